Source: an optimization exercise on an open RTL-to-GDS flow (aim: small area). Production flows keep margins and buffers that such runs may drop. RTL that was checked went through simulation tests only; none was proved equivalent to the original. Order is by start time. A run may have started before the one above it ended, and the first run may already hold edits. Some runs may be left out. An edit can pass the tests and still lose a function that they never use. The RTL of runs 4 to 7, 9 to 13, 18 and 24 was laid out without a check of its function. No activity file was given, so power comes from the tool's default toggle rates.

==> flow/design.v <==
`timescale 1ns / 1ps
module compare(
	clk, rst,
	valid_dog,
    data_dog1, data_dog2, data_dog3,
	cpr_end,
	cnt_seed,
	valid_max,
	addr_max
    );
parameter  WIDE = 64,
					  HIGN = 64,
					  DW = 8,
					  CNT_DW = 16;   
  input clk, rst;	
  input valid_dog;
  input signed [DW-1:0] data_dog1, data_dog2, data_dog3;	
  output reg valid_max;
  output reg cpr_end;
  output reg [8:0] cnt_seed;
  output reg [CNT_DW-1:0] addr_max;
  wire valid_row2;
  wire signed [DW-1:0] data_row[0:2][0:5];
  wire valid_cal0;
  wire signed [DW-1:0] data_cal[0:2][0:1];
  reg [CNT_DW-1:0] cnt_w, cnt_h;
 compare_one
 #(WIDE,  HIGN, DW, CNT_DW )
one1 (
	.clk(clk), .rst(rst),
	.valid_dog(valid_dog),
	.data_dog(data_dog1),
	.valid_cal0(valid_cal0),
	.valid_row2(valid_row2),
	.data_row0(data_row[0][0]),. data_row1(data_row[0][1]), .data_row2(data_row[0][2]), .data_row3(data_row[0][3]), .data_row4(data_row[0][4]), .data_row5(data_row[0][5]),
	.data_cal0(data_cal[0][0]), .data_cal1(data_cal[0][1])
	);
	 compare_one
	 #(WIDE,  HIGN, DW, CNT_DW )
	one2 (
		.clk(clk), .rst(rst),
		.valid_dog(valid_dog),
		.data_dog(data_dog2),
		.valid_cal0(),
		.valid_row2(),
		.data_row0(data_row[1][0]),. data_row1(data_row[1][1]), .data_row2(data_row[1][2]), .data_row3(data_row[1][3]), .data_row4(data_row[1][4]), .data_row5(data_row[1][5]),
		.data_cal0(data_cal[1][0]), .data_cal1(data_cal[1][1])
		);		
	 compare_one
	 #(WIDE,  HIGN, DW, CNT_DW )
	one3 (
		.clk(clk), .rst(rst),
		.valid_dog(valid_dog),
		.data_dog(data_dog3),
		.valid_cal0(),
		.valid_row2(),
		.data_row0(data_row[2][0]),. data_row1(data_row[2][1]), .data_row2(data_row[2][2]), .data_row3(data_row[2][3]), .data_row4(data_row[2][4]), .data_row5(data_row[2][5]),
		.data_cal0(data_cal[2][0]), .data_cal1(data_cal[2][1])
		);	
	always @(posedge clk or negedge rst)
		if(!rst)
			begin
			cnt_h<=0;
			cnt_w<=0;
			end
		else if(!valid_row2)
			begin
			cnt_h<=0;
			cnt_w<=0;
			end
		else if(cnt_h==(HIGN-1)&&cnt_w==(WIDE-1))
			begin
			cnt_h<=0;
			cnt_w<=0;
			end
		else if(cnt_w==(WIDE-1))
			begin
			cnt_h<=cnt_h+1;
			cnt_w<=0;
			end
		else 
			begin
			cnt_h<=cnt_h;
			cnt_w<=cnt_w+1;
			end
	always@(posedge clk or negedge rst)
		if(!rst)
			begin
			valid_max<=0;
			addr_max<=0;
			end
		else if((data_row[1][2]>1)&&(cnt_w>17&&cnt_w<WIDE-18)&&(cnt_h>17&&cnt_h<HIGN-18)
					&&(data_row[1][2]>data_dog2&&data_row[1][2]>data_row[1][0]&&data_row[1][2]>data_row[1][1]&&data_row[1][2]>data_cal[1][0]&&data_row[1][2]>data_row[1][3]&&data_row[1][2]>data_cal[1][1]&&data_row[1][2]>data_row[1][4]&&data_row[1][2]>data_row[1][5])	
							&&(data_row[1][2]>data_dog1&&data_row[1][2]>data_row[0][0]&&data_row[1][2]>data_row[0][1]&&data_row[1][2]>data_cal[0][0]&&data_row[1][2]>data_row[0][2]&&data_row[1][2]>data_row[0][3]&&data_row[1][2]>data_cal[0][1]&&data_row[1][2]>data_row[0][4]&&data_row[1][2]>data_row[0][5])	
								&&(data_row[1][2]>data_dog3&&data_row[1][2]>data_row[2][0]&&data_row[1][2]>data_row[2][1]&&data_row[1][2]>data_cal[2][0]&&data_row[1][2]>data_row[2][2]&&data_row[1][2]>data_row[2][3]&&data_row[1][2]>data_cal[2][1]&&data_row[1][2]>data_row[2][4]&&data_row[1][2]>data_row[2][5])	)
											begin
											valid_max<=1;
											addr_max<=cnt_h*WIDE+cnt_w;																		
											end
	 else
		 begin
		 valid_max<=0;
		 addr_max<=0;
		 end
	always @(posedge clk or negedge rst)
		if(!rst)
			cnt_seed<=9'b0;
		else if(valid_max)
			cnt_seed<=cnt_seed+9'd1;
		else
			cnt_seed<=cnt_seed;	
	always @(posedge clk or negedge rst)
		if(!rst)
			cpr_end<=1'b0;
		else if((~valid_cal0)&valid_row2)
			cpr_end<=1'b1;
		else 
			cpr_end<=1'b0;
endmodule
`timescale 1ns / 1ps
module compare_one(
	clk, rst,
	valid_dog,
    data_dog,
	valid_cal0,
	valid_row2,
	data_row0, data_row1, data_row2, data_row3, data_row4, data_row5,
	data_cal0, data_cal1
    );
parameter   WIDE = 256,
					  HIGN = 256,
					  DW = 8,
					  CNT_DW = 16;   
  input clk, rst;	
  input valid_dog;
  input signed [DW-1:0] data_dog;	
  output valid_cal0;
  output valid_row2;
  output signed [DW-1:0] data_row0, data_row1, data_row2, data_row3, data_row4, data_row5;
  output signed [DW-1:0] data_cal0, data_cal1;
  reg valid_row[0:5];
  reg signed [DW-1:0] data_row[0:5];
  wire valid_cal[0:1];
  wire signed [DW-1:0] data_cal[0:1];
  assign data_row0 = data_row[0];
  assign data_row1 = data_row[1];
  assign data_row2 = data_row[2];
  assign data_row3 = data_row[3];
  assign data_row4 = data_row[4];
  assign data_row5 = data_row[5];
  assign data_cal0 = data_cal[0];
  assign data_cal1 = data_cal[1];
  assign valid_cal0 = valid_cal[0];
  assign valid_row2 = valid_row[2];
   Line_buff #(.NUM(WIDE), .DW(DW)) buff1(
	 .clk(clk) ,
	 .rst(rst),
	 .valid_in(valid_dog),
	 .data_in(data_dog),
	 .valid_out(valid_cal[0]),
	 .data_out(data_cal[0])
				 );
  Line_buff #(.NUM(WIDE), .DW(DW)) buff2(
	 .clk(clk) ,
	 .rst(rst),
	 .valid_in(valid_cal[0]),
	 .data_in(data_cal[0]),
	 .valid_out(valid_cal[1]),
	 .data_out(data_cal[1])
				 );
generate
genvar j;
for(j=0;j<6;j=j+1)
	begin
	  always@(posedge clk or negedge rst)
		if(!rst)
			begin
			data_row[j]<=0;
			valid_row[j]<=0;
			end
		else if(j==0)
			begin
			data_row[j]<=data_dog;
			valid_row[j]<=valid_dog;
			end		
		else if(j==2)
			begin
			data_row[j]<=data_cal[0];
			valid_row[j]<=valid_cal[0];
			end	
		else if(j==4)
			begin
			data_row[j]<=data_cal[1];
			valid_row[j]<=valid_cal[1];
			end			
		else 
			begin
			data_row[j]<=data_row[j-1];
			valid_row[j]<=valid_row[j-1];
			end									
	end
endgenerate
endmodule
`timescale 1ns / 1ps
module Line_buff(
	clk ,rst,
	valid_in,
	data_in,
	valid_out,
	data_out
    );
    parameter NUM = 160,
                        DW = 16;
    input clk, rst;
    input valid_in;
    input [DW-1:0] data_in;
    output reg valid_out;
    output reg [DW-1:0] data_out;    
    reg [DW-1:0] data_tem[0:NUM-1];       
    reg valid_tem[0:NUM-1]; 
    generate
    genvar i;
    for(i=0;i<NUM-1;i=i+1)
    	begin
    	always@(posedge clk or negedge rst)
    		if(!rst)
    			begin
    			valid_tem[i]<=1'b0;
    			data_tem[i]<= {DW{1'b0}};
    			end
		   else if(i==0)
    			begin
				valid_tem[i]<=valid_in;
				data_tem[i]<=data_in;
			    end	
		   else 
    			begin
				valid_tem[i]<=valid_tem[i-1];
				data_tem[i]<=data_tem[i-1];
			    end	
		end
   endgenerate
   always@(posedge clk or negedge rst)
		if(!rst)
			begin
			valid_out<=1'b0;
			data_out<={DW{1'b0}};
			end
	   else 
			begin
			valid_out<=valid_tem[NUM-2];
			data_out<=data_tem[NUM-2];
			end	
endmodule
==> flow/run.sh <==
#!/bin/bash
# synth_recipe.tcl (not shown) runs the flow's synth.tcl, then flattens the netlist and writes it again
# the make line also repeats each setting of config.mk as NAME=value (left out here)
make -C /OpenROAD-flow-scripts/flow DESIGN_CONFIG=/design/flow/config.mk WORK_HOME=/design/flow/orfs CLKGATE_MAP_FILE= SYNTH_SCRIPT=/design/flow/synth_recipe.tcl finish
==> flow/config.mk <==
export PLATFORM = sky130hd
export DESIGN_NAME = compare
export DESIGN_NICKNAME = compare
export VERILOG_FILES = /design/flow/design.v
export SDC_FILE = /design/flow/constraint.sdc
export NUM_CORES = 4
export LEC_CHECK = 0
export CAP_MARGIN = 20
export CORE_MARGIN = 2
export CORE_UTILIZATION = 40
export SLEW_MARGIN = 20
==> flow/constraint.sdc <==
create_clock -name core_clock -period 4.0 [get_ports {clk}]
set_input_delay 0.8000 -clock core_clock [delete_from_list [all_inputs] [get_ports {clk}]]
set_output_delay 0.8000 -clock core_clock [all_outputs]
set_load 0.01 [all_outputs]
==> results of run 1 <==
==> sequential cells by signal (all words and copies together) (netlist names), 9 cells and up <==
name / flops
one3.buff1.data_tem: 504
one1.buff1.data_tem: 496
one2.buff1.data_tem: 496
one2.buff2.data_tem: 496
one3.buff2.data_tem: 496
one1.buff2.data_tem: 488
one1.buff1.valid_tem: 63
one1.data_row: 40
one2.data_row: 32
one3.data_row: 24
addr_max: 16
cnt_h: 16
cnt_w: 16
cnt_seed: 9
==> through the flow <==
| stage | hold slack, ns | setup slack (ns) |
|---|---|---|
| global placement | 0.331 | 0.103 |
| floorplan | 0.331 | 0.945 |
| detailed placement | 0.335 | -0.0594 |
| global route | 0.294 | 0.317 |
| CTS | 0.251 | 0.527 |
| finish | 0.284 | 0.505 |
==> power breakdown <==
group	switching [mW]	internal [mW]
clock network	12.1	18.3
registers	0.236	33.4
logic	0.673	0.123
total	13.0	51.9
==> cell usage after synthesis, drive strengths merged (3+ instances only) <==
master,number
a21oi,58
nand2b,13
nand4,46
or4,4
clkbuf,7
and4,4
o21ai,24
a221oi,5
inv,230
a21o,27
o221ai,4
a2111oi,12
nor4,31
o32ai,6
o211ai,12
xor2,22
or3,5
ha,224
nand2,44
and2,5
dfrtp,3244
and3,11
o31ai,3
a21boi,3
nor2,52
xnor2,16
a211oi,5
nor2b,19
o2111ai,3
nor3,10
nor4b,3
nand3,34
o22ai,8
==> metal layers <==
layer / part of all wire (%) / track usage, % / up-vias
met5: 0.039 / 0 / -
met4: 2.7 / 4.26 / 12
met3: 4.5 / 3.06 / 334
met2: 46 / 19.9 / 589
met1: 47 / 20.3 / 18300
li1: - / - / 14400
==> area by class of cell <==
cell class / instances / area share [%]
clock inverter: 107 / 1.45
tap: 2871 / 3.46
antenna: 5 / 0.0121
inverter: 230 / 0.832
sequential: 3244 / 78.2
clock buffer: 446 / 8.94
multi-input combinational: 729 / 5.70
timing repair buffer: 130 / 1.42
==> cells by family (layout without fill, tap and decap cells) <==
logic type	Yosys count	count (layout)	share of synthesized area (%)
AOI/OAI and AO/OA	181	181	1.36
and+or+nand+nor	283	283	1.74
other	0	5	0
DFF	3244	3244	92.3
adders and majority gates	225	225	3.21
muxes	2	2	0.0242
buffers and inverters	240	913	1.04
xor gates and xnor gates	38	38	0.378
==> worst max-delay path, stage by stage, from the launching register on <==
cell       delay (ns)
dfrtp_1          0.67
buf_4            0.40
ha_1             0.30
nand4_1          0.15
nor2_1           0.10
nor4_1           0.27
o2111ai_1        0.22
nor4_1           0.33
buf_4            0.17
nand4_1          0.10
buf_4            0.26
nor4_1           0.35
==> worst paths after layout <==
kind | from | to | slack (ns) | cells after the start
min in group asynchronous | rst | one3.buff2.data_tem[48][2] | 0.44 | 2
max reg2reg | one2.buff2.data_tem[0][4] | addr_max[0] | 0.50 | 11
min | one3.buff1.data_tem[48][2] | one3.buff1.data_tem[49][2] | 0.28 | 0
max in group asynchronous | rst | one2.buff2.data_tem[44][2] | 1.96 | 5
min reg2reg | one3.buff1.data_tem[48][2] | one3.buff1.data_tem[49][2] | 0.28 | 0
max | one2.buff2.data_tem[0][4] | addr_max[0] | 0.50 | 11
==> flow_metrics.env, run 1 <==
export IMPL_status="complete, no violations"
export IMPL_cts_clk_slew_worst_paths_ns=0.07
export IMPL_antenna_found_initial=27
export IMPL_netlist_instances=4213
export IMPL_finalSetupViolations=0
export IMPL_initial_core_util_pct=40.2
export IMPL_ir_worst_vdd_mv=0.405
export IMPL_syn2layout_area_growth_pct=18.0
export IMPL_ctsHoldBuffers=1
export IMPL_relSlewSlack_pct=30.2
export IMPL_cts_resized_gates=0
export IMPL_async_flop_share_pct=100
export IMPL_grt_ovfl_total=0
export IMPL_routedWlPerCell_um=18.5
export IMPL_num_fill_cells=17600
export IMPL_ios=54
export IMPL_fmax_mhz=286
export IMPL_die_w_um=473
export IMPL_holdCritPathClass="reg2reg"
export IMPL_dp_hpwl_um=73100
export IMPL_layout_common_cells="dfrtp_1 (3244), clkbuf_16 (326), inv_1 (230)"
export IMPL_cts_setup_buffers=0
export IMPL_stdcell_count=7762
export IMPL_rsz0062_at_grt="no"
export IMPL_drcViolationCount=0
export IMPL_die_h_um=473
export IMPL_num_vias=33700
export IMPL_grt_pass1_wl_um=234000
export IMPL_nets=4907
export IMPL_finalPower_mw=64.9
export IMPL_avgSynthCellArea_um2=20.9
export IMPL_startpoint_type="flop"
export IMPL_vias_per_cell=4.34
export IMPL_core_um2=219000
export IMPL_cts_buffers_inserted=320
export IMPL_grt_max_degree=161
export IMPL_synth_area_um2=88000
export IMPL_synth_seq_cells=3244
export IMPL_yosysSeqAreaShare_pct=92.3
export IMPL_synth_flop_cell="dfrtp_1"
export IMPL_portBuffers=53
export IMPL_power_density_nw_per_um2=625
export IMPL_cp_end_kind="flop"
export IMPL_antenna_left=0
export IMPL_fin_crit_sh_pct=87.4
export IMPL_place_inst=7203
export IMPL_clkSinkCount=3244
export IMPL_slew_viol_final=0
export IMPL_synth_top_cell_by_area="dfrtp_1"
export IMPL_cp_max_fo=17
export IMPL_clock_latency_ns=0.94
export IMPL_synth_edf_count=0
export IMPL_fin_skew_ns=0.0744
export IMPL_netlist_area_leader_share_pct=92.3
export IMPL_synth_warning_count=9
export IMPL_final_common_cell="dfrtp_1"
export IMPL_synth_area_leaders="dfrtp_1 (92%), ha_1 (3.2%), inv_1 (0.98%)"
export IMPL_setup_worst_path_class="reg2reg"
export IMPL_cts_root_buf="clkbuf_16"
export IMPL_h_tree_depth=5
export IMPL_placed_area_um2=93000
export IMPL_worst_pin_slew_ns=1.04
export IMPL_cp_arrival_ns=4.26
export IMPL_drive_gt1_share_pct=12.1
export IMPL_p_leak_nw=51.9
export IMPL_finalHoldViolations=0
export IMPL_grt_pass1_vias=39000
export IMPL_drtIter0Drc=2436
export IMPL_die_area_um2=224000
export IMPL_yosysUniqueCellTypes=58
export IMPL_clockBufferDepth=4
export IMPL_finalCriticalPeriod_ns=3.50
export IMPL_routabilityCongestion=0.850
export IMPL_first_pass_iters=5
export IMPL_totalWireLength_um=144000
export IMPL_rows=172
export IMPL_fin_tns_setup_ns=0
export IMPL_finish_utilization_pct=47.4
export IMPL_multiInputGateArea_um2=5910
export IMPL_seqCellArea_um2=81200
export IMPL_worstPathRequired_ns=4.76
export IMPL_maxCapViolCount=0
export IMPL_cts_tree="yes"
export IMPL_track_usage_pct=13.6
export IMPL_fin_area_um2=104000
==> inputs of run 2 (changes only) <==
==> flow/design.v (replaced) <==
`timescale 1ns / 1ps
module compare(
	clk, rst,
	valid_dog,
    data_dog1, data_dog2, data_dog3,
	cpr_end,
	cnt_seed,
	valid_max,
	addr_max
    );
  input clk, rst;
  input valid_dog;
  input signed [7:0] data_dog1, data_dog2, data_dog3;
  output reg valid_max;
  output reg cpr_end;
  output reg [8:0] cnt_seed;
  output [15:0] addr_max;
  reg [11:0] pos;
  wire [5:0] col = pos[5:0];    
  wire [5:0] row = pos[11:6];   
  wire win = (col >= 6'd17) && (col <= 6'd44);
  wire row_ok = (row >= 6'd18) && (row <= 6'd45);
  wire [6:0] x1, x2, x3;
  compare_one c1 (.data_dog(data_dog1), .data_clip(x1));
  compare_one c2 (.data_dog(data_dog2), .data_clip(x2));
  compare_one c3 (.data_dog(data_dog3), .data_clip(x3));
  wire [6:0] x13 = (x1 > x3) ? x1 : x3;
  wire [6:0] a_in = (x13 > x2) ? x13 : x2;
  reg [6:0] a1;    
  reg [6:0] m;     
  reg ok1;         
  wire [7:0] head;
  wire hflag = head[7];
  wire [6:0] hx = head[6:0];
  wire [6:0] h_new = (m > a_in) ? m : a_in;
  wire flag_new = ok1 && (a1 > a_in) && (a1 > hx);
  Line_buff #(.NUM(32), .DW(8)) store (
	.clk(clk),
	.load(win),
	.data_in({flag_new, h_new}),
	.data_out(head)
	);
  always @(posedge clk) begin
    a1 <= a_in;
    m <= (a1 > a_in) ? a1 : a_in;
    ok1 <= (x2 > x1) && (x2 > x3) && (x2 > a1);
  end
  wire hit = win && row_ok && hflag && (hx > m) && (hx > a_in);
  always @(posedge clk or negedge rst)
    if (!rst) begin
      pos <= 12'd4030;
      valid_max <= 1'b0;
      cnt_seed <= 9'd0;
    end else begin
      if (valid_dog)
        pos <= pos + 12'd1;
      valid_max <= hit;
      if (valid_max)
        cnt_seed <= cnt_seed + 9'd1;
    end
  assign addr_max = {4'd0, pos & {12{valid_max}}};
  reg prev_valid, run;
  reg [5:0] q;
  wire start = prev_valid && !valid_dog;
  always @(posedge clk)
    q <= start ? 6'd0 : q + 6'd1;
  always @(posedge clk or negedge rst)
    if (!rst) begin
      prev_valid <= 1'b0;
      run <= 1'b0;
      cpr_end <= 1'b0;
    end else begin
      prev_valid <= valid_dog;
      run <= start || (run && q != 6'd63);
      cpr_end <= run && q == 6'd63;
    end
endmodule
`timescale 1ns / 1ps
module compare_one(
	data_dog,
	data_clip
    );
  input signed [7:0] data_dog;
  output [6:0] data_clip;
  assign data_clip = (data_dog[7] || data_dog[6:1] == 6'd0) ? 7'd1 : data_dog[6:0];
endmodule
`timescale 1ns / 1ps
module Line_buff(
	clk,
	load,
	data_in,
	data_out
    );
    parameter NUM = 32,
              DW = 8;
    input clk;
    input load;
    input [DW-1:0] data_in;
    output [DW-1:0] data_out;
    reg [DW-1:0] data_tem[0:NUM-1];
    assign data_out = data_tem[NUM-1];
    generate
    genvar i;
    for(i=0;i<NUM;i=i+1)
    	begin : stage
    	always@(posedge clk)
    		if(i==0)
    			data_tem[i] <= load ? data_in : data_tem[NUM-1];
    		else
    			data_tem[i] <= data_tem[i-1];
    	end
    endgenerate
endmodule
==> run 2 against run 1 <==
Against the previous run: the layout now fails its checks (negative setup slack); clock-buffer cell count decreased by 408; area after synthesis shrank 90%; routed wire length fell by 88%; cell area decreased by 88%; critical path type is now in2reg.
==> flow_metrics.env, run 2 <==
export IMPL_synth_area_um2=9160
export IMPL_cp_max_fo=5
export IMPL_synth_top_cell_by_area="dfxtp_1"
export IMPL_worst_r2r_setup_slack_ns=1.62
export IMPL_p_leak_nw=5.11
export IMPL_core_um2=22600
export IMPL_synth_warning_count=3
export IMPL_drive_gt1_share_pct=26.5
export IMPL_placed_area_um2=10600
export IMPL_clkSinkCount=302
export IMPL_rsz0062_at_grt="yes"
export IMPL_synth_compound_area_share_pct=7.61
export IMPL_cts_buffers_inserted=28
export IMPL_setup_worst_path_class="in2reg"
export IMPL_track_usage_pct=14.6
export IMPL_worstPathRequired_ns=4.42
export IMPL_h_tree_depth=1
export IMPL_first_pass_iters=4
export IMPL_finalHoldViolations=0
export IMPL_grt_pass1_vias=5878
export IMPL_ff2ff_path_depth=8
export IMPL_fin_area_um2=12100
export IMPL_synth_seq_cells=302
export IMPL_grt_max_degree=26
export IMPL_grt_ovfl_total=0
export IMPL_finalCriticalPeriod_ns=4.93
export IMPL_routabilityCongestion=0.847
export IMPL_cts_root_buf="clkbuf_16"
export IMPL_cp_end_kind="flop"
export IMPL_whs_ns=0.249
export IMPL_netlist_instances=712
export IMPL_syn2layout_area_growth_pct=32.4
export IMPL_finalSetupViolations=16
export IMPL_drtIter0Drc=227
export IMPL_muxShareOfSynthArea_pct=1.28
export IMPL_r2r_end="store.data_tem[0][5]"
export IMPL_initial_core_util_pct=40.6
export IMPL_power_density_nw_per_um2=721
export IMPL_synth_xor_area_share_pct=2.39
export IMPL_rr_startpoint="pos[1]"
export IMPL_yosys_area_share_adder_pct=9.93
export IMPL_avgSynthCellArea_um2=12.9
export IMPL_yosysSeqAreaShare_pct=67.5
export IMPL_rows=55
export IMPL_clockBufferDepth=3
export IMPL_grt_pass1_wl_um=28600
export IMPL_routedWlPerCell_um=14.9
export IMPL_synth_area_leaders="dfxtp_1 (61%), ha_1 (9.7%), dfrtp_1 (4.1%)"
export IMPL_layout_common_cells="dfxtp_1 (277), buf_4 (75), ha_1 (57)"
export IMPL_die_area_um2=24100
export IMPL_fin_skew_ns=0.00721
export IMPL_portBuffers=49
export IMPL_antenna_left=0
export IMPL_netlist_area_leader_share_pct=60.5
export IMPL_clock_latency_ns=0.53
export IMPL_setup_ws_ns=-0.933
export IMPL_die_h_um=155
export IMPL_status="finished with violations"
export IMPL_synth_edf_count=0
export IMPL_fmax_mhz=203
export IMPL_synth_flop_cell="dfxtp_1"
export IMPL_drcViolationCount=0
export IMPL_yosysMostFrequentCell="dfxtp_1"
export IMPL_synth_common_cells="dfxtp_1 (277), ha_1 (71), inv_1 (44)"
export IMPL_startpoint_type="input port"
export IMPL_dp_slack_ns=-2.06
export IMPL_fin_crit_sh_pct=123
export IMPL_top_regs="store.data_tem: 256 flops, pos: 12 flops, cnt_seed: 9 flops"
export IMPL_totalWireLength_um=17500
export IMPL_num_vias=5591
export IMPL_final_common_cell="dfxtp_1"
export IMPL_vias_per_cell=4.77
export IMPL_async_flop_share_pct=8.28
export IMPL_holdCritPathClass="in2async"
export IMPL_nets=966
export IMPL_synth_simple_gate_area_share_pct=8.85
export IMPL_synth_top_family_by_area="adder cells"
export IMPL_largest_register_ffs=256
export IMPL_cts_clk_slew_worst_paths_ns=0.06
export IMPL_antenna_found_initial=0
export IMPL_fin_tns_setup_ns=-13.42
export IMPL_n_antenna_cell=0
export IMPL_dp_hpwl_um=12100
export IMPL_top_register="store.data_tem"
export IMPL_cp_arrival_ns=5.35
export IMPL_die_w_um=155
export IMPL_relSlewSlack_pct=58.9
export IMPL_worst_pin_slew_ns=0.610
export IMPL_ios=54
export IMPL_ir_worst_vdd_mv=0.370
export IMPL_violatedChecks="negative setup slack"
export IMPL_yosysUniqueCellTypes=58
export IMPL_cts_tree="yes"
export IMPL_slew_viol_final=0
export IMPL_maxCapViolCount=0
-- run 2: worst max-delay path by stage --
stage | cells past startpoint | startpoint | end | slack, ns
floorplan | 23 | data_dog3[2] | m[1] | -1.12
global placement | 23 | data_dog3[2] | valid_max | -1.81
detailed placement | 23 | data_dog3[2] | valid_max | -2.06
CTS | 23 | data_dog3[1] | store.data_tem[0][1] | -0.87
global route | 23 | data_dog3[4] | store.data_tem[0][3] | -1.07
finish | 24 | data_dog3[4] | store.data_tem[0][5] | -0.93
-- run 2: cells by family after synthesis --
kind of cell / count (synthesis)
flip-flops: 302
XOR/XNOR: 25
other: 1
AO/OA/AOI/OAI: 98
buffers and inverters: 54
adder cells (fa/ha/maj): 73
AND/OR/NAND/NOR: 149
multiplexers: 10
-- run 2: report_power, final --
part | switching [mW] | leakage (nW) | total, mW | internal, mW
Combinational | 0.905 | 2.07 | 1.81 | 0.903
Sequential | 0.330 | 2.57 | 4.23 | 3.90
Clock | 1.07 | 0.471 | 2.71 | 1.64
Total | 2.30 | 5.11 | 8.74 | 6.44
-- run 2: critical path: stages --
cell and delay, ns:
buf_6 0.09, or4_4 0.53, o31ai_4 0.25, ha_2 0.21, nor2b_2 0.04, o22ai_2 0.15, a211oi_4 0.12, o2bb2ai_4 0.27
mux2i_4 0.31, ha_4 0.23, o21ai_2 0.14, o21bai_2 0.09, or2_4 0.26, o31a_1 0.13, a21oi_2 0.19, inv_2 0.08
ha_4 0.26, nand4_1 0.19, buf_4 0.21, nor2_4 0.11, buf_6 0.12, nor3_4 0.04, a22o_1 0.23, a221o_1 0.27
-- run 2: per-stage QoR --
step / util (%) / std cells / total power, mW
2_1_floorplan: - / 715 / 5.02
3_3_place_gp: 46.7 / 1107 / 5.55
3_5_place_dp: 46.7 / 1107 / 5.60
4_1_cts: 52.9 / 1169 / 8.68
5_1_grt: 53.7 / 1173 / 9.21
6_report: 53.7 / 1173 / 8.74
-- run 2: what timing repair did --
action,4_1_cts,5_1_grt
buffers inserted,12,4
pin swaps,47,19
resized for setup,84,44
setup endpoints to repair,20,17
gates cloned,1,0
hold buffers,0,0
-- run 2: layout make-up --
| class | count | area, um^2 |
|---|---|---|
| flip-flops and latches | 302 | 6180 |
| inverters | 44 | 168 |
| multi-input cells | 359 | 3280 |
| repair buffers | 133 | 1160 |
| well taps | 285 | 357 |
| clock inverters | 12 | 184 |
| fillers | 1859 | 10400 |
| clock buffers | 38 | 788 |
-- run 2: per-layer routing --
metal | GRT usage, % | vias up | wire [um]
met2 | 24.7 | 153 | 8160
met1 | 18.5 | 2626 | 7930
met3 | 2.84 | 57 | 784
li1 | - | 2755 | -
met4 | 5.85 | 0 | 643
met5 | 0 | - | 0
==> inputs of run 3 (changes only) <==
--- a/flow/design.v
+++ b/flow/design.v
@@ -15,37 +15,57 @@
   output reg cpr_end;
   output reg [8:0] cnt_seed;
   output [15:0] addr_max;
+  function gt7;
+    input [6:0] a, b;
+    integer i;
+    reg g;
+    begin
+      g = 1'b0;
+      for (i = 0; i < 7; i = i + 1)
+        g = (a[i] & ~b[i]) | (a[i] & g) | (~b[i] & g);
+      gt7 = g;
+    end
+  endfunction
   reg [11:0] pos;
   wire [5:0] col = pos[5:0];    
   wire [5:0] row = pos[11:6];   
-  wire win = (col >= 6'd17) && (col <= 6'd44);
+  wire win_hit = (col >= 6'd17) && (col <= 6'd44);
+  wire win_wr = (col >= 6'd18) && (col <= 6'd45);
   wire row_ok = (row >= 6'd18) && (row <= 6'd45);
   wire [6:0] x1, x2, x3;
   compare_one c1 (.data_dog(data_dog1), .data_clip(x1));
   compare_one c2 (.data_dog(data_dog2), .data_clip(x2));
   compare_one c3 (.data_dog(data_dog3), .data_clip(x3));
-  wire [6:0] x13 = (x1 > x3) ? x1 : x3;
-  wire [6:0] a_in = (x13 > x2) ? x13 : x2;
-  reg [6:0] a1;    
-  reg [6:0] m;     
-  reg ok1;         
-  wire [7:0] head;
-  wire hflag = head[7];
+  wire g21 = gt7(x2, x1);
+  wire g23 = gt7(x2, x3);
+  wire g31 = gt7(x3, x1);
+  wire [6:0] a_in = (g21 & g23) ? x2 : (g31 ? x3 : x1);
+  reg [6:0] a1, a2;    
+  reg [6:0] m;         
+  reg ok1, ok2;        
+  wire ge12 = ~gt7(a2, a1);
+  wire [6:0] mx12 = ge12 ? a1 : a2;
+  wire [6:0] h_new = gt7(m, a1) ? m : a1;
+  wire [7:0] head, head1;
   wire [6:0] hx = head[6:0];
-  wire [6:0] h_new = (m > a_in) ? m : a_in;
-  wire flag_new = ok1 && (a1 > a_in) && (a1 > hx);
+  wire flag_new = ok2 && !ge12 && gt7(a2, hx);
   Line_buff #(.NUM(32), .DW(8)) store (
 	.clk(clk),
-	.load(win),
+	.load(win_wr),
 	.data_in({flag_new, h_new}),
-	.data_out(head)
+	.data_out(head),
+	.data_next(head1)
 	);
   always @(posedge clk) begin
     a1 <= a_in;
-    m <= (a1 > a_in) ? a1 : a_in;
-    ok1 <= (x2 > x1) && (x2 > x3) && (x2 > a1);
+    a2 <= a1;
+    m <= mx12;
+    ok1 <= g21 && g23 && gt7(x2, a1) && (x2[6:1] != 6'd0);
+    ok2 <= ok1;
   end
-  wire hit = win && row_ok && hflag && (hx > m) && (hx > a_in);
+  wire [6:0] hx1 = head1[6:0];
+  wire hit = win_hit && row_ok && head1[7] && gt7(hx1, mx12)
+             && gt7(hx1, x1) && gt7(hx1, x2) && gt7(hx1, x3);
   always @(posedge clk or negedge rst)
     if (!rst) begin
       pos <= 12'd4030;
@@ -82,14 +102,15 @@
     );
   input signed [7:0] data_dog;
   output [6:0] data_clip;
-  assign data_clip = (data_dog[7] || data_dog[6:1] == 6'd0) ? 7'd1 : data_dog[6:0];
+  assign data_clip = data_dog[6:0] & {7{~data_dog[7]}};
 endmodule
 `timescale 1ns / 1ps
 module Line_buff(
 	clk,
 	load,
 	data_in,
-	data_out
+	data_out,
+	data_next
     );
     parameter NUM = 32,
               DW = 8;
@@ -97,8 +118,10 @@
     input load;
     input [DW-1:0] data_in;
     output [DW-1:0] data_out;
+    output [DW-1:0] data_next;    
     reg [DW-1:0] data_tem[0:NUM-1];
     assign data_out = data_tem[NUM-1];
+    assign data_next = data_tem[NUM-2];
     generate
     genvar i;
     for(i=0;i<NUM;i=i+1)
==> run 3 against run 2 <==
Against the previous run: the run now finishes clean; combinational power decreased by 64%; hold slack improved by 0.075 ns; clock power increased by 8.5%; critical path depth decreased by 15; critical endpoint is now valid_max; largest power group unchanged; clock-buffer cell count decreased by 1; clock skew increased by 0.0070 ns; register-to-register slack got worse by 0.37 ns; maximum frequency increased by 70%.
==> flow_metrics.env, run 3 <==
export IMPL_yosysSeqAreaShare_pct=71.9
export IMPL_finalSetupViolations=0
export IMPL_cpPeakStageDelay_ns=0.64
export IMPL_place_inst=1016
export IMPL_drcViolationCount=0
export IMPL_cts_tree="yes"
export IMPL_netlist_area_leader_share_pct=64.7
export IMPL_relSlewSlack_pct=39.6
export IMPL_p_leak_nw=4.35
export IMPL_n_antenna_cell=0
export IMPL_top_regs="store.data_tem: 256 flops, pos: 12 flops, cnt_seed: 9 flops"
export IMPL_crit_top_cell="a22oi_1"
export IMPL_yosysUniqueCellTypes=63
export IMPL_cts_clk_slew_worst_paths_ns=0.07
export IMPL_syn2layout_area_growth_pct=21.2
export IMPL_nets=798
export IMPL_yosys_area_share_adder_pct=3.42
export IMPL_startpoint_type="input port"
export IMPL_grt_ovfl_total=0
export IMPL_die_area_um2=23200
export IMPL_synth_xor_area_share_pct=2.28
export IMPL_grt_max_degree=22
export IMPL_top_register="store.data_tem"
export IMPL_rsz0062_at_grt="no"
export IMPL_clockBufferDepth=3
export IMPL_grt_pass1_vias=4879
export IMPL_avgSynthCellArea_um2=12.7
export IMPL_finalCriticalPeriod_ns=2.89
export IMPL_finish_utilization_pct=49.1
export IMPL_num_fill_cells=1886
export IMPL_multiInputGateArea_um2=2270
export IMPL_slew_viol_final=0
export IMPL_ios=54
export IMPL_seqCellArea_um2=6340
export IMPL_cts_root_buf="clkbuf_16"
export IMPL_clkSinkCount=310
export IMPL_num_vias=4993
export IMPL_ctsHoldBuffers=0
export IMPL_synth_top_cell_by_area="dfxtp_1"
export IMPL_synth_top_family_by_area="simple AND/OR/NAND/NOR gates"
export IMPL_stdcell_count=1068
export IMPL_drtIter0Drc=303
export IMPL_initial_core_util_pct=40.5
export IMPL_worstPathRequired_ns=4.39
export IMPL_portBuffers=49
export IMPL_cp_max_fo=9
export IMPL_routabilityCongestion=0.927
export IMPL_core_um2=21800
export IMPL_fin_skew_ns=0.0142
export IMPL_fmax_mhz=346
export IMPL_synth_warning_count=3
export IMPL_synth_edf_count=0
export IMPL_cts_resized_gates=0
export IMPL_layout_common_cells="dfxtp_1 (285), clkdlybuf4s50_1 (49), nand2_1 (41)"
export IMPL_worst_pin_slew_ns=0.904
export IMPL_totalWireLength_um=15400
export IMPL_synth_common_cells="dfxtp_1 (285), nand2_1 (41), inv_1 (34)"
export IMPL_holdCritPathClass="reg2reg"
export IMPL_cts_setup_buffers=0
export IMPL_maxCapViolCount=0
export IMPL_setup_worst_path_class="in2reg"
export IMPL_synth_area_um2=8820
export IMPL_clock_latency_ns=0.53
export IMPL_die_h_um=152
export IMPL_routedWlPerCell_um=14.4
export IMPL_synth_flop_cell="dfxtp_1"
export IMPL_vias_per_cell=4.68
export IMPL_drive_gt1_share_pct=10.4
export IMPL_cts_buffers_inserted=28
export IMPL_cp_arrival_ns=3.28
export IMPL_yosysMostFrequentCell="dfxtp_1"
export IMPL_async_flop_share_pct=8.06
export IMPL_antenna_found_initial=0
export IMPL_h_tree_depth=1
export IMPL_slowest_stage="clkdlybuf4s50_1"
export IMPL_finalHoldViolations=0
export IMPL_synth_area_leaders="dfxtp_1 (65%), dfrtp_1 (4.3%), dfstp_2 (3.0%)"
export IMPL_netlist_instances=694
export IMPL_grt_pass1_wl_um=25300
export IMPL_dp_hpwl_um=10300
export IMPL_antenna_left=0
export IMPL_final_common_cell="dfxtp_1"
export IMPL_fin_crit_sh_pct=72.3
export IMPL_power_density_nw_per_um2=743
export IMPL_synth_compound_area_share_pct=8.50
export IMPL_die_w_um=152
export IMPL_status="complete, no violations"
export IMPL_track_usage_pct=13.2
export IMPL_path_cells="clkdlybuf4s50_1 > inv_2 > a22oi_1 > a221oi_1 > a22oi_1 > maj3_1 > a21oi_1 > or4_1 > a311oi_1"
export IMPL_muxShareOfSynthArea_pct=2.28
export IMPL_synth_simple_gate_area_share_pct=9.12
export IMPL_largest_register_ffs=256
export IMPL_first_pass_iters=5
export IMPL_fin_tns_setup_ns=0
export IMPL_cp_end_kind="flop"
export IMPL_synth_seq_cells=310
export IMPL_ir_worst_vdd_mv=0.587
export IMPL_rows=54
## run 3: cell type report
cell class | count | share of cell area [%]
clock buffer | 37 | 7.74
tap | 280 | 3.28
clock inverter | 15 | 2.21
multi-input combinational | 337 | 21.3
sequential | 310 | 59.4
timing repair buffer | 52 | 4.80
inverter | 37 | 1.30
## run 3: final timing paths
check	cells after the start	slack [ns]	to	from
min	0	0.32	store.data_tem[8][0]	store.data_tem[7][0]
max in group asynchronous	2	2.51	pos[5]	rst
max	9	1.11	valid_max	data_dog2[7]
min in group asynchronous	1	0.79	cnt_seed[1]	rst
min reg2reg	0	0.32	store.data_tem[8][0]	store.data_tem[7][0]
max reg2reg	8	1.25	valid_max	store.data_tem[30][2]
## run 3: report_power, final
part | internal, mW | total, mW | switching (mW) | leakage, nW
Clock | 1.84 | 2.94 | 1.09 | 0.517
Sequential | 4.02 | 4.35 | 0.334 | 2.64
Combinational | 0.292 | 0.655 | 0.363 | 1.19
## run 3: critical path: cells and delay by family
kind / cells / cell delay (ns)
AO/OA/AOI/OAI: 5 / 0.92
adder cells (fa/ha/maj): 1 / 0.23
buffers and inverters: 2 / 0.81
AND/OR/NAND/NOR: 1 / 0.51
## run 3: stage by stage
stage	hold WS, ns	power [mW]	area, um^2	setup slack (ns)
6_report	0.324	7.94	10700	1.11
5_1_grt	0.329	8.32	10700	0.872
4_1_cts	0.323	8.04	10700	1.08
3_5_place_dp	0.312	5.06	9620	0.546
3_3_place_gp	0.311	5.05	9620	0.459
2_1_floorplan	0.310	4.77	8830	1.43
## run 3: cells by family after synthesis
| group | count (synthesis) |
|---|---|
| flip-flops | 310 |
| AND/OR/NAND/NOR | 158 |
| AO/OA/AOI/OAI | 104 |
| buffers and inverters | 50 |
| adder cells (fa/ha/maj) | 28 |
| XOR/XNOR | 23 |
| multiplexers | 20 |
| other | 1 |
## run 3: layer usage
| layer | vias up | routed length, um | track usage [%] | part of all wire [%] |
|---|---|---|---|---|
| met2 | 118 | 6420 | 19.2 | 42 |
| met3 | 30 | 856 | 3.10 | 5.6 |
| li1 | 2477 | - | - | - |
| met4 | 0 | 342 | 3.31 | 2.2 |
| met5 | - | 0 | 0 | 0 |
| met1 | 2368 | 7740 | 19.8 | 50 |
==> inputs of run 4 (changes only) <==
--- a/flow/design.v
+++ b/flow/design.v
@@ -11,7 +11,7 @@
   input clk, rst;
   input valid_dog;
   input signed [7:0] data_dog1, data_dog2, data_dog3;
-  output reg valid_max;
+  output reg valid_max;    
   output reg cpr_end;
   output reg [8:0] cnt_seed;
   output [15:0] addr_max;
@@ -30,54 +30,48 @@
   wire [5:0] col = pos[5:0];    
   wire [5:0] row = pos[11:6];   
   wire win_hit = (col >= 6'd17) && (col <= 6'd44);
-  wire win_wr = (col >= 6'd18) && (col <= 6'd45);
+  wire win_wr = (col >= 6'd17) && (col <= 6'd46);
   wire row_ok = (row >= 6'd18) && (row <= 6'd45);
   wire [6:0] x1, x2, x3;
   compare_one c1 (.data_dog(data_dog1), .data_clip(x1));
   compare_one c2 (.data_dog(data_dog2), .data_clip(x2));
   compare_one c3 (.data_dog(data_dog3), .data_clip(x3));
-  wire g21 = gt7(x2, x1);
-  wire g23 = gt7(x2, x3);
   wire g31 = gt7(x3, x1);
-  wire [6:0] a_in = (g21 & g23) ? x2 : (g31 ? x3 : x1);
+  wire [6:0] x13 = g31 ? x3 : x1;
+  wire g2 = gt7(x2, x13);
+  wire [6:0] a_in = g2 ? x2 : x13;
   reg [6:0] a1, a2;    
-  reg [6:0] m;         
-  reg ok1, ok2;        
-  wire ge12 = ~gt7(a2, a1);
-  wire [6:0] mx12 = ge12 ? a1 : a2;
-  wire [6:0] h_new = gt7(m, a1) ? m : a1;
-  wire [7:0] head, head1;
-  wire [6:0] hx = head[6:0];
-  wire flag_new = ok2 && !ge12 && gt7(a2, hx);
+  reg ok1;             
+  reg ok2;             
+  wire [7:0] r0, r1, r2;    
   Line_buff #(.NUM(32), .DW(8)) store (
 	.clk(clk),
 	.load(win_wr),
-	.data_in({flag_new, h_new}),
-	.data_out(head),
-	.data_next(head1)
+	.data_in({ok2 && gt7(a2, a1), a2}),
+	.data_out(r0),
+	.tap1(r1),
+	.tap2(r2)
 	);
   always @(posedge clk) begin
     a1 <= a_in;
     a2 <= a1;
-    m <= mx12;
-    ok1 <= g21 && g23 && gt7(x2, a1) && (x2[6:1] != 6'd0);
-    ok2 <= ok1;
+    ok1 <= g2 && gt7(x2, a1) && (x2[6:1] != 6'd0);
+    ok2 <= ok1 && gt7(a1, r0[6:0]) && gt7(a1, r1[6:0]) && gt7(a1, r2[6:0]);
   end
-  wire [6:0] hx1 = head1[6:0];
-  wire hit = win_hit && row_ok && head1[7] && gt7(hx1, mx12)
-             && gt7(hx1, x1) && gt7(hx1, x2) && gt7(hx1, x3);
+  reg hp;
   always @(posedge clk or negedge rst)
     if (!rst) begin
       pos <= 12'd4030;
-      valid_max <= 1'b0;
+      hp <= 1'b0;
       cnt_seed <= 9'd0;
     end else begin
       if (valid_dog)
         pos <= pos + 12'd1;
-      valid_max <= hit;
+      hp <= win_hit && row_ok && r1[7] && gt7(r1[6:0], a1) && gt7(r1[6:0], a2);
       if (valid_max)
         cnt_seed <= cnt_seed + 9'd1;
     end
+  always @(*) valid_max = hp && gt7(r0[6:0], a1);
   assign addr_max = {4'd0, pos & {12{valid_max}}};
   reg prev_valid, run;
   reg [5:0] q;
@@ -110,7 +104,8 @@
 	load,
 	data_in,
 	data_out,
-	data_next
+	tap1,
+	tap2
     );
     parameter NUM = 32,
               DW = 8;
@@ -118,10 +113,12 @@
     input load;
     input [DW-1:0] data_in;
     output [DW-1:0] data_out;
-    output [DW-1:0] data_next;    
+    output [DW-1:0] tap1;
+    output [DW-1:0] tap2;
     reg [DW-1:0] data_tem[0:NUM-1];
     assign data_out = data_tem[NUM-1];
-    assign data_next = data_tem[NUM-2];
+    assign tap1 = data_tem[NUM-2];
+    assign tap2 = data_tem[NUM-3];
     generate
     genvar i;
     for(i=0;i<NUM;i=i+1)
==> run 4 against run 3 <==
Against the previous run: area after synthesis shrank 5.7%; clock power fell by 12%; synthesized cell count shrank 8.2%; routed wire length shrank 13%; maximum frequency fell by 22%; cell area down 6.0%; utilization rose by 0.35 points; final cell count shrank 6.6%; critical path type is now reg2out.
==> flow_metrics.env, run 4 <==
export IMPL_status="complete, no violations"
export IMPL_top_register="store.data_tem"
export IMPL_synth_area_um2=8320
export IMPL_cts_buffers_inserted=28
export IMPL_yosysSeqAreaShare_pct=74.6
export IMPL_ctsHoldBuffers=0
export IMPL_ff2ff_path_depth=7
export IMPL_synth_warning_count=3
export IMPL_synth_common_cells="dfxtp_1 (278), inv_1 (38), nand2_1 (24)"
export IMPL_clock_latency_ns=0.54
export IMPL_synth_flop_cell="dfxtp_1"
export IMPL_worstPathRequired_ns=3.20
export IMPL_cp_end_kind="output port"
export IMPL_grt_pass1_vias=4675
export IMPL_synth_top_cell_by_area="dfxtp_1"
export IMPL_synth_seq_cells=303
export IMPL_netlist_instances=637
export IMPL_cts_clk_slew_worst_paths_ns=0.07
export IMPL_setup_worst_path_class="reg2out"
export IMPL_relSlewSlack_pct=60.3
export IMPL_layout_common_cells="dfxtp_1 (278), clkdlybuf4s50_1 (48), inv_1 (38)"
export IMPL_path_delay_family="simple AND/OR/NAND/NOR gates"
export IMPL_fin_skew_ns=0.0253
export IMPL_cts_root_buf="clkbuf_16"
export IMPL_cpPeakStageDelay_ns=0.53
export IMPL_worst_r2r_setup_slack_ns=1.41
export IMPL_ios=54
export IMPL_syn2layout_area_growth_pct=20.7
export IMPL_num_fill_cells=1758
export IMPL_cp_arrival_ns=2.93
export IMPL_holdCritPathClass="in2async"
export IMPL_h_tree_depth=1
export IMPL_fmax_mhz=268
export IMPL_stdcell_count=998
export IMPL_clockBufferDepth=3
export IMPL_seqCellArea_um2=6200
export IMPL_finish_utilization_pct=49.5
export IMPL_totalWireLength_um=13400
export IMPL_grt_max_degree=26
export IMPL_power_density_nw_per_um2=732
export IMPL_die_area_um2=22000
export IMPL_n_antenna_cell=0
export IMPL_avgSynthCellArea_um2=13.1
export IMPL_p_sw_share_pct=23.1
export IMPL_drtIter0Drc=147
export IMPL_maxCapViolCount=0
export IMPL_core_um2=20300
export IMPL_yosysUniqueCellTypes=57
export IMPL_startpoint_type="flop"
export IMPL_pwr_share_comb_pct=7.2
export IMPL_routabilityCongestion=0.816
export IMPL_synth_xor_area_share_pct=2.32
export IMPL_grt_ovfl_total=0
export IMPL_track_usage_pct=12.6
export IMPL_fin_crit_sh_pct=93.2
export IMPL_largest_register_ffs=256
export IMPL_rsz0062_at_grt="no"
export IMPL_synth_edf_count=0
export IMPL_top_regs="store.data_tem: 256 flops, pos: 12 flops, cnt_seed: 9 flops"
export IMPL_cts_tree="yes"
export IMPL_async_flop_share_pct=8.25
export IMPL_cp_max_fo=12
export IMPL_cts_setup_buffers=0
export IMPL_worst_pin_slew_ns=0.596
export IMPL_slowest_stage="clkdlybuf4s50_1"
export IMPL_vias_per_cell=4.57
export IMPL_first_pass_iters=6
export IMPL_antenna_left=0
export IMPL_critPathBufInv=1
export IMPL_portBuffers=49
export IMPL_synth_simple_gate_area_share_pct=8.41
export IMPL_clockPowerShare_pct=35.2
export IMPL_nets=738
export IMPL_drive_gt1_share_pct=10.7
export IMPL_dp_hpwl_um=8660
export IMPL_initial_core_util_pct=41.0
export IMPL_p_leak_nw=4.07
export IMPL_final_common_cell="dfxtp_1"
export IMPL_ir_worst_vdd_mv=0.434
export IMPL_seqPwrFrac_pct=57.6
export IMPL_grt_pass1_wl_um=22900
export IMPL_netlist_area_leader_share_pct=66.9
export IMPL_p_sw_mw=1.69
export IMPL_finalHoldViolations=0
export IMPL_synth_area_leaders="dfxtp_1 (67%), dfrtp_1 (4.5%), dfstp_2 (3.2%)"
export IMPL_drcViolationCount=0
export IMPL_yosysMostFrequentCell="dfxtp_1"
export IMPL_muxShareOfSynthArea_pct=0.812
export IMPL_whs_ns=0.235
export IMPL_finalCriticalPeriod_ns=3.73
export IMPL_cts_resized_gates=0
export IMPL_synth_compound_area_share_pct=7.46
export IMPL_finalSetupViolations=0
export IMPL_die_w_um=148
export IMPL_antenna_found_initial=0
export IMPL_routedWlPerCell_um=13.4
export IMPL_path_cells="nand2b_1 > maj3_1 > a221oi_1 > o22ai_1 > nand2_2 > and2_1 > clkdlybuf4s50_1"
export IMPL_yosys_area_share_adder_pct=3.72
export IMPL_rows=52
export IMPL_fin_tns_setup_ns=0
export IMPL_p_int_mw=5.66
export IMPL_clkSinkCount=303
export IMPL_multiInputGateArea_um2=1910
export IMPL_place_inst=946
export IMPL_num_vias=4559
export IMPL_cp_num_cells=7
export IMPL_die_h_um=148
export IMPL_slew_viol_final=0
export IMPL_synth_top_family_by_area="simple AND/OR/NAND/NOR gates"
-- run 4: changes by cell type in the layout (fill, tap and decap cells not counted), moves of 5 or more --
| cell | change |
|---|---|
| mux2i_1 | -19 |
| and3_1 | +5 |
| o22ai_1 | +7 |
| bufinv_16 | -5 |
| dfxtp_1 | -7 |
| xor2_1 | -5 |
| nand2_1 | -18 |
| mux2_2 | +5 |
| nor2_1 | -15 |
| nand2b_1 | -6 |
| nor2b_1 | -8 |
| o21ai_1 | -11 |
-- run 4: path summary, 6_finish.rpt --
kind | to | startpoint
worst max register to register | ok2 | a1[0]
worst min register to register | store.data_tem[24][0] | store.data_tem[23][0]
max in group asynchronous | pos[2] | rst
worst min-delay path | pos[0] | rst
worst max-delay path | addr_max[9] | a1[0]
min in group core_clock | store.data_tem[24][0] | store.data_tem[23][0]
-- run 4: metrics by stage --
| stage | total power, mW | setup WS (ns) | instance area, um^2 |
|---|---|---|---|
| floorplan | 4.57 | 1.37 | 8330 |
| global placement | 4.81 | 0.718 | 9100 |
| detailed placement | 4.81 | 0.663 | 9100 |
| CTS | 7.45 | 0.0804 | 10000 |
| global route | 7.72 | 0.0139 | 10000 |
| finish | 7.35 | 0.271 | 10000 |
-- run 4: cell families after synthesis --
group	Yosys count
adders and majority gates	29
AOI/OAI and AO/OA	91
xor gates and xnor gates	22
DFF	303
muxes	6
and+or+nand+nor	130
buffers and inverters	55
other	1
-- run 4: area by class of cell --
| type | count | area share, % |
|---|---|---|
| timing repair buffer | 51 | 4.99 |
| clock inverter | 16 | 1.58 |
| multi-input combinational | 282 | 19.0 |
| tap | 270 | 3.37 |
| sequential | 303 | 61.8 |
| inverter | 40 | 1.50 |
| clock buffer | 36 | 7.78 |
-- run 4: power groups by stage --
| stage | Clock, mW | Combinational, mW | Sequential (mW) |
|---|---|---|---|
| final | 2.59 | 0.526 | 4.23 |
| after global routing | 2.80 | 0.590 | 4.33 |
| after CTS | 2.66 | 0.531 | 4.26 |
| after detailed placement | 0 | 0.528 | 4.29 |
| after global placement | 0 | 0.523 | 4.28 |
| after floorplan | 0 | 0.398 | 4.17 |
-- run 4: per-layer routing --
metal  GRT usage (%)  up-vias  share of wire [%]
met5               0        -                  0
met4            4.10        0                2.5
met3            3.22       32                4.7
met2            19.3       87                 44
met1            17.4     2140                 49
li1                -     2300                  -
==> inputs of run 5 (changes only) <==
--- a/flow/config.mk
+++ b/flow/config.mk
@@ -7,5 +7,8 @@
 export LEC_CHECK = 0
 export CAP_MARGIN = 20
 export CORE_MARGIN = 2
-export CORE_UTILIZATION = 40
+export CORE_UTILIZATION = 60
+export CTS_BUF_LIST = sky130_fd_sc_hd__clkbuf_8
+export CTS_CLUSTER_DIAMETER = 60
+export CTS_CLUSTER_SIZE = 20
 export SLEW_MARGIN = 20
==> run 5 against run 4 <==
Against the previous run: still clean on timing, DRC and antenna; register-to-register slack better by 0.06 ns; clock power down 49%; sequential power about the same; hold slack better by 0.011 ns; area after synthesis unchanged; cell area down 7.5%; clock-buffer cell count down 16; combinational power down 2%; critical path type unchanged; critical endpoint is now addr_max[2].
==> flow_metrics.env, run 5 <==
export IMPL_core_um2=13700
export IMPL_synth_top_cell_by_area="dfxtp_1"
export IMPL_rows=43
export IMPL_totalWireLength_um=12500
export IMPL_avgSynthCellArea_um2=13.1
export IMPL_num_fill_cells=1013
export IMPL_finalCriticalPeriod_ns=3.74
export IMPL_clock_latency_ns=0.52
export IMPL_cts_tree="yes"
export IMPL_cp_max_fo=20
export IMPL_path_delay_family="simple AND/OR/NAND/NOR gates"
export IMPL_netlist_area_leader_share_pct=66.9
export IMPL_fin_crit_sh_pct=93.5
export IMPL_ios=54
export IMPL_synth_warning_count=3
export IMPL_nets=727
export IMPL_grt_max_degree=26
export IMPL_relSlewSlack_pct=55.8
export IMPL_die_area_um2=14800
export IMPL_synth_edf_count=0
export IMPL_layout_common_cells="dfxtp_1 (278), clkdlybuf4s50_1 (48), inv_1 (40)"
export IMPL_first_pass_iters=4
export IMPL_fin_area_um2=9280
export IMPL_fin_skew_ns=0.0161
export IMPL_final_common_cell="dfxtp_1"
export IMPL_place_inst=854
export IMPL_num_vias=4419
export IMPL_maxCapViolCount=0
export IMPL_p_leak_nw=3.76
export IMPL_netlist_instances=637
export IMPL_p_int_mw=4.64
export IMPL_holdCritPathClass="in2async"
export IMPL_power_density_nw_per_um2=653
export IMPL_routabilityCongestion=0.848
export IMPL_worst_pin_slew_ns=0.657
export IMPL_cp_arrival_ns=2.94
export IMPL_stdcell_count=879
export IMPL_async_flop_share_pct=8.25
export IMPL_fin_tns_setup_ns=0
export IMPL_p_sw_share_pct=23.4
export IMPL_path_cells="nand2b_1 > maj3_1 > a221oi_1 > o22ai_1 > nand2_2 > and2_1 > clkdlybuf4s50_1"
export IMPL_drcViolationCount=0
export IMPL_yosysUniqueCellTypes=57
export IMPL_dp_hpwl_um=8300
export IMPL_yosysSeqAreaShare_pct=74.6
export IMPL_clockBufferDepth=3
export IMPL_grt_pass1_wl_um=20900
export IMPL_antenna_found_initial=0
export IMPL_rsz0062_at_grt="no"
export IMPL_clkSinkCount=303
export IMPL_cpPeakStageDelay_ns=0.54
export IMPL_status="complete, no violations"
export IMPL_placed_area_um2=8970
export IMPL_n_antenna_cell=0
export IMPL_worstPathRequired_ns=3.20
export IMPL_ir_worst_vdd_mv=0.504
export IMPL_pwr_share_comb_pct=8.5
export IMPL_syn2layout_area_growth_pct=11.6
export IMPL_die_h_um=122
export IMPL_drive_gt1_share_pct=7.15
export IMPL_critPathBufInv=1
export IMPL_top_register="store.data_tem"
export IMPL_synth_common_cells="dfxtp_1 (278), inv_1 (38), nand2_1 (24)"
export IMPL_die_w_um=122
export IMPL_top_regs="store.data_tem: 256 flops, pos: 12 flops, cnt_seed: 9 flops"
export IMPL_slowest_stage="clkdlybuf4s50_1"
export IMPL_cts_clk_slew_worst_paths_ns=0.12
export IMPL_fmax_mhz=267
export IMPL_finalPower_mw=6.06
export IMPL_drtIter0Drc=193
export IMPL_cts_buffers_inserted=19
export IMPL_largest_register_ffs=256
export IMPL_slew_viol_final=0
export IMPL_yosysMostFrequentCell="dfxtp_1"
export IMPL_clockPowerShare_pct=21.7
export IMPL_seqPwrFrac_pct=69.8
export IMPL_cp_end_kind="output port"
export IMPL_grt_pass1_vias=4331
export IMPL_h_tree_depth=1
export IMPL_vias_per_cell=5.03
export IMPL_finalHoldViolations=0
export IMPL_synth_flop_cell="dfxtp_1"
export IMPL_portBuffers=49
export IMPL_startpoint_type="flop"
export IMPL_cts_root_buf="clkbuf_8"
export IMPL_track_usage_pct=17.5
export IMPL_whs_ns=0.245
export IMPL_routedWlPerCell_um=14.2
export IMPL_grt_ovfl_total=0
export IMPL_synth_area_leaders="dfxtp_1 (67%), dfrtp_1 (4.5%), dfstp_2 (3.2%)"
export IMPL_setup_worst_path_class="reg2out"
export IMPL_finalSetupViolations=0
export IMPL_p_sw_mw=1.42
export IMPL_synth_area_um2=8320
export IMPL_initial_core_util_pct=60.6
export IMPL_antenna_left=0
export IMPL_synth_seq_cells=303
run 5: path summary, 6_finish.rpt:
check	slack, ns	start	depth (start not counted)	end
max in group asynchronous	3.39	rst	1	pos[10]
setup / recovery	0.26	a1[0]	7	addr_max[2]
hold reg to reg	0.32	store.data_tem[1][7]	0	store.data_tem[2][7]
hold / removal	0.25	rst	1	cpr_end
min in group core_clock	0.32	store.data_tem[1][7]	0	store.data_tem[2][7]
setup reg to reg	1.47	a1[0]	7	ok2
run 5: cell type report:
class	instances	area [um^2]	share of cell area (%)
flip-flops and latches	303	6200	66.8
multi-input cells	282	1910	20.5
repair buffers	49	485	5.23
clock buffers	20	275	2.97
well taps	180	225	2.43
inverters	40	150	1.62
clock inverters	5	36.3	0.391
run 5: per-stage QoR:
| stage | utilization [%] | setup slack, ns |
|---|---|---|
| after CTS | 67.7 | 0.0162 |
| after global placement | 65.4 | 0.687 |
| after global routing | 67.7 | 0.0704 |
| final | 67.7 | 0.261 |
| after floorplan | - | 1.37 |
| after detailed placement | 65.4 | 0.536 |
run 5: cell families after synthesis:
logic type                 Yosys count  synth area share [%]
and+or+nand+nor                    130                  8.41
adders and majority gates           29                  3.72
DFF                                303                  74.6
other                                1                0.0451
muxes                                6                 0.812
buffers and inverters               55                  2.66
xor gates and xnor gates            22                  2.32
AOI/OAI and AO/OA                   91                  7.46
run 5: routing by layer:
metal,vias up,part of all wire (%),GRT usage [%],wire length (um)
met2,63,44,28.0,5570
met3,19,3.4,3.09,425
met4,0,1.6,4.67,202
met5,-,0,0,0
li1,2251,-,-,-
met1,2086,51,24.8,6320
run 5: power groups by stage:
stage,clock (mW),sequential (mW),combinational [mW]
2_1_floorplan,0,4.17,0.398
3_3_place_gp,0,4.28,0.505
3_5_place_dp,0,4.29,0.517
4_1_cts,1.36,4.26,0.521
5_1_grt,1.46,4.33,0.582
6_report,1.31,4.24,0.515
run 5: worst register-to-register path, cell delays in order (launching register included):
cell       delay [ns]
dfxtp_1          0.45
nand2b_1         0.11
maj3_2           0.31
maj3_2           0.31
maj3_2           0.31
maj3_2           0.31
maj3_2           0.32
a2111oi_2        0.33
run 5: repair_timing:
item                       CTS  global route
setup buffers                0             0
hold buffers                 0             0
gates resized for setup      0             1
setup endpoints to repair    0            11
==> inputs of run 6 (changes only) <==
--- a/flow/config.mk
+++ b/flow/config.mk
@@ -8,7 +8,7 @@
 export CAP_MARGIN = 20
 export CORE_MARGIN = 2
 export CORE_UTILIZATION = 60
-export CTS_BUF_LIST = sky130_fd_sc_hd__clkbuf_8
-export CTS_CLUSTER_DIAMETER = 60
-export CTS_CLUSTER_SIZE = 20
+export CTS_BUF_LIST = sky130_fd_sc_hd__clkbuf_4
+export CTS_CLUSTER_DIAMETER = 40
+export CTS_CLUSTER_SIZE = 12
 export SLEW_MARGIN = 20
==> run 6 against run 5 <==
Against the previous run: register-to-register slack got worse by 0.05 ns; area after synthesis unchanged; combinational power about the same; utilization increased by 0.25 points; critical path type unchanged; largest cell class unchanged; still clean; sequential power about the same; highest routed layer unchanged; sequential share of layout area decreased by 0.24 points; critical path depth unchanged.
==> flow_metrics.env, run 6 <==
export IMPL_grt_pass1_vias=4464
export IMPL_h_tree_depth=1
export IMPL_ir_worst_vdd_mv=0.419
export IMPL_pwr_share_comb_pct=8.5
export IMPL_grt_ovfl_total=0
export IMPL_cp_end_kind="output port"
export IMPL_top_regs="store.data_tem: 256 flops, pos: 12 flops, cnt_seed: 9 flops"
export IMPL_stdcell_count=896
export IMPL_finalCriticalPeriod_ns=3.81
export IMPL_finish_utilization_pct=67.9
export IMPL_portBuffers=49
export IMPL_avgSynthCellArea_um2=13.1
export IMPL_die_w_um=122
export IMPL_maxCapViolCount=0
export IMPL_rsz0062_at_grt="no"
export IMPL_vias_per_cell=5.08
export IMPL_clock_latency_ns=0.66
export IMPL_clockPowerShare_pct=21.8
export IMPL_nets=740
export IMPL_die_area_um2=14800
export IMPL_num_fill_cells=1027
export IMPL_routabilityCongestion=0.848
export IMPL_drtIter0Drc=179
export IMPL_rows=43
export IMPL_holdCritPathClass="in2async"
export IMPL_synth_edf_count=0
export IMPL_yosysUniqueCellTypes=57
export IMPL_power_density_nw_per_um2=653
export IMPL_rr_startpoint="a1[0]"
export IMPL_synth_top_cell_by_area="dfxtp_1"
export IMPL_finalPower_mw=6.08
export IMPL_initial_core_util_pct=60.6
export IMPL_final_common_cell="dfxtp_1"
export IMPL_synth_flop_cell="dfxtp_1"
export IMPL_p_leak_nw=3.79
export IMPL_relSlewSlack_pct=55.9
export IMPL_p_int_mw=4.64
export IMPL_largest_register_ffs=256
export IMPL_synth_area_um2=8320
export IMPL_synth_common_cells="dfxtp_1 (278), inv_1 (38), nand2_1 (24)"
export IMPL_num_vias=4549
export IMPL_worstPathRequired_ns=3.20
export IMPL_p_sw_mw=1.44
export IMPL_grt_pass1_wl_um=21200
export IMPL_drive_gt1_share_pct=9.51
export IMPL_drcViolationCount=0
export IMPL_core_um2=13700
export IMPL_layout_common_cells="dfxtp_1 (278), clkdlybuf4s50_1 (48), inv_1 (38)"
export IMPL_die_h_um=122
export IMPL_synth_area_leaders="dfxtp_1 (67%), dfrtp_1 (4.5%), dfstp_2 (3.2%)"
export IMPL_wl_met1_um=6230
export IMPL_netlist_area_leader_share_pct=66.9
export IMPL_async_flop_share_pct=8.25
export IMPL_synth_seq_cells=303
export IMPL_route_met3_wl_um=462
export IMPL_routedWlPerCell_um=14.0
export IMPL_slew_viol_final=0
export IMPL_ios=54
export IMPL_netlist_instances=637
export IMPL_synth_warning_count=3
export IMPL_cts_clk_slew_worst_paths_ns=0.12
export IMPL_top_register="store.data_tem"
export IMPL_yosysSeqAreaShare_pct=74.6
export IMPL_yosysMostFrequentCell="dfxtp_1"
export IMPL_worst_pin_slew_ns=0.655
export IMPL_clockBufferDepth=3
export IMPL_totalWireLength_um=12600
export IMPL_critPathLaunch="a1[0]"
export IMPL_grt_max_degree=26
export IMPL_status="complete, no violations"
export IMPL_clkSinkCount=303
export IMPL_startpoint_type="flop"
export IMPL_antenna_left=0
export IMPL_setup_worst_path_class="reg2out"
export IMPL_cts_root_buf="clkbuf_4"
export IMPL_finalHoldViolations=0
export IMPL_fin_skew_ns=0.0377
export IMPL_cp_max_fo=10
export IMPL_fin_crit_sh_pct=95.4
export IMPL_p_sw_share_pct=23.7
export IMPL_fmax_mhz=262
export IMPL_fin_tns_setup_ns=0
export IMPL_track_usage_pct=17.6
export IMPL_syn2layout_area_growth_pct=12.0
export IMPL_dr_wl_met2_um=5680
export IMPL_dp_hpwl_um=8300
export IMPL_cp_arrival_ns=3.01
export IMPL_cts_tree="yes"
export IMPL_finalSetupViolations=0
export IMPL_place_inst=854
export IMPL_first_pass_iters=4
export IMPL_worst_r2r_setup_slack_ns=1.42
export IMPL_antenna_found_initial=1
export IMPL_top_layer="met4"
export IMPL_cts_buffers_inserted=31
export IMPL_ctsHoldBuffers=0
export IMPL_seqPwrFrac_pct=69.6
-- run 6: cell count changes in the layout (fill, tap and decap cells not counted), moves of 2 or more --
cell	previous run	this run
inv_1	40	38
clkbuf_4	0	33
clkinv_4	0	2
clkbuf_8	20	0
-- run 6: metrics by stage --
step | worst slack [ns] | hold slack (ns) | area (um^2)
6_report | 0.186 | 0.114 | 9320
5_1_grt | 0.0367 | 0.108 | 9320
4_1_cts | 0.00149 | 0.297 | 9300
3_5_place_dp | 0.536 | 0.312 | 8970
3_3_place_gp | 0.687 | 0.312 | 8970
2_1_floorplan | 1.37 | 0.310 | 8330
-- run 6: logic make-up (layout without fill, tap and decap cells) --
family	count (synthesis)	count (layout)	synth area share [%]
compound gates	91	91	7.46
xor+xnor	22	22	2.32
fa+ha+maj	29	29	3.72
buf+inv	55	129	2.66
flops	303	303	74.6
mux	6	6	0.812
other cells	1	5	0.0451
simple gates	130	131	8.41
-- run 6: area by class of cell --
type | count | area, um^2 | share of cell area (%)
inverter | 40 | 150 | 1.61
multi-input combinational | 283 | 1920 | 20.7
antenna | 1 | 2.50 | 0.0269
tap | 180 | 225 | 2.42
clock buffer | 33 | 248 | 2.66
clock inverter | 7 | 77.6 | 0.833
timing repair buffer | 49 | 485 | 5.21
sequential | 303 | 6200 | 66.6
-- run 6: path summary, 6_finish.rpt --
path                       cells after the start                    end
hold reg to reg                                0  store.data_tem[18][5]
min in group core_clock                        0  store.data_tem[18][5]
max in group asynchronous                      1                pos[10]
setup / recovery                               7            addr_max[2]
setup reg to reg                               7                    ok2
hold / removal                                 1            cnt_seed[8]
-- run 6: critical path: stages (launching register included) --
cell,delay (ns)
dfxtp_1,0.39
nand2b_1,0.17
maj3_1,0.35
a221oi_1,0.37
o22ai_2,0.23
nand2_4,0.16
and2_1,0.15
clkdlybuf4s50_1,0.54
-- run 6: repair_timing --
action / CTS / global route
setup endpoints to repair: 11 / 10
resized for setup: 1 / 2
pin swaps: 0 / 1
gates cloned: 0 / 1
endpoints found under the hold margin: 0 / 0
buffers inserted: 0 / 0
-- run 6: routing by layer --
metal	vias up	track usage [%]
li1	2287	-
met2	81	28.4
met5	-	0
met4	0	4.67
met1	2161	24.4
met3	20	3.70
-- run 6: power by group through the flow --
| stage | logic, mW | registers [mW] | clock network, mW |
|---|---|---|---|
| floorplan | 0.398 | 4.17 | 0 |
| global placement | 0.505 | 4.28 | 0 |
| detailed placement | 0.517 | 4.29 | 0 |
| CTS | 0.521 | 4.25 | 1.38 |
| global route | 0.584 | 4.33 | 1.50 |
| finish | 0.518 | 4.23 | 1.33 |
==> inputs of run 7 (changes only) <==
==> flow/flow/run.sh (new file) <==
#!/bin/bash
# The standard layout (standard.sh: ORFS synthesis to finish), with
# every input and output port buffered by the smallest buffer cell.
set -euo pipefail
export BUFFER_PORTS_ARGS="-buffer_cell sky130_fd_sc_hd__buf_1"
bash standard.sh > standard.log 2>&1
==> flow/standard.sh (new file) <==
#!/bin/bash
# synth_recipe.tcl (not shown) runs the flow's synth.tcl, then flattens the netlist and writes it again
# the make line also repeats each setting of config.mk as NAME=value (left out here)
make -C /OpenROAD-flow-scripts/flow DESIGN_CONFIG=/design/flow/config.mk WORK_HOME=/design/flow/orfs CLKGATE_MAP_FILE= SYNTH_SCRIPT=/design/flow/synth_recipe.tcl "${@:-finish}"
--- a/flow/config.mk
+++ b/flow/config.mk
@@ -8,7 +8,7 @@
 export CAP_MARGIN = 20
 export CORE_MARGIN = 2
 export CORE_UTILIZATION = 60
-export CTS_BUF_LIST = sky130_fd_sc_hd__clkbuf_4
-export CTS_CLUSTER_DIAMETER = 40
-export CTS_CLUSTER_SIZE = 12
+export CTS_BUF_LIST = sky130_fd_sc_hd__clkbuf_8
+export CTS_CLUSTER_DIAMETER = 60
+export CTS_CLUSTER_SIZE = 20
 export SLEW_MARGIN = 20
removed: flow/run.sh
==> run 7 against run 6 <==
Against the previous run: combinational power shrank 3%; final cell count shrank 1.8%; total power is essentially flat; synthesized cell count is the same; routed wire length shrank 4.2%; global-route usage shrank 0.61 points; sequential power is essentially flat; sequential share of layout area grew 2.3 points; still clean on timing, DRC and antenna; utilization shrank 2.3 points.
==> flow_metrics.env, run 7 <==
export IMPL_synth_common_cells="dfxtp_1 (278), inv_1 (38), nand2_1 (24)"
export IMPL_power_density_nw_per_um2=675
export IMPL_routedWlPerCell_um=13.7
export IMPL_fin_crit_sh_pct=88.3
export IMPL_clock_latency_ns=0.52
export IMPL_syn2layout_area_growth_pct=8.21
export IMPL_dp_slack_ns=0.963
export IMPL_maxCapViolCount=0
export IMPL_nets=728
export IMPL_place_inst=855
export IMPL_yosysMostFrequentCell="dfxtp_1"
export IMPL_rows=43
export IMPL_cp_max_fo=20
export IMPL_layout_common_cells="dfxtp_1 (278), buf_1 (49), inv_1 (41)"
export IMPL_final_common_cell="dfxtp_1"
export IMPL_finalCriticalPeriod_ns=3.53
export IMPL_netlist_area_leader_share_pct=66.9
export IMPL_yosysUniqueCellTypes=57
export IMPL_finalHoldViolations=0
export IMPL_core_um2=13700
export IMPL_synth_top_cell_by_area="dfxtp_1"
export IMPL_num_vias=4413
export IMPL_grt_max_degree=26
export IMPL_fin_tns_setup_ns=0
export IMPL_first_pass_iters=4
export IMPL_status="complete, no violations"
export IMPL_worst_r2r_setup_slack_ns=1.46
export IMPL_cts_setup_buffers=0
export IMPL_grt_ovfl_total=0
export IMPL_num_fill_cells=1030
export IMPL_antenna_found_initial=0
export IMPL_portBuffers=49
export IMPL_r2r_end="ok2"
export IMPL_synth_flop_cell="dfxtp_1"
export IMPL_cts_buffers_inserted=19
export IMPL_grt_pass1_wl_um=20300
export IMPL_track_usage_pct=17.0
export IMPL_worstSetupEndpoint="addr_max[11]"
export IMPL_relSlewSlack_pct=56.7
export IMPL_p_leak_nw=3.66
export IMPL_ff2ff_path_depth=7
export IMPL_netlist_instances=637
export IMPL_setup_ws_ns=0.468
export IMPL_rr_startpoint="a1[1]"
export IMPL_ctsHoldBuffers=0
export IMPL_worstPathRequired_ns=3.20
export IMPL_initial_core_util_pct=60.6
export IMPL_cts_root_buf="clkbuf_8"
export IMPL_fin_skew_ns=0.0243
export IMPL_cts_clk_slew_worst_paths_ns=0.12
export IMPL_top_regs="store.data_tem: 256 flops, pos: 12 flops, cnt_seed: 9 flops"
export IMPL_finalSetupViolations=0
export IMPL_synth_warning_count=3
export IMPL_clkSinkCount=303
export IMPL_grt_pass1_vias=4219
export IMPL_dp_hpwl_um=8070
export IMPL_critPathLaunch="a1[0]"
export IMPL_drive_gt1_share_pct=6.86
export IMPL_n_antenna_cell=0
export IMPL_stdcell_count=880
export IMPL_routabilityCongestion=0.831
export IMPL_holdCritPathClass="in2async"
export IMPL_avgSynthCellArea_um2=13.1
export IMPL_vias_per_cell=5.01
export IMPL_clockBufferDepth=3
export IMPL_totalWireLength_um=12100
export IMPL_largest_register_ffs=256
export IMPL_finalPower_mw=6.08
export IMPL_antenna_left=0
export IMPL_fin_area_um2=9000
export IMPL_die_area_um2=14800
export IMPL_synth_edf_count=0
export IMPL_h_tree_depth=1
export IMPL_yosysSeqAreaShare_pct=74.6
export IMPL_synth_area_um2=8320
export IMPL_top_register="store.data_tem"
export IMPL_synth_seq_cells=303
export IMPL_setup_worst_path_class="reg2out"
export IMPL_cp_end_kind="output port"
export IMPL_startpoint_type="flop"
export IMPL_cp_arrival_ns=2.73
export IMPL_synth_area_leaders="dfxtp_1 (67%), dfrtp_1 (4.5%), dfstp_2 (3.2%)"
export IMPL_drcViolationCount=0
export IMPL_ios=54
export IMPL_cts_tree="yes"
export IMPL_async_flop_share_pct=8.25
export IMPL_drtIter0Drc=208
export IMPL_rsz0062_at_grt="no"
export IMPL_cts_resized_gates=0
export IMPL_slew_viol_final=0
export IMPL_placed_area_um2=8670
export IMPL_die_w_um=122
export IMPL_fmax_mhz=283
export IMPL_worst_pin_slew_ns=0.644
export IMPL_die_h_um=122
export IMPL_ir_worst_vdd_mv=0.464
## run 7: final cells by class
cell class                 count  area, um^2  area share, %
clock buffer                  19         262           2.91
clock inverter                 6        65.1          0.723
inverter                      40         150           1.67
multi-input combinational    282        1900           21.2
sequential                   303        6200           68.9
tap                          180         225           2.50
timing repair buffer          50         191           2.13
## run 7: metal layers
metal | GRT usage (%) | wire length, um | part of all wire [%] | up-vias
met5 | 0 | 0 | 0 | -
met4 | 4.53 | 248 | 2.1 | 0
met3 | 3.18 | 552 | 4.6 | 22
met2 | 25.8 | 5190 | 43 | 86
met1 | 25.2 | 6060 | 50 | 2040
li1 | - | - | - | 2265
## run 7: kinds of logic (layout without fill, tap and decap cells)
kind of cell / Yosys count / count (layout) / synth area share (%)
xor gates and xnor gates: 22 / 22 / 2.32
AOI/OAI and AO/OA: 91 / 91 / 7.46
and+or+nand+nor: 130 / 130 / 8.41
other: 1 / 4 / 0.0451
DFF: 303 / 303 / 74.6
buffers and inverters: 55 / 115 / 2.66
adders and majority gates: 29 / 29 / 3.72
muxes: 6 / 6 / 0.812
## run 7: report_power, final
| group | total [mW] | internal, mW | leakage (nW) | switching, mW |
|---|---|---|---|---|
| clock network | 1.35 | 0.513 | 0.174 | 0.833 |
| registers | 4.23 | 3.93 | 2.60 | 0.301 |
| logic | 0.503 | 0.231 | 0.887 | 0.272 |
| total | 6.08 | 4.67 | 3.66 | 1.41 |
## run 7: metrics by stage
step / hold WS, ns / util, %
after floorplan: 0.310 / -
after global placement: 0.313 / 63.2
after detailed placement: 0.312 / 63.2
after CTS: 0.216 / 65.6
after global routing: 0.229 / 65.6
final: 0.227 / 65.6
## run 7: worst min path at each step
| stage | startpoint | to | slack (ns) |
|---|---|---|---|
| after floorplan | store.data_tem[9][0] | store.data_tem[10][0] | 0.31 |
| after global placement | store.data_tem[14][6] | store.data_tem[15][6] | 0.31 |
| after detailed placement | store.data_tem[15][1] | store.data_tem[16][1] | 0.31 |
| after CTS | rst | cnt_seed[5] | 0.22 |
| after global routing | rst | cnt_seed[6] | 0.23 |
| final | rst | cnt_seed[6] | 0.23 |
## run 7: worst max-delay path, cell delays in order (launching register included)
cell,delay [ns]
dfxtp_1,0.37
nand2b_1,0.17
maj3_1,0.35
a221oi_1,0.32
o22ai_1,0.19
nand2_1,0.45
and2_1,0.21
buf_1,0.16
==> inputs of run 8 (changes only) <==
--- a/flow/design.v
+++ b/flow/design.v
@@ -26,7 +26,8 @@
       gt7 = g;
     end
   endfunction
-  reg [11:0] pos;
+  reg [11:0] pos_n;             
+  wire [11:0] pos = ~pos_n;
   wire [5:0] col = pos[5:0];    
   wire [5:0] row = pos[11:6];   
   wire win_hit = (col >= 6'd17) && (col <= 6'd44);
@@ -61,18 +62,18 @@
   reg hp;
   always @(posedge clk or negedge rst)
     if (!rst) begin
-      pos <= 12'd4030;
+      pos_n <= 12'd65;
       hp <= 1'b0;
       cnt_seed <= 9'd0;
     end else begin
       if (valid_dog)
-        pos <= pos + 12'd1;
+        pos_n <= pos_n - 12'd1;
       hp <= win_hit && row_ok && r1[7] && gt7(r1[6:0], a1) && gt7(r1[6:0], a2);
       if (valid_max)
         cnt_seed <= cnt_seed + 9'd1;
     end
   always @(*) valid_max = hp && gt7(r0[6:0], a1);
-  assign addr_max = {4'd0, pos & {12{valid_max}}};
+  assign addr_max = {4'd0, ~(pos_n | {12{~valid_max}})};
   reg prev_valid, run;
   reg [5:0] q;
   wire start = prev_valid && !valid_dog;
--- a/flow/config.mk
+++ b/flow/config.mk
@@ -10,5 +10,5 @@
 export CORE_UTILIZATION = 60
 export CTS_BUF_LIST = sky130_fd_sc_hd__clkbuf_8
 export CTS_CLUSTER_DIAMETER = 60
-export CTS_CLUSTER_SIZE = 20
+export CTS_CLUSTER_SIZE = 16
 export SLEW_MARGIN = 20
==> run 8 against run 7 <==
Against the previous run: clock skew decreased by 0.010 ns; non-clock buffer count is 1 higher; final cell count is 0.91% higher; sequential share of layout area is essentially flat; total power grew 6.2%; routed wire length increased by 1.6%; maximum frequency grew 9.1%; global-route usage up 0.31 points; sequential power grew 5.9%; critical endpoint is now addr_max[0].
==> flow_metrics.env, run 8 <==
export IMPL_layout_common_cells="dfxtp_1 (278), buf_1 (49), nor2_1 (45)"
export IMPL_cp_arrival_ns=2.44
export IMPL_ios=54
export IMPL_relSlewSlack_pct=53.4
export IMPL_grt_max_degree=26
export IMPL_top_register="store.data_tem"
export IMPL_grt_pass1_wl_um=20800
export IMPL_antenna_left=0
export IMPL_synth_area_um2=8300
export IMPL_vias_per_cell=5.10
export IMPL_routedWlPerCell_um=13.8
export IMPL_maxCapViolCount=0
export IMPL_setup_worst_path_class="reg2out"
export IMPL_rsz0062_at_grt="no"
export IMPL_n_antenna_cell=0
export IMPL_synth_seq_cells=303
export IMPL_synth_common_cells="dfxtp_1 (278), nor2_1 (45), inv_1 (33)"
export IMPL_worstPathRequired_ns=3.20
export IMPL_place_inst=861
export IMPL_antenna_found_initial=0
export IMPL_portBuffers=49
export IMPL_cts_setup_buffers=0
export IMPL_fmax_mhz=309
export IMPL_grt_pass1_vias=4338
export IMPL_synth_area_leaders="dfxtp_1 (67%), dfrtp_1 (6.9%), nor2_1 (2.0%)"
export IMPL_rr_startpoint="store.data_tem[30][0]"
export IMPL_die_w_um=122
export IMPL_cts_clk_slew_worst_paths_ns=0.10
export IMPL_path_delay_family="compound AO/OA/AOI/OAI gates"
export IMPL_route_met3_wl_um=633
export IMPL_cp_max_fo=20
export IMPL_cts_tree="yes"
export IMPL_power_density_nw_per_um2=719
export IMPL_finalSetupViolations=0
export IMPL_yosysMostFrequentCell="dfxtp_1"
export IMPL_synth_flop_cell="dfxtp_1"
export IMPL_startpoint_type="flop"
export IMPL_final_common_cell="dfxtp_1"
export IMPL_drive_gt1_share_pct=5.48
export IMPL_avgSynthCellArea_um2=12.8
export IMPL_drcViolationCount=0
export IMPL_num_vias=4533
export IMPL_syn2layout_area_growth_pct=8.23
export IMPL_ctsHoldBuffers=0
export IMPL_initial_core_util_pct=61.9
export IMPL_cts_root_buf="clkbuf_8"
export IMPL_synth_top_cell_by_area="dfxtp_1"
export IMPL_crit_top_cell="nor2_1"
export IMPL_cts_buffers_inserted=22
export IMPL_grt_ovfl_total=0
export IMPL_nets=742
export IMPL_totalWireLength_um=12200
export IMPL_first_pass_iters=7
export IMPL_track_usage_pct=17.3
export IMPL_clock_latency_ns=0.53
export IMPL_wl_met1_um=6100
export IMPL_h_tree_depth=1
export IMPL_yosysUniqueCellTypes=56
export IMPL_ir_worst_vdd_mv=0.496
export IMPL_critPathBufInv=3
export IMPL_drtIter0Drc=285
export IMPL_synth_edf_count=0
export IMPL_routabilityCongestion=0.888
export IMPL_die_area_um2=14800
export IMPL_netlist_instances=647
export IMPL_finish_utilization_pct=67.0
export IMPL_async_flop_share_pct=8.25
export IMPL_cts_resized_gates=0
export IMPL_top_regs="store.data_tem: 256 flops, pos_n: 12 flops, cnt_seed: 9 flops"
export IMPL_die_h_um=122
export IMPL_top_layer="met4"
export IMPL_synth_warning_count=3
export IMPL_dr_wl_met2_um=5180
export IMPL_slew_viol_final=0
export IMPL_rows=42
export IMPL_worst_pin_slew_ns=0.689
export IMPL_dp_hpwl_um=7940
export IMPL_stdcell_count=888
export IMPL_largest_register_ffs=256
export IMPL_clockBufferDepth=3
export IMPL_holdCritPathClass="in2async"
export IMPL_critPathLaunch="a1[2]"
export IMPL_path_cells="inv_1 > nor2_1 > o32ai_1 > o311a_1 > o2111a_1 > nor2_1 > buf_4 > nor2_1 > buf_1"
export IMPL_p_leak_nw=3.72
export IMPL_clkSinkCount=303
export IMPL_finalCriticalPeriod_ns=3.24
export IMPL_fin_tns_setup_ns=0
export IMPL_slowest_stage="dfxtp_1"
export IMPL_finalHoldViolations=0
export IMPL_fin_skew_ns=0.0143
export IMPL_core_um2=13400
export IMPL_cpPeakStageDelay_ns=0.37
export IMPL_status="complete, no violations"
export IMPL_cp_end_kind="output port"
export IMPL_netlist_area_leader_share_pct=67.1
export IMPL_yosysSeqAreaShare_pct=74.6
export IMPL_fin_crit_sh_pct=80.9
[run 8: per-layer routing]
| metal | vias up | global-route usage (%) |
|---|---|---|
| met5 | - | 0 |
| met4 | 0 | 5.68 |
| met3 | 31 | 3.32 |
| met2 | 149 | 26.0 |
| met1 | 2095 | 25.5 |
| li1 | 2258 | - |
[run 8: path summary, 6_finish.rpt]
path	endpoint	slack (ns)	depth (start not counted)
worst max-delay path	addr_max[0]	0.76	9
worst min-delay path	run	0.24	2
worst max register to register	hp	1.65	8
worst min register to register	store.data_tem[14][6]	0.32	0
max in group asynchronous	pos_n[6]	3.48	2
min in group core_clock	store.data_tem[14][6]	0.32	0
[run 8: area by class of cell]
cell class              instances  area (um^2)
clock buffers                  23          317
well taps                     176          220
inverters                      34          128
fillers                      1016         4420
multi-input cells             297         1910
clock inverters                 4         15.0
flip-flops and latches        303         6190
repair buffers                 51          199
[run 8: report_power, final]
group / switching (mW) / internal [mW]
logic: 0.339 / 0.291
clock network: 0.826 / 0.521
registers: 0.413 / 4.07
[run 8: through the flow]
stage	area, um^2	hold slack, ns	worst slack, ns	total power [mW]
2_1_floorplan	8310	0.310	1.47	4.89
3_3_place_gp	8650	0.312	0.772	5.14
3_5_place_dp	8650	0.312	0.539	5.17
4_1_cts	8980	0.217	0.723	6.55
5_1_grt	8980	0.241	0.588	6.84
6_report	8980	0.236	0.763	6.46
[run 8: cells by family (layout without fill, tap and decap cells)]
group,count (synthesis),count (layout),share of synthesized area [%]
flip-flops,303,303,74.6
multiplexers,12,12,1.48
AO/OA/AOI/OAI,94,94,7.55
adder cells (fa/ha/maj),24,24,3.18
AND/OR/NAND/NOR,140,140,8.20
other,1,4,0.0452
XOR/XNOR,23,23,2.43
buffers and inverters,50,112,2.49
==> inputs of run 9 (changes only) <==
--- a/flow/design.v
+++ b/flow/design.v
@@ -26,8 +26,7 @@
       gt7 = g;
     end
   endfunction
-  reg [11:0] pos_n;             
-  wire [11:0] pos = ~pos_n;
+  reg [11:0] pos;
   wire [5:0] col = pos[5:0];    
   wire [5:0] row = pos[11:6];   
   wire win_hit = (col >= 6'd17) && (col <= 6'd44);
@@ -62,18 +61,18 @@
   reg hp;
   always @(posedge clk or negedge rst)
     if (!rst) begin
-      pos_n <= 12'd65;
+      pos <= 12'd4030;
       hp <= 1'b0;
       cnt_seed <= 9'd0;
     end else begin
       if (valid_dog)
-        pos_n <= pos_n - 12'd1;
+        pos <= pos + 12'd1;
       hp <= win_hit && row_ok && r1[7] && gt7(r1[6:0], a1) && gt7(r1[6:0], a2);
       if (valid_max)
         cnt_seed <= cnt_seed + 9'd1;
     end
   always @(*) valid_max = hp && gt7(r0[6:0], a1);
-  assign addr_max = {4'd0, ~(pos_n | {12{~valid_max}})};
+  assign addr_max = {4'd0, pos & {12{valid_max}}};
   reg prev_valid, run;
   reg [5:0] q;
   wire start = prev_valid && !valid_dog;
--- a/flow/config.mk
+++ b/flow/config.mk
@@ -7,7 +7,7 @@
 export LEC_CHECK = 0
 export CAP_MARGIN = 20
 export CORE_MARGIN = 2
-export CORE_UTILIZATION = 60
+export CORE_UTILIZATION = 75
 export CTS_BUF_LIST = sky130_fd_sc_hd__clkbuf_8
 export CTS_CLUSTER_DIAMETER = 60
 export CTS_CLUSTER_SIZE = 16
==> run 9 against run 8 <==
Against the previous run: still clean; clock power about the same; combinational power down 16%; first-iteration DRC count up 26%; setup slack worse by 0.29 ns; routed wire length up 18%; register-to-register slack worse by 0.30 ns; maximum frequency down 8.3%; sequential power down 4%; die area down 19%; final cell count down 5.0%; critical path type unchanged; critical endpoint is now addr_max[9]; largest cell class unchanged; largest power group unchanged.
==> flow_metrics.env, run 9 <==
export IMPL_cts_setup_buffers=0
export IMPL_die_w_um=109
export IMPL_clockBufferDepth=3
export IMPL_cts_root_buf="clkbuf_8"
export IMPL_die_area_um2=11900
export IMPL_netlist_instances=637
export IMPL_fin_area_um2=8960
export IMPL_p_sw_share_pct=24.1
export IMPL_first_pass_iters=5
export IMPL_totalWireLength_um=14500
export IMPL_dp_hpwl_um=9890
export IMPL_clkSinkCount=303
export IMPL_layout_common_cells="dfxtp_1 (278), buf_1 (49), inv_1 (44)"
export IMPL_antenna_found_initial=0
export IMPL_ir_worst_vdd_mv=0.660
export IMPL_finalSetupViolations=0
export IMPL_synth_warning_count=3
export IMPL_finalCriticalPeriod_ns=3.53
export IMPL_ctsHoldBuffers=0
export IMPL_rows=38
export IMPL_final_common_cell="dfxtp_1"
export IMPL_routedWlPerCell_um=17.1
export IMPL_grt_pass1_vias=4770
export IMPL_status="complete, no violations"
export IMPL_yosysSeqAreaShare_pct=74.6
export IMPL_initial_core_util_pct=76.7
export IMPL_finalHoldViolations=0
export IMPL_setup_ws_ns=0.470
export IMPL_dp_slack_ns=0.969
export IMPL_setup_worst_path_class="reg2out"
export IMPL_ff2ff_path_depth=7
export IMPL_seqPwrFrac_pct=69.3
export IMPL_largest_register_ffs=256
export IMPL_rsz0062_at_grt="no"
export IMPL_placed_area_um2=8620
export IMPL_slew_viol_final=0
export IMPL_synth_common_cells="dfxtp_1 (278), inv_1 (38), nand2_1 (24)"
export IMPL_cts_buffers_inserted=22
export IMPL_drive_gt1_share_pct=6.96
export IMPL_cts_resized_gates=0
export IMPL_syn2layout_area_growth_pct=7.76
export IMPL_routabilityCongestion=0.912
export IMPL_cp_end_kind="output port"
export IMPL_vias_per_cell=5.68
export IMPL_fmax_mhz=283
export IMPL_pwr_share_comb_pct=8.6
export IMPL_cp_arrival_ns=2.73
export IMPL_yosysMostFrequentCell="dfxtp_1"
export IMPL_grt_pass1_wl_um=23100
export IMPL_die_h_um=109
export IMPL_synth_edf_count=0
export IMPL_track_usage_pct=25.1
export IMPL_ios=54
export IMPL_grt_ovfl_total=0
export IMPL_synth_flop_cell="dfxtp_1"
export IMPL_synth_area_um2=8320
export IMPL_drcViolationCount=0
export IMPL_fin_tns_setup_ns=0
export IMPL_p_leak_nw=3.68
export IMPL_synth_area_leaders="dfxtp_1 (67%), dfrtp_1 (4.5%), dfstp_2 (3.2%)"
export IMPL_synth_top_cell_by_area="dfxtp_1"
export IMPL_clockPowerShare_pct=22.1
export IMPL_top_register="store.data_tem"
export IMPL_fin_crit_sh_pct=88.2
export IMPL_p_int_mw=4.69
export IMPL_netlist_area_leader_share_pct=66.9
export IMPL_fin_skew_ns=0.0159
export IMPL_top_regs="store.data_tem: 256 flops, pos: 12 flops, cnt_seed: 9 flops"
export IMPL_startpoint_type="flop"
export IMPL_cts_clk_slew_worst_paths_ns=0.10
export IMPL_antenna_left=0
export IMPL_async_flop_share_pct=8.25
export IMPL_p_sw_mw=1.49
export IMPL_maxCapViolCount=0
export IMPL_grt_max_degree=25
export IMPL_clock_latency_ns=0.52
export IMPL_cp_max_fo=20
export IMPL_worstPathRequired_ns=3.20
export IMPL_relSlewSlack_pct=59.3
export IMPL_worst_pin_slew_ns=0.606
export IMPL_core_um2=10800
export IMPL_yosysUniqueCellTypes=57
export IMPL_drtIter0Drc=360
export IMPL_h_tree_depth=1
export IMPL_portBuffers=49
export IMPL_avgSynthCellArea_um2=13.1
export IMPL_nets=731
export IMPL_n_antenna_cell=0
export IMPL_holdCritPathClass="in2async"
export IMPL_cts_tree="yes"
export IMPL_num_vias=4792
export IMPL_power_density_nw_per_um2=689
export IMPL_synth_seq_cells=303
==> run 9: cell types whose count changed in the layout (fill, tap and decap cells not counted), moves of 8 or more <==
cell | before | now
a21oi_1 | 21 | 12
and2_1 | 0 | 12
maj3_1 | 11 | 19
dfrtp_1 | 23 | 15
mux2i_1 | 10 | 0
nor2_1 | 45 | 15
o22ai_1 | 0 | 15
dfstp_2 | 2 | 10
xor2_1 | 12 | 4
nand3_1 | 8 | 19
==> run 9: layout make-up <==
class                   instances  area, um^2
fillers                       585        1880
flip-flops and latches        303        6200
clock inverters                 6        22.5
well taps                     140         175
clock buffers                  23         317
repair buffers                 50         191
multi-input cells             282        1900
inverters                      40         150
==> run 9: metal layers <==
layer,up-vias,wire [um],GRT usage [%]
met1,2243,5920,31.0
met5,-,0,0
met4,0,608,11.7
met2,217,7020,43.3
li1,2263,-,-
met3,69,904,4.39
==> run 9: path summary, 6_finish.rpt <==
check	startpoint	to	slack, ns
max in group asynchronous	rst	pos[2]	3.42
worst min register to register	store.data_tem[15][0]	store.data_tem[16][0]	0.33
worst min-delay path	rst	cnt_seed[8]	0.04
min in group core_clock	store.data_tem[15][0]	store.data_tem[16][0]	0.33
worst max-delay path	a1[0]	addr_max[9]	0.47
worst max register to register	a1[0]	ok2	1.35
==> run 9: per-stage QoR <==
| stage | cells | power [mW] | hold WS [ns] | util (%) |
|---|---|---|---|---|
| after detailed placement | 815 | 4.85 | 0.312 | 79.6 |
| final | 844 | 6.18 | 0.0406 | 82.7 |
| after global placement | 815 | 4.76 | 0.312 | 79.6 |
| after CTS | 844 | 6.21 | 0.0242 | 82.7 |
| after global routing | 844 | 6.44 | 0.0284 | 82.7 |
| after floorplan | 640 | 4.57 | 0.310 | - |
==> run 9: power by group through the flow <==
stage	combinational, mW	clock (mW)	sequential (mW)
global placement	0.488	0	4.28
detailed placement	0.516	0	4.34
finish	0.529	1.37	4.28
global route	0.582	1.49	4.37
floorplan	0.398	0	4.17
CTS	0.524	1.39	4.30
==> run 9: kinds of logic (layout without fill, tap and decap cells) <==
kind of cell,count (synthesis),count (layout),share of synthesized area [%]
AOI/OAI and AO/OA,91,91,7.46
xor gates and xnor gates,22,22,2.32
adders and majority gates,29,29,3.72
buffers and inverters,55,119,2.66
DFF,303,303,74.6
muxes,6,6,0.812
other,1,4,0.0451
and+or+nand+nor,130,130,8.41
==> run 9: worst max-delay path, cell delays in order, from the launching register on <==
cell      delay, ns
dfxtp_1        0.38
nand2b_1       0.17
maj3_1         0.36
a221oi_1       0.29
o22ai_1        0.18
nand2_1        0.46
and2_1         0.20
buf_1          0.15
==> inputs of run 10 (changes only) <==
--- a/flow/design.v
+++ b/flow/design.v
@@ -26,20 +26,33 @@
       gt7 = g;
     end
   endfunction
-  reg [11:0] pos;
+  function gt8;
+    input [7:0] a, b;
+    integer i;
+    reg g;
+    begin
+      g = 1'b0;
+      for (i = 0; i < 8; i = i + 1)
+        g = (a[i] & ~b[i]) | (a[i] & g) | (~b[i] & g);
+      gt8 = g;
+    end
+  endfunction
+  reg [11:0] pos_n;             
+  wire [11:0] pos = ~pos_n;
   wire [5:0] col = pos[5:0];    
   wire [5:0] row = pos[11:6];   
   wire win_hit = (col >= 6'd17) && (col <= 6'd44);
   wire win_wr = (col >= 6'd17) && (col <= 6'd46);
   wire row_ok = (row >= 6'd18) && (row <= 6'd45);
-  wire [6:0] x1, x2, x3;
-  compare_one c1 (.data_dog(data_dog1), .data_clip(x1));
-  compare_one c2 (.data_dog(data_dog2), .data_clip(x2));
-  compare_one c3 (.data_dog(data_dog3), .data_clip(x3));
-  wire g31 = gt7(x3, x1);
-  wire [6:0] x13 = g31 ? x3 : x1;
-  wire g2 = gt7(x2, x13);
-  wire [6:0] a_in = g2 ? x2 : x13;
+  function sgt8;
+    input [7:0] a, b;
+    sgt8 = gt8({~a[7], a[6:0]}, {~b[7], b[6:0]});
+  endfunction
+  wire [7:0] d13 = sgt8(data_dog3, data_dog1) ? data_dog3 : data_dog1;
+  wire g2 = sgt8(data_dog2, d13);
+  wire [7:0] dmax = g2 ? data_dog2 : d13;
+  wire [6:0] a_in = dmax[6:0] & {7{~dmax[7]}};
+  wire [6:0] x2 = data_dog2[6:0] & {7{~data_dog2[7]}};
   reg [6:0] a1, a2;    
   reg ok1;             
   reg ok2;             
@@ -61,23 +74,24 @@
   reg hp;
   always @(posedge clk or negedge rst)
     if (!rst) begin
-      pos <= 12'd4030;
+      pos_n <= 12'd65;
       hp <= 1'b0;
       cnt_seed <= 9'd0;
     end else begin
       if (valid_dog)
-        pos <= pos + 12'd1;
+        pos_n <= pos_n - 12'd1;
       hp <= win_hit && row_ok && r1[7] && gt7(r1[6:0], a1) && gt7(r1[6:0], a2);
       if (valid_max)
         cnt_seed <= cnt_seed + 9'd1;
     end
   always @(*) valid_max = hp && gt7(r0[6:0], a1);
-  assign addr_max = {4'd0, pos & {12{valid_max}}};
+  assign addr_max = {4'd0, ~(pos_n | {12{~valid_max}})};
   reg prev_valid, run;
-  reg [5:0] q;
+  reg [6:0] q;
   wire start = prev_valid && !valid_dog;
+  wire q_end = (q == 7'd120);
   always @(posedge clk)
-    q <= start ? 6'd0 : q + 6'd1;
+    q <= start ? 7'd0 : {q[5:0], ~(q[6] ^ q[5])};
   always @(posedge clk or negedge rst)
     if (!rst) begin
       prev_valid <= 1'b0;
@@ -85,8 +99,8 @@
       cpr_end <= 1'b0;
     end else begin
       prev_valid <= valid_dog;
-      run <= start || (run && q != 6'd63);
-      cpr_end <= run && q == 6'd63;
+      run <= start || (run && !q_end);
+      cpr_end <= run && q_end;
     end
 endmodule
 `timescale 1ns / 1ps
==> run 10 against run 9 <==
Against the previous run: largest cell class unchanged; combinational power is 56% higher; synthesized cell count is 3.0% lower; still clean; global-route usage is 1.7 points higher; cell area is 0.21% lower; utilization is 0.19 points higher; register-to-register slack worse by 0.19 ns; clock power about the same.
==> flow_metrics.env, run 10 <==
export IMPL_die_area_um2=11900
export IMPL_p_leak_nw=3.73
export IMPL_yosysSeqAreaShare_pct=75.0
export IMPL_syn2layout_area_growth_pct=7.94
export IMPL_portBuffers=49
export IMPL_vias_per_cell=5.57
export IMPL_top_register="store.data_tem"
export IMPL_slowest_stage="or4_1"
export IMPL_synth_edf_count=0
export IMPL_cts_setup_buffers=0
export IMPL_routedWlPerCell_um=18.4
export IMPL_startpoint_type="flop"
export IMPL_cts_buffers_inserted=22
export IMPL_die_w_um=109
export IMPL_ios=54
export IMPL_netlist_area_leader_share_pct=67.4
export IMPL_synth_seq_cells=304
export IMPL_holdCritPathClass="in2async"
export IMPL_nets=715
export IMPL_grt_pass1_wl_um=24400
export IMPL_ir_worst_vdd_mv=0.590
export IMPL_grt_ovfl_total=0
export IMPL_initial_core_util_pct=76.8
export IMPL_status="complete, no violations"
export IMPL_num_fill_cells=528
export IMPL_fin_skew_ns=0.0506
export IMPL_synth_warning_count=3
export IMPL_die_h_um=109
export IMPL_routabilityCongestion=0.814
export IMPL_maxCapViolCount=0
export IMPL_num_vias=4606
export IMPL_totalWireLength_um=15200
export IMPL_synth_flop_cell="dfxtp_1"
export IMPL_drive_gt1_share_pct=10.3
export IMPL_clock_latency_ns=0.57
export IMPL_n_antenna_cell=0
export IMPL_finalCriticalPeriod_ns=3.83
export IMPL_slew_viol_final=0
export IMPL_dp_hpwl_um=9820
export IMPL_synth_area_um2=8290
export IMPL_grt_max_degree=26
export IMPL_finalPower_mw=6.97
export IMPL_rows=38
export IMPL_first_pass_iters=4
export IMPL_yosysUniqueCellTypes=63
export IMPL_grt_pass1_vias=4742
export IMPL_finalHoldViolations=0
export IMPL_fin_crit_sh_pct=95.8
export IMPL_cts_clk_slew_worst_paths_ns=0.12
export IMPL_avgSynthCellArea_um2=13.4
export IMPL_antenna_left=0
export IMPL_yosysMostFrequentCell="dfxtp_1"
export IMPL_worst_pin_slew_ns=0.996
export IMPL_synth_common_cells="dfxtp_1 (279), nor2_1 (40), inv_1 (27)"
export IMPL_final_common_cell="dfxtp_1"
export IMPL_layout_common_cells="dfxtp_1 (277), buf_1 (49), nor2_1 (38)"
export IMPL_cts_root_buf="clkbuf_8"
export IMPL_power_density_nw_per_um2=779
export IMPL_worstPathRequired_ns=3.20
export IMPL_setup_worst_path_class="reg2out"
export IMPL_core_um2=10800
export IMPL_synth_area_leaders="dfxtp_1 (67%), dfrtp_1 (6.9%), maj3_2 (2.4%)"
export IMPL_finalSetupViolations=0
export IMPL_clockBufferDepth=3
export IMPL_track_usage_pct=26.8
export IMPL_largest_register_ffs=256
export IMPL_top_regs="store.data_tem: 256 flops, pos_n: 12 flops, cnt_seed: 9 flops"
export IMPL_finish_utilization_pct=82.9
export IMPL_path_cells="nor2_2 > a21o_1 > a31oi_1 > or4_1 > maj3_1 > a21oi_2 > o21ai_4 > nor2_1 > buf_1"
export IMPL_cp_end_kind="output port"
export IMPL_cts_tree="yes"
export IMPL_synth_top_cell_by_area="dfxtp_1"
export IMPL_clkSinkCount=304
export IMPL_netlist_instances=618
export IMPL_async_flop_share_pct=8.22
export IMPL_cp_arrival_ns=3.03
export IMPL_h_tree_depth=1
export IMPL_cp_max_fo=17
export IMPL_drtIter0Drc=434
export IMPL_whs_ns=0.203
export IMPL_relSlewSlack_pct=33.5
export IMPL_drcViolationCount=0
export IMPL_antenna_found_initial=1
export IMPL_fmax_mhz=261
export IMPL_cpPeakStageDelay_ns=0.52
==> run 10: changes by cell type in the layout (fill, tap and decap cells not counted), sizes merged, moves of 4 or more <==
cell    previous run  this run
and2              13         8
nor2              15        41
xor2               4         8
a211oi             5         1
xnor2             18        11
dfstp             10         2
o22ai             15         3
maj3              24        32
inv               45        37
nor2b              9         4
nand4              8         2
dfrtp             15        23
nand3             19         7
mux2i              0         5
==> run 10: critical path, delay by kind of cell (launching register included) <==
family	cells	cell delay, ns
adder cells (fa/ha/maj)	1	0.39
AO/OA/AOI/OAI	4	0.66
flip-flops	1	0.40
buffers and inverters	1	0.16
AND/OR/NAND/NOR	3	0.84
==> run 10: power by group <==
| group | switching (mW) | internal (mW) | leakage (nW) | total [mW] |
|---|---|---|---|---|
| registers | 0.565 | 4.20 | 2.64 | 4.76 |
| clock network | 0.874 | 0.508 | 0.186 | 1.38 |
| logic | 0.453 | 0.370 | 0.905 | 0.823 |
| total | 1.89 | 5.07 | 3.73 | 6.97 |
==> run 10: cells by family after synthesis <==
group | share of synthesized area, %
flops | 75.0
simple gates | 7.40
compound gates | 6.58
buf+inv | 2.42
fa+ha+maj | 4.74
xor+xnor | 2.01
mux | 1.83
other cells | 0.0453
==> run 10: worst paths after layout <==
check | end | slack [ns] | start | cells after the start
worst max-delay path | addr_max[1] | 0.17 | a1[1] | 9
worst min register to register | store.data_tem[20][5] | 0.31 | store.data_tem[19][5] | 0
max in group asynchronous | pos_n[0] | 3.46 | rst | 2
worst min-delay path | pos_n[10] | 0.20 | rst | 2
min in group core_clock | store.data_tem[20][5] | 0.31 | store.data_tem[19][5] | 0
worst max register to register | cnt_seed[7] | 1.16 | a1[1] | 10
==> run 10: what timing repair did <==
action	in CTS	in global routing
endpoints found under the setup margin	1	13
hold buffers	0	0
endpoints found under the hold margin	0	0
gates resized for setup	1	5
==> run 10: through the flow <==
stage / area [um^2] / TNS, ns / instances / setup slack (ns)
4_1_cts: 8930 / 0 / 827 / 0.00534
5_1_grt: 8940 / -0.00580 / 827 / -0.00580
3_5_place_dp: 8590 / 0 / 800 / 0.580
2_1_floorplan: 8300 / 0 / 621 / 1.00
3_3_place_gp: 8590 / 0 / 800 / 0.675
6_report: 8940 / 0 / 827 / 0.167
==> run 10: cell type report <==
type                       count  area (um^2)  area share [%]
clock buffer                  22          303            3.39
clock inverter                 5         31.3           0.350
inverter                      34          128            1.43
multi-input combinational    272         1900            21.2
sequential                   304         6220            69.5
tap                          140          175            1.96
timing repair buffer          50          191            2.14
==> run 10: routing by layer <==
layer	share of wire [%]	track usage [%]	vias up	routed length, um
met5	0	0	-	0
met4	3.8	12.2	0	576
met3	4.4	4.72	56	665
met2	51	47.9	152	7830
met1	40	31.5	2225	6150
li1	-	-	2173	-
==> inputs of run 11 (changes only) <==
--- a/flow/config.mk
+++ b/flow/config.mk
@@ -5,6 +5,7 @@
 export SDC_FILE = /design/flow/constraint.sdc
 export NUM_CORES = 4
 export LEC_CHECK = 0
+export ABC_AREA = 1
 export CAP_MARGIN = 20
 export CORE_MARGIN = 2
 export CORE_UTILIZATION = 75
==> run 11 against run 10 <==
Against the previous run: still clean on timing, DRC and antenna; clock-buffer cell count stayed put; maximum frequency increased by 16%; sequential share of layout area is 1.1 points higher; first-iteration DRC count is 17% lower.
==> flow_metrics.env, run 11 <==
export IMPL_final_common_cell="dfxtp_1"
export IMPL_fmax_mhz=302
export IMPL_finalSetupViolations=0
export IMPL_power_density_nw_per_um2=781
export IMPL_cts_resized_gates=0
export IMPL_status="complete, no violations"
export IMPL_synth_flop_cell="dfxtp_1"
export IMPL_p_leak_nw=4.02
export IMPL_h_tree_depth=1
export IMPL_cts_setup_buffers=0
export IMPL_drive_gt1_share_pct=5.81
export IMPL_avgSynthCellArea_um2=11.6
export IMPL_grt_ovfl_total=0
export IMPL_worst_pin_slew_ns=0.742
export IMPL_yosysUniqueCellTypes=39
export IMPL_cts_root_buf="clkbuf_8"
export IMPL_yosysSeqAreaShare_pct=76.1
export IMPL_nets=802
export IMPL_portBuffers=49
export IMPL_whs_ns=0.244
export IMPL_die_w_um=108
export IMPL_ios=54
export IMPL_clkSinkCount=304
export IMPL_die_area_um2=11700
export IMPL_drcViolationCount=0
export IMPL_slew_viol_final=0
export IMPL_rsz0062_at_grt="no"
export IMPL_synth_common_cells="dfxtp_1 (279), nand2_1 (108), inv_1 (75)"
export IMPL_track_usage_pct=24.8
export IMPL_top_regs="store.data_tem: 256 flops, pos_n: 12 flops, cnt_seed: 9 flops"
export IMPL_startpoint_type="flop"
export IMPL_fin_crit_sh_pct=82.8
export IMPL_vias_per_cell=5.19
export IMPL_relSlewSlack_pct=50.3
export IMPL_layout_common_cells="dfxtp_1 (279), nand2_1 (108), inv_1 (79)"
export IMPL_routabilityCongestion=0.912
export IMPL_ff2ff_path_depth=14
export IMPL_grt_pass1_vias=4928
export IMPL_num_vias=4748
export IMPL_maxCapViolCount=0
export IMPL_finalCriticalPeriod_ns=3.31
export IMPL_antenna_left=0
export IMPL_cts_clk_slew_worst_paths_ns=0.10
export IMPL_cp_max_fo=18
export IMPL_cts_tree="yes"
export IMPL_syn2layout_area_growth_pct=7.80
export IMPL_synth_top_cell_by_area="dfxtp_1"
export IMPL_cp_arrival_ns=2.51
export IMPL_rr_startpoint="a1[1]"
export IMPL_ir_worst_vdd_mv=0.565
export IMPL_worstPathRequired_ns=3.20
export IMPL_async_flop_share_pct=8.22
export IMPL_antenna_found_initial=0
export IMPL_ctsHoldBuffers=0
export IMPL_top_register="store.data_tem"
export IMPL_clockBufferDepth=3
export IMPL_dp_hpwl_um=9670
export IMPL_netlist_instances=704
export IMPL_largest_register_ffs=256
export IMPL_clock_latency_ns=0.52
export IMPL_synth_area_leaders="dfxtp_1 (68%), dfrtp_1 (7.0%), nand2_1 (5.0%)"
export IMPL_cts_buffers_inserted=22
export IMPL_setup_worst_path_class="reg2out"
export IMPL_totalWireLength_um=13900
export IMPL_fin_skew_ns=0.0302
export IMPL_finalPower_mw=6.87
export IMPL_first_pass_iters=5
export IMPL_synth_warning_count=3
export IMPL_grt_max_degree=26
export IMPL_finalHoldViolations=0
export IMPL_grt_pass1_wl_um=22900
export IMPL_yosysMostFrequentCell="dfxtp_1"
export IMPL_r2r_end="cnt_seed[8]"
export IMPL_synth_area_um2=8160
export IMPL_routedWlPerCell_um=15.2
export IMPL_initial_core_util_pct=76.0
export IMPL_synth_seq_cells=304
export IMPL_core_um2=10700
export IMPL_drtIter0Drc=362
export IMPL_cp_end_kind="output port"
export IMPL_die_h_um=108
export IMPL_synth_edf_count=0
export IMPL_fin_tns_setup_ns=0
export IMPL_holdCritPathClass="in2async"
export IMPL_n_antenna_cell=0
export IMPL_netlist_area_leader_share_pct=68.4
export IMPL_rows=38
export IMPL_worst_r2r_setup_slack_ns=1.40
## run 11: cell types whose count changed in the layout (fill, tap and decap cells not counted), sizes merged, moves of 8 or more
cell    previous run  this run
o22ai              3        11
inv               37        87
nand2             26       113
mux2               9         0
o21ai             25        35
nand2b             9         0
maj3              32         0
and2               8         0
nand3              7        19
nor2              41        61
o221ai             2        13
## run 11: report_power, final
| part | internal (mW) | switching (mW) | leakage (nW) | total (mW) |
|---|---|---|---|---|
| combinational | 0.258 | 0.463 | 1.19 | 0.720 |
| clock | 0.505 | 0.838 | 0.184 | 1.34 |
| sequential | 4.30 | 0.504 | 2.65 | 4.81 |
## run 11: routing by layer
layer,global-route usage (%),routed length [um],up-vias
met4,6.23,219,0
met1,30.5,5840,2241
met2,45.4,7050,156
met3,4.58,770,20
met5,0,0,-
li1,-,-,2331
## run 11: how the worst max path moves through the flow
stage                        to  depth (start not counted)    startpoint  slack (ns)
floorplan                 a1[4]                         22  data_dog3[2]        1.52
global placement          a1[4]                         26  data_dog1[1]        1.35
detailed placement        a1[0]                         24  data_dog1[1]        1.13
CTS                 addr_max[3]                         11         a1[1]        0.67
global route        addr_max[3]                         11         a1[1]        0.43
finish              addr_max[3]                         11         a1[1]        0.69
## run 11: layout make-up
class                           instances  area, um^2
Fill cell                             598        1940
Clock inverter                          5        23.8
Sequential cell                       304        6210
Timing Repair Buffer                   50         191
Tap cell                              140         175
Inverter                               83         312
Clock buffer                           22         303
Multi-Input combinational cell        310        1580
## run 11: critical path, stage by stage, from the launching register on
cell	delay, ns
dfxtp_1	0.34
inv_2	0.15
nand2_1	0.09
o21ai_1	0.08
nor3b_1	0.21
o21ai_1	0.09
nand2_1	0.06
o221ai_1	0.10
o211ai_1	0.15
nand3_2	0.34
nor2_1	0.21
buf_1	0.17
## run 11: logic make-up (layout without fill, tap and decap cells)
| kind of cell | count (synthesis) | after routing | synth area share [%] |
|---|---|---|---|
| buffers and inverters | 93 | 160 | 4.64 |
| AOI/OAI and AO/OA | 78 | 78 | 6.12 |
| and+or+nand+nor | 206 | 206 | 10.5 |
| adders and majority gates | 4 | 4 | 0.613 |
| other | 1 | 4 | 0.0459 |
| xor gates and xnor gates | 18 | 18 | 1.93 |
| DFF | 304 | 304 | 76.1 |
## run 11: metrics by stage
step | worst slack (ns) | utilization (%) | cell area [um^2] | instances
3_5_place_dp | 1.13 | 78.9 | 8470 | 887
3_3_place_gp | 1.35 | 78.9 | 8470 | 887
6_report | 0.688 | 81.9 | 8800 | 914
5_1_grt | 0.431 | 81.9 | 8800 | 914
4_1_cts | 0.669 | 81.9 | 8800 | 914
2_1_floorplan | 1.52 | - | 8180 | 707
==> inputs of run 12 (changes only) <==
==> flow/flow/run.sh (replaced) <==
#!/bin/bash
# The standard layout (standard.sh: ORFS synthesis to finish), with
# every input and output port buffered by the smallest buffer cell, and a
# clock tree of clkbuf_8 cells without dummy loads.
set -euo pipefail
export BUFFER_PORTS_ARGS="-buffer_cell sky130_fd_sc_hd__buf_1"
export CTS_ARGS="-sink_clustering_enable -repair_clock_nets -sink_clustering_size 16 -sink_clustering_max_diameter 60 -buf_list sky130_fd_sc_hd__clkbuf_8 -dont_use_dummy_load"
bash standard.sh > standard.log 2>&1
==> run 12 against run 11 <==
Against the previous run: utilization is 0.22 points lower; sequential share of layout area is 0.19 points higher; final cell count is 0.55% lower; clock power hardly changed; still clean; critical path depth stayed put; area after synthesis stayed put; clock skew is 0.017 ns higher; maximum frequency is 1.5% lower; die area stayed put.
==> flow_metrics.env, run 12 <==
export IMPL_status="complete, no violations"
export IMPL_drtIter0Drc=419
export IMPL_maxCapViolCount=0
export IMPL_relSlewSlack_pct=50.8
export IMPL_die_w_um=108
export IMPL_n_antenna_cell=0
export IMPL_holdCritPathClass="in2async"
export IMPL_ctsHoldBuffers=0
export IMPL_totalWireLength_um=14000
export IMPL_async_flop_share_pct=8.22
export IMPL_nets=802
export IMPL_dp_hpwl_um=9670
export IMPL_h_tree_depth=1
export IMPL_rows=38
export IMPL_met1_usage_pct=30.6
export IMPL_netlist_instances=704
export IMPL_cts_tree="yes"
export IMPL_p_leak_nw=4.00
export IMPL_drive_gt1_share_pct=5.72
export IMPL_synth_seq_cells=304
export IMPL_finalCriticalPeriod_ns=3.36
export IMPL_finalSetupViolations=0
export IMPL_path_delay_family="simple AND/OR/NAND/NOR gates"
export IMPL_core_um2=10700
export IMPL_power_density_nw_per_um2=780
export IMPL_first_pass_iters=4
export IMPL_cts_resized_gates=0
export IMPL_grt_max_degree=26
export IMPL_cts_root_buf="clkbuf_8"
export IMPL_final_common_cell="dfxtp_1"
export IMPL_met2_usage_pct=45.3
export IMPL_cts_buffers_inserted=22
export IMPL_cpPeakStageDelay_ns=0.36
export IMPL_finalPower_mw=6.85
export IMPL_initial_core_util_pct=76.0
export IMPL_syn2layout_area_growth_pct=7.51
export IMPL_cts_clk_slew_worst_paths_ns=0.09
export IMPL_setup_worst_path_class="reg2out"
export IMPL_drcViolationCount=0
export IMPL_routabilityCongestion=0.912
export IMPL_antenna_found_initial=0
export IMPL_synth_warning_count=3
export IMPL_grt_pass1_wl_um=23000
export IMPL_slew_viol_final=0
export IMPL_cts_setup_buffers=0
export IMPL_num_vias=4754
export IMPL_portBuffers=49
export IMPL_synth_common_cells="dfxtp_1 (279), nand2_1 (108), inv_1 (75)"
export IMPL_startpoint_type="flop"
export IMPL_synth_area_um2=8160
export IMPL_fmax_mhz=297
export IMPL_top_register="store.data_tem"
export IMPL_avgSynthCellArea_um2=11.6
export IMPL_routedWlPerCell_um=15.4
export IMPL_grt_pass1_vias=4958
export IMPL_clockBufferDepth=3
export IMPL_critPathBufInv=2
export IMPL_yosysMostFrequentCell="dfxtp_1"
export IMPL_fin_tns_setup_ns=0
export IMPL_finalHoldViolations=0
export IMPL_p_sw_share_pct=26.2
export IMPL_fin_area_um2=8780
export IMPL_die_area_um2=11700
export IMPL_netlist_area_leader_share_pct=68.4
export IMPL_p_sw_mw=1.79
export IMPL_ir_worst_vdd_mv=0.566
export IMPL_cp_max_fo=18
export IMPL_largest_register_ffs=256
export IMPL_worstPathRequired_ns=3.20
export IMPL_clkSinkCount=304
export IMPL_placed_area_um2=8470
export IMPL_layout_common_cells="dfxtp_1 (279), nand2_1 (108), inv_1 (75)"
export IMPL_pwr_share_comb_pct=10.6
export IMPL_top_regs="store.data_tem: 256 flops, pos_n: 12 flops, cnt_seed: 9 flops"
export IMPL_cp_arrival_ns=2.56
export IMPL_fin_crit_sh_pct=84.1
export IMPL_seqPwrFrac_pct=70.2
export IMPL_synth_edf_count=0
export IMPL_synth_area_leaders="dfxtp_1 (68%), dfrtp_1 (7.0%), nand2_1 (5.0%)"
export IMPL_clockPowerShare_pct=19.2
export IMPL_whs_ns=0.246
export IMPL_antenna_left=0
export IMPL_cp_end_kind="output port"
export IMPL_slowest_stage="nand3_2"
export IMPL_die_h_um=108
export IMPL_yosysUniqueCellTypes=39
export IMPL_rsz0062_at_grt="no"
export IMPL_use_met3_pct=4.46
export IMPL_vias_per_cell=5.23
export IMPL_yosysSeqAreaShare_pct=76.1
export IMPL_synth_top_cell_by_area="dfxtp_1"
export IMPL_grt_ovfl_total=0
export IMPL_synth_flop_cell="dfxtp_1"
export IMPL_p_int_mw=5.06
export IMPL_clock_latency_ns=0.52
export IMPL_worst_pin_slew_ns=0.735
export IMPL_path_cells="inv_2 > nand2_1 > o21ai_1 > nor3b_1 > o21ai_1 > nand2_1 > o221ai_1 > o211ai_1 > nand3_2 > nor2_1 > buf_1"
export IMPL_track_usage_pct=25.0
export IMPL_grt_busiest_layer="met2"
export IMPL_ios=54
export IMPL_fin_skew_ns=0.0471
run 12: kinds of logic after synthesis:
logic type / count (synthesis) / synth area share, %
flops: 304 / 76.1
fa+ha+maj: 4 / 0.613
other cells: 1 / 0.0459
compound gates: 78 / 6.12
buf+inv: 93 / 4.64
xor+xnor: 18 / 1.93
simple gates: 206 / 10.5
run 12: metal layers:
metal	up-vias	wire length, um
met5	-	0
met3	29	820
met4	0	318
met2	156	7040
met1	2240	5780
li1	2329	-
run 12: final cells by class:
cell class	count	area, um^2
clock buffers	22	303
fillers	605	1970
inverters	83	312
multi-input cells	310	1580
flip-flops and latches	304	6210
well taps	140	175
repair buffers	50	191
run 12: per-stage QoR:
stage / util [%] / setup slack (ns) / cells
after floorplan: - / 1.52 / 707
after global placement: 78.9 / 1.35 / 887
after detailed placement: 78.9 / 1.13 / 887
after CTS: 81.7 / 0.644 / 909
after global routing: 81.7 / 0.428 / 909
final: 81.7 / 0.636 / 909
run 12: path summary, 6_finish.rpt:
kind                                              end                   from  cells after the start  slack, ns
worst min-delay path                              run                    rst                      2       0.25
max in group asynchronous                    pos_n[6]                    rst                      2       3.47
worst min register to register  store.data_tem[11][4]  store.data_tem[10][4]                      0       0.31
worst max register to register            cnt_seed[8]                  a1[1]                     14       1.33
worst max-delay path                      addr_max[3]                  a1[1]                     11       0.64
min in group core_clock         store.data_tem[11][4]  store.data_tem[10][4]                      0       0.31
run 12: power by group through the flow:
stage | combinational (mW) | sequential (mW) | clock (mW)
after global placement | 0.674 | 4.78 | 0
after detailed placement | 0.705 | 4.87 | 0
after floorplan | 0.538 | 4.63 | 0
after CTS | 0.716 | 4.83 | 1.35
after global routing | 0.820 | 4.93 | 1.46
final | 0.723 | 4.81 | 1.32
==> inputs of run 13 (changes only) <==
==> flow/flow/run.sh (replaced) <==
#!/bin/bash
# The standard layout (standard.sh: ORFS synthesis to finish), with
# every input and output port buffered by the smallest buffer cell.
set -euo pipefail
export BUFFER_PORTS_ARGS="-buffer_cell sky130_fd_sc_hd__buf_1"
bash standard.sh > standard.log 2>&1
--- a/flow/config.mk
+++ b/flow/config.mk
@@ -9,7 +9,7 @@
 export CAP_MARGIN = 20
 export CORE_MARGIN = 2
 export CORE_UTILIZATION = 75
-export CTS_BUF_LIST = sky130_fd_sc_hd__clkbuf_8
-export CTS_CLUSTER_DIAMETER = 60
-export CTS_CLUSTER_SIZE = 16
+export CTS_BUF_LIST = sky130_fd_sc_hd__clkbuf_16
+export CTS_CLUSTER_DIAMETER = 80
+export CTS_CLUSTER_SIZE = 30
 export SLEW_MARGIN = 20
==> run 13 against run 12 <==
Against the previous run: clock power up about 20%; critical path type unchanged; clock skew decreased by 0.019 ns; sequential power about the same; global-route usage is 3.1 points higher; critical path depth unchanged; area after synthesis unchanged; non-clock buffer count is the same; hold slack improved by 0.056 ns.
==> flow_metrics.env, run 13 <==
export IMPL_finalSetupViolations=0
export IMPL_top_register="store.data_tem"
export IMPL_slew_viol_final=0
export IMPL_cp_end_kind="output port"
export IMPL_ir_worst_vdd_mv=0.680
export IMPL_syn2layout_area_growth_pct=8.90
export IMPL_cp_max_fo=18
export IMPL_finalHoldViolations=0
export IMPL_synth_compound_area_share_pct=6.11
export IMPL_synth_simple_gate_area_share_pct=10.5
export IMPL_yosysMostFrequentCell="dfxtp_1"
export IMPL_synth_flop_cell="dfxtp_1"
export IMPL_ios=54
export IMPL_num_fill_cells=556
export IMPL_synth_top_family_by_area="simple AND/OR/NAND/NOR gates"
export IMPL_holdCritPathClass="in2async"
export IMPL_largest_register_ffs=256
export IMPL_setup_worst_path_class="reg2out"
export IMPL_grt_pass1_vias=5056
export IMPL_muxShareOfSynthArea_pct=0
export IMPL_r2r_end="cnt_seed[8]"
export IMPL_worst_r2r_setup_slack_ns=1.43
export IMPL_die_h_um=108
export IMPL_grt_ovfl_total=0
export IMPL_cpPeakStageDelay_ns=0.34
export IMPL_initial_core_util_pct=76.0
export IMPL_grt_pass1_wl_um=25000
export IMPL_routabilityCongestion=0.912
export IMPL_rsz0062_at_grt="no"
export IMPL_layout_common_cells="dfxtp_1 (279), nand2_1 (108), inv_1 (78)"
export IMPL_cts_resized_gates=0
export IMPL_clkSinkCount=304
export IMPL_top_regs="store.data_tem: 256 flops, pos_n: 12 flops, cnt_seed: 9 flops"
export IMPL_cts_root_buf="clkbuf_16"
export IMPL_dp_hpwl_um=9670
export IMPL_slowest_stage="dfxtp_1"
export IMPL_worstPathRequired_ns=3.20
export IMPL_cts_setup_buffers=0
export IMPL_relSlewSlack_pct=50.6
export IMPL_cts_clk_slew_worst_paths_ns=0.11
export IMPL_async_flop_share_pct=8.22
export IMPL_yosysUniqueCellTypes=39
export IMPL_fin_skew_ns=0.0278
export IMPL_final_common_cell="dfxtp_1"
export IMPL_synth_warning_count=3
export IMPL_fin_area_um2=8890
export IMPL_die_area_um2=11700
export IMPL_drcViolationCount=0
export IMPL_status="complete, no violations"
export IMPL_rr_startpoint="a1[1]"
export IMPL_synth_seq_cells=304
export IMPL_maxCapViolCount=0
export IMPL_track_usage_pct=28.1
export IMPL_rows=38
export IMPL_routedWlPerCell_um=17.4
export IMPL_cts_buffers_inserted=14
export IMPL_n_antenna_cell=0
export IMPL_worst_pin_slew_ns=0.738
export IMPL_avgSynthCellArea_um2=11.6
export IMPL_p_leak_nw=4.05
export IMPL_num_vias=4854
export IMPL_yosys_area_share_adder_pct=0.613
export IMPL_finalCriticalPeriod_ns=3.31
export IMPL_synth_top_cell_by_area="dfxtp_1"
export IMPL_synth_xor_area_share_pct=1.93
export IMPL_die_w_um=108
export IMPL_portBuffers=49
export IMPL_drtIter0Drc=435
export IMPL_netlist_area_leader_share_pct=68.4
export IMPL_clock_latency_ns=0.49
export IMPL_antenna_found_initial=0
export IMPL_synth_area_um2=8160
export IMPL_path_cells="inv_2 > nand2_1 > o21ai_1 > nor3b_1 > o21ai_1 > nand2_1 > o221ai_1 > o211ai_1 > nand3_2 > nor2_1 > buf_1"
export IMPL_ff2ff_path_depth=14
export IMPL_startpoint_type="flop"
export IMPL_clockBufferDepth=3
export IMPL_fin_crit_sh_pct=82.7
export IMPL_synth_area_leaders="dfxtp_1 (68%), dfrtp_1 (7.0%), nand2_1 (5.0%)"
export IMPL_drive_gt1_share_pct=4.96
export IMPL_h_tree_depth=1
export IMPL_cp_arrival_ns=2.51
export IMPL_fin_tns_setup_ns=0
export IMPL_yosysSeqAreaShare_pct=76.1
export IMPL_first_pass_iters=5
export IMPL_totalWireLength_um=15800
export IMPL_fmax_mhz=302
export IMPL_core_um2=10700
export IMPL_vias_per_cell=5.36
export IMPL_netlist_instances=704
export IMPL_finalPower_mw=7.17
export IMPL_antenna_left=0
export IMPL_synth_edf_count=0
export IMPL_cts_tree="yes"
export IMPL_synth_common_cells="dfxtp_1 (279), nand2_1 (108), inv_1 (75)"
export IMPL_power_density_nw_per_um2=806
export IMPL_nets=794
export IMPL_ctsHoldBuffers=0
export IMPL_grt_max_degree=32
export IMPL_placed_area_um2=8470
==> run 13: cell families after synthesis <==
family | after synthesis
adders and majority gates | 4
and+or+nand+nor | 206
xor gates and xnor gates | 18
buffers and inverters | 93
DFF | 304
other | 1
AOI/OAI and AO/OA | 78
==> run 13: worst max-delay path by stage <==
| stage | start | endpoint | slack, ns | cells past startpoint |
|---|---|---|---|---|
| 2_1_floorplan | data_dog3[2] | a1[4] | 1.52 | 22 |
| 3_3_place_gp | data_dog1[1] | a1[4] | 1.35 | 26 |
| 3_5_place_dp | data_dog1[1] | a1[0] | 1.13 | 24 |
| 4_1_cts | a1[1] | addr_max[4] | 0.70 | 11 |
| 5_1_grt | a1[1] | addr_max[6] | 0.45 | 11 |
| 6_report | a1[1] | addr_max[4] | 0.69 | 11 |
==> run 13: critical path, delay by kind of cell (launching register included) <==
kind            cells  cell delay [ns]
flops               1             0.34
simple gates        5             0.92
compound gates      4             0.42
buf+inv             2             0.34
==> run 13: per-layer routing <==
layer | GRT usage [%] | up-vias | wire [um]
li1 | - | 2324 | -
met3 | 4.76 | 53 | 971
met5 | 0 | - | 0
met1 | 32.5 | 2260 | 6110
met4 | 11.5 | 0 | 601
met2 | 51.5 | 217 | 8080
==> run 13: cell type report <==
cell class	instances	area [um^2]	share of cell area [%]
clock buffer	15	375	4.22
clock inverter	4	41.3	0.464
inverter	83	312	3.50
multi-input combinational	310	1580	17.8
sequential	304	6210	69.9
tap	140	175	1.97
timing repair buffer	50	191	2.15
==> run 13: power breakdown <==
group          internal (mW)  switching [mW]
logic                  0.259           0.493
clock network          0.695           0.888
registers               4.30           0.533
total                   5.26            1.91
==> run 13: per-stage QoR <==
| step | hold WS (ns) | instances | util [%] | worst slack (ns) |
|---|---|---|---|---|
| floorplan | 0.310 | 707 | - | 1.52 |
| global route | 0.315 | 906 | 82.7 | 0.451 |
| global placement | 0.310 | 887 | 78.9 | 1.35 |
| finish | 0.303 | 906 | 82.7 | 0.692 |
| CTS | 0.313 | 906 | 82.7 | 0.697 |
| detailed placement | 0.312 | 887 | 78.9 | 1.13 |
==> inputs of run 14 (changes only) <==
--- a/flow/design.v
+++ b/flow/design.v
@@ -37,8 +37,7 @@
       gt8 = g;
     end
   endfunction
-  reg [11:0] pos_n;             
-  wire [11:0] pos = ~pos_n;
+  reg [11:0] pos;
   wire [5:0] col = pos[5:0];    
   wire [5:0] row = pos[11:6];   
   wire win_hit = (col >= 6'd17) && (col <= 6'd44);
@@ -74,18 +73,27 @@
   reg hp;
   always @(posedge clk or negedge rst)
     if (!rst) begin
-      pos_n <= 12'd65;
+      pos <= 12'd4030;
       hp <= 1'b0;
       cnt_seed <= 9'd0;
     end else begin
-      if (valid_dog)
-        pos_n <= pos_n - 12'd1;
+      pos <= pos ^ pos_t;
       hp <= win_hit && row_ok && r1[7] && gt7(r1[6:0], a1) && gt7(r1[6:0], a2);
-      if (valid_max)
-        cnt_seed <= cnt_seed + 9'd1;
+      cnt_seed <= cnt_seed ^ cnt_t;
     end
   always @(*) valid_max = hp && gt7(r0[6:0], a1);
-  assign addr_max = {4'd0, ~(pos_n | {12{~valid_max}})};
+  assign addr_max = {4'd0, pos & {12{valid_max}}};
+  reg [11:0] pos_t;
+  reg [8:0] cnt_t;
+  integer i;
+  always @(*) begin
+    pos_t[0] = valid_dog;
+    for (i = 1; i < 12; i = i + 1)
+      pos_t[i] = pos_t[i-1] & pos[i-1];
+    cnt_t[0] = valid_max;
+    for (i = 1; i < 9; i = i + 1)
+      cnt_t[i] = cnt_t[i-1] & cnt_seed[i-1];
+  end
   reg prev_valid, run;
   reg [6:0] q;
   wire start = prev_valid && !valid_dog;
==> flow/flow/run.sh (replaced) <==
#!/bin/bash
# The standard layout (standard.sh: ORFS synthesis to finish), with
# every input and output port buffered by the smallest buffer cell, and a
# clock tree of clkbuf_4 and clkbuf_8 cells without dummy loads.
set -euo pipefail
export BUFFER_PORTS_ARGS="-buffer_cell sky130_fd_sc_hd__buf_1"
export CTS_ARGS="-sink_clustering_enable -repair_clock_nets -sink_clustering_size 16 -sink_clustering_max_diameter 60 -buf_list {sky130_fd_sc_hd__clkbuf_4 sky130_fd_sc_hd__clkbuf_8} -dont_use_dummy_load"
bash standard.sh > standard.log 2>&1
--- a/flow/config.mk
+++ b/flow/config.mk
@@ -9,7 +9,7 @@
 export CAP_MARGIN = 20
 export CORE_MARGIN = 2
 export CORE_UTILIZATION = 75
-export CTS_BUF_LIST = sky130_fd_sc_hd__clkbuf_16
-export CTS_CLUSTER_DIAMETER = 80
-export CTS_CLUSTER_SIZE = 30
+export CTS_BUF_LIST = sky130_fd_sc_hd__clkbuf_8
+export CTS_CLUSTER_DIAMETER = 60
+export CTS_CLUSTER_SIZE = 16
 export SLEW_MARGIN = 20
==> run 14 against run 13 <==
Against the previous run: final cell count decreased by 4.3%; synthesized cell count decreased by 5.5%; maximum frequency decreased by 9.9%; still clean; largest power group unchanged; area after synthesis decreased by 1.4%.
==> flow_metrics.env, run 14 <==
export IMPL_status="complete, no violations"
export IMPL_pwr_share_comb_pct=8.2
export IMPL_worst_pin_slew_ns=0.651
export IMPL_portBuffers=49
export IMPL_drcViolationCount=0
export IMPL_p_sw_mw=1.57
export IMPL_critPathLaunch="a1[1]"
export IMPL_clockBufferDepth=3
export IMPL_rsz0062_at_grt="no"
export IMPL_p_int_mw=4.72
export IMPL_num_fill_cells=500
export IMPL_die_h_um=108
export IMPL_worstPathRequired_ns=4.39
export IMPL_synth_common_cells="dfxtp_1 (279), nand2_1 (104), inv_1 (72)"
export IMPL_cts_setup_buffers=0
export IMPL_yosysMostFrequentCell="dfxtp_1"
export IMPL_core_um2=10400
export IMPL_rows=37
export IMPL_ir_worst_vdd_mv=0.513
export IMPL_grt_pass1_vias=4773
export IMPL_finalPower_mw=6.29
export IMPL_synth_area_leaders="dfxtp_1 (69%), nand2_1 (4.9%), dfrtp_1 (4.7%)"
export IMPL_netlist_instances=665
export IMPL_cts_tree="yes"
export IMPL_totalWireLength_um=14600
export IMPL_grt_ovfl_total=0
export IMPL_initial_core_util_pct=77.6
export IMPL_dp_hpwl_um=9780
export IMPL_multiInputGateArea_um2=1490
export IMPL_async_flop_share_pct=8.22
export IMPL_cp_end_kind="flop"
export IMPL_fin_tns_setup_ns=0
export IMPL_holdCritPathClass="in2async"
export IMPL_routedWlPerCell_um=16.8
export IMPL_antenna_left=0
export IMPL_drtIter0Drc=348
export IMPL_clock_latency_ns=0.51
export IMPL_maxCapViolCount=0
export IMPL_cts_buffers_inserted=22
export IMPL_cp_max_fo=13
export IMPL_top_register="store.data_tem"
export IMPL_routabilityCongestion=0.819
export IMPL_yosysSeqAreaShare_pct=77.3
export IMPL_n_antenna_cell=0
export IMPL_die_w_um=108
export IMPL_synth_edf_count=0
export IMPL_cpPeakStageDelay_ns=0.37
export IMPL_slew_viol_final=0
export IMPL_synth_top_family_by_area="simple AND/OR/NAND/NOR gates"
export IMPL_cp_arrival_ns=4.06
export IMPL_p_leak_nw=3.89
export IMPL_synth_seq_cells=304
export IMPL_finalSetupViolations=0
export IMPL_netlist_area_leader_share_pct=69.4
export IMPL_antenna_found_initial=0
export IMPL_path_delay_family="adder cells"
export IMPL_synth_area_um2=8050
export IMPL_slowest_stage="dfxtp_1"
export IMPL_cts_resized_gates=0
export IMPL_syn2layout_area_growth_pct=7.60
export IMPL_synth_compound_area_share_pct=5.54
export IMPL_yosys_area_share_adder_pct=2.95
export IMPL_fin_skew_ns=0.0138
export IMPL_top_regs="store.data_tem: 256 flops, pos: 12 flops, cnt_seed: 9 flops"
export IMPL_ios=54
export IMPL_clockPowerShare_pct=20.9
export IMPL_cts_root_buf="clkbuf_8"
export IMPL_fin_crit_sh_pct=91.8
export IMPL_seqPwrFrac_pct=70.8
export IMPL_final_common_cell="dfxtp_1"
export IMPL_critPathBufInv=3
export IMPL_grt_pass1_wl_um=23200
export IMPL_finalCriticalPeriod_ns=3.67
export IMPL_first_pass_iters=5
export IMPL_cts_clk_slew_worst_paths_ns=0.09
export IMPL_synth_warning_count=3
export IMPL_grt_max_degree=25
export IMPL_finalHoldViolations=0
export IMPL_p_sw_share_pct=24.9
export IMPL_rr_startpoint="a1[1]"
export IMPL_die_area_um2=11600
export IMPL_synth_simple_gate_area_share_pct=9.56
export IMPL_setup_worst_path_class="reg2reg"
export IMPL_synth_flop_cell="dfxtp_1"
export IMPL_drive_gt1_share_pct=6.16
export IMPL_vias_per_cell=5.34
export IMPL_layout_common_cells="dfxtp_1 (279), nand2_1 (104), inv_1 (72)"
export IMPL_relSlewSlack_pct=56.5
export IMPL_clkSinkCount=304
export IMPL_largest_register_ffs=256
export IMPL_startpoint_type="flop"
export IMPL_power_density_nw_per_um2=727
export IMPL_seqCellArea_um2=6220
export IMPL_nets=779
export IMPL_synth_xor_area_share_pct=0.218
export IMPL_fmax_mhz=272
export IMPL_track_usage_pct=26.2
export IMPL_muxShareOfSynthArea_pct=0
export IMPL_synth_top_cell_by_area="dfxtp_1"
export IMPL_path_cells="clkinv_1 > nand2_1 > o21ai_0 > inv_1 > o211ai_1 > o221a_2 > o21ai_0 > nand2_1 > nand2_1 > inv_1 > ha_1 > ha_1 > ha_1 > ha_1 > ha_1 > ha_1 > ha_1 > ha_1 > xor2_1"
export IMPL_num_vias=4629
export IMPL_yosysUniqueCellTypes=36
export IMPL_avgSynthCellArea_um2=12.1
export IMPL_crit_top_cell="ha_1"
export IMPL_ctsHoldBuffers=0
export IMPL_h_tree_depth=1
-- run 14: changes by cell type after synthesis, sizes merged, moves of 2 or more --
cell | previous run | this run
dfrtp | 23 | 15
nand2 | 113 | 108
a21oi | 8 | 6
dfstp | 2 | 10
xnor2 | 5 | 0
xor2 | 13 | 2
o21ai | 35 | 31
or2 | 1 | 3
clkinv | 1 | 4
nor2 | 61 | 46
o221a | 0 | 2
inv | 82 | 72
ha | 4 | 19
-- run 14: kinds of logic (layout without fill, tap and decap cells) --
| family | Yosys count | count (layout) |
|---|---|---|
| xor+xnor | 2 | 2 |
| other cells | 1 | 4 |
| compound gates | 69 | 69 |
| fa+ha+maj | 19 | 19 |
| flops | 304 | 304 |
| simple gates | 185 | 185 |
| buf+inv | 85 | 148 |
-- run 14: path summary, 6_finish.rpt --
path | endpoint | slack, ns | cells after the start
setup / recovery | cnt_seed[8] | 0.33 | 19
hold / removal | cnt_seed[8] | 0.06 | 1
setup reg to reg | cnt_seed[8] | 0.33 | 19
hold reg to reg | store.data_tem[15][1] | 0.32 | 0
max in group asynchronous | pos[7] | 3.41 | 2
min in group core_clock | store.data_tem[15][1] | 0.32 | 0
-- run 14: stage by stage --
step	util [%]	std cells	worst slack (ns)	hold slack [ns]	area (um^2)
final	83.5	867	0.329	0.0577	8660
after floorplan	-	668	0.664	0.310	8060
after global routing	83.5	867	0.137	0.0497	8660
after detailed placement	80.6	845	0.420	0.312	8360
after CTS	83.5	867	0.346	0.0449	8660
after global placement	80.6	845	0.602	0.313	8360
-- run 14: routing by layer --
layer / vias to the layer above / share of wire, % / track usage [%]
met2: 172 / 53 / 48.9
met4: 0 / 3.9 / 11.0
met1: 2179 / 39 / 29.8
met5: - / 0 / 0
met3: 56 / 4.6 / 3.75
li1: 2222 / - / -
-- run 14: power groups by stage --
stage / logic [mW] / registers [mW] / clock network [mW]
after detailed placement: 0.498 / 4.50 / 0
final: 0.519 / 4.46 / 1.32
after global placement: 0.444 / 4.43 / 0
after global routing: 0.577 / 4.54 / 1.43
after floorplan: 0.361 / 4.30 / 0
after CTS: 0.512 / 4.47 / 1.35
-- run 14: final cells by class --
type | count | area share [%]
inverter | 76 | 3.29
sequential | 304 | 71.9
clock buffer | 22 | 3.50
multi-input combinational | 279 | 17.2
tap | 136 | 1.97
timing repair buffer | 50 | 2.21
==> inputs of run 15 (changes only) <==
==> flow/flow/run.sh (replaced) <==
#!/bin/bash
# The standard layout (standard.sh: ORFS synthesis to finish), with
# every input and output port buffered by the smallest buffer cell, and a
# clock tree of clkbuf_8 cells without dummy loads.
set -euo pipefail
export BUFFER_PORTS_ARGS="-buffer_cell sky130_fd_sc_hd__buf_1"
export CTS_ARGS="-sink_clustering_enable -repair_clock_nets -sink_clustering_size 16 -sink_clustering_max_diameter 60 -buf_list sky130_fd_sc_hd__clkbuf_8 -dont_use_dummy_load"
bash standard.sh > standard.log 2>&1
==> run 15 against run 14 <==
Against the previous run: area after synthesis is the same; global-route usage did not move; utilization did not move; first-iteration DRC count stayed put; largest cell class unchanged; setup slack unchanged; clock power barely moved; largest power group unchanged; synthesized cell count unchanged; clock-buffer cell count unchanged; routed wire length is the same.
==> flow_metrics.env, run 15 <==
export IMPL_fin_tns_setup_ns=0
export IMPL_routabilityCongestion=0.819
export IMPL_ir_worst_vdd_mv=0.513
export IMPL_finalCriticalPeriod_ns=3.67
export IMPL_worst_pin_slew_ns=0.651
export IMPL_path_delay_family="adder cells"
export IMPL_startpoint_type="flop"
export IMPL_status="complete, no violations"
export IMPL_core_um2=10400
export IMPL_critPathBufInv=3
export IMPL_ff2ff_path_depth=19
export IMPL_synth_warning_count=3
export IMPL_cts_root_buf="clkbuf_8"
export IMPL_yosysMostFrequentCell="dfxtp_1"
export IMPL_maxCapViolCount=0
export IMPL_slew_viol_final=0
export IMPL_synth_flop_cell="dfxtp_1"
export IMPL_placed_area_um2=8360
export IMPL_vias_per_cell=5.34
export IMPL_cts_setup_buffers=0
export IMPL_drive_gt1_share_pct=6.16
export IMPL_path_cells="clkinv_1 > nand2_1 > o21ai_0 > inv_1 > o211ai_1 > o221a_2 > o21ai_0 > nand2_1 > nand2_1 > inv_1 > ha_1 > ha_1 > ha_1 > ha_1 > ha_1 > ha_1 > ha_1 > ha_1 > xor2_1"
export IMPL_synth_edf_count=0
export IMPL_synth_top_cell_by_area="dfxtp_1"
export IMPL_cp_arrival_ns=4.06
export IMPL_worst_r2r_setup_slack_ns=0.33
export IMPL_num_vias=4629
export IMPL_drtIter0Drc=348
export IMPL_finalHoldViolations=0
export IMPL_yosysUniqueCellTypes=36
export IMPL_cts_buffers_inserted=22
export IMPL_synth_area_leaders="dfxtp_1 (69%), nand2_1 (4.9%), dfrtp_1 (4.7%)"
export IMPL_totalWireLength_um=14600
export IMPL_setup_worst_path_class="reg2reg"
export IMPL_track_usage_pct=26.2
export IMPL_top_register="store.data_tem"
export IMPL_multiInputGateArea_um2=1490
export IMPL_worstSetupEndpoint="cnt_seed[8]"
export IMPL_rr_startpoint="a1[1]"
export IMPL_synth_seq_cells=304
export IMPL_clock_latency_ns=0.51
export IMPL_portBuffers=49
export IMPL_async_flop_share_pct=8.22
export IMPL_nets=779
export IMPL_slowest_stage="dfxtp_1"
export IMPL_yosysSeqAreaShare_pct=77.3
export IMPL_rows=37
export IMPL_num_fill_cells=500
export IMPL_cp_end_kind="flop"
export IMPL_seqCellArea_um2=6220
export IMPL_cts_clk_slew_worst_paths_ns=0.09
export IMPL_layout_common_cells="dfxtp_1 (279), nand2_1 (104), inv_1 (72)"
export IMPL_cp_max_fo=13
export IMPL_first_pass_iters=5
export IMPL_finalSetupViolations=0
export IMPL_critPathLaunch="a1[1]"
export IMPL_drcViolationCount=0
export IMPL_ctsHoldBuffers=0
export IMPL_grt_pass1_vias=4773
export IMPL_cpPeakStageDelay_ns=0.37
export IMPL_setup_ws_ns=0.329
export IMPL_fin_crit_sh_pct=91.8
export IMPL_final_common_cell="dfxtp_1"
export IMPL_grt_pass1_wl_um=23200
export IMPL_ios=54
export IMPL_cp_num_cells=19
export IMPL_cts_resized_gates=0
export IMPL_die_h_um=108
export IMPL_n_antenna_cell=0
export IMPL_antenna_left=0
export IMPL_synth_area_um2=8050
export IMPL_h_tree_depth=1
export IMPL_relSlewSlack_pct=56.5
export IMPL_synth_common_cells="dfxtp_1 (279), nand2_1 (104), inv_1 (72)"
export IMPL_antenna_found_initial=0
export IMPL_worstPathRequired_ns=4.39
export IMPL_die_area_um2=11600
export IMPL_fin_skew_ns=0.0138
export IMPL_top_regs="store.data_tem: 256 flops, pos: 12 flops, cnt_seed: 9 flops"
export IMPL_rsz0062_at_grt="no"
export IMPL_clockBufferDepth=3
export IMPL_grt_max_degree=25
export IMPL_clkSinkCount=304
export IMPL_crit_top_cell="ha_1"
export IMPL_dp_hpwl_um=9780
export IMPL_syn2layout_area_growth_pct=7.60
export IMPL_routedWlPerCell_um=16.8
export IMPL_p_leak_nw=3.89
export IMPL_power_density_nw_per_um2=727
export IMPL_r2r_end="cnt_seed[8]"
export IMPL_stdcell_count=867
export IMPL_holdCritPathClass="in2async"
export IMPL_netlist_instances=665
export IMPL_avgSynthCellArea_um2=12.1
export IMPL_fmax_mhz=272
export IMPL_netlist_area_leader_share_pct=69.4
export IMPL_grt_ovfl_total=0
export IMPL_place_inst=845
export IMPL_initial_core_util_pct=77.6
export IMPL_largest_register_ffs=256
export IMPL_cts_tree="yes"
export IMPL_fin_area_um2=8660
export IMPL_dp_slack_ns=0.420
export IMPL_die_w_um=108
run 15: worst min-delay path by stage:
stage | from | endpoint
after floorplan | store.data_tem[9][0] | store.data_tem[10][0]
after global placement | store.data_tem[15][4] | store.data_tem[16][4]
after detailed placement | store.data_tem[20][7] | store.data_tem[21][7]
after CTS | rst | cnt_seed[8]
after global routing | rst | cnt_seed[8]
final | rst | cnt_seed[8]
run 15: metal layers:
metal | vias up | track usage, % | share of wire [%]
met5 | - | 0 | 0
met4 | 0 | 11.0 | 3.9
met3 | 56 | 3.75 | 4.6
met2 | 172 | 48.9 | 53
met1 | 2179 | 29.8 | 39
li1 | 2222 | - | -
run 15: logic make-up (layout without fill, tap and decap cells):
kind of cell / count (synthesis) / after routing / share of synthesized area, %
compound gates: 69 / 69 / 5.54
flops: 304 / 304 / 77.3
xor+xnor: 2 / 2 / 0.218
other cells: 1 / 4 / 0.0466
simple gates: 185 / 185 / 9.56
fa+ha+maj: 19 / 19 / 2.95
buf+inv: 85 / 148 / 4.34
run 15: layout make-up:
| type | instances | share of cell area (%) |
|---|---|---|
| inverters | 76 | 3.29 |
| flip-flops and latches | 304 | 71.9 |
| well taps | 136 | 1.97 |
| repair buffers | 50 | 2.21 |
| multi-input cells | 279 | 17.2 |
| clock buffers | 22 | 3.50 |
run 15: power breakdown:
group / internal, mW / switching (mW) / leakage (nW)
logic: 0.167 / 0.352 / 1.13
registers: 4.06 / 0.394 / 2.61
clock network: 0.496 / 0.822 / 0.158
run 15: stage by stage:
step           util (%)  hold WS [ns]  power, mW
2_1_floorplan         -         0.310       4.66
3_3_place_gp       80.6         0.313       4.87
3_5_place_dp       80.6         0.312       5.00
4_1_cts            83.5        0.0449       6.33
5_1_grt            83.5        0.0497       6.54
6_report           83.5        0.0577       6.29
==> inputs of run 16 (changes only) <==
==> flow/flow/run.sh (replaced) <==
#!/bin/bash
# The standard layout (standard.sh: ORFS synthesis to finish), with
# every input and output port buffered by the smallest buffer cell, and a
# clock tree of clkbuf_8 cells without dummy loads.
set -euo pipefail
export BUFFER_PORTS_ARGS="-buffer_cell sky130_fd_sc_hd__buf_1"
export CTS_ARGS="-sink_clustering_enable -repair_clock_nets -sink_clustering_size 18 -sink_clustering_max_diameter 60 -buf_list sky130_fd_sc_hd__clkbuf_8 -dont_use_dummy_load"
bash standard.sh > standard.log 2>&1
==> run 16 against run 15 <==
Against the previous run: still clean; routed wire length up 0.95%; combinational power about the same; area after synthesis unchanged; synthesized cell count unchanged; die area unchanged; highest routed layer unchanged.
==> flow_metrics.env, run 16 <==
export IMPL_fin_crit_sh_pct=92.8
export IMPL_synth_seq_cells=304
export IMPL_grt_pass1_vias=4783
export IMPL_syn2layout_area_growth_pct=7.43
export IMPL_clockBufferDepth=3
export IMPL_n_antenna_cell=0
export IMPL_power_density_nw_per_um2=727
export IMPL_die_area_um2=11600
export IMPL_first_pass_iters=7
export IMPL_h_tree_depth=1
export IMPL_p_sw_mw=1.58
export IMPL_grt_pass1_wl_um=24000
export IMPL_clockPowerShare_pct=20.7
export IMPL_drcViolationCount=0
export IMPL_fin_tns_setup_ns=0
export IMPL_slew_viol_final=0
export IMPL_cts_root_buf="clkbuf_8"
export IMPL_cts_tree="yes"
export IMPL_p_sw_share_pct=25.2
export IMPL_antenna_left=0
export IMPL_synth_common_cells="dfxtp_1 (279), nand2_1 (104), inv_1 (72)"
export IMPL_seqPwrFrac_pct=71.0
export IMPL_maxCapViolCount=0
export IMPL_fmax_mhz=269
export IMPL_path_delay_family="adder cells"
export IMPL_nets=778
export IMPL_top_register="store.data_tem"
export IMPL_avgSynthCellArea_um2=12.1
export IMPL_grt_ovfl_total=0
export IMPL_grt_max_degree=25
export IMPL_num_vias=4570
export IMPL_synth_edf_count=0
export IMPL_rr_startpoint="a1[1]"
export IMPL_clock_latency_ns=0.51
export IMPL_vias_per_cell=5.28
export IMPL_finish_utilization_pct=83.4
export IMPL_finalSetupViolations=0
export IMPL_setup_ws_ns=0.286
export IMPL_ctsHoldBuffers=0
export IMPL_slowest_stage="dfxtp_1"
export IMPL_track_usage_pct=27.1
export IMPL_cp_end_kind="flop"
export IMPL_num_fill_cells=503
export IMPL_worst_pin_slew_ns=0.609
export IMPL_yosysUniqueCellTypes=36
export IMPL_synth_area_um2=8050
export IMPL_initial_core_util_pct=77.6
export IMPL_holdCritPathClass="in2async"
export IMPL_relSlewSlack_pct=59.3
export IMPL_dp_hpwl_um=9780
export IMPL_crit_top_cell="ha_1"
export IMPL_status="complete, no violations"
export IMPL_fin_skew_ns=0.0414
export IMPL_cts_clk_slew_worst_paths_ns=0.10
export IMPL_yosysSeqAreaShare_pct=77.3
export IMPL_pwr_share_comb_pct=8.2
export IMPL_cp_max_fo=13
export IMPL_die_w_um=108
export IMPL_path_cells="clkinv_1 > nand2_1 > o21ai_0 > inv_1 > o211ai_1 > o221a_2 > o21ai_0 > nand2_1 > nand2_1 > inv_1 > ha_1 > ha_1 > ha_1 > ha_1 > ha_1 > ha_1 > ha_1 > ha_1 > xor2_1"
export IMPL_cts_buffers_inserted=21
export IMPL_drtIter0Drc=325
export IMPL_synth_flop_cell="dfxtp_1"
export IMPL_synth_top_cell_by_area="dfxtp_1"
export IMPL_die_h_um=108
export IMPL_finalHoldViolations=0
export IMPL_cp_arrival_ns=4.10
export IMPL_yosysMostFrequentCell="dfxtp_1"
export IMPL_dp_slack_ns=0.420
export IMPL_drive_gt1_share_pct=6.03
export IMPL_critPathBufInv=3
export IMPL_netlist_instances=665
export IMPL_final_common_cell="dfxtp_1"
export IMPL_synth_warning_count=3
export IMPL_p_int_mw=4.70
export IMPL_setup_worst_path_class="reg2reg"
export IMPL_finalCriticalPeriod_ns=3.71
export IMPL_totalWireLength_um=14700
export IMPL_portBuffers=49
export IMPL_cpPeakStageDelay_ns=0.37
export IMPL_routedWlPerCell_um=17.0
export IMPL_synth_area_leaders="dfxtp_1 (69%), nand2_1 (4.9%), dfrtp_1 (4.7%)"
export IMPL_seqCellArea_um2=6220
export IMPL_ir_worst_vdd_mv=0.536
export IMPL_rows=37
export IMPL_cts_setup_buffers=0
export IMPL_top_regs="store.data_tem: 256 flops, pos: 12 flops, cnt_seed: 9 flops"
export IMPL_critPathLaunch="a1[1]"
export IMPL_multiInputGateArea_um2=1490
export IMPL_ios=54
export IMPL_core_um2=10400
export IMPL_largest_register_ffs=256
export IMPL_layout_common_cells="dfxtp_1 (279), nand2_1 (104), inv_1 (72)"
export IMPL_p_leak_nw=3.89
export IMPL_cts_resized_gates=0
export IMPL_startpoint_type="flop"
export IMPL_antenna_found_initial=0
export IMPL_netlist_area_leader_share_pct=69.4
export IMPL_worstPathRequired_ns=4.39
export IMPL_clkSinkCount=304
export IMPL_async_flop_share_pct=8.22
export IMPL_whs_ns=0.0619
export IMPL_rsz0062_at_grt="no"
export IMPL_routabilityCongestion=0.819
==> run 16: cells by family (layout without fill, tap and decap cells) <==
family	Yosys count	after routing	synth area share, %
flip-flops	304	304	77.3
XOR/XNOR	2	2	0.218
other	1	4	0.0466
buffers and inverters	85	147	4.34
AND/OR/NAND/NOR	185	185	9.56
adder cells (fa/ha/maj)	19	19	2.95
AO/OA/AOI/OAI	69	69	5.54
==> run 16: routing by layer <==
| metal | vias up | wire length [um] | global-route usage [%] |
|---|---|---|---|
| li1 | 2219 | - | - |
| met1 | 2147 | 5730 | 30.6 |
| met2 | 156 | 7820 | 49.9 |
| met3 | 48 | 634 | 4.30 |
| met4 | 0 | 538 | 12.3 |
| met5 | - | 0 | 0 |
==> run 16: worst paths after layout <==
kind,endpoint,slack (ns),cells past startpoint
max,cnt_seed[8],0.29,19
min,cnt_seed[8],0.06,1
max reg2reg,cnt_seed[8],0.29,19
min reg2reg,store.data_tem[22][0],0.28,0
max in group asynchronous,pos[5],3.41,2
min in group core_clock,store.data_tem[22][0],0.28,0
==> run 16: final cells by class <==
class / count / share of cell area [%]
multi-input combinational: 279 / 17.2
tap: 136 / 1.97
sequential: 304 / 72.0
inverter: 76 / 3.30
clock buffer: 21 / 3.34
timing repair buffer: 50 / 2.21
==> run 16: stage by stage <==
stage               std cells  power [mW]  cell area [um^2]
floorplan                 668        4.66              8060
global placement          845        4.87              8360
detailed placement        845        5.00              8360
CTS                       866        6.32              8640
global route              866        6.54              8640
finish                    866        6.29              8640
==> run 16: power groups by stage <==
| stage | sequential [mW] | combinational [mW] | clock (mW) |
|---|---|---|---|
| 2_1_floorplan | 4.30 | 0.361 | 0 |
| 3_3_place_gp | 4.43 | 0.444 | 0 |
| 3_5_place_dp | 4.50 | 0.498 | 0 |
| 4_1_cts | 4.48 | 0.512 | 1.33 |
| 5_1_grt | 4.54 | 0.582 | 1.42 |
| 6_report | 4.47 | 0.518 | 1.30 |
==> inputs of run 17 (changes only) <==
==> flow/flow/run.sh (replaced) <==
#!/bin/bash
# The standard layout (standard.sh: ORFS synthesis to finish), with
# every input and output port buffered by the smallest buffer cell, and a
# clock tree of clkbuf_8 cells without dummy loads.
set -euo pipefail
export BUFFER_PORTS_ARGS="-buffer_cell sky130_fd_sc_hd__buf_1"
export CTS_ARGS="-sink_clustering_enable -repair_clock_nets -sink_clustering_size 20 -sink_clustering_max_diameter 100 -buf_list sky130_fd_sc_hd__clkbuf_8 -dont_use_dummy_load"
bash standard.sh > standard.log 2>&1
==> run 17 against run 16 <==
Against the previous run: still clean on timing, DRC and antenna; first-iteration DRC count grew 9.2%; via count shrank 0.66%; die area is the same; sequential share of layout area grew 0.23 points; setup slack gained 0.048 ns; critical path depth is the same; global-route usage shrank 1.6 points; cell area shrank 0.32%; combinational power shrank 1%; register-to-register slack gained 0.05 ns; final cell count shrank 0.23%; routed wire length shrank 4.2%; largest cell class unchanged.
==> flow_metrics.env, run 17 <==
export IMPL_track_usage_pct=25.5
export IMPL_synth_seq_cells=304
export IMPL_seqCellArea_um2=6220
export IMPL_routabilityCongestion=0.819
export IMPL_num_fill_cells=518
export IMPL_finish_utilization_pct=83.1
export IMPL_cts_setup_buffers=0
export IMPL_finalPower_mw=6.20
export IMPL_stdcell_count=864
export IMPL_setup_worst_path_class="reg2reg"
export IMPL_place_inst=845
export IMPL_finalHoldViolations=0
export IMPL_relSlewSlack_pct=60.2
export IMPL_antenna_left=0
export IMPL_cts_clk_slew_worst_paths_ns=0.11
export IMPL_maxCapViolCount=0
export IMPL_cp_arrival_ns=4.05
export IMPL_synth_edf_count=0
export IMPL_drcViolationCount=0
export IMPL_clkSinkCount=304
export IMPL_grt_pass1_vias=4683
export IMPL_status="complete, no violations"
export IMPL_dp_hpwl_um=9780
export IMPL_rows=37
export IMPL_grt_max_degree=25
export IMPL_ir_worst_vdd_mv=0.624
export IMPL_p_leak_nw=3.87
export IMPL_path_cells="clkinv_1 > nand2_1 > o21ai_0 > inv_1 > o211ai_1 > o221a_2 > o21ai_0 > nand2_1 > nand2_1 > inv_1 > ha_1 > ha_1 > ha_1 > ha_1 > ha_1 > ha_1 > ha_1 > ha_1 > xor2_1"
export IMPL_die_h_um=108
export IMPL_cts_root_buf="clkbuf_8"
export IMPL_syn2layout_area_growth_pct=7.09
export IMPL_grt_ovfl_total=0
export IMPL_synth_common_cells="dfxtp_1 (279), nand2_1 (104), inv_1 (72)"
export IMPL_fin_skew_ns=0.0599
export IMPL_cp_max_fo=13
export IMPL_dp_slack_ns=0.420
export IMPL_worst_pin_slew_ns=0.595
export IMPL_cts_tree="yes"
export IMPL_antenna_found_initial=0
export IMPL_fmax_mhz=273
export IMPL_fin_tns_setup_ns=0
export IMPL_top_register="store.data_tem"
export IMPL_fin_crit_sh_pct=91.6
export IMPL_synth_area_um2=8050
export IMPL_yosysSeqAreaShare_pct=77.3
export IMPL_multiInputGateArea_um2=1490
export IMPL_finalSetupViolations=0
export IMPL_clockBufferDepth=3
export IMPL_slew_viol_final=0
export IMPL_ios=54
export IMPL_netlist_area_leader_share_pct=69.4
export IMPL_nets=776
export IMPL_cp_end_kind="flop"
export IMPL_power_density_nw_per_um2=719
export IMPL_num_vias=4540
export IMPL_startpoint_type="flop"
export IMPL_final_common_cell="dfxtp_1"
export IMPL_h_tree_depth=1
export IMPL_grt_pass1_wl_um=22800
export IMPL_cpPeakStageDelay_ns=0.37
export IMPL_crit_top_cell="ha_1"
export IMPL_yosysMostFrequentCell="dfxtp_1"
export IMPL_die_w_um=108
export IMPL_critPathLaunch="a1[1]"
export IMPL_synth_top_cell_by_area="dfxtp_1"
export IMPL_routedWlPerCell_um=16.3
export IMPL_core_um2=10400
export IMPL_totalWireLength_um=14100
export IMPL_layout_common_cells="dfxtp_1 (279), nand2_1 (104), inv_1 (72)"
export IMPL_cts_buffers_inserted=19
export IMPL_rr_startpoint="a1[1]"
export IMPL_cts_resized_gates=0
export IMPL_holdCritPathClass="in2async"
export IMPL_drtIter0Drc=355
export IMPL_n_antenna_cell=0
export IMPL_setup_ws_ns=0.334
export IMPL_synth_area_leaders="dfxtp_1 (69%), nand2_1 (4.9%), dfrtp_1 (4.7%)"
export IMPL_worstPathRequired_ns=4.38
export IMPL_die_area_um2=11600
export IMPL_netlist_instances=665
export IMPL_portBuffers=49
export IMPL_initial_core_util_pct=77.6
export IMPL_first_pass_iters=5
export IMPL_rsz0062_at_grt="no"
export IMPL_async_flop_share_pct=8.22
export IMPL_clock_latency_ns=0.49
export IMPL_slowest_stage="dfxtp_1"
export IMPL_ctsHoldBuffers=0
export IMPL_finalCriticalPeriod_ns=3.67
export IMPL_synth_flop_cell="dfxtp_1"
export IMPL_largest_register_ffs=256
export IMPL_top_regs="store.data_tem: 256 flops, pos: 12 flops, cnt_seed: 9 flops"
export IMPL_drive_gt1_share_pct=5.77
export IMPL_vias_per_cell=5.25
export IMPL_avgSynthCellArea_um2=12.1
export IMPL_yosysUniqueCellTypes=36
export IMPL_synth_warning_count=3
run 17: cell count changes in the layout (fill, tap and decap cells not counted), sizes merged:
cell	before	now
clkbuf	21	19
run 17: critical path: cells and delay by family (launching register included):
kind                     cells  cell delay [ns]
AO/OA/AOI/OAI                4             0.52
XOR/XNOR                     1             0.15
adder cells (fa/ha/maj)      8             1.50
buffers and inverters        3             0.42
flip-flops                   1             0.37
AND/OR/NAND/NOR              3             0.58
run 17: area by class of cell:
type / count / area share [%]
timing repair buffer: 50 / 2.22
inverter: 76 / 3.31
multi-input combinational: 279 / 17.2
tap: 136 / 1.97
clock buffer: 19 / 3.03
sequential: 304 / 72.2
run 17: final timing paths:
check | end | slack, ns | cells past startpoint
setup / recovery | cnt_seed[8] | 0.33 | 19
hold / removal | cnt_seed[8] | 0.07 | 1
setup reg to reg | cnt_seed[8] | 0.33 | 19
hold reg to reg | store.data_tem[9][0] | 0.25 | 0
max in group asynchronous | pos[11] | 3.40 | 2
min in group core_clock | store.data_tem[9][0] | 0.25 | 0
run 17: report_power, final:
group | internal [mW] | leakage (nW) | total [mW] | switching, mW
Combinational | 0.168 | 1.13 | 0.511 | 0.343
Clock | 0.431 | 0.137 | 1.24 | 0.805
Sequential | 4.06 | 2.61 | 4.45 | 0.391
run 17: through the flow:
| step | hold slack [ns] | cell area (um^2) |
|---|---|---|
| 2_1_floorplan | 0.310 | 8060 |
| 3_3_place_gp | 0.313 | 8360 |
| 3_5_place_dp | 0.312 | 8360 |
| 4_1_cts | 0.0520 | 8620 |
| 5_1_grt | 0.0444 | 8620 |
| 6_report | 0.0691 | 8620 |
run 17: cells by family (layout without fill, tap and decap cells):
| logic type | Yosys count | after routing | share of synthesized area (%) |
|---|---|---|---|
| other | 1 | 4 | 0.0466 |
| buffers and inverters | 85 | 145 | 4.34 |
| adder cells (fa/ha/maj) | 19 | 19 | 2.95 |
| XOR/XNOR | 2 | 2 | 0.218 |
| AND/OR/NAND/NOR | 185 | 185 | 9.56 |
| flip-flops | 304 | 304 | 77.3 |
| AO/OA/AOI/OAI | 69 | 69 | 5.54 |
run 17: layer usage:
metal  track usage (%)  wire length, um
met5                 0                0
met2              47.1             7310
met4              9.34              561
met1              29.9             5640
met3              3.93              597
==> inputs of run 18 (changes only) <==
--- a/flow/design.v
+++ b/flow/design.v
@@ -11,7 +11,7 @@
   input clk, rst;
   input valid_dog;
   input signed [7:0] data_dog1, data_dog2, data_dog3;
-  output reg valid_max;    
+  output reg valid_max;
   output reg cpr_end;
   output reg [8:0] cnt_seed;
   output [15:0] addr_max;
@@ -41,7 +41,7 @@
   wire [5:0] col = pos[5:0];    
   wire [5:0] row = pos[11:6];   
   wire win_hit = (col >= 6'd17) && (col <= 6'd44);
-  wire win_wr = (col >= 6'd17) && (col <= 6'd46);
+  wire win_wr = (col >= 6'd16) && (col <= 6'd45);
   wire row_ok = (row >= 6'd18) && (row <= 6'd45);
   function sgt8;
     input [7:0] a, b;
@@ -52,36 +52,39 @@
   wire [7:0] dmax = g2 ? data_dog2 : d13;
   wire [6:0] a_in = dmax[6:0] & {7{~dmax[7]}};
   wire [6:0] x2 = data_dog2[6:0] & {7{~data_dog2[7]}};
-  reg [6:0] a1, a2;    
+  reg [6:0] a1;        
   reg ok1;             
   reg ok2;             
-  wire [7:0] r0, r1, r2;    
-  Line_buff #(.NUM(32), .DW(8)) store (
+  wire [6:0] u1;       
+  wire f1;             
+  wire [6:0] u2;       
+  wire [6:0] w0;       
+  Line_buff #(.NUM(32), .DW(7)) store (
 	.clk(clk),
 	.load(win_wr),
-	.data_in({ok2 && gt7(a2, a1), a2}),
-	.data_out(r0),
-	.tap1(r1),
-	.tap2(r2)
+	.data_in(a1),
+	.flag_in(ok2 && gt7(w0, a1)),
+	.data_last(u1),
+	.flag_last(f1),
+	.data_prev(u2),
+	.data_first(w0)
 	);
   always @(posedge clk) begin
     a1 <= a_in;
-    a2 <= a1;
-    ok1 <= g2 && gt7(x2, a1) && (x2[6:1] != 6'd0);
-    ok2 <= ok1 && gt7(a1, r0[6:0]) && gt7(a1, r1[6:0]) && gt7(a1, r2[6:0]);
+    ok1 <= g2 && gt7(x2, a1) && gt7(x2, u1) && (x2[6:1] != 6'd0);
+    ok2 <= ok1 && gt7(a1, u1) && gt7(a1, u2);
   end
-  reg hp;
   always @(posedge clk or negedge rst)
     if (!rst) begin
       pos <= 12'd4030;
-      hp <= 1'b0;
+      valid_max <= 1'b0;
       cnt_seed <= 9'd0;
     end else begin
       pos <= pos ^ pos_t;
-      hp <= win_hit && row_ok && r1[7] && gt7(r1[6:0], a1) && gt7(r1[6:0], a2);
+      valid_max <= win_hit && row_ok && f1 && gt7(u1, w0) && gt7(u1, a1)
+                   && gt7(u1, a_in);
       cnt_seed <= cnt_seed ^ cnt_t;
     end
-  always @(*) valid_max = hp && gt7(r0[6:0], a1);
   assign addr_max = {4'd0, pos & {12{valid_max}}};
   reg [11:0] pos_t;
   reg [8:0] cnt_t;
@@ -125,31 +128,43 @@
 	clk,
 	load,
 	data_in,
-	data_out,
-	tap1,
-	tap2
+	flag_in,
+	data_last,
+	flag_last,
+	data_prev,
+	data_first
     );
     parameter NUM = 32,
-              DW = 8;
+              DW = 7;
     input clk;
     input load;
     input [DW-1:0] data_in;
-    output [DW-1:0] data_out;
-    output [DW-1:0] tap1;
-    output [DW-1:0] tap2;
+    input flag_in;
+    output [DW-1:0] data_last;     
+    output flag_last;
+    output [DW-1:0] data_prev;     
+    output [DW-1:0] data_first;    
     reg [DW-1:0] data_tem[0:NUM-1];
-    assign data_out = data_tem[NUM-1];
-    assign tap1 = data_tem[NUM-2];
-    assign tap2 = data_tem[NUM-3];
+    reg flag_tem[0:NUM-1];
+    assign data_last = data_tem[NUM-1];
+    assign flag_last = flag_tem[NUM-1];
+    assign data_prev = data_tem[NUM-2];
+    assign data_first = data_tem[0];
     generate
     genvar i;
     for(i=0;i<NUM;i=i+1)
     	begin : stage
     	always@(posedge clk)
-    		if(i==0)
+    		if(i==0) begin
     			data_tem[i] <= load ? data_in : data_tem[NUM-1];
-    		else
+    			flag_tem[i] <= flag_tem[NUM-1];
+    		end else if(i==1) begin
     			data_tem[i] <= data_tem[i-1];
+    			flag_tem[i] <= load ? flag_in : flag_tem[i-1];
+    		end else begin
+    			data_tem[i] <= data_tem[i-1];
+    			flag_tem[i] <= flag_tem[i-1];
+    		end
     	end
     endgenerate
 endmodule
==> flow/flow/run.sh (replaced) <==
#!/bin/bash
# The standard layout (standard.sh: ORFS synthesis to finish), with
# every input and output port buffered by the smallest buffer cell, and a
# clock tree of clkbuf_8 cells without dummy loads.
set -euo pipefail
export BUFFER_PORTS_ARGS="-buffer_cell sky130_fd_sc_hd__buf_1"
export CTS_ARGS="-sink_clustering_enable -repair_clock_nets -sink_clustering_size 18 -sink_clustering_max_diameter 60 -buf_list sky130_fd_sc_hd__clkbuf_8 -dont_use_dummy_load"
bash standard.sh > standard.log 2>&1
==> run 18 against run 17 <==
Against the previous run: clock power hardly changed; clock skew is 0.018 ns lower; die area is 0.33% lower; sequential power is 2% lower; synthesized cell count is 0.90% lower; non-clock buffer count stayed put; total power is 0.30% lower; combinational power is about 10% higher; cell area is 0.12% lower; maximum frequency is 22% higher; final cell count is 0.46% lower.
==> flow_metrics.env, run 18 <==
export IMPL_holdCritPathClass="in2async"
export IMPL_netlist_area_leader_share_pct=67.9
export IMPL_first_pass_iters=5
export IMPL_final_common_cell="dfxtp_1"
export IMPL_worstPathRequired_ns=4.39
export IMPL_cts_root_buf="clkbuf_8"
export IMPL_fin_tns_setup_ns=0
export IMPL_vias_per_cell=5.35
export IMPL_cts_setup_buffers=0
export IMPL_track_usage_pct=25.4
export IMPL_maxCapViolCount=0
export IMPL_synth_common_cells="dfxtp_1 (272), nand2_1 (100), inv_1 (77)"
export IMPL_ir_worst_vdd_mv=0.607
export IMPL_crit_top_cell="nand2_1"
export IMPL_fin_crit_sh_pct=74.9
export IMPL_ctsHoldBuffers=0
export IMPL_clockBufferDepth=3
export IMPL_num_vias=4604
export IMPL_nets=772
export IMPL_routabilityCongestion=0.860
export IMPL_drtIter0Drc=382
export IMPL_syn2layout_area_growth_pct=7.33
export IMPL_finalPower_mw=6.18
export IMPL_finalHoldViolations=0
export IMPL_antenna_left=0
export IMPL_initial_core_util_pct=77.3
export IMPL_portBuffers=49
export IMPL_synth_top_cell_by_area="dfxtp_1"
export IMPL_yosysMostFrequentCell="dfxtp_1"
export IMPL_antenna_found_initial=0
export IMPL_cts_resized_gates=0
export IMPL_largest_register_ffs=224
export IMPL_rsz0062_at_grt="no"
export IMPL_slew_viol_final=0
export IMPL_yosysSeqAreaShare_pct=75.9
export IMPL_h_tree_depth=1
export IMPL_slowest_stage="nand4_1"
export IMPL_cp_max_fo=13
export IMPL_top_register="store.data_tem"
export IMPL_synth_flop_cell="dfxtp_1"
export IMPL_startpoint_type="input port"
export IMPL_drcViolationCount=0
export IMPL_yosysUniqueCellTypes=41
export IMPL_synth_seq_cells=297
export IMPL_die_h_um=107
export IMPL_power_density_nw_per_um2=718
export IMPL_worst_pin_slew_ns=0.540
export IMPL_cp_end_kind="flop"
export IMPL_finalCriticalPeriod_ns=2.99
export IMPL_async_flop_share_pct=8.42
export IMPL_multiInputGateArea_um2=1570
export IMPL_cts_tree="yes"
export IMPL_synth_warning_count=4
export IMPL_cts_clk_slew_worst_paths_ns=0.10
export IMPL_drive_gt1_share_pct=8.70
export IMPL_grt_pass1_vias=4601
export IMPL_netlist_instances=659
export IMPL_wl_met1_um=5650
export IMPL_dp_hpwl_um=9610
export IMPL_setup_worst_path_class="in2reg"
export IMPL_status="complete, no violations"
export IMPL_seqCellArea_um2=6080
export IMPL_fin_skew_ns=0.0416
export IMPL_dr_wl_met2_um=6940
export IMPL_num_fill_cells=503
export IMPL_grt_ovfl_total=0
export IMPL_synth_area_um2=8020
export IMPL_synth_area_leaders="dfxtp_1 (68%), dfrtp_1 (4.7%), nand2_1 (4.7%)"
export IMPL_n_antenna_cell=0
export IMPL_synth_edf_count=0
export IMPL_die_w_um=107
export IMPL_totalWireLength_um=14000
export IMPL_p_leak_nw=3.94
export IMPL_layout_common_cells="dfxtp_1 (272), nand2_1 (100), inv_1 (77)"
export IMPL_fmax_mhz=334
export IMPL_rows=37
export IMPL_clkSinkCount=297
export IMPL_top_regs="store.data_tem: 224 flops, store.flag_tem: 32 flops, pos: 12 flops"
export IMPL_grt_pass1_wl_um=22500
export IMPL_grt_max_degree=26
export IMPL_route_met3_wl_um=692
export IMPL_die_area_um2=11500
export IMPL_ios=54
export IMPL_cp_arrival_ns=3.38
export IMPL_avgSynthCellArea_um2=12.2
export IMPL_relSlewSlack_pct=63.9
export IMPL_finalSetupViolations=0
export IMPL_top_layer="met4"
export IMPL_cpPeakStageDelay_ns=0.13
export IMPL_clock_latency_ns=0.53
export IMPL_routedWlPerCell_um=16.3
export IMPL_core_um2=10400
export IMPL_cts_buffers_inserted=20
==> run 18: cell families (layout without fill, tap and decap cells) <==
kind of cell / after synthesis / after routing / share of synthesized area, %
AO/OA/AOI/OAI: 66 / 66 / 5.20
XOR/XNOR: 2 / 2 / 0.218
adder cells (fa/ha/maj): 31 / 31 / 4.65
buffers and inverters: 93 / 155 / 4.73
flip-flops: 297 / 297 / 75.9
other: 1 / 4 / 0.0468
AND/OR/NAND/NOR: 169 / 169 / 9.30
==> run 18: layer usage <==
metal / track usage (%) / vias up
met4: 13.0 / 0
li1: - / 2203
met1: 30.3 / 2125
met2: 44.2 / 201
met3: 4.48 / 75
met5: 0 / -
==> run 18: through the flow <==
| stage | utilization [%] | instances | hold WS [ns] | setup WS, ns | instance area, um^2 |
|---|---|---|---|---|---|
| final | 83.0 | 860 | 0.258 | 1.01 | 8610 |
| after global routing | 83.0 | 860 | 0.262 | 0.727 | 8610 |
| after CTS | 83.0 | 860 | 0.253 | 1.14 | 8610 |
| after detailed placement | 80.3 | 840 | 0.312 | 0.643 | 8330 |
| after global placement | 80.3 | 840 | 0.311 | 0.820 | 8330 |
| after floorplan | - | 662 | 0.310 | 1.09 | 8030 |
==> run 18: final cells by class <==
type / count / share of cell area (%)
inverters: 85 / 3.71
clock buffers: 20 / 3.20
flip-flops and latches: 297 / 70.7
well taps: 136 / 1.98
multi-input cells: 272 / 18.2
repair buffers: 50 / 2.22
==> run 18: final timing paths <==
kind / startpoint / to / slack [ns] / depth (start not counted)
min in group core_clock: store.data_tem[7][5] / store.data_tem[8][5] / 0.32 / 0
worst max-delay path: data_dog3[2] / valid_max / 1.01 / 34
max in group asynchronous: rst / pos[3] / 3.44 / 2
worst min-delay path: rst / pos[0] / 0.26 / 2
worst max register to register: pos[0] / pos[11] / 1.23 / 12
worst min register to register: store.data_tem[7][5] / store.data_tem[8][5] / 0.32 / 0
==> run 18: where the power goes <==
group | internal [mW] | switching, mW
Clock | 0.452 | 0.801
Combinational | 0.202 | 0.361
Sequential | 3.96 | 0.405
Total | 4.61 | 1.57
==> run 18: worst max-delay path: cells and delay by family <==
| family | cells | cell delay (ns) |
|---|---|---|
| simple gates | 28 | 2.17 |
| compound gates | 1 | 0.05 |
| buf+inv | 5 | 0.38 |
==> inputs of run 19 (changes only) <==
--- a/flow/design.v
+++ b/flow/design.v
@@ -100,19 +100,18 @@
   reg prev_valid, run;
   reg [6:0] q;
   wire start = prev_valid && !valid_dog;
-  wire q_end = (q == 7'd120);
+  wire q_end = (q == 7'd113);
   always @(posedge clk)
     q <= start ? 7'd0 : {q[5:0], ~(q[6] ^ q[5])};
   always @(posedge clk or negedge rst)
     if (!rst) begin
       prev_valid <= 1'b0;
       run <= 1'b0;
-      cpr_end <= 1'b0;
     end else begin
       prev_valid <= valid_dog;
       run <= start || (run && !q_end);
-      cpr_end <= run && q_end;
     end
+  always @(*) cpr_end = run && q_end;    
 endmodule
 `timescale 1ns / 1ps
 module compare_one(
==> run 19 against run 18 <==
Against the previous run: clock power hardly changed; final cell count is the same; sequential cell count is 1 lower; still clean; area after synthesis is 0.27% lower; utilization up 0.17 points; via count grew 1.2%; combinational power up 3%; clock-buffer cell count is the same; critical endpoint unchanged.
==> flow_metrics.env, run 19 <==
export IMPL_worstPathRequired_ns=4.43
export IMPL_synth_area_leaders="dfxtp_1 (68%), nand2_1 (4.7%), dfrtp_1 (4.4%)"
export IMPL_nets=772
export IMPL_num_vias=4659
export IMPL_die_w_um=107
export IMPL_synth_top_cell_by_area="dfxtp_1"
export IMPL_synth_compound_area_share_pct=5.23
export IMPL_cp_max_fo=13
export IMPL_multiInputGateArea_um2=1570
export IMPL_grt_pass1_wl_um=24200
export IMPL_totalWireLength_um=15100
export IMPL_routabilityCongestion=0.865
export IMPL_netlist_instances=659
export IMPL_clkSinkCount=296
export IMPL_synth_flop_cell="dfxtp_1"
export IMPL_cts_resized_gates=0
export IMPL_p_sw_mw=1.63
export IMPL_grt_ovfl_total=0
export IMPL_yosysUniqueCellTypes=41
export IMPL_routedWlPerCell_um=17.5
export IMPL_status="complete, no violations"
export IMPL_die_area_um2=11500
export IMPL_slew_viol_final=0
export IMPL_track_usage_pct=27.5
export IMPL_synth_warning_count=4
export IMPL_vias_per_cell=5.42
export IMPL_startpoint_type="input port"
export IMPL_power_density_nw_per_um2=726
export IMPL_drtIter0Drc=456
export IMPL_cts_setup_buffers=0
export IMPL_maxCapViolCount=0
export IMPL_cpPeakStageDelay_ns=0.16
export IMPL_top_register="store.data_tem"
export IMPL_worst_pin_slew_ns=0.562
export IMPL_cts_root_buf="clkbuf_8"
export IMPL_layout_common_cells="dfxtp_1 (272), nand2_1 (101), inv_1 (78)"
export IMPL_cp_arrival_ns=3.46
export IMPL_die_h_um=107
export IMPL_num_fill_cells=479
export IMPL_syn2layout_area_growth_pct=7.35
export IMPL_fin_skew_ns=0.0404
export IMPL_clock_latency_ns=0.53
export IMPL_ir_worst_vdd_mv=0.522
export IMPL_netlist_area_leader_share_pct=68.1
export IMPL_clockBufferDepth=3
export IMPL_grt_max_degree=25
export IMPL_antenna_found_initial=0
export IMPL_finalHoldViolations=0
export IMPL_place_inst=840
export IMPL_rr_startpoint="pos[0]"
export IMPL_n_antenna_cell=0
export IMPL_finalSetupViolations=0
export IMPL_synth_area_um2=8000
export IMPL_synth_xor_area_share_pct=0.219
export IMPL_synth_common_cells="dfxtp_1 (272), nand2_1 (101), inv_1 (78)"
export IMPL_ctsHoldBuffers=0
export IMPL_p_int_mw=4.60
export IMPL_avgSynthCellArea_um2=12.1
export IMPL_fin_tns_setup_ns=0
export IMPL_fin_crit_sh_pct=75.6
export IMPL_ios=54
export IMPL_portBuffers=49
export IMPL_p_leak_nw=3.92
export IMPL_holdCritPathClass="in2async"
export IMPL_yosysMostFrequentCell="dfxtp_1"
export IMPL_drive_gt1_share_pct=8.70
export IMPL_antenna_left=0
export IMPL_p_sw_share_pct=26.1
export IMPL_clockPowerShare_pct=20.4
export IMPL_synth_top_family_by_area="simple AND/OR/NAND/NOR gates"
export IMPL_muxShareOfSynthArea_pct=0
export IMPL_finalCriticalPeriod_ns=3.03
export IMPL_final_common_cell="dfxtp_1"
export IMPL_h_tree_depth=1
export IMPL_relSlewSlack_pct=62.4
export IMPL_rsz0062_at_grt="no"
export IMPL_critPathLaunch="data_dog3[1]"
export IMPL_grt_pass1_vias=4758
export IMPL_seqPwrFrac_pct=70.3
export IMPL_synth_simple_gate_area_share_pct=9.31
export IMPL_pwr_share_comb_pct=9.3
export IMPL_finalPower_mw=6.23
export IMPL_cts_buffers_inserted=20
export IMPL_stdcell_count=860
export IMPL_cts_tree="yes"
export IMPL_initial_core_util_pct=77.5
export IMPL_async_flop_share_pct=8.11
export IMPL_yosysSeqAreaShare_pct=75.8
export IMPL_synth_edf_count=0
export IMPL_synth_seq_cells=296
export IMPL_drcViolationCount=0
export IMPL_first_pass_iters=6
export IMPL_slowest_stage="buf_1"
export IMPL_fmax_mhz=331
export IMPL_setup_worst_path_class="in2reg"
export IMPL_cts_clk_slew_worst_paths_ns=0.11
export IMPL_dp_hpwl_um=9550
export IMPL_top_regs="store.data_tem: 224 flops, store.flag_tem: 32 flops, pos: 12 flops"
export IMPL_seqCellArea_um2=6060
export IMPL_cp_end_kind="flop"
export IMPL_core_um2=10300
export IMPL_rows=37
export IMPL_yosys_area_share_adder_pct=4.66
export IMPL_crit_top_cell="nand2_1"
export IMPL_largest_register_ffs=224
## run 19: cell count changes in the layout (fill, tap and decap cells not counted), sizes merged
| cell | before | now |
|---|---|---|
| o22ai | 14 | 15 |
| inv | 83 | 84 |
| nand2 | 107 | 108 |
| nand4 | 3 | 2 |
| o21ai | 28 | 27 |
| nor3 | 5 | 4 |
| dfrtp | 15 | 14 |
| nor4 | 1 | 2 |
## run 19: critical path, delay by kind of cell
kind / cells / cell delay, ns
AO/OA/AOI/OAI: 1 / 0.12
AND/OR/NAND/NOR: 29 / 2.21
buffers and inverters: 3 / 0.29
## run 19: path summary, 6_finish.rpt
kind | end | cells after the start | slack, ns
setup reg to reg | pos[11] | 12 | 1.23
hold reg to reg | store.data_tem[12][5] | 0 | 0.31
hold / removal | valid_max | 2 | 0.27
max in group asynchronous | pos[2] | 2 | 3.44
min in group core_clock | store.data_tem[12][5] | 0 | 0.31
setup / recovery | valid_max | 33 | 0.97
## run 19: logic make-up (layout without fill, tap and decap cells)
kind of cell             count (synthesis)  count (layout)
buffers and inverters                   94             156
AND/OR/NAND/NOR                        169             169
flip-flops                             296             296
AO/OA/AOI/OAI                           66              66
XOR/XNOR                                 2               2
adder cells (fa/ha/maj)                 31              31
other                                    1               4
## run 19: area by class of cell
class                      instances  area share (%)
clock buffer                      20            3.21
inverter                          86            3.76
multi-input combinational        272            18.3
sequential                       296            70.6
tap                              136            1.98
timing repair buffer              50            2.23
## run 19: stage by stage
stage / utilization, % / area, um^2 / setup slack, ns / hold slack (ns)
6_report: 83.2 / 8590 / 0.975 / 0.272
3_3_place_gp: 80.5 / 8310 / 0.820 / 0.311
5_1_grt: 83.2 / 8590 / 0.632 / 0.296
3_5_place_dp: 80.5 / 8310 / 0.673 / 0.312
4_1_cts: 83.2 / 8590 / 1.09 / 0.277
2_1_floorplan: - / 8010 / 1.09 / 0.310
## run 19: layer usage
layer  share of wire [%]  routed length, um  GRT usage (%)
met5                   0                  0              0
met4                 4.9                734           12.4
met3                 5.4                820           4.12
met2                  50               7570           48.8
met1                  39               5940           33.0
## run 19: power groups by stage
stage | registers, mW | clock network (mW) | logic, mW
floorplan | 4.20 | 0 | 0.406
global placement | 4.32 | 0 | 0.482
detailed placement | 4.39 | 0 | 0.546
CTS | 4.38 | 1.29 | 0.563
global route | 4.44 | 1.38 | 0.635
finish | 4.38 | 1.27 | 0.578
==> inputs of run 20 (changes only) <==
--- a/flow/flow/run.sh
+++ b/flow/flow/run.sh
@@ -5,4 +5,5 @@
 set -euo pipefail
 export BUFFER_PORTS_ARGS="-buffer_cell sky130_fd_sc_hd__buf_1"
 export CTS_ARGS="-sink_clustering_enable -repair_clock_nets -sink_clustering_size 18 -sink_clustering_max_diameter 60 -buf_list sky130_fd_sc_hd__clkbuf_8 -dont_use_dummy_load"
+export RECOVER_POWER=100
 bash standard.sh > standard.log 2>&1
==> run 20 against run 19 <==
Against the previous run: still clean; sequential cell count did not move; critical path depth stayed put; total power about the same; sequential power about the same.
==> flow_metrics.env, run 20 <==
export IMPL_status="complete, no violations"
export IMPL_worstPathRequired_ns=4.43
export IMPL_relSlewSlack_pct=16.9
export IMPL_finalCriticalPeriod_ns=3.26
export IMPL_drive_gt1_share_pct=8.01
export IMPL_ios=54
export IMPL_n_antenna_cell=0
export IMPL_fmax_mhz=307
export IMPL_synth_top_cell_by_area="dfxtp_1"
export IMPL_clkSinkCount=296
export IMPL_rr_startpoint="pos[0]"
export IMPL_synth_flop_cell="dfxtp_1"
export IMPL_top_regs="store.data_tem: 224 flops, store.flag_tem: 32 flops, pos: 12 flops"
export IMPL_startpoint_type="input port"
export IMPL_route_met3_wl_um=830
export IMPL_ctsHoldBuffers=0
export IMPL_slew_viol_final=0
export IMPL_hold_depth=0
export IMPL_grt_pass1_wl_um=24200
export IMPL_placed_area_um2=8310
export IMPL_avgSynthCellArea_um2=12.1
export IMPL_cts_clk_slew_worst_paths_ns=0.11
export IMPL_fin_tns_setup_ns=0
export IMPL_grt_max_degree=25
export IMPL_dp_hpwl_um=9550
export IMPL_track_usage_pct=27.5
export IMPL_initial_core_util_pct=77.5
export IMPL_setup_ws_ns=0.738
export IMPL_portBuffers=49
export IMPL_dp_slack_ns=0.673
export IMPL_h_tree_depth=1
export IMPL_largest_register_ffs=224
export IMPL_synth_area_um2=8000
export IMPL_vias_per_cell=5.42
export IMPL_totalWireLength_um=15000
export IMPL_clockBufferDepth=3
export IMPL_netlist_instances=659
export IMPL_antenna_left=0
export IMPL_crit_top_cell="nand2_1"
export IMPL_cts_root_buf="clkbuf_8"
export IMPL_cp_end_kind="flop"
export IMPL_cts_resized_gates=0
export IMPL_drcViolationCount=0
export IMPL_finalHoldViolations=0
export IMPL_finalSetupViolations=0
export IMPL_synth_common_cells="dfxtp_1 (272), nand2_1 (101), inv_1 (78)"
export IMPL_rsz0062_at_grt="no"
export IMPL_holdCritPathClass="reg2reg"
export IMPL_cpPeakStageDelay_ns=0.29
export IMPL_p_leak_nw=3.92
export IMPL_maxCapViolCount=0
export IMPL_top_layer="met4"
export IMPL_yosysUniqueCellTypes=41
export IMPL_slowest_stage="o21ai_0"
export IMPL_antenna_found_initial=0
export IMPL_wl_met1_um=5890
export IMPL_cts_buffers_inserted=20
export IMPL_clock_latency_ns=0.53
export IMPL_cts_setup_buffers=0
export IMPL_die_w_um=107
export IMPL_yosysSeqAreaShare_pct=75.8
export IMPL_r2r_end="pos[11]"
export IMPL_core_um2=10300
export IMPL_num_vias=4664
export IMPL_worst_pin_slew_ns=1.25
export IMPL_whs_ns=0.315
export IMPL_die_area_um2=11500
export IMPL_cp_max_fo=13
export IMPL_grt_ovfl_total=0
export IMPL_fin_area_um2=8570
export IMPL_die_h_um=107
export IMPL_routabilityCongestion=0.865
export IMPL_fin_crit_sh_pct=81.5
export IMPL_seqCellArea_um2=6060
export IMPL_power_density_nw_per_um2=726
export IMPL_num_fill_cells=483
export IMPL_routedWlPerCell_um=17.5
export IMPL_grt_pass1_vias=4758
export IMPL_async_flop_share_pct=8.11
export IMPL_final_common_cell="dfxtp_1"
export IMPL_first_pass_iters=11
export IMPL_synth_area_leaders="dfxtp_1 (68%), nand2_1 (4.7%), dfrtp_1 (4.4%)"
export IMPL_rows=37
export IMPL_setup_worst_path_class="in2reg"
export IMPL_cp_arrival_ns=3.69
export IMPL_fin_skew_ns=0.0398
export IMPL_ff2ff_path_depth=12
export IMPL_synth_edf_count=0
export IMPL_top_register="store.data_tem"
export IMPL_holdPathEnd="store.data_tem[12][5]"
export IMPL_yosysMostFrequentCell="dfxtp_1"
export IMPL_synth_seq_cells=296
export IMPL_drtIter0Drc=496
export IMPL_layout_common_cells="dfxtp_1 (272), nand2_1 (102), inv_1 (80)"
export IMPL_holdCritStartpoint="store.data_tem[11][5]"
export IMPL_dr_wl_met2_um=7430
export IMPL_finish_utilization_pct=83.1
export IMPL_netlist_area_leader_share_pct=68.1
export IMPL_critPathLaunch="data_dog3[1]"
export IMPL_multiInputGateArea_um2=1560
export IMPL_syn2layout_area_growth_pct=7.21
export IMPL_cts_tree="yes"
export IMPL_nets=772
export IMPL_synth_warning_count=4
export IMPL_ir_worst_vdd_mv=0.522
export IMPL_worst_r2r_setup_slack_ns=1.23
## run 20: how the worst max path moves through the flow
stage	to	slack (ns)	cells after the start
CTS	valid_max	1.09	33
detailed placement	valid_max	0.67	33
finish	valid_max	0.74	33
global placement	ok1	0.82	10
global route	valid_max	0.32	33
floorplan	pos[11]	1.09	12
## run 20: logic make-up after synthesis
logic type,after synthesis,share of synthesized area (%)
compound gates,66,5.23
xor+xnor,2,0.219
fa+ha+maj,31,4.66
buf+inv,94,4.79
flops,296,75.8
other cells,1,0.0469
simple gates,169,9.31
## run 20: final cells by class
type | instances | share of cell area [%]
clock buffer | 20 | 3.21
inverter | 86 | 3.76
multi-input combinational | 272 | 18.2
sequential | 296 | 70.7
tap | 136 | 1.98
timing repair buffer | 50 | 2.19
## run 20: through the flow
step	cells	power [mW]
6_report	860	6.22
3_5_place_dp	840	4.94
3_3_place_gp	840	4.80
2_1_floorplan	662	4.60
4_1_cts	860	6.23
5_1_grt	860	6.45
## run 20: worst max-delay path: cells and delay by family
family / cells / cell delay (ns)
AOI/OAI and AO/OA: 2 / 0.41
buffers and inverters: 4 / 0.33
and+or+nand+nor: 27 / 2.16
## run 20: power breakdown
group | internal (mW) | leakage (nW) | switching (mW)
sequential | 3.95 | 2.53 | 0.430
combinational | 0.201 | 1.24 | 0.374
clock | 0.452 | 0.144 | 0.819
## run 20: layer usage
layer | track usage (%) | vias to the layer above
li1 | - | 2201
met1 | 33.0 | 2127
met2 | 48.8 | 243
met3 | 4.12 | 93
met4 | 12.4 | 0
met5 | 0 | -
==> inputs of run 21 (changes only) <==
--- a/flow/flow/run.sh
+++ b/flow/flow/run.sh
@@ -5,5 +5,4 @@
 set -euo pipefail
 export BUFFER_PORTS_ARGS="-buffer_cell sky130_fd_sc_hd__buf_1"
 export CTS_ARGS="-sink_clustering_enable -repair_clock_nets -sink_clustering_size 18 -sink_clustering_max_diameter 60 -buf_list sky130_fd_sc_hd__clkbuf_8 -dont_use_dummy_load"
-export RECOVER_POWER=100
 bash standard.sh > standard.log 2>&1
--- a/flow/config.mk
+++ b/flow/config.mk
@@ -8,7 +8,7 @@
 export ABC_AREA = 1
 export CAP_MARGIN = 20
 export CORE_MARGIN = 2
-export CORE_UTILIZATION = 75
+export CORE_UTILIZATION = 85
 export CTS_BUF_LIST = sky130_fd_sc_hd__clkbuf_8
 export CTS_CLUSTER_DIAMETER = 60
 export CTS_CLUSTER_SIZE = 16
==> run 21 against run 20 <==
Against the previous run: the run now fails in global routing (5_1_grt); area after synthesis is the same; synthesized cell count is the same.
==> flow_metrics.env, run 21 <==
export IMPL_synth_seq_cells=296
export IMPL_synth_area_leaders="dfxtp_1 (68%), nand2_1 (4.7%), dfrtp_1 (4.4%)"
export IMPL_synth_edf_count=0
export IMPL_clockBufferDepth=3
export IMPL_grt_ovfl_total=2
export IMPL_cts_resized_gates=0
export IMPL_netlist_area_leader_share_pct=68.1
export IMPL_haltStage="global routing (5_1_grt)"
export IMPL_synth_warning_count=4
export IMPL_portBuffers=49
export IMPL_netlist_instances=659
export IMPL_die_w_um=101
export IMPL_avgSynthCellArea_um2=12.1
export IMPL_synth_area_um2=8000
export IMPL_status="aborted with a tool error"
export IMPL_dp_hpwl_um=14100
export IMPL_toolErrorMsg="[ERROR GRT-0232] Routing congestion too high. Check the congestion heatmap in the GUI."
export IMPL_routabilityCongestion=0.835
export IMPL_async_flop_share_pct=8.11
export IMPL_worstEndpointGrtRepair="valid_max$_DFF_PN0_/D"
export IMPL_yosysSeqAreaShare_pct=75.8
export IMPL_synth_flop_cell="dfxtp_1"
export IMPL_clkSinkCount=296
export IMPL_track_usage_pct=65.3
export IMPL_dp_slack_ns=0.237
export IMPL_cts_setup_buffers=0
export IMPL_cts_root_buf="clkbuf_8"
export IMPL_ctsHoldBuffers=0
export IMPL_initial_core_util_pct=87.0
export IMPL_grt_max_degree=25
export IMPL_die_h_um=101
export IMPL_yosysMostFrequentCell="dfxtp_1"
export IMPL_worst_path_end_type="register data pin"
export IMPL_rows=35
export IMPL_synth_common_cells="dfxtp_1 (272), nand2_1 (101), inv_1 (78)"
export IMPL_ios=54
export IMPL_yosysUniqueCellTypes=41
export IMPL_synth_top_cell_by_area="dfxtp_1"
export IMPL_h_tree_depth=1
export IMPL_cts_buffers_inserted=20
## run 21: cell counts after synthesis
No cell type changed its count.
## run 21: how the worst max path moves through the flow
| stage | to | slack [ns] | depth (start not counted) |
|---|---|---|---|
| after floorplan | pos[11] | 1.09 | 12 |
| after global placement | ok1 | 0.82 | 10 |
| after detailed placement | valid_max | 0.24 | 30 |
| after CTS | valid_max | 0.45 | 28 |
## run 21: layer usage
metal  track usage [%]  overflow
met2              85.9         0
met5              9.74         0
met4              64.9         2
met3              50.0         0
met1              62.1         0
## run 21: per-stage QoR
| step | total power, mW | hold slack (ns) | std cells | area [um^2] |
|---|---|---|---|---|
| after detailed placement | 5.07 | 0.312 | 815 | 8280 |
| after floorplan | 4.60 | 0.310 | 662 | 8010 |
| after global placement | 4.80 | 0.312 | 815 | 8280 |
| after CTS | 6.46 | 0.274 | 835 | 8550 |
## run 21: power groups by stage
| stage | Clock, mW | Sequential, mW | Combinational [mW] |
|---|---|---|---|
| after global placement | 0 | 4.32 | 0.479 |
| after CTS | 1.30 | 4.45 | 0.704 |
| after floorplan | 0 | 4.20 | 0.406 |
| after detailed placement | 0 | 4.42 | 0.644 |
## run 21: kinds of logic after synthesis
group                    Yosys count  synth area share (%)
other                              1                0.0469
flip-flops                       296                  75.8
XOR/XNOR                           2                 0.219
AND/OR/NAND/NOR                  169                  9.31
buffers and inverters             94                  4.79
adder cells (fa/ha/maj)           31                  4.66
AO/OA/AOI/OAI                     66                  5.23
==> inputs of run 22 (changes only) <==
--- a/flow/design.v
+++ b/flow/design.v
@@ -51,7 +51,6 @@
   wire g2 = sgt8(data_dog2, d13);
   wire [7:0] dmax = g2 ? data_dog2 : d13;
   wire [6:0] a_in = dmax[6:0] & {7{~dmax[7]}};
-  wire [6:0] x2 = data_dog2[6:0] & {7{~data_dog2[7]}};
   reg [6:0] a1;        
   reg ok1;             
   reg ok2;             
@@ -71,7 +70,7 @@
 	);
   always @(posedge clk) begin
     a1 <= a_in;
-    ok1 <= g2 && gt7(x2, a1) && gt7(x2, u1) && (x2[6:1] != 6'd0);
+    ok1 <= g2 && gt7(a_in, a1) && gt7(a_in, u1) && (a_in[6:1] != 6'd0);
     ok2 <= ok1 && gt7(a1, u1) && gt7(a1, u2);
   end
   always @(posedge clk or negedge rst)
--- a/flow/config.mk
+++ b/flow/config.mk
@@ -8,7 +8,7 @@
 export ABC_AREA = 1
 export CAP_MARGIN = 20
 export CORE_MARGIN = 2
-export CORE_UTILIZATION = 85
+export CORE_UTILIZATION = 75
 export CTS_BUF_LIST = sky130_fd_sc_hd__clkbuf_8
 export CTS_CLUSTER_DIAMETER = 60
 export CTS_CLUSTER_SIZE = 16
==> run 22 against run 21 <==
Against the previous run: now clean on timing, DRC and antenna; area after synthesis down 0.14%; synthesized cell count increased by 2.7%.
==> flow_metrics.env, run 22 <==
export IMPL_yosysUniqueCellTypes=41
export IMPL_synth_seq_cells=296
export IMPL_num_fill_cells=490
export IMPL_track_usage_pct=26.8
export IMPL_grt_max_degree=19
export IMPL_synth_warning_count=4
export IMPL_avgSynthCellArea_um2=11.8
export IMPL_ios=54
export IMPL_num_vias=4739
export IMPL_ctsHoldBuffers=0
export IMPL_fin_skew_ns=0.0679
export IMPL_slowest_stage="o21ai_1"
export IMPL_synth_top_cell_by_area="dfxtp_1"
export IMPL_maxCapViolCount=0
export IMPL_setup_ws_ns=0.896
export IMPL_finalSetupViolations=0
export IMPL_routabilityCongestion=0.853
export IMPL_drcViolationCount=0
export IMPL_yosysSeqAreaShare_pct=75.9
export IMPL_cts_buffers_inserted=20
export IMPL_seqCellArea_um2=6060
export IMPL_rows=37
export IMPL_die_h_um=107
export IMPL_place_inst=858
export IMPL_cts_resized_gates=0
export IMPL_routedWlPerCell_um=16.8
export IMPL_cts_setup_buffers=0
export IMPL_ir_worst_vdd_mv=0.648
export IMPL_final_common_cell="dfxtp_1"
export IMPL_power_density_nw_per_um2=725
export IMPL_multiInputGateArea_um2=1560
export IMPL_cp_max_fo=13
export IMPL_drive_gt1_share_pct=6.87
export IMPL_totalWireLength_um=14800
export IMPL_yosysMostFrequentCell="dfxtp_1"
export IMPL_dp_slack_ns=0.476
export IMPL_placed_area_um2=8310
export IMPL_nets=790
export IMPL_cpPeakStageDelay_ns=0.24
export IMPL_first_pass_iters=6
export IMPL_fin_tns_setup_ns=0
export IMPL_grt_ovfl_total=0
export IMPL_die_area_um2=11500
export IMPL_portBuffers=49
export IMPL_grt_pass1_wl_um=23600
export IMPL_finish_utilization_pct=83.1
export IMPL_dp_hpwl_um=9910
export IMPL_antenna_left=0
export IMPL_p_leak_nw=4.00
export IMPL_worstPathRequired_ns=4.44
export IMPL_whs_ns=0.309
export IMPL_synth_edf_count=0
export IMPL_clockBufferDepth=3
export IMPL_core_um2=10300
export IMPL_netlist_instances=677
export IMPL_drtIter0Drc=324
export IMPL_top_register="store.data_tem"
export IMPL_synth_area_leaders="dfxtp_1 (68%), nand2_1 (6.2%), dfrtp_1 (4.4%)"
export IMPL_async_flop_share_pct=8.11
export IMPL_crit_top_cell="nand2_1"
export IMPL_n_antenna_cell=0
export IMPL_synth_common_cells="dfxtp_1 (272), nand2_1 (131), inv_1 (78)"
export IMPL_cp_arrival_ns=3.54
export IMPL_relSlewSlack_pct=41.3
export IMPL_finalCriticalPeriod_ns=3.10
export IMPL_top_regs="store.data_tem: 224 flops, store.flag_tem: 32 flops, pos: 12 flops"
export IMPL_h_tree_depth=1
export IMPL_synth_flop_cell="dfxtp_1"
export IMPL_vias_per_cell=5.40
export IMPL_cp_end_kind="flop"
export IMPL_largest_register_ffs=224
export IMPL_clkSinkCount=296
export IMPL_setup_worst_path_class="in2reg"
export IMPL_clock_latency_ns=0.52
export IMPL_finalHoldViolations=0
export IMPL_fmax_mhz=322
export IMPL_startpoint_type="input port"
export IMPL_slew_viol_final=0
export IMPL_layout_common_cells="dfxtp_1 (272), nand2_1 (131), inv_1 (78)"
export IMPL_critPathBufInv=5
export IMPL_path_delay_family="simple AND/OR/NAND/NOR gates"
export IMPL_rsz0062_at_grt="no"
export IMPL_synth_area_um2=7990
export IMPL_fin_crit_sh_pct=77.6
export IMPL_status="complete, no violations"
export IMPL_fin_area_um2=8580
export IMPL_cts_tree="yes"
export IMPL_worst_pin_slew_ns=0.881
export IMPL_stdcell_count=878
export IMPL_cts_root_buf="clkbuf_8"
export IMPL_syn2layout_area_growth_pct=7.44
export IMPL_netlist_area_leader_share_pct=68.2
export IMPL_grt_pass1_vias=4903
export IMPL_initial_core_util_pct=77.4
export IMPL_antenna_found_initial=0
export IMPL_die_w_um=107
export IMPL_holdCritPathClass="reg2reg"
export IMPL_finalPower_mw=6.22
export IMPL_cts_clk_slew_worst_paths_ns=0.11
==> run 22: cell count changes after synthesis, sizes merged, moves of 4 or more <==
cell,before,now
nand2,108,135
a21oi,4,8
nand4,2,6
o22ai,15,11
nor2,26,22
maj3,12,0
==> run 22: final timing paths <==
kind / from / endpoint / slack [ns] / depth (start not counted)
max: data_dog3[1] / ok1 / 0.90 / 33
min: store.data_tem[14][5] / store.data_tem[15][5] / 0.31 / 0
max reg2reg: pos[0] / pos[11] / 1.29 / 12
min reg2reg: store.data_tem[14][5] / store.data_tem[15][5] / 0.31 / 0
max in group asynchronous: rst / pos[5] / 2.83 / 2
min in group asynchronous: rst / cnt_seed[7] / 0.40 / 1
==> run 22: layout make-up <==
cell class,count,area share [%]
Multi-Input combinational cell,289,18.2
Inverter,87,3.81
Clock buffer,20,3.21
Sequential cell,296,70.6
Timing Repair Buffer,50,2.23
Tap cell,136,1.98
==> run 22: metal layers <==
metal	global-route usage, %	wire (um)
met1	30.1	5820
met2	47.9	7500
met3	4.38	635
met4	15.3	801
met5	0	0
==> run 22: cell families (layout without fill, tap and decap cells) <==
| group | count (synthesis) | in the layout | share of synthesized area (%) |
|---|---|---|---|
| XOR/XNOR | 2 | 2 | 0.219 |
| adder cells (fa/ha/maj) | 19 | 19 | 2.98 |
| buffers and inverters | 95 | 157 | 4.76 |
| AO/OA/AOI/OAI | 71 | 71 | 5.75 |
| other | 1 | 4 | 0.0470 |
| flip-flops | 296 | 296 | 75.9 |
| AND/OR/NAND/NOR | 193 | 193 | 10.4 |
==> run 22: power by group <==
group          switching, mW  internal [mW]  total [mW]
Clock                  0.786          0.452        1.24
Combinational          0.412          0.193       0.606
Sequential             0.423           3.95        4.38
==> inputs of run 23 (changes only) <==
==> flow/flow/run.sh (replaced) <==
#!/bin/bash
# The standard layout (standard.sh: ORFS synthesis to finish), with
# every input and output port buffered by the smallest buffer cell, and a
# clock tree of clkbuf_8 cells without dummy loads, and gates on paths with
# timing slack downsized after global routing.
set -euo pipefail
export BUFFER_PORTS_ARGS="-buffer_cell sky130_fd_sc_hd__buf_1"
export CTS_ARGS="-sink_clustering_enable -repair_clock_nets -sink_clustering_size 18 -sink_clustering_max_diameter 60 -buf_list sky130_fd_sc_hd__clkbuf_8 -dont_use_dummy_load"
export RECOVER_POWER=100
bash standard.sh > standard.log 2>&1
==> run 23 against run 22 <==
Against the previous run: synthesized cell count did not move; sequential share of layout area rose by 0.19 points; routed wire length barely moved; die area did not move; clock skew fell by 0.00080 ns; clock-buffer cell count did not move; sequential power barely moved; register-to-register slack barely moved; highest routed layer unchanged; maximum frequency fell by 7.4%; first-iteration DRC count rose by 15%; sequential cell count did not move; non-clock buffer count did not move; critical path type unchanged.
==> flow_metrics.env, run 23 <==
export IMPL_fmax_mhz=298
export IMPL_synth_xor_area_share_pct=0.219
export IMPL_rows=37
export IMPL_clockBufferDepth=3
export IMPL_n_antenna_cell=0
export IMPL_netlist_area_leader_share_pct=68.2
export IMPL_core_um2=10300
export IMPL_top_register="store.data_tem"
export IMPL_yosysMostFrequentCell="dfxtp_1"
export IMPL_p_sw_share_pct=26.0
export IMPL_yosysSeqAreaShare_pct=75.9
export IMPL_synth_seq_cells=296
export IMPL_cts_resized_gates=0
export IMPL_synth_common_cells="dfxtp_1 (272), nand2_1 (131), inv_1 (78)"
export IMPL_rsz0062_at_grt="no"
export IMPL_pwr_share_comb_pct=9.7
export IMPL_synth_flop_cell="dfxtp_1"
export IMPL_layout_common_cells="dfxtp_1 (272), nand2_1 (132), inv_1 (78)"
export IMPL_drive_gt1_share_pct=6.06
export IMPL_r2r_end="pos[11]"
export IMPL_hold_depth=0
export IMPL_fin_crit_sh_pct=83.8
export IMPL_worst_pin_slew_ns=0.877
export IMPL_cp_max_fo=13
export IMPL_num_vias=4736
export IMPL_rr_startpoint="pos[0]"
export IMPL_cp_end_kind="flop"
export IMPL_relSlewSlack_pct=41.6
export IMPL_clockPowerShare_pct=19.9
export IMPL_synth_top_family_by_area="simple AND/OR/NAND/NOR gates"
export IMPL_synth_compound_area_share_pct=5.75
export IMPL_cp_arrival_ns=3.79
export IMPL_cts_tree="yes"
export IMPL_grt_pass1_wl_um=23600
export IMPL_netlist_instances=677
export IMPL_ir_worst_vdd_mv=0.648
export IMPL_cts_setup_buffers=0
export IMPL_fin_skew_ns=0.0671
export IMPL_totalWireLength_um=14700
export IMPL_initial_core_util_pct=77.4
export IMPL_track_usage_pct=26.8
export IMPL_cts_root_buf="clkbuf_8"
export IMPL_die_h_um=107
export IMPL_synth_area_leaders="dfxtp_1 (68%), nand2_1 (6.2%), dfrtp_1 (4.4%)"
export IMPL_p_leak_nw=3.99
export IMPL_setup_worst_path_class="in2reg"
export IMPL_portBuffers=49
export IMPL_routedWlPerCell_um=16.8
export IMPL_finalHoldViolations=0
export IMPL_h_tree_depth=1
export IMPL_p_int_mw=4.60
export IMPL_cpPeakStageDelay_ns=0.32
export IMPL_status="complete, no violations"
export IMPL_yosysUniqueCellTypes=41
export IMPL_p_sw_mw=1.62
export IMPL_seqPwrFrac_pct=70.4
export IMPL_placed_area_um2=8310
export IMPL_synth_edf_count=0
export IMPL_finalSetupViolations=0
export IMPL_worstPathRequired_ns=4.44
export IMPL_vias_per_cell=5.39
export IMPL_grt_pass1_vias=4903
export IMPL_antenna_found_initial=0
export IMPL_drtIter0Drc=374
export IMPL_routabilityCongestion=0.853
export IMPL_nets=790
export IMPL_clkSinkCount=296
export IMPL_yosys_area_share_adder_pct=2.98
export IMPL_syn2layout_area_growth_pct=7.16
export IMPL_largest_register_ffs=224
export IMPL_final_common_cell="dfxtp_1"
export IMPL_holdCritStartpoint="store.data_tem[14][5]"
export IMPL_synth_warning_count=4
export IMPL_synth_area_um2=7990
export IMPL_dp_slack_ns=0.476
export IMPL_avgSynthCellArea_um2=11.8
export IMPL_fin_tns_setup_ns=0
export IMPL_slew_viol_final=0
export IMPL_synth_top_cell_by_area="dfxtp_1"
export IMPL_drcViolationCount=0
export IMPL_slowest_stage="o21ai_0"
export IMPL_power_density_nw_per_um2=726
export IMPL_synth_simple_gate_area_share_pct=10.4
export IMPL_ff2ff_path_depth=12
export IMPL_cts_buffers_inserted=20
export IMPL_top_regs="store.data_tem: 224 flops, store.flag_tem: 32 flops, pos: 12 flops"
export IMPL_ios=54
export IMPL_clock_latency_ns=0.52
export IMPL_crit_top_cell="nand2_1"
export IMPL_fin_area_um2=8560
export IMPL_grt_max_degree=19
export IMPL_grt_ovfl_total=0
export IMPL_dp_hpwl_um=9910
export IMPL_finalCriticalPeriod_ns=3.35
export IMPL_holdCritPathClass="reg2reg"
export IMPL_maxCapViolCount=0
export IMPL_muxShareOfSynthArea_pct=0
export IMPL_antenna_left=0
export IMPL_async_flop_share_pct=8.11
export IMPL_die_area_um2=11500
export IMPL_first_pass_iters=5
export IMPL_startpoint_type="input port"
export IMPL_ctsHoldBuffers=0
export IMPL_setup_ws_ns=0.650
export IMPL_worst_r2r_setup_slack_ns=1.29
export IMPL_die_w_um=107
export IMPL_cts_clk_slew_worst_paths_ns=0.11
export IMPL_holdPathEnd="store.data_tem[15][5]"
-- run 23: cell counts after synthesis --
Identical to the previous run, type by type.
-- run 23: layer usage --
layer	track usage [%]	wire (um)	up-vias
met4	15.3	802	0
met2	47.9	7520	186
met1	30.1	5840	2223
met3	4.38	583	74
met5	0	0	-
li1	-	-	2253
-- run 23: worst max-delay path by stage --
| stage | start | to | depth (start not counted) |
|---|---|---|---|
| finish | data_dog3[1] | ok1 | 33 |
| global route | data_dog3[1] | ok1 | 34 |
| CTS | data_dog3[1] | ok1 | 33 |
| detailed placement | data_dog3[1] | ok1 | 32 |
| global placement | data_dog3[1] | ok1 | 32 |
| floorplan | data_dog3[2] | ok1 | 35 |
-- run 23: power groups by stage --
stage | clock network (mW) | registers, mW | logic [mW]
after floorplan | 0 | 4.20 | 0.420
after global placement | 0 | 4.33 | 0.505
after detailed placement | 0 | 4.41 | 0.563
after CTS | 1.26 | 4.38 | 0.594
after global routing | 1.35 | 4.44 | 0.662
final | 1.24 | 4.37 | 0.601
-- run 23: cell type report --
| class | count | area (um^2) |
|---|---|---|
| fillers | 494 | 1770 |
| clock buffers | 20 | 275 |
| repair buffers | 50 | 188 |
| well taps | 136 | 170 |
| flip-flops and latches | 296 | 6060 |
| multi-input cells | 289 | 1540 |
| inverters | 87 | 327 |
-- run 23: cell families after synthesis --
kind of cell | count (synthesis)
buf+inv | 95
xor+xnor | 2
other cells | 1
simple gates | 193
compound gates | 71
fa+ha+maj | 19
flops | 296
-- run 23: critical path, delay by kind of cell --
kind,cells,cell delay (ns)
simple gates,26,2.20
compound gates,3,0.54
buf+inv,4,0.24
-- run 23: per-stage QoR --
stage	std cells	utilization [%]	total power [mW]	hold WS, ns
after floorplan	680	-	4.62	0.310
after global placement	858	80.5	4.83	0.313
after detailed placement	858	80.5	4.97	0.312
after CTS	878	83.1	6.23	0.311
after global routing	878	82.9	6.46	0.332
final	878	82.9	6.21	0.310
==> inputs of run 24 (changes only) <==
--- a/flow/design.v
+++ b/flow/design.v
@@ -53,25 +53,25 @@
   wire [6:0] a_in = dmax[6:0] & {7{~dmax[7]}};
   reg [6:0] a1;        
   reg ok1;             
-  reg ok2;             
-  wire [6:0] u1;       
-  wire f1;             
-  wire [6:0] u2;       
-  wire [6:0] w0;       
-  Line_buff #(.NUM(32), .DW(7)) store (
+  wire [7:0] e1;       
+  wire [7:0] e2;       
+  wire [7:0] e0;       
+  wire [6:0] u1 = e1[6:0];
+  wire f1 = e1[7];
+  wire [6:0] u2 = e2[6:0];
+  wire [6:0] w0 = e0[6:0];
+  wire flag = ok1 && gt7(a1, u1) && gt7(a1, u2) && gt7(a1, a_in);
+  Line_buff #(.NUM(32), .DW(8)) store (
 	.clk(clk),
 	.load(win_wr),
-	.data_in(a1),
-	.flag_in(ok2 && gt7(w0, a1)),
-	.data_last(u1),
-	.flag_last(f1),
-	.data_prev(u2),
-	.data_first(w0)
+	.data_in({flag, a1}),
+	.data_last(e1),
+	.data_prev(e2),
+	.data_first(e0)
 	);
   always @(posedge clk) begin
     a1 <= a_in;
     ok1 <= g2 && gt7(a_in, a1) && gt7(a_in, u1) && (a_in[6:1] != 6'd0);
-    ok2 <= ok1 && gt7(a1, u1) && gt7(a1, u2);
   end
   always @(posedge clk or negedge rst)
     if (!rst) begin
@@ -126,26 +126,20 @@
 	clk,
 	load,
 	data_in,
-	flag_in,
 	data_last,
-	flag_last,
 	data_prev,
 	data_first
     );
     parameter NUM = 32,
-              DW = 7;
+              DW = 8;
     input clk;
     input load;
     input [DW-1:0] data_in;
-    input flag_in;
     output [DW-1:0] data_last;     
-    output flag_last;
     output [DW-1:0] data_prev;     
     output [DW-1:0] data_first;    
     reg [DW-1:0] data_tem[0:NUM-1];
-    reg flag_tem[0:NUM-1];
     assign data_last = data_tem[NUM-1];
-    assign flag_last = flag_tem[NUM-1];
     assign data_prev = data_tem[NUM-2];
     assign data_first = data_tem[0];
     generate
@@ -153,16 +147,10 @@
     for(i=0;i<NUM;i=i+1)
     	begin : stage
     	always@(posedge clk)
-    		if(i==0) begin
+    		if(i==0)
     			data_tem[i] <= load ? data_in : data_tem[NUM-1];
-    			flag_tem[i] <= flag_tem[NUM-1];
-    		end else if(i==1) begin
+    		else
     			data_tem[i] <= data_tem[i-1];
-    			flag_tem[i] <= load ? flag_in : flag_tem[i-1];
-    		end else begin
-    			data_tem[i] <= data_tem[i-1];
-    			flag_tem[i] <= flag_tem[i-1];
-    		end
     	end
     endgenerate
 endmodule
==> run 24 against run 23 <==
Against the previous run: now fails the layout checks on max-capacitance violations, max-slew violations; total power shrank 0.11%; combinational power shrank 2%; clock skew shrank 0.029 ns; clock-buffer cell count is the same; clock power is essentially flat; setup slack lost 0.0092 ns; area after synthesis shrank 0.50%; non-clock buffer count is the same; sequential share of layout area grew 0.12 points.
==> flow_metrics.env, run 24 <==
export IMPL_track_usage_pct=25.5
export IMPL_setup_ws_ns=0.640
export IMPL_finalHoldViolations=0
export IMPL_vias_per_cell=5.25
export IMPL_power_density_nw_per_um2=729
export IMPL_clockBufferDepth=3
export IMPL_synth_area_um2=7950
export IMPL_synth_xor_area_share_pct=0.220
export IMPL_async_flop_share_pct=8.14
export IMPL_die_w_um=107
export IMPL_die_h_um=107
export IMPL_cp_end_kind="flop"
export IMPL_dp_hpwl_um=9670
export IMPL_synth_top_family_by_area="simple AND/OR/NAND/NOR gates"
export IMPL_routedWlPerCell_um=15.7
export IMPL_muxShareOfSynthArea_pct=0
export IMPL_layout_common_cells="dfxtp_1 (271), nand2_1 (143), inv_1 (81)"
export IMPL_dp_slack_ns=0.532
export IMPL_cts_setup_buffers=0
export IMPL_crit_top_cell="nand2_1"
export IMPL_relSlewSlack_pct=-20.1
export IMPL_h_tree_depth=1
export IMPL_p_leak_nw=4.02
export IMPL_avgSynthCellArea_um2=11.6
export IMPL_antenna_found_initial=0
export IMPL_rr_startpoint="pos[0]"
export IMPL_synth_seq_cells=295
export IMPL_n_antenna_cell=0
export IMPL_synth_edf_count=0
export IMPL_violatedChecks="max-capacitance violations, max-slew violations"
export IMPL_syn2layout_area_growth_pct=7.16
export IMPL_yosysMostFrequentCell="dfxtp_1"
export IMPL_finalPower_mw=6.20
export IMPL_fin_skew_ns=0.0385
export IMPL_netlist_instances=686
export IMPL_maxCapViolCount=1
export IMPL_worst_pin_slew_ns=1.78
export IMPL_cts_clk_slew_worst_paths_ns=0.11
export IMPL_num_vias=4659
export IMPL_startpoint_type="input port"
export IMPL_fin_crit_sh_pct=84.0
export IMPL_drive_gt1_share_pct=6.26
export IMPL_core_um2=10300
export IMPL_critPathLaunch="data_dog3[1]"
export IMPL_synth_top_cell_by_area="dfxtp_1"
export IMPL_critPathBufInv=7
export IMPL_top_register="store.data_tem"
export IMPL_largest_register_ffs=256
export IMPL_final_common_cell="dfxtp_1"
export IMPL_cts_buffers_inserted=20
export IMPL_grt_pass1_wl_um=22700
export IMPL_yosysSeqAreaShare_pct=76.0
export IMPL_ir_worst_vdd_mv=0.574
export IMPL_first_pass_iters=5
export IMPL_nets=799
export IMPL_synth_simple_gate_area_share_pct=11.6
export IMPL_fin_tns_setup_ns=0
export IMPL_ctsHoldBuffers=0
export IMPL_status="finished with violations"
export IMPL_slowest_stage="o211ai_1"
export IMPL_cts_resized_gates=0
export IMPL_cts_root_buf="clkbuf_8"
export IMPL_path_delay_family="simple AND/OR/NAND/NOR gates"
export IMPL_synth_common_cells="dfxtp_1 (271), nand2_1 (142), inv_1 (80)"
export IMPL_yosysUniqueCellTypes=37
export IMPL_cts_tree="yes"
export IMPL_portBuffers=49
export IMPL_rows=37
export IMPL_initial_core_util_pct=77.0
export IMPL_clock_latency_ns=0.53
export IMPL_grt_pass1_vias=4836
export IMPL_die_area_um2=11400
export IMPL_setup_worst_path_class="in2reg"
export IMPL_slew_viol_final=17
export IMPL_top_regs="store.data_tem: 256 flops, pos: 12 flops, cnt_seed: 9 flops"
export IMPL_finalCriticalPeriod_ns=3.36
export IMPL_synth_warning_count=3
export IMPL_synth_compound_area_share_pct=4.16
export IMPL_holdCritPathClass="in2async"
export IMPL_routabilityCongestion=0.849
export IMPL_netlist_area_leader_share_pct=68.3
export IMPL_cp_max_fo=13
export IMPL_cp_arrival_ns=3.76
export IMPL_drtIter0Drc=387
export IMPL_finalSetupViolations=0
export IMPL_clkSinkCount=295
export IMPL_synth_flop_cell="dfxtp_1"
export IMPL_antenna_left=0
export IMPL_fmax_mhz=298
export IMPL_totalWireLength_um=13900
export IMPL_drcViolationCount=0
export IMPL_synth_area_leaders="dfxtp_1 (68%), nand2_1 (6.7%), dfrtp_1 (4.4%)"
export IMPL_rsz0062_at_grt="no"
export IMPL_grt_max_degree=24
export IMPL_ios=54
export IMPL_worstPathRequired_ns=4.40
export IMPL_yosys_area_share_adder_pct=2.99
export IMPL_grt_ovfl_total=0
export IMPL_cpPeakStageDelay_ns=0.39
[run 24: layer usage]
layer / up-vias / wire length [um] / global-route usage, %
li1: 2236 / - / -
met1: 2159 / 5720 / 30.0
met2: 197 / 6930 / 45.5
met3: 67 / 658 / 4.26
met4: 0 / 638 / 12.4
met5: - / 0 / 0
[run 24: per-stage QoR]
stage	cell area (um^2)	hold WS, ns	std cells	util [%]
6_report	8520	0.0517	887	82.5
3_3_place_gp	8270	0.312	867	80.1
4_1_cts	8540	0.0527	887	82.7
2_1_floorplan	7960	0.310	689	-
5_1_grt	8520	0.0468	887	82.5
3_5_place_dp	8270	0.312	867	80.1
[run 24: report_power, final]
group,internal (mW),total (mW),switching (mW)
logic,0.189,0.587,0.398
registers,3.97,4.37,0.393
clock network,0.452,1.25,0.799
total,4.61,6.20,1.59
[run 24: path summary, 6_finish.rpt]
check | to | slack, ns | cells past startpoint
worst min-delay path | cnt_seed[8] | 0.05 | 1
max in group asynchronous | run | 2.69 | 2
min in group core_clock | store.data_tem[27][0] | 0.29 | 0
worst max register to register | pos[11] | 1.23 | 12
worst max-delay path | ok1 | 0.64 | 34
worst min register to register | store.data_tem[27][0] | 0.29 | 0
[run 24: cell families (layout without fill, tap and decap cells)]
group	after synthesis	count (layout)
adder cells (fa/ha/maj)	19	19
flip-flops	295	295
XOR/XNOR	2	2
AO/OA/AOI/OAI	56	56
buffers and inverters	99	161
AND/OR/NAND/NOR	214	214
other	1	4
[run 24: final cells by class]
class | count | area (um^2)
clock buffers | 20 | 275
multi-input cells | 295 | 1500
inverters | 91 | 342
flip-flops and latches | 295 | 6040
fillers | 512 | 1810
repair buffers | 50 | 188
well taps | 136 | 170
[run 24: worst reg2reg max path: cells and delay by family, from the launching register on]
kind                       cells  cell delay (ns)
adders and majority gates     11             2.11
xor gates and xnor gates       1             0.16
DFF                            1             0.43
==> inputs of run 25 (changes only) <==
--- a/flow/design.v
+++ b/flow/design.v
@@ -53,25 +53,25 @@
   wire [6:0] a_in = dmax[6:0] & {7{~dmax[7]}};
   reg [6:0] a1;        
   reg ok1;             
-  wire [7:0] e1;       
-  wire [7:0] e2;       
-  wire [7:0] e0;       
-  wire [6:0] u1 = e1[6:0];
-  wire f1 = e1[7];
-  wire [6:0] u2 = e2[6:0];
-  wire [6:0] w0 = e0[6:0];
-  wire flag = ok1 && gt7(a1, u1) && gt7(a1, u2) && gt7(a1, a_in);
-  Line_buff #(.NUM(32), .DW(8)) store (
+  reg ok2;             
+  wire [6:0] u1;       
+  wire f1;             
+  wire [6:0] u2;       
+  wire [6:0] w0;       
+  Line_buff #(.NUM(32), .DW(7)) store (
 	.clk(clk),
 	.load(win_wr),
-	.data_in({flag, a1}),
-	.data_last(e1),
-	.data_prev(e2),
-	.data_first(e0)
+	.data_in(a1),
+	.flag_in(ok2 && gt7(w0, a1)),
+	.data_last(u1),
+	.flag_last(f1),
+	.data_prev(u2),
+	.data_first(w0)
 	);
   always @(posedge clk) begin
     a1 <= a_in;
     ok1 <= g2 && gt7(a_in, a1) && gt7(a_in, u1) && (a_in[6:1] != 6'd0);
+    ok2 <= ok1 && gt7(a1, u1) && gt7(a1, u2);
   end
   always @(posedge clk or negedge rst)
     if (!rst) begin
@@ -126,20 +126,26 @@
 	clk,
 	load,
 	data_in,
+	flag_in,
 	data_last,
+	flag_last,
 	data_prev,
 	data_first
     );
     parameter NUM = 32,
-              DW = 8;
+              DW = 7;
     input clk;
     input load;
     input [DW-1:0] data_in;
+    input flag_in;
     output [DW-1:0] data_last;     
+    output flag_last;
     output [DW-1:0] data_prev;     
     output [DW-1:0] data_first;    
     reg [DW-1:0] data_tem[0:NUM-1];
+    reg flag_tem[0:NUM-1];
     assign data_last = data_tem[NUM-1];
+    assign flag_last = flag_tem[NUM-1];
     assign data_prev = data_tem[NUM-2];
     assign data_first = data_tem[0];
     generate
@@ -147,10 +153,16 @@
     for(i=0;i<NUM;i=i+1)
     	begin : stage
     	always@(posedge clk)
-    		if(i==0)
+    		if(i==0) begin
     			data_tem[i] <= load ? data_in : data_tem[NUM-1];
-    		else
+    			flag_tem[i] <= flag_tem[NUM-1];
+    		end else if(i==1) begin
     			data_tem[i] <= data_tem[i-1];
+    			flag_tem[i] <= load ? flag_in : flag_tem[i-1];
+    		end else begin
+    			data_tem[i] <= data_tem[i-1];
+    			flag_tem[i] <= flag_tem[i-1];
+    		end
     	end
     endgenerate
 endmodule
==> flow/flow/run.sh (replaced) <==
#!/bin/bash
# The standard layout (standard.sh), with three changes:
# - after the standard synthesis, the gates between the flip-flops are
#   mapped again for area (flow/remap.tcl); the flip-flops stay as they are;
# - every input and output port is buffered by the smallest buffer cell;
# - the clock tree is built of clkbuf_8 cells without dummy loads, and gates
#   on paths with timing slack are downsized after global routing.
set -euo pipefail
export BUFFER_PORTS_ARGS="-buffer_cell sky130_fd_sc_hd__buf_1"
export CTS_ARGS="-sink_clustering_enable -repair_clock_nets -sink_clustering_size 18 -sink_clustering_max_diameter 60 -buf_list sky130_fd_sc_hd__clkbuf_8 -dont_use_dummy_load"
export RECOVER_POWER=100

results=orfs/results/$FLOW_PLATFORM/compare/base
bash standard.sh synth > synth.log 2>&1

cp $results/1_2_yosys.v standard_1_2_yosys.v
YOSYS=$(command -v yosys || echo "$FLOW_HOME/../tools/install/yosys/bin/yosys")
REMAP_LIB=$FLOW_HOME/platforms/$FLOW_PLATFORM/lib/sky130_fd_sc_hd__tt_025C_1v80.lib \
REMAP_IN=standard_1_2_yosys.v REMAP_OUT=remap_1_2_yosys.v REMAP_STAT=remap_stat.txt \
REMAP_ABC=flow/remap.abc \
  "$YOSYS" -c flow/remap.tcl > remap.log 2>&1
cp remap_1_2_yosys.v $results/1_2_yosys.v

bash standard.sh > standard.log 2>&1
==> flow/flow/remap.abc (new file) <==
strash
&get -n
&dch -f
&nf -R 1000
&put
topo
dnsize
==> flow/flow/remap.tcl (new file) <==
# Maps the standard synthesis's logic between the flip-flops again, for
# area: every flip-flop (and the tie cell) is kept as the same instance of
# the same cell; only the gates between them change.
# Reads REMAP_IN, writes REMAP_OUT; REMAP_LIB is the platform's liberty and
# REMAP_ABC the abc script.
yosys read_liberty -ignore_miss_func $::env(REMAP_LIB)
yosys read_verilog $::env(REMAP_IN)
yosys hierarchy -top $::env(FLOW_TOP)
yosys setattr -mod -set keep_hierarchy 1 sky130_fd_sc_hd__df* sky130_fd_sc_hd__conb_1
yosys flatten
yosys opt_clean -purge
yosys abc -liberty $::env(REMAP_LIB) -dont_use sky130_fd_sc_hd__probe_p_8 -dont_use sky130_fd_sc_hd__probec_p_8 -dont_use sky130_fd_sc_hd__lpflow_* -script $::env(REMAP_ABC)
yosys opt_clean -purge
yosys splitnets
yosys insbuf -buf sky130_fd_sc_hd__buf_4 A X
yosys opt_clean -purge
yosys rename -enumerate
yosys tee -o $::env(REMAP_STAT) stat -liberty $::env(REMAP_LIB)
yosys select $::env(FLOW_TOP)
yosys write_verilog -noattr -nohex -nodec -selected $::env(REMAP_OUT)
==> run 25 against run 24 <==
Against the previous run: the run now fails in global routing (5_1_grt); area after synthesis down 3.6%; synthesized cell count down 17%.
==> flow_metrics.env, run 25 <==
export IMPL_netlist_instances=572
export IMPL_portBuffers=49
export IMPL_ios=54
export IMPL_haltStage="global routing (5_1_grt)"
export IMPL_cts_root_buf="clkbuf_8"
export IMPL_grt_max_degree=19
export IMPL_toolErrorMsg="[ERROR DPL-0033] detailed placement checks failed during check placement."
export IMPL_cts_buffers_inserted=20
export IMPL_synth_area_um2=7660
export IMPL_clockBufferDepth=3
export IMPL_dp_hpwl_um=10000
export IMPL_h_tree_depth=1
export IMPL_rows=36
export IMPL_die_h_um=105
export IMPL_synth_warning_count=4
export IMPL_die_w_um=105
export IMPL_status="aborted with a tool error"
export IMPL_antenna_found_initial=1
export IMPL_worstEndpointGrtRepair="ok1$_DFF_P_/D"
export IMPL_avgSynthCellArea_um2=13.4
export IMPL_routabilityCongestion=0.881
export IMPL_dp_slack_ns=-0.639
export IMPL_initial_core_util_pct=77.7
export IMPL_worst_path_end_type="register data pin"
run 25: power groups by stage:
stage                     Combinational, mW  Sequential [mW]  Clock [mW]
after detailed placement              0.768             4.79           0
after global placement                0.641             4.68           0
after floorplan                       0.489             4.53           0
after CTS                             0.903             4.81        1.31
run 25: per-stage QoR:
step / instances / hold slack (ns) / TNS [ns] / instance area [um^2]
4_1_cts: 807 / 0.308 / -0.373 / 8740
3_5_place_dp: 777 / 0.312 / -1.27 / 8240
3_3_place_gp: 777 / 0.311 / -0.337 / 8240
2_1_floorplan: 575 / 0.310 / 0 / 7740
run 25: worst min path at each step:
stage | from | to | slack (ns) | depth (start not counted)
after floorplan | store.data_tem[9][0] | store.data_tem[10][0] | 0.31 | 0
after global placement | store.data_tem[13][0] | store.data_tem[14][0] | 0.31 | 0
after detailed placement | store.data_tem[12][3] | store.data_tem[13][3] | 0.31 | 0
after CTS | store.data_tem[22][0] | store.data_tem[23][0] | 0.31 | 0
run 25: timing repair:
| action | CTS |
|---|---|
| gates resized for setup | 35 |
| gates cloned | 1 |
| hold endpoints to repair | 0 |
| buffers inserted | 9 |
| pin swaps | 18 |
| hold buffers | 0 |
| setup endpoints to repair | 2 |
==> inputs of run 26 (changes only) <==
--- a/flow/design.v
+++ b/flow/design.v
@@ -51,6 +51,8 @@
   wire g2 = sgt8(data_dog2, d13);
   wire [7:0] dmax = g2 ? data_dog2 : d13;
   wire [6:0] a_in = dmax[6:0] & {7{~dmax[7]}};
+  wire [6:0] x13 = d13[6:0] & {7{~d13[7]}};
+  wire [6:0] x2 = data_dog2[6:0] & {7{~data_dog2[7]}};
   reg [6:0] a1;        
   reg ok1;             
   reg ok2;             
@@ -70,7 +72,7 @@
 	);
   always @(posedge clk) begin
     a1 <= a_in;
-    ok1 <= g2 && gt7(a_in, a1) && gt7(a_in, u1) && (a_in[6:1] != 6'd0);
+    ok1 <= g2 && gt7(x2, a1) && gt7(x2, u1) && (x2[6:1] != 6'd0);
     ok2 <= ok1 && gt7(a1, u1) && gt7(a1, u2);
   end
   always @(posedge clk or negedge rst)
@@ -81,7 +83,7 @@
     end else begin
       pos <= pos ^ pos_t;
       valid_max <= win_hit && row_ok && f1 && gt7(u1, w0) && gt7(u1, a1)
-                   && gt7(u1, a_in);
+                   && gt7(u1, x13) && gt7(u1, x2);
       cnt_seed <= cnt_seed ^ cnt_t;
     end
   assign addr_max = {4'd0, pos & {12{valid_max}}};
--- a/flow/flow/run.sh
+++ b/flow/flow/run.sh
@@ -3,12 +3,10 @@
 # - after the standard synthesis, the gates between the flip-flops are
 #   mapped again for area (flow/remap.tcl); the flip-flops stay as they are;
 # - every input and output port is buffered by the smallest buffer cell;
-# - the clock tree is built of clkbuf_8 cells without dummy loads, and gates
-#   on paths with timing slack are downsized after global routing.
+# - the clock tree is built of clkbuf_8 cells without dummy loads.
 set -euo pipefail
 export BUFFER_PORTS_ARGS="-buffer_cell sky130_fd_sc_hd__buf_1"
 export CTS_ARGS="-sink_clustering_enable -repair_clock_nets -sink_clustering_size 18 -sink_clustering_max_diameter 60 -buf_list sky130_fd_sc_hd__clkbuf_8 -dont_use_dummy_load"
-export RECOVER_POWER=100
 
 results=orfs/results/$FLOW_PLATFORM/compare/base
 bash standard.sh synth > synth.log 2>&1
==> flow/flow/remap.abc (replaced) <==
strash
&get -n
&dch -f
&nf -R 1000
&put
topo
stime -c
buffer -c
upsize -c -D 2500
dnsize -c -D 2500
stime -p
==> run 26 against run 25 <==
Against the previous run: synthesized cell count increased by 1.9%; the run now finishes clean; area after synthesis is 1.3% higher.
==> flow_metrics.env, run 26 <==
export IMPL_status="complete, no violations"
export IMPL_avgSynthCellArea_um2=13.3
export IMPL_vias_per_cell=5.58
export IMPL_ff2ff_path_depth=10
export IMPL_whs_ns=0.266
export IMPL_finalPower_mw=6.73
export IMPL_portBuffers=49
export IMPL_initial_core_util_pct=76.2
export IMPL_cts_setup_buffers=0
export IMPL_maxCapViolCount=0
export IMPL_finalSetupViolations=0
export IMPL_rsz0062_at_grt="no"
export IMPL_first_pass_iters=8
export IMPL_path_cells="buf_1 > inv_1 > a22oi_1 > a21oi_1 > a221oi_1 > o21ai_0 > o2bb2ai_1 > nor2_1 > a21oi_1 > a22oi_1 > o21ai_0 > o21ai_0 > a21oi_1 > a221oi_1 > o22ai_1 > buf_4 > or2_2 > a21oi_1"
export IMPL_fin_skew_ns=0.0293
export IMPL_cts_buffers_inserted=20
export IMPL_cts_clk_slew_worst_paths_ns=0.10
export IMPL_relSlewSlack_pct=41.8
export IMPL_routabilityCongestion=0.803
export IMPL_top_register="store.data_tem"
export IMPL_h_tree_depth=1
export IMPL_rows=37
export IMPL_startpoint_type="input port"
export IMPL_cts_resized_gates=0
export IMPL_largest_register_ffs=224
export IMPL_totalWireLength_um=13600
export IMPL_n_antenna_cell=0
export IMPL_place_inst=755
export IMPL_ctsHoldBuffers=0
export IMPL_grt_pass1_wl_um=22000
export IMPL_worstPathRequired_ns=4.41
export IMPL_path_delay_family="compound AO/OA/AOI/OAI gates"
export IMPL_ios=54
export IMPL_grt_ovfl_total=0
export IMPL_critPathBufInv=3
export IMPL_nets=668
export IMPL_fmax_mhz=301
export IMPL_power_density_nw_per_um2=812
export IMPL_crit_top_cell="a21oi_1"
export IMPL_routedWlPerCell_um=17.6
export IMPL_drive_gt1_share_pct=6.10
export IMPL_finish_utilization_pct=81.4
export IMPL_num_vias=4324
export IMPL_clkSinkCount=296
export IMPL_synth_area_um2=7760
export IMPL_finalCriticalPeriod_ns=3.33
export IMPL_top_regs="store.data_tem: 224 flops, store.flag_tem: 32 flops, pos: 12 flops"
export IMPL_cpPeakStageDelay_ns=0.34
export IMPL_stdcell_count=775
export IMPL_cts_root_buf="clkbuf_8"
export IMPL_syn2layout_area_growth_pct=6.92
export IMPL_cp_end_kind="flop"
export IMPL_slew_viol_final=0
export IMPL_fin_crit_sh_pct=83.2
export IMPL_drtIter0Drc=421
export IMPL_track_usage_pct=25.1
export IMPL_slowest_stage="o2bb2ai_1"
export IMPL_die_area_um2=11200
export IMPL_final_common_cell="dfxtp_1"
export IMPL_grt_pass1_vias=4279
export IMPL_die_h_um=106
export IMPL_dp_hpwl_um=8090
export IMPL_ir_worst_vdd_mv=0.519
export IMPL_drcViolationCount=0
export IMPL_synth_warning_count=4
export IMPL_core_um2=10200
export IMPL_clockBufferDepth=3
export IMPL_antenna_left=0
export IMPL_finalHoldViolations=0
export IMPL_fin_tns_setup_ns=0
export IMPL_cp_arrival_ns=3.74
export IMPL_die_w_um=106
export IMPL_grt_max_degree=25
export IMPL_holdCritPathClass="in2async"
export IMPL_layout_common_cells="dfxtp_1 (272), buf_1 (49), a21oi_1 (36)"
export IMPL_cp_num_cells=18
export IMPL_cts_tree="yes"
export IMPL_cp_max_fo=15
export IMPL_clock_latency_ns=0.51
export IMPL_antenna_found_initial=0
export IMPL_netlist_instances=583
export IMPL_p_leak_nw=3.42
export IMPL_setup_worst_path_class="in2reg"
export IMPL_worst_pin_slew_ns=0.873
## run 26: report_power, final
group          internal, mW  switching [mW]
Combinational         0.297           0.433
Clock                 0.453           0.824
Sequential             4.18           0.551
Total                  4.93            1.81
## run 26: layout make-up
type	count	area [um^2]
tap	136	170
clock buffer	20	275
multi-input combinational	247	1500
timing repair buffer	51	199
inverter	25	93.8
fill	559	1890
sequential	296	6060
## run 26: worst paths after layout
path | start | to | slack [ns]
max | data_dog3[2] | a1[3] | 0.67
min | rst | pos[6] | 0.27
max reg2reg | store.data_tem[31][1] | valid_max | 1.57
min reg2reg | store.data_tem[20][0] | store.data_tem[21][0] | 0.31
max in group asynchronous | rst | pos[10] | 3.43
min in group core_clock | store.data_tem[20][0] | store.data_tem[21][0] | 0.31
## run 26: per-stage QoR
stage	setup WS, ns	instance area, um^2
floorplan	0.789	7770
CTS	0.724	8300
global placement	0.495	8020
detailed placement	0.342	8020
global route	0.345	8300
finish	0.673	8300
## run 26: layer usage
layer	vias to the layer above	part of all wire (%)	wire [um]	GRT usage, %
met5	-	0	0	0
met4	0	2.6	359	7.61
met3	38	5.9	807	4.39
met2	195	49	6740	43.3
met1	2033	42	5730	32.7
li1	2058	-	-	-
==> inputs of run 27 (changes only) <==
--- a/flow/design.v
+++ b/flow/design.v
@@ -51,8 +51,6 @@
   wire g2 = sgt8(data_dog2, d13);
   wire [7:0] dmax = g2 ? data_dog2 : d13;
   wire [6:0] a_in = dmax[6:0] & {7{~dmax[7]}};
-  wire [6:0] x13 = d13[6:0] & {7{~d13[7]}};
-  wire [6:0] x2 = data_dog2[6:0] & {7{~data_dog2[7]}};
   reg [6:0] a1;        
   reg ok1;             
   reg ok2;             
@@ -72,7 +70,7 @@
 	);
   always @(posedge clk) begin
     a1 <= a_in;
-    ok1 <= g2 && gt7(x2, a1) && gt7(x2, u1) && (x2[6:1] != 6'd0);
+    ok1 <= g2 && gt7(a_in, a1) && gt7(a_in, u1) && (a_in[6:1] != 6'd0);
     ok2 <= ok1 && gt7(a1, u1) && gt7(a1, u2);
   end
   always @(posedge clk or negedge rst)
@@ -83,7 +81,7 @@
     end else begin
       pos <= pos ^ pos_t;
       valid_max <= win_hit && row_ok && f1 && gt7(u1, w0) && gt7(u1, a1)
-                   && gt7(u1, x13) && gt7(u1, x2);
+                   && gt7(u1, a_in);
       cnt_seed <= cnt_seed ^ cnt_t;
     end
   assign addr_max = {4'd0, pos & {12{valid_max}}};
==> run 27 against run 26 <==
Against the previous run: now fails the layout checks on negative setup slack; maximum frequency fell by 21%; hold slack got worse by 0.017 ns; combinational power rose by 21%; critical path type unchanged.
==> flow_metrics.env, run 27 <==
export IMPL_routedWlPerCell_um=20.0
export IMPL_cts_tree="yes"
export IMPL_violatedChecks="negative setup slack"
export IMPL_grt_pass1_vias=4645
export IMPL_antenna_found_initial=0
export IMPL_fin_tns_setup_ns=-0.406
export IMPL_worstPathRequired_ns=4.42
export IMPL_drtIter0Drc=386
export IMPL_startpoint_type="input port"
export IMPL_stdcell_count=801
export IMPL_final_common_cell="dfxtp_1"
export IMPL_synth_warning_count=4
export IMPL_clkSinkCount=296
export IMPL_finalPower_mw=6.96
export IMPL_grt_pass1_wl_um=24300
export IMPL_power_density_nw_per_um2=803
export IMPL_h_tree_depth=1
export IMPL_routabilityCongestion=0.871
export IMPL_num_vias=4568
export IMPL_cp_end_kind="flop"
export IMPL_cp_max_fo=7
export IMPL_layout_common_cells="dfxtp_1 (272), buf_1 (44), buf_4 (32)"
export IMPL_finalCriticalPeriod_ns=4.23
export IMPL_fin_crit_sh_pct=106
export IMPL_cts_buffers_inserted=20
export IMPL_finalSetupViolations=2
export IMPL_antenna_left=0
export IMPL_cp_arrival_ns=4.65
export IMPL_grt_ovfl_total=0
export IMPL_track_usage_pct=28.3
export IMPL_worst_pin_slew_ns=0.801
export IMPL_r2r_end="valid_max"
export IMPL_fmax_mhz=237
export IMPL_top_register="store.data_tem"
export IMPL_grt_max_degree=19
export IMPL_p_leak_nw=3.62
export IMPL_n_antenna_cell=0
export IMPL_die_h_um=106
export IMPL_ctsHoldBuffers=0
export IMPL_holdCritPathClass="in2async"
export IMPL_portBuffers=49
export IMPL_totalWireLength_um=16000
export IMPL_syn2layout_area_growth_pct=11.7
export IMPL_status="finished with violations"
export IMPL_vias_per_cell=5.70
export IMPL_top_regs="store.data_tem: 224 flops, store.flag_tem: 32 flops, pos: 12 flops"
export IMPL_dp_hpwl_um=8830
export IMPL_whs_ns=0.250
export IMPL_ios=54
export IMPL_initial_core_util_pct=76.2
export IMPL_largest_register_ffs=224
export IMPL_clock_latency_ns=0.51
export IMPL_fin_area_um2=8670
export IMPL_worst_r2r_setup_slack_ns=1.74
export IMPL_die_w_um=106
export IMPL_maxCapViolCount=0
export IMPL_place_inst=776
export IMPL_slew_viol_final=0
export IMPL_avgSynthCellArea_um2=13.5
export IMPL_relSlewSlack_pct=46.6
export IMPL_rows=37
export IMPL_drive_gt1_share_pct=15.9
export IMPL_netlist_instances=576
export IMPL_finish_utilization_pct=85.2
export IMPL_rr_startpoint="store.data_tem[31][1]"
export IMPL_cts_clk_slew_worst_paths_ns=0.11
export IMPL_placed_area_um2=8220
export IMPL_clockBufferDepth=3
export IMPL_core_um2=10200
export IMPL_fin_skew_ns=0.0221
export IMPL_synth_area_um2=7760
export IMPL_cts_root_buf="clkbuf_8"
export IMPL_ff2ff_path_depth=7
export IMPL_nets=694
export IMPL_first_pass_iters=5
export IMPL_dp_slack_ns=-0.447
export IMPL_ir_worst_vdd_mv=0.611
export IMPL_setup_worst_path_class="in2reg"
export IMPL_drcViolationCount=0
export IMPL_die_area_um2=11200
export IMPL_setup_ws_ns=-0.225
export IMPL_finalHoldViolations=0
export IMPL_rsz0062_at_grt="yes"
-- run 27: worst max-delay path by stage --
stage | startpoint | end | slack [ns] | cells past startpoint
2_1_floorplan | data_dog3[2] | valid_max | 0.10 | 21
3_3_place_gp | data_dog3[2] | valid_max | -0.17 | 22
3_5_place_dp | data_dog1[2] | valid_max | -0.45 | 21
4_1_cts | data_dog1[2] | valid_max | -0.02 | 21
5_1_grt | data_dog3[2] | ok1 | -0.44 | 23
6_report | data_dog3[2] | valid_max | -0.23 | 22
-- run 27: cell type report --
cell class              count  area, um^2
flip-flops and latches    296        6060
multi-input cells         235        1590
fillers                   420        1510
repair buffers             83         465
clock buffers              20         275
well taps                 136         170
inverters                  31         119
-- run 27: routing by layer --
| layer | vias to the layer above | global-route usage, % | routed length, um |
|---|---|---|---|
| met5 | - | 0 | 0 |
| met4 | 0 | 11.7 | 820 |
| met3 | 76 | 5.19 | 1000 |
| met2 | 253 | 50.0 | 8070 |
| met1 | 2162 | 34.1 | 6150 |
| li1 | 2077 | - | - |
-- run 27: timing repair --
item | CTS | global route
gates resized for setup | 2 | 31
setup buffers | 0 | 5
endpoints found under the setup margin | 1 | 2
pin swaps | 0 | 17
-- run 27: report_power, final --
part           leakage, nW  internal, mW  switching, mW
logic                0.913         0.342          0.544
clock network        0.144         0.453          0.816
registers             2.57          4.21          0.595
total                 3.62          5.01           1.96
-- run 27: worst max-delay path: stages --
cell and delay (ns):
buf_1 0.09, inv_2 0.07, a22oi_2 0.08, a21o_1 0.17, a21oi_2 0.15, a221oi_2 0.05, o2bb2ai_2 0.16, buf_6 0.18
mux2i_4 0.29, o22ai_1 0.12, o21ai_1 0.19, o221ai_1 0.14, a21oi_1 0.17, a21oi_1 0.06, maj3_2 0.41, o21ai_4 0.29
nand2_2 0.16, a211oi_4 0.33, a21oi_2 0.08, a221oi_2 0.26, o22ai_1 0.13, a211oi_1 0.25
==> inputs of run 28 (changes only) <==
--- a/flow/design.v
+++ b/flow/design.v
@@ -51,6 +51,8 @@
   wire g2 = sgt8(data_dog2, d13);
   wire [7:0] dmax = g2 ? data_dog2 : d13;
   wire [6:0] a_in = dmax[6:0] & {7{~dmax[7]}};
+  wire [6:0] x13 = d13[6:0] & {7{~d13[7]}};
+  wire [6:0] x2 = data_dog2[6:0] & {7{~data_dog2[7]}};
   reg [6:0] a1;        
   reg ok1;             
   reg ok2;             
@@ -70,7 +72,7 @@
 	);
   always @(posedge clk) begin
     a1 <= a_in;
-    ok1 <= g2 && gt7(a_in, a1) && gt7(a_in, u1) && (a_in[6:1] != 6'd0);
+    ok1 <= g2 && gt7(x2, a1) && gt7(x2, u1) && (x2[6:1] != 6'd0);
     ok2 <= ok1 && gt7(a1, u1) && gt7(a1, u2);
   end
   always @(posedge clk or negedge rst)
@@ -81,7 +83,7 @@
     end else begin
       pos <= pos ^ pos_t;
       valid_max <= win_hit && row_ok && f1 && gt7(u1, w0) && gt7(u1, a1)
-                   && gt7(u1, a_in);
+                   && gt7(u1, x13) && gt7(u1, x2);
       cnt_seed <= cnt_seed ^ cnt_t;
     end
   assign addr_max = {4'd0, pos & {12{valid_max}}};
==> flow/flow/remap.abc (replaced) <==
strash
&get -n
&dch -f
&nf -R 1000
&put
topo
stime -c
upsize -c -D 2500
dnsize -c -D 2500
stime -p
==> run 28 against run 27 <==
Against the previous run: the run now finishes clean; routed wire length shrank 23%; global-route usage shrank 5.4 points; maximum frequency grew 29%; register-to-register slack lost 0.27 ns; setup slack gained 0.95 ns; via count shrank 7.6%; area after synthesis shrank 0.18%; clock power is essentially flat; utilization shrank 3.7 points; clock skew grew 0.010 ns; synthesized cell count grew 0.35%.
==> flow_metrics.env, run 28 <==
export IMPL_status="complete, no violations"
export IMPL_nets=667
export IMPL_avgSynthCellArea_um2=13.4
export IMPL_finalSetupViolations=0
export IMPL_maxCapViolCount=0
export IMPL_grt_ovfl_total=0
export IMPL_grt_pass1_vias=4239
export IMPL_num_vias=4222
export IMPL_core_um2=10200
export IMPL_path_delay_family="compound AO/OA/AOI/OAI gates"
export IMPL_drive_gt1_share_pct=5.17
export IMPL_n_antenna_cell=0
export IMPL_cts_tree="yes"
export IMPL_cts_setup_buffers=0
export IMPL_place_inst=754
export IMPL_finalHoldViolations=0
export IMPL_largest_register_ffs=224
export IMPL_worstPathRequired_ns=4.35
export IMPL_p_int_mw=4.92
export IMPL_num_fill_cells=541
export IMPL_p_sw_share_pct=25.7
export IMPL_clockBufferDepth=3
export IMPL_ctsHoldBuffers=0
export IMPL_syn2layout_area_growth_pct=7.10
export IMPL_vias_per_cell=5.45
export IMPL_fin_skew_ns=0.0325
export IMPL_drcViolationCount=0
export IMPL_portBuffers=49
export IMPL_first_pass_iters=5
export IMPL_whs_ns=0.269
export IMPL_finalCriticalPeriod_ns=3.28
export IMPL_clockPowerShare_pct=18.8
export IMPL_path_cells="buf_1 > clkinv_1 > a22oi_1 > a21oi_1 > a221oi_1 > o21ai_0 > o2bb2ai_2 > mux2i_1 > o22ai_1 > o21ai_1 > o21ai_0 > a21oi_1 > a221oi_1 > o22ai_2 > nor2_1 > a21oi_1 > nor2_1"
export IMPL_synth_warning_count=4
export IMPL_die_w_um=106
export IMPL_track_usage_pct=22.9
export IMPL_final_common_cell="dfxtp_1"
export IMPL_p_sw_mw=1.70
export IMPL_fin_crit_sh_pct=82.0
export IMPL_startpoint_type="input port"
export IMPL_totalWireLength_um=12300
export IMPL_clkSinkCount=296
export IMPL_die_area_um2=11200
export IMPL_cts_root_buf="clkbuf_8"
export IMPL_crit_top_cell="a21oi_1"
export IMPL_fmax_mhz=305
export IMPL_dp_hpwl_um=7980
export IMPL_antenna_left=0
export IMPL_die_h_um=106
export IMPL_initial_core_util_pct=76.1
export IMPL_cp_arrival_ns=3.63
export IMPL_clock_latency_ns=0.51
export IMPL_rsz0062_at_grt="no"
export IMPL_h_tree_depth=1
export IMPL_worst_pin_slew_ns=0.666
export IMPL_cts_clk_slew_worst_paths_ns=0.11
export IMPL_seqPwrFrac_pct=70.6
export IMPL_synth_area_um2=7750
export IMPL_power_density_nw_per_um2=798
export IMPL_dp_slack_ns=0.317
export IMPL_relSlewSlack_pct=55.6
export IMPL_rows=37
export IMPL_cts_buffers_inserted=20
export IMPL_holdCritPathClass="in2async"
export IMPL_cpPeakStageDelay_ns=0.46
export IMPL_pwr_share_comb_pct=10.7
export IMPL_netlist_instances=578
export IMPL_setup_worst_path_class="in2reg"
export IMPL_critPathBufInv=2
export IMPL_cts_resized_gates=0
export IMPL_setup_ws_ns=0.721
export IMPL_slew_viol_final=0
export IMPL_ios=54
export IMPL_routabilityCongestion=0.920
export IMPL_grt_max_degree=25
export IMPL_slowest_stage="o22ai_2"
export IMPL_routedWlPerCell_um=15.9
export IMPL_ir_worst_vdd_mv=0.571
export IMPL_drtIter0Drc=260
export IMPL_p_leak_nw=3.34
export IMPL_stdcell_count=774
export IMPL_fin_tns_setup_ns=0
export IMPL_top_regs="store.data_tem: 224 flops, store.flag_tem: 32 flops, pos: 12 flops"
export IMPL_cp_max_fo=15
export IMPL_top_register="store.data_tem"
export IMPL_antenna_found_initial=0
export IMPL_grt_pass1_wl_um=20400
export IMPL_cp_end_kind="flop"
export IMPL_layout_common_cells="dfxtp_1 (272), buf_1 (49), a21oi_1 (36)"
## run 28: changes by cell type in the layout (fill, tap and decap cells not counted), moves of 4 or more
| cell | before | now |
|---|---|---|
| or2_0 | 0 | 7 |
| a21oi_2 | 5 | 0 |
| buf_4 | 32 | 1 |
| o21ai_1 | 6 | 1 |
| buf_1 | 44 | 49 |
| o22ai_1 | 17 | 23 |
| inv_1 | 25 | 0 |
| nor2_1 | 31 | 25 |
| clkinv_1 | 1 | 25 |
| buf_6 | 4 | 0 |
| a21oi_1 | 29 | 36 |
| o21ai_0 | 6 | 17 |
| inv_2 | 4 | 0 |
| nand2_1 | 19 | 26 |
## run 28: worst register-to-register path: stages (launching register included)
cell,delay [ns]
dfxtp_1,0.49
clkinv_1,0.22
o22ai_1,0.20
o21ai_0,0.17
maj3_1,0.39
maj3_1,0.36
a21oi_1,0.15
o2bb2ai_1,0.10
a21oi_1,0.16
o31ai_1,0.09
a21oi_1,0.14
## run 28: per-stage QoR
stage,power (mW),utilization [%],instance area (um^2)
finish,6.62,81.5,8300
global route,6.94,81.5,8300
detailed placement,5.40,78.8,8030
global placement,5.29,78.8,8030
CTS,6.66,81.5,8300
floorplan,5.02,-,7760
## run 28: area by class of cell
class | count | area, um^2 | share of cell area, %
Timing Repair Buffer | 50 | 191 | 2.31
Inverter | 25 | 93.8 | 1.13
Clock buffer | 20 | 275 | 3.32
Multi-Input combinational cell | 247 | 1510 | 18.2
Tap cell | 136 | 170 | 2.05
Sequential cell | 296 | 6060 | 73.0
## run 28: metal layers
metal | routed length [um] | GRT usage [%] | share of wire (%) | vias up
met1 | 5470 | 30.3 | 44 | 2018
met5 | 0 | 0 | 0 | -
met4 | 301 | 8.65 | 2.4 | 0
met3 | 514 | 3.59 | 4.2 | 31
li1 | - | - | - | 2051
met2 | 6060 | 38.4 | 49 | 122
## run 28: power groups by stage
stage	clock (mW)	combinational, mW	sequential (mW)
final	1.24	0.707	4.67
after global routing	1.37	0.780	4.79
after CTS	1.28	0.691	4.69
after detailed placement	0	0.681	4.72
after global placement	0	0.620	4.67
after floorplan	0	0.524	4.50
## run 28: path summary, 6_finish.rpt
| check | start | endpoint | slack, ns | depth (start not counted) |
|---|---|---|---|---|
| max in group asynchronous | rst | pos[5] | 3.43 | 2 |
| max | data_dog3[2] | a1[5] | 0.72 | 17 |
| min | rst | pos[6] | 0.27 | 2 |
| min in group core_clock | store.flag_tem[2] | store.flag_tem[3] | 0.31 | 0 |
| min reg2reg | store.flag_tem[2] | store.flag_tem[3] | 0.31 | 0 |
| max reg2reg | store.data_tem[31][1] | valid_max | 1.47 | 10 |
==> inputs of run 29 (changes only) <==
==> flow/flow/remap.abc (replaced) <==
strash
&get -n
&deepsyn -T 30
&dch -f
&nf -R 1000
&put
topo
stime -c
upsize -c -D 2500
dnsize -c -D 2500
stime -p
==> run 29 against run 28 <==
Against the previous run: sequential power shrank 5.4%; synthesized cell count is 3.6% lower; largest power group unchanged; clock skew increased by 0.047 ns; utilization rose by 1.8 points; final cell count fell by 3.1%; global-route usage up 5.3 points; critical path depth stayed put; still clean; cell area fell by 1.5%; die area is 1.5% lower; non-clock buffer count unchanged; routed wire length up 22%.
==> flow_metrics.env, run 29 <==
export IMPL_status="complete, no violations"
export IMPL_relSlewSlack_pct=50.8
export IMPL_largest_register_ffs=224
export IMPL_routedWlPerCell_um=20.1
export IMPL_portBuffers=49
export IMPL_pwr_share_comb_pct=9.5
export IMPL_ios=54
export IMPL_grt_max_degree=19
export IMPL_fmax_mhz=280
export IMPL_grt_pass1_vias=4386
export IMPL_cp_end_kind="flop"
export IMPL_slew_viol_final=0
export IMPL_rsz0062_at_grt="no"
export IMPL_cp_max_fo=7
export IMPL_die_h_um=105
export IMPL_p_sw_mw=1.67
export IMPL_synth_warning_count=4
export IMPL_placed_area_um2=7900
export IMPL_synth_area_um2=7630
export IMPL_maxCapViolCount=0
export IMPL_setup_ws_ns=0.432
export IMPL_worst_pin_slew_ns=0.738
export IMPL_syn2layout_area_growth_pct=7.20
export IMPL_drive_gt1_share_pct=5.51
export IMPL_top_register="store.data_tem"
export IMPL_whs_ns=0.286
export IMPL_n_antenna_cell=0
export IMPL_fin_skew_ns=0.0795
export IMPL_p_sw_share_pct=26.6
export IMPL_fin_area_um2=8180
export IMPL_p_int_mw=4.62
export IMPL_core_um2=9820
export IMPL_antenna_found_initial=0
export IMPL_routabilityCongestion=0.874
export IMPL_finalSetupViolations=0
export IMPL_grt_ovfl_total=0
export IMPL_die_w_um=105
export IMPL_num_vias=4299
export IMPL_avgSynthCellArea_um2=13.7
export IMPL_setup_worst_path_class="in2reg"
export IMPL_drcViolationCount=0
export IMPL_finalCriticalPeriod_ns=3.57
export IMPL_layout_common_cells="dfxtp_1 (272), buf_1 (49), clkinv_1 (29)"
export IMPL_cts_clk_slew_worst_paths_ns=0.11
export IMPL_clock_latency_ns=0.54
export IMPL_finalHoldViolations=0
export IMPL_netlist_instances=557
export IMPL_cp_arrival_ns=3.95
export IMPL_path_delay_family="compound AO/OA/AOI/OAI gates"
export IMPL_clockBufferDepth=3
export IMPL_rows=36
export IMPL_ir_worst_vdd_mv=0.484
export IMPL_h_tree_depth=1
export IMPL_slowest_stage="mux2i_1"
export IMPL_critPathBufInv=2
export IMPL_power_density_nw_per_um2=770
export IMPL_cts_root_buf="clkbuf_8"
export IMPL_holdCritPathClass="reg2reg"
export IMPL_clkSinkCount=296
export IMPL_antenna_left=0
export IMPL_finalPower_mw=6.29
export IMPL_clockPowerShare_pct=20.2
export IMPL_finish_utilization_pct=83.3
export IMPL_first_pass_iters=5
export IMPL_top_regs="store.data_tem: 224 flops, store.flag_tem: 32 flops, pos: 12 flops"
export IMPL_grt_pass1_wl_um=23700
export IMPL_ctsHoldBuffers=0
export IMPL_drtIter0Drc=482
export IMPL_totalWireLength_um=15100
export IMPL_nets=646
export IMPL_die_area_um2=11000
export IMPL_track_usage_pct=28.2
export IMPL_dp_hpwl_um=9440
export IMPL_startpoint_type="input port"
export IMPL_dp_slack_ns=-0.0348
export IMPL_final_common_cell="dfxtp_1"
export IMPL_fin_crit_sh_pct=89.2
export IMPL_initial_core_util_pct=77.7
export IMPL_crit_top_cell="o21ai_0"
export IMPL_cts_setup_buffers=0
export IMPL_cts_tree="yes"
export IMPL_cpPeakStageDelay_ns=0.46
export IMPL_worstPathRequired_ns=4.38
export IMPL_vias_per_cell=5.73
export IMPL_path_cells="buf_1 > clkinv_1 > o22ai_1 > a21oi_1 > o221ai_1 > a221o_1 > o21ai_0 > nor2_2 > mux2i_1 > a22oi_1 > o21ai_1 > a222oi_1 > nor3_1 > a21oi_2 > nor3_2 > nand2_1 > o21ai_0"
export IMPL_p_leak_nw=3.29
export IMPL_cts_buffers_inserted=20
export IMPL_seqPwrFrac_pct=70.3
==> run 29: cell count changes in the layout (fill, tap and decap cells not counted), moves of 4 or more <==
| cell | before | now |
|---|---|---|
| a21oi_1 | 36 | 20 |
| nor3_1 | 2 | 10 |
| o22ai_1 | 23 | 16 |
| or2_0 | 7 | 0 |
| clkinv_1 | 25 | 29 |
| o21ai_0 | 17 | 21 |
| nand2_1 | 26 | 18 |
==> run 29: worst reg2reg max path, delay by kind of cell (launching register included) <==
family                   cells  cell delay (ns)
adder cells (fa/ha/maj)      4             1.51
AO/OA/AOI/OAI                3             0.45
AND/OR/NAND/NOR              1             0.17
buffers and inverters        1             0.23
flip-flops                   1             0.52
==> run 29: per-stage QoR <==
| step | std cells | TNS [ns] |
|---|---|---|
| finish | 750 | 0 |
| detailed placement | 730 | -0.0419 |
| CTS | 750 | 0 |
| global placement | 730 | 0 |
| global route | 750 | 0 |
| floorplan | 560 | 0 |
==> run 29: per-layer routing <==
| layer | up-vias | track usage (%) | part of all wire (%) |
|---|---|---|---|
| li1 | 1957 | - | - |
| met1 | 2058 | 37.2 | 41 |
| met2 | 220 | 47.1 | 48 |
| met3 | 64 | 4.68 | 6.7 |
| met4 | 0 | 10.6 | 4.0 |
| met5 | - | 0 | 0 |
==> run 29: final cells by class <==
type | instances | area, um^2
Tap cell | 133 | 166
Clock buffer | 20 | 275
Fill cell | 474 | 1640
Sequential cell | 296 | 6060
Inverter | 29 | 109
Multi-Input combinational cell | 222 | 1380
Timing Repair Buffer | 50 | 191
==> run 29: timing repair <==
action,CTS,global route
hold endpoints to repair,0,0
resized for setup,0,1
setup endpoints to repair,0,2
==> run 29: path summary, 6_finish.rpt <==
kind                                         start                 end  slack (ns)  cells past startpoint
worst max register to register               a1[1]                 ok2        1.05                      9
worst min-delay path            store.flag_tem[27]  store.flag_tem[28]        0.29                      0
min in group asynchronous                      rst          prev_valid        0.34                      1
max in group asynchronous                      rst         cnt_seed[1]        3.02                      2
worst min register to register  store.flag_tem[27]  store.flag_tem[28]        0.29                      0
worst max-delay path                  data_dog3[2]               a1[4]        0.43                     17
==> run 29: power groups by stage <==
stage	Combinational, mW	Sequential, mW	Clock [mW]
after CTS	0.571	4.40	1.27
final	0.596	4.42	1.27
after global routing	0.638	4.49	1.37
after floorplan	0.391	4.22	0
after detailed placement	0.544	4.43	0
after global placement	0.488	4.35	0

afterwards: timing with drivers on the ports:
In the flow no input, the clock included, has a driving cell. The finished layouts below were timed again as built, in two steps. Step 1: set_driving_cell puts a clkbuf_16 on clk and a buf_2 on each other input, an assumption about the parent block. Step 2 times the ports against the registers' clock, not the clock port: input delays grow and output delays shrink by t, the midpoint of the rising clock arrivals with the driver on. Three values: ideal, step 1, step 2; two values: the first two.
| run | t, ns | setup WS [ns] | worst register clock-pin slew, ns | worst data-port slew with drivers (ns) | pins driven straight from the clock port |
|---|---|---|---|---|---|
| run 1 | 0.976 | 0.505 / 0.505 / -0.258 | 0.07 / 0.07 | 0.19 | 1 |
| run 2 | 0.572 | -0.933 / -0.923 / -1.495 | 0.07 / 0.07 | 0.04 | 1 |
| run 3 | 0.565 | 1.106 / 1.113 / 0.548 | 0.07 / 0.07 | 0.04 | 1 |
| run 4 | 0.569 | 0.271 / 0.228 / 0.642 | 0.07 / 0.07 | 0.04 | 1 |
| run 5 | 0.546 | 0.261 / 0.226 / 0.548 | 0.12 / 0.12 | 0.04 | 1 |
| run 6 | 0.674 | 0.186 / 0.152 / 0.564 | 0.12 / 0.12 | 0.04 | 1 |
| run 7 | 0.546 | 0.468 / 0.433 / 0.911 | 0.12 / 0.12 | 0.04 | 1 |
| run 8 | 0.557 | 0.763 / 0.725 / 0.450 | 0.10 / 0.10 | 0.03 | 1 |
| run 9 | 0.548 | 0.470 / 0.436 / 0.881 | 0.10 / 0.10 | 0.05 | 1 |
| run 10 | 0.576 | 0.167 / 0.129 / 0.571 | 0.12 / 0.12 | 0.04 | 1 |
| run 11 | 0.538 | 0.688 / 0.654 / 1.099 | 0.10 / 0.10 | 0.04 | 1 |
| run 12 | 0.532 | 0.636 / 0.602 / 1.109 | 0.10 / 0.10 | 0.04 | 1 |
| run 13 | 0.515 | 0.692 / 0.653 / 0.826 | 0.11 / 0.11 | 0.04 | 1 |
| run 14 | 0.532 | 0.329 / 0.329 / 0.329 | 0.10 / 0.10 | 0.06 | 1 |
| run 15 | 0.532 | 0.329 / 0.329 / 0.329 | 0.10 / 0.10 | 0.06 | 1 |
| run 16 | 0.526 | 0.286 / 0.286 / 0.286 | 0.11 / 0.11 | 0.06 | 1 |
| run 17 | 0.497 | 0.334 / 0.334 / 0.334 | 0.12 / 0.12 | 0.06 | 1 |
| run 18 | 0.543 | 1.006 / 1.016 / 0.473 | 0.11 / 0.11 | 0.05 | 1 |
| run 19 | 0.542 | 0.975 / 0.964 / 0.422 | 0.11 / 0.11 | 0.04 | 1 |
| run 20 | 0.541 | 0.738 / 0.728 / 0.187 | 0.11 / 0.11 | 0.04 | 1 |
| run 22 | 0.522 | 0.896 / 0.908 / 0.386 | 0.11 / 0.11 | 0.04 | 1 |
| run 23 | 0.518 | 0.650 / 0.662 / 0.143 | 0.11 / 0.11 | 0.04 | 1 |
| run 24 | 0.545 | 0.640 / 0.635 / 0.090 | 0.11 / 0.11 | 0.04 | 1 |
| run 26 | 0.526 | 0.673 / 0.667 / 0.142 | 0.12 / 0.12 | 0.04 | 1 |
| run 27 | 0.538 | -0.225 / -0.224 / -0.761 | 0.11 / 0.11 | 0.05 | 1 |
| run 28 | 0.517 | 0.721 / 0.735 / 0.218 | 0.11 / 0.11 | 0.04 | 1 |
| run 29 | 0.534 | 0.432 / 0.441 / -0.093 | 0.11 / 0.11 | 0.06 | 1 |
With both steps, setup timing fails in run 1 and run 29, where it was met with ideal ports. For run 1, which loses most, drivers alone change the setup slack by 0.000 ns; drivers and shift together by -0.763 ns.
